Background: an optimization exercise with open tools, aiming at small area. Do not read the settings as production practice.
RTL that was checked went through simulation tests only; none was proved equivalent to the original.
Order is by start time. A run may have started before the one above it ended, and the first run may already hold edits.
Not every run is shown, and edits may drop behaviour that the tests do not exercise.
No functional check of the RTL was part of runs 3 to 6 and 13 to 15.
Power figures rest on the tool's default switching activity, not on a simulated workload.

==> design/flow/design.v <==
module mc10101(input bit a1, b1, c1, d1, abcd2,
	       output bit nqa, qa,
	       output bit nqb, qb,
	       output bit nqc, qc,
	       output bit nqd, qd);
always_comb begin
   {qa, qb, qc, qd} = {a1, b1, c1, d1} | {4{abcd2}};
   nqa = !qa;
   nqb = !qb;
   nqc = !qc;
   nqd = !qd;
end
endmodule  
module mc10109(input bit a1, a2, a3, a4, b1, b2, b3, b4, b5,
	       output bit qa, nqa,
	       output bit qb, nqb);
  always_comb begin
    qa = a1 | a2 | a3 | a4;
    nqa = !qa;
    qb = b1 | b2 | b3 | b4 | b5;
    nqb = !qb;
  end
endmodule  
module mc10113(input bit a1,a2, b1,b2, c1,c2, d1,d2, ne,
	       output bit qa, qb, qc, qd);
  always_comb begin
    {qa,qb,qc,qd} = ne ? '0 : {a1 ^ a2, b1 ^ b2, c1 ^ c2, d1 ^ d2};
  end
endmodule  
module mc10136(input bit  d8, d4, d2, d1, nCryIn,
	       input bit  sel2, sel1, clk,
	       output bit q8, q4, q2, q1, nCryOut);
  bit [1:0] mode;
  bit [3:0] value;
  bit [3:0] ci;
  bit co;
  always_comb begin
    mode = {sel2, sel1};
    ci = 4'(!nCryIn);
  end
  always_ff @(posedge clk) begin
    unique case (mode)
      2'd0: value <= {d8,d4,d2,d1};
      2'd2: value <= value + ci;
      2'd1: value <= value - ci;
      2'd3: value <= value;
    endcase
  end
  always_comb begin
    unique case (mode)
      2'd0: co = 1;
      2'd2:  co = ci[0] & (value == 4'b1111);
      2'd1:  co = ci[0] & (value == 4'b0000);
      2'd3: co = 0;
    endcase
    nCryOut = !co;
    {q8,q4,q2,q1} = value;
  end
endmodule  
module mc10141(input bit shft0in,
               input bit d0, d1, d2, d3,
               input bit shft3in,
               input bit op2, op1,
               input bit clk,
               output bit q0, q1, q2, q3);
  bit [0:3] value;
  always_comb {q0,q1,q2,q3} = value;
  always_ff @(posedge clk) begin
    unique case ({op2, op1})
      2'd0:     
        value <= {d0,d1,d2,d3};
      2'd2:   
      value <= {value[1:3], shft3in};
      2'd1:   
      value <= {shft0in, value[0:2]};
      2'd3:     
        ;
    endcase
  end
endmodule
module mc10158(input bit d00,d01, d10,d11, d20,d21, d30,d31,
	       sel,
	       output bit b0, b1, b2, b3);
  always_comb {b0,b1,b2,b3} = sel ? {d01,d11,d21,d31} : {d00,d10,d20,d30};
endmodule
module mc10164(input bit d0,d1,d2,d3,d4,d5,d6,d7,
	       sel4, sel2, sel1,
	       nen,
	       output bit b);
  always_comb
    unique case ({nen, sel4, sel2, sel1})
      4'b0000: b = d0;
      4'b0001: b = d1;
      4'b0010: b = d2;
      4'b0011: b = d3;
      4'b0100: b = d4;
      4'b0101: b = d5;
      4'b0110: b = d6;
      4'b0111: b = d7;
      default: b = '0;
    endcase
endmodule
module mc10174(input bit d00,d01,d02,d03, d10,d11,d12,d13,
	       sel2,sel1, nen,
	       output bit b0,b1);
  always_comb begin
    if (!nen) begin
      unique case ({sel2, sel1})
	2'b00: b0 = d00;
	2'b01: b0 = d01;
	2'b10: b0 = d02;
	2'b11: b0 = d03;
      endcase
      unique case ({sel2, sel1})
	2'b00: b1 = d10;
	2'b01: b1 = d11;
	2'b10: b1 = d12;
	2'b11: b1 = d13;
      endcase
    end else
      {b0,b1} = 0;
  end
endmodule
module mc10179(input bit g8,g4,g2,g1, p8,p4,p2,p1, cin,
               output bit gout, pout, c8out, c2out);
  always_comb begin
    c8out = ~|{~g1,
  	       ~|{p1, g2},
  	       ~|{p1, p2, g4},
  	       ~|{p1, p2, p4, g8},
  	       ~|{p1, p2, p4, p8, cin}};
    c2out = ~|{~g4,
  	       ~|{p4, g8},
  	       ~|{p4, p8, cin}};
    gout = ~|{~g1,
  	      ~|{p1, g2},
  	      ~|{p1, p2, g4},
  	      ~|{p1, p2, p4, g8}};
    pout = p1 | p2 | p4 | p8;
  end
endmodule  
module mc10181(input bit s8,s4,s2,s1, boole, cin,
               input bit a8,a4,a2,a1, b8,b4,b2,b1,
               output bit f8,f4,f2,f1, cg, cp, cout);
  bit [3:0] G, P;
  bit notGG;
  bit [3:0] A;
  bit [3:0] B;
  always_comb begin
    A = {a8,a4,a2,a1};
    B = {b8,b4,b2,b1};
    G = ~(~({4{s8}} | B | A) | ~({4{s4}} | A | ~B));
    P = ~(~(~B | {4{s2}}) | ~({4{s1}} | B) | ~A);
    f8 = ~(G[3] ^ P[3] ^ (~(boole | G[2]) |
			  ~(boole | P[2] | G[1]) |
			  ~(boole | P[2] | P[1] | G[0]) |
			  ~(boole | P[2] | P[1] | P[0] | cin)));
    f4 = ~(G[2] ^ P[2] ^ (~(boole | G[1]) |
			  ~(boole | P[1] | G[0]) |
			  ~(boole | P[1] | P[0] | cin)));
    f2 = ~(G[1] ^ P[1] ^ (~(boole | G[0]) |
			  ~(boole | P[0] | cin)));
    f1 = ~(G[0] ^ P[0] ^ (~(boole | cin)));
    notGG = ~G[3]  |
            ~(P[3] | G[2]) |
            ~(P[3] | P[2]  | G[1]) |
            ~(P[3] | P[2]  | P[1]  | G[0]);
    cg = ~notGG;
    cp = P[3] | P[2] | P[1] | P[0];
    cout = ~(notGG | ~(P[3] | P[2] | P[1] | P[0] | cin));  
  end
endmodule  
module kl10_vma (
  input clk,
  input ad_13_h,
  input ad_14_h,
  input ad_15_h,
  input ad_16_a_h,
  input ad_17_a_h,
  input ad_18_a_h,
  input ad_19_h,
  input ad_20_h,
  input ad_21_h,
  input ad_22_a_h,
  input ad_23_a_h,
  input ad_24_a_h,
  input ad_25_h,
  input ad_26_h,
  input ad_27_h,
  input ad_28_a_h,
  input ad_29_a_h,
  input ad_30_a_h,
  input ad_31_h,
  input ad_32_h,
  input ad_33_h,
  input ad_34_a_h,
  input ad_35_a_h,
  input con_cond_sel_vma_h,
  input con_cond_vma_gets_num_h,
  input con_datao_apr_l,
  input con_load_prev_context_l,
  input cram_num_00_a_h,
  input cram_num_01_a_h,
  input cram_num_02_a_h,
  input cram_num_03_a_h,
  input cram_num_04_a_h,
  input csh3_gate_vma_27_33_h,
  input ctl1_load_pc_l,
  input diag_04_b_h,
  input diag_05_b_h,
  input diag_06_b_h,
  input diag_read_func_15x_l,
  input mcl1_load_vma_held_l,
  input mcl2_vma_read_or_write_l,
  input mcl4_vma_gets_ad_h,
  input mcl4_vma_inc_h,
  input mcl4_vmax_sel_1_h,
  input mcl4_vmax_sel_2_h,
  input mcl5_vmax_en_l,
  input mcl6_vma_fetch_h,
  input n_con_cond_vma_gets_num_l,
  input n_con_vma_sel_1_h,
  input n_con_vma_sel_2_h,
  input n_mcl2_vma_extended_h,
  input n_mcl5_adr_err_l,
  input n_mcl6_page_uebr_ref_a_l,
  input n_vma1_ac_ref_a_h,
  input n_vma1_local_ac_address_h,
  input n_vma1_misc_eq_0_h,
  input n_vma1_vma_section_0_1_l,
  input n_vma1_vma_section_0_h,
  input n_vma2_vma_12_l,
  input n_vma2_vma_13_l,
  input n_vma2_vma_14_l,
  input n_vma2_vma_15_l,
  input n_vma2_vma_16_l,
  input n_vma2_vma_17_l,
  input n_vma2_vma_18_l,
  input n_vma2_vma_19_l,
  input n_vma2_vma_20_l,
  input n_vma2_vma_21_l,
  input n_vma2_vma_22_l,
  input n_vma2_vma_23_l,
  input n_vma2_vma_24_l,
  input n_vma2_vma_25_l,
  input n_vma2_vma_26_l,
  input n_vma2_vma_27_l,
  input n_vma2_vma_28_l,
  input n_vma2_vma_29_l,
  input n_vma2_vma_30_l,
  input n_vma2_vma_31_l,
  input n_vma3_match_13_35_h,
  input n_vma3_pc_section_0_h,
  input n_vma4_pcs_section_0_h,
  input n_vma4_prev_sec_13_l,
  input n_vma4_prev_sec_14_l,
  input n_vma4_prev_sec_15_l,
  input scd3_trap_mix_32_h,
  input scd3_trap_mix_33_h,
  input scd3_trap_mix_34_h,
  input scd3_trap_mix_35_h,
  output ebus_d11,
  output ebus_d13,
  output ebus_d15,
  output ebus_d17,
  output ebus_d19,
  output ebus_d21,
  output ebus_d23,
  output ebus_d25,
  output ebus_d27,
  output ebus_d29,
  output ebus_d31,
  output ebus_d33,
  output ebus_d35,
  output vma1_ac_ref_a_h,
  output vma1_ac_ref_a_l,
  output vma1_ac_ref_h,
  output vma1_local_ac_address_l,
  output vma1_vma_32_b_h,
  output vma1_vma_33_b_h,
  output vma1_vma_34_b_h,
  output vma1_vma_35_b_h,
  output vma1_vma_section_0_l,
  output vma2_vma_12_h,
  output vma2_vma_13_a_h,
  output vma2_vma_14_a_h,
  output vma2_vma_15_a_h,
  output vma2_vma_16_a_h,
  output vma2_vma_17_a_h,
  output vma2_vma_17_h,
  output vma2_vma_18_h,
  output vma2_vma_19_h,
  output vma2_vma_20_h,
  output vma2_vma_21_a_h,
  output vma2_vma_21_h,
  output vma2_vma_22_a_h,
  output vma2_vma_22_h,
  output vma2_vma_23_a_h,
  output vma2_vma_23_h,
  output vma2_vma_24_a_h,
  output vma2_vma_24_h,
  output vma2_vma_25_a_h,
  output vma2_vma_25_h,
  output vma2_vma_26_a_h,
  output vma2_vma_26_h,
  output vma2_vma_27_h,
  output vma2_vma_28_h,
  output vma2_vma_29_h,
  output vma2_vma_30_h,
  output vma2_vma_31_h,
  output vma2_vma_32_h,
  output vma2_vma_33_h,
  output vma2_vma_34_h,
  output vma2_vma_35_h,
  output vma3_match_13_35_l,
  output vma3_pc_section_0_l,
  output vma4_pcs_section_0_l,
  output vma4_vma_13_in_h,
  output vma4_vma_14_in_h,
  output vma4_vma_15_in_h,
  output vma4_vma_16_in_h,
  output vma4_vma_17_in_h,
  output vma_18_a_h,
  output vma_19_a_h,
  output vma_20_a_h,
  output vma_27_g_h,
  output vma_28_g_h,
  output vma_29_g_h,
  output vma_30_g_h,
  output vma_31_g_h,
  output vma_32_g_h,
  output vma_33_g_h,
  output vma_ac_ref_l,
  output vma_held_or_pc_13_h,
  output vma_held_or_pc_14_h,
  output vma_held_or_pc_15_h,
  output vma_held_or_pc_16_h,
  output vma_held_or_pc_17_h,
  output vma_held_or_pc_18_h,
  output vma_held_or_pc_19_h,
  output vma_held_or_pc_20_h,
  output vma_held_or_pc_21_h,
  output vma_held_or_pc_22_h,
  output vma_held_or_pc_23_h,
  output vma_held_or_pc_24_h,
  output vma_held_or_pc_25_h,
  output vma_held_or_pc_26_h,
  output vma_held_or_pc_27_h,
  output vma_held_or_pc_28_h,
  output vma_held_or_pc_29_h,
  output vma_held_or_pc_30_h,
  output vma_held_or_pc_31_h,
  output vma_held_or_pc_32_h,
  output vma_held_or_pc_33_h,
  output vma_held_or_pc_34_h,
  output vma_held_or_pc_35_h
);
  wire vma1_20_27_eq_0_l;
  wire vma1_ad_18_h;
  wire vma1_ad_19_h;
  wire vma1_ad_20_23_cg_h;
  wire vma1_ad_20_23_cp_h;
  wire vma1_ad_20_h;
  wire vma1_ad_21_h;
  wire vma1_ad_22_h;
  wire vma1_ad_23_h;
  wire vma1_ad_24_27_cg_h;
  wire vma1_ad_24_27_cp_h;
  wire vma1_ad_24_h;
  wire vma1_ad_25_h;
  wire vma1_ad_26_h;
  wire vma1_ad_27_h;
  wire vma1_ad_28_31_cg_h;
  wire vma1_ad_28_31_cp_h;
  wire vma1_ad_28_h;
  wire vma1_ad_29_h;
  wire vma1_ad_30_h;
  wire vma1_ad_31_h;
  wire vma1_ad_32_h;
  wire vma1_ad_33_h;
  wire vma1_ad_34_h;
  wire vma1_ad_35_h;
  wire vma1_ad_cry_20_h;
  wire vma1_ad_cry_24_h;
  wire vma1_ad_cry_28_h;
  wire vma1_ad_cry_32_h;
  wire vma1_hi;
  wire vma1_local_l;
  wire vma1_misc_eq_0_l;
  wire vma1_spec_vma_gets_num_h;
  wire vma1_vma_section_0_1_h;
  wire vma2_cry_16_l;
  wire vma2_cry_20_l;
  wire vma2_cry_24_l;
  wire vma2_cry_28_l;
  wire vma2_cry_32_l;
  wire vma2_e10_14;
  wire vma2_e10_15;
  wire vma2_e20_1;
  wire vma2_e20_14;
  wire vma2_e20_15;
  wire vma2_e20_2;
  wire vma2_e43_1;
  wire vma2_e43_14;
  wire vma2_e43_15;
  wire vma2_e43_2;
  wire vma2_e53_1;
  wire vma2_e53_14;
  wire vma2_e53_15;
  wire vma2_e53_2;
  wire vma2_e80_1;
  wire vma2_e80_14;
  wire vma2_e80_15;
  wire vma2_e80_2;
  wire vma2_vma_13_h;
  wire vma2_vma_14_h;
  wire vma2_vma_15_h;
  wire vma2_vma_16_h;
  wire vma2_vma_27_a_h;
  wire vma2_vma_28_a_h;
  wire vma2_vma_29_a_h;
  wire vma2_vma_30_a_h;
  wire vma2_vma_31_a_h;
  wire vma2_vma_32_a_h;
  wire vma2_vma_33_a_h;
  wire vma2_vma_34_a_h;
  wire vma2_vma_35_a_h;
  wire vma3_adr_brk_13_h;
  wire vma3_adr_brk_14_h;
  wire vma3_adr_brk_15_h;
  wire vma3_adr_brk_16_h;
  wire vma3_adr_brk_17_h;
  wire vma3_adr_brk_18_h;
  wire vma3_adr_brk_19_h;
  wire vma3_adr_brk_20_h;
  wire vma3_adr_brk_21_h;
  wire vma3_adr_brk_22_h;
  wire vma3_adr_brk_23_h;
  wire vma3_adr_brk_24_h;
  wire vma3_adr_brk_25_h;
  wire vma3_adr_brk_26_h;
  wire vma3_adr_brk_27_h;
  wire vma3_adr_brk_28_h;
  wire vma3_adr_brk_29_h;
  wire vma3_adr_brk_30_h;
  wire vma3_adr_brk_31_h;
  wire vma3_adr_brk_32_h;
  wire vma3_adr_brk_33_h;
  wire vma3_adr_brk_34_h;
  wire vma3_adr_brk_35_h;
  wire vma3_match_13_19_l;
  wire vma3_match_16_19_l;
  wire vma3_match_20_23_l;
  wire vma3_match_24_27_l;
  wire vma3_match_28_31_l;
  wire vma3_match_32_35_l;
  wire vma3_pc_13_h;
  wire vma3_pc_14_h;
  wire vma3_pc_15_h;
  wire vma3_pc_16_h;
  wire vma3_pc_17_h;
  wire vma3_pc_18_h;
  wire vma3_pc_19_h;
  wire vma3_pc_20_h;
  wire vma3_pc_21_h;
  wire vma3_pc_22_h;
  wire vma3_pc_23_h;
  wire vma3_pc_24_h;
  wire vma3_pc_25_h;
  wire vma3_pc_26_h;
  wire vma3_pc_27_h;
  wire vma3_pc_28_h;
  wire vma3_pc_29_h;
  wire vma3_pc_30_h;
  wire vma3_pc_31_h;
  wire vma3_pc_32_h;
  wire vma3_pc_33_h;
  wire vma3_pc_34_h;
  wire vma3_pc_35_h;
  wire vma4_e24_3;
  wire vma4_held_13_h;
  wire vma4_held_14_h;
  wire vma4_held_15_h;
  wire vma4_held_16_h;
  wire vma4_held_17_h;
  wire vma4_held_18_h;
  wire vma4_held_19_h;
  wire vma4_held_20_h;
  wire vma4_held_21_h;
  wire vma4_held_22_h;
  wire vma4_held_23_h;
  wire vma4_held_24_h;
  wire vma4_held_25_h;
  wire vma4_held_26_h;
  wire vma4_held_27_h;
  wire vma4_held_28_h;
  wire vma4_held_29_h;
  wire vma4_held_30_h;
  wire vma4_held_31_h;
  wire vma4_held_32_h;
  wire vma4_held_33_h;
  wire vma4_held_34_h;
  wire vma4_held_35_h;
  wire vma4_prev_sec_13_h;
  wire vma4_prev_sec_14_h;
  wire vma4_prev_sec_15_h;
  wire vma4_prev_sec_16_17_h;
  wire vma4_prev_sec_16_h;
  wire vma4_prev_sec_17_h;
  wire vma4_vma_12_in_h;
  wire vma4_vmax_en_l;
  wire vma5_datao_apr_l;
  wire vma5_diag_04_h;
  wire vma5_diag_04_l;
  wire vma5_diag_05_h;
  wire vma5_diag_05_l;
  wire vma5_diag_06_h;
  wire vma5_diag_06_l;
  wire vma5_load_pc_l;
  wire vma5_load_vma_held_l;
  wire vma5_read_vma_a_l;
  wire vma5_read_vma_l;
  wire vma1_misc_eq_0_l__wor0;
  wire vma1_misc_eq_0_l__wor1;
  assign vma1_misc_eq_0_l = vma1_misc_eq_0_l__wor0 | vma1_misc_eq_0_l__wor1;   
  wire vma1_20_27_eq_0_l__wor0;
  wire vma1_20_27_eq_0_l__wor1;
  assign vma1_20_27_eq_0_l = vma1_20_27_eq_0_l__wor0 | vma1_20_27_eq_0_l__wor1;   
  wire vma4_vmax_en_l__wor0;
  wire vma4_vmax_en_l__wor1;
  assign vma4_vmax_en_l = vma4_vmax_en_l__wor0 | vma4_vmax_en_l__wor1;   
  wire vma3_match_13_19_l__wor0;
  wire vma3_match_13_19_l__wor1;
  wire vma3_match_13_19_l__wor2;
  wire vma3_match_13_19_l__wor3;
  assign vma3_match_13_19_l = vma3_match_13_19_l__wor0 | vma3_match_13_19_l__wor1 | vma3_match_13_19_l__wor2 | vma3_match_13_19_l__wor3;   
  wire vma3_match_16_19_l__wor0;
  wire vma3_match_16_19_l__wor1;
  wire vma3_match_16_19_l__wor2;
  wire vma3_match_16_19_l__wor3;
  assign vma3_match_16_19_l = vma3_match_16_19_l__wor0 | vma3_match_16_19_l__wor1 | vma3_match_16_19_l__wor2 | vma3_match_16_19_l__wor3;   
  wire vma3_match_20_23_l__wor0;
  wire vma3_match_20_23_l__wor1;
  wire vma3_match_20_23_l__wor2;
  wire vma3_match_20_23_l__wor3;
  assign vma3_match_20_23_l = vma3_match_20_23_l__wor0 | vma3_match_20_23_l__wor1 | vma3_match_20_23_l__wor2 | vma3_match_20_23_l__wor3;   
  wire vma3_match_24_27_l__wor0;
  wire vma3_match_24_27_l__wor1;
  wire vma3_match_24_27_l__wor2;
  wire vma3_match_24_27_l__wor3;
  assign vma3_match_24_27_l = vma3_match_24_27_l__wor0 | vma3_match_24_27_l__wor1 | vma3_match_24_27_l__wor2 | vma3_match_24_27_l__wor3;   
  wire vma3_match_28_31_l__wor0;
  wire vma3_match_28_31_l__wor1;
  wire vma3_match_28_31_l__wor2;
  wire vma3_match_28_31_l__wor3;
  assign vma3_match_28_31_l = vma3_match_28_31_l__wor0 | vma3_match_28_31_l__wor1 | vma3_match_28_31_l__wor2 | vma3_match_28_31_l__wor3;   
  wire vma3_match_32_35_l__wor0;
  wire vma3_match_32_35_l__wor1;
  wire vma3_match_32_35_l__wor2;
  wire vma3_match_32_35_l__wor3;
  assign vma3_match_32_35_l = vma3_match_32_35_l__wor0 | vma3_match_32_35_l__wor1 | vma3_match_32_35_l__wor2 | vma3_match_32_35_l__wor3;   
  mc10181 e1 (.a8(1'b0), .b8(1'b0), .a4(1'b0), .b4(1'b0), .a2(vma3_pc_18_h), .b2(1'b0), .a1(vma3_pc_19_h), .b1(1'b0), .cin(vma1_ad_cry_20_h), .s8(vma1_spec_vma_gets_num_h), .s4(1'b0), .s2(vma1_spec_vma_gets_num_h), .s1(1'b0), .boole(vma1_spec_vma_gets_num_h), .cout(), .f8(), .f4(), .f2(vma1_ad_18_h), .f1(vma1_ad_19_h), .cg(), .cp());
  mc10181 e48 (.a8(vma3_pc_20_h), .b8(1'b0), .a4(vma3_pc_21_h), .b4(1'b0), .a2(vma3_pc_22_h), .b2(1'b0), .a1(vma3_pc_23_h), .b1(1'b0), .cin(vma1_ad_cry_24_h), .s8(con_cond_vma_gets_num_h), .s4(1'b0), .s2(con_cond_vma_gets_num_h), .s1(1'b0), .boole(vma1_spec_vma_gets_num_h), .cout(), .f8(vma1_ad_20_h), .f4(vma1_ad_21_h), .f2(vma1_ad_22_h), .f1(vma1_ad_23_h), .cg(vma1_ad_20_23_cg_h), .cp(vma1_ad_20_23_cp_h));
  mc10181 e59 (.a8(vma3_pc_24_h), .b8(1'b0), .a4(vma3_pc_25_h), .b4(1'b0), .a2(vma3_pc_26_h), .b2(1'b0), .a1(vma3_pc_27_h), .b1(cram_num_00_a_h), .cin(vma1_ad_cry_28_h), .s8(con_cond_vma_gets_num_h), .s4(1'b0), .s2(con_cond_vma_gets_num_h), .s1(1'b0), .boole(vma1_spec_vma_gets_num_h), .cout(), .f8(vma1_ad_24_h), .f4(vma1_ad_25_h), .f2(vma1_ad_26_h), .f1(vma1_ad_27_h), .cg(vma1_ad_24_27_cg_h), .cp(vma1_ad_24_27_cp_h));
  mc10181 e85 (.a8(vma3_pc_28_h), .b8(cram_num_01_a_h), .a4(vma3_pc_29_h), .b4(cram_num_02_a_h), .a2(vma3_pc_30_h), .b2(cram_num_03_a_h), .a1(vma3_pc_31_h), .b1(cram_num_04_a_h), .cin(vma1_ad_cry_32_h), .s8(con_cond_vma_gets_num_h), .s4(1'b0), .s2(con_cond_vma_gets_num_h), .s1(1'b0), .boole(vma1_spec_vma_gets_num_h), .cout(vma1_ad_cry_28_h), .f8(vma1_ad_28_h), .f4(vma1_ad_29_h), .f2(vma1_ad_30_h), .f1(vma1_ad_31_h), .cg(vma1_ad_28_31_cg_h), .cp(vma1_ad_28_31_cp_h));
  mc10181 e84 (.a8(scd3_trap_mix_32_h), .b8(vma3_pc_32_h), .a4(scd3_trap_mix_33_h), .b4(vma3_pc_33_h), .a2(scd3_trap_mix_34_h), .b2(vma3_pc_34_h), .a1(scd3_trap_mix_35_h), .b1(vma3_pc_35_h), .cin(mcl4_vma_inc_h), .s8(con_cond_vma_gets_num_h), .s4(vma1_hi), .s2(vma1_hi), .s1(con_cond_vma_gets_num_h), .boole(vma1_spec_vma_gets_num_h), .cout(vma1_ad_cry_32_h), .f8(vma1_ad_32_h), .f4(vma1_ad_33_h), .f2(vma1_ad_34_h), .f1(vma1_ad_35_h), .cg(), .cp());
  mc10179 e79 (.g8(vma1_ad_20_23_cg_h), .p8(vma1_ad_20_23_cp_h), .g4(vma1_ad_20_23_cg_h), .p4(1'b0), .g2(vma1_ad_24_27_cg_h), .p2(vma1_ad_24_27_cp_h), .g1(vma1_ad_28_31_cg_h), .p1(vma1_ad_28_31_cp_h), .cin(vma1_ad_cry_32_h), .gout(), .pout(), .c8out(vma1_ad_cry_20_h), .c2out(vma1_ad_cry_24_h));
  mc10109 e69 (.b1(n_vma2_vma_18_l), .b2(n_vma2_vma_19_l), .b3(1'b0), .b4(n_vma2_vma_12_l), .b5(n_mcl5_adr_err_l), .nqb(), .qb(vma1_misc_eq_0_l__wor0), .a1(n_vma2_vma_28_l), .a2(n_vma2_vma_29_l), .a3(n_vma2_vma_30_l), .a4(n_vma2_vma_31_l), .nqa(), .qa(vma1_misc_eq_0_l__wor1));
  mc10109 e26 (.a1(n_vma2_vma_20_l), .a2(n_vma2_vma_21_l), .a3(n_vma2_vma_22_l), .a4(n_vma2_vma_23_l), .nqa(), .qa(vma1_20_27_eq_0_l__wor0), .b1(n_vma2_vma_24_l), .b2(n_vma2_vma_25_l), .b3(n_vma2_vma_26_l), .b4(n_vma2_vma_27_l), .b5(1'b0), .nqb(), .qb(vma1_20_27_eq_0_l__wor1));
  mc10109 e27 (.b1(vma1_20_27_eq_0_l), .b2(vma1_misc_eq_0_l), .b3(n_mcl6_page_uebr_ref_a_l), .b4(mcl2_vma_read_or_write_l), .b5(vma1_local_l), .nqb(vma1_ac_ref_h), .qb(vma_ac_ref_l), .a1(vma4_e24_3), .a2(n_vma4_prev_sec_13_l), .a3(n_vma4_prev_sec_14_l), .a4(n_vma4_prev_sec_15_l), .nqa(), .qa(vma4_pcs_section_0_l));
  mc10109 e15 (.b5(vma1_misc_eq_0_l), .b4(n_mcl6_page_uebr_ref_a_l), .b3(mcl2_vma_read_or_write_l), .b2(vma1_local_l), .b1(vma1_20_27_eq_0_l), .nqb(vma1_ac_ref_a_h), .qb(vma1_ac_ref_a_l), .a1(n_mcl2_vma_extended_h), .a2(mcl6_vma_fetch_h), .a3(vma1_vma_section_0_1_h), .a4(1'b0), .nqa(vma1_local_l), .qa());
  mc10101 e83 (.a1(con_cond_vma_gets_num_h), .abcd2(1'b0), .nqa(), .qa(vma1_spec_vma_gets_num_h), .b1(1'b0), .nqb(vma1_hi), .qb(), .c1(mcl5_vmax_en_l), .nqc(), .qc(vma4_vmax_en_l__wor0), .d1(n_con_cond_vma_gets_num_l), .nqd(), .qd(vma4_vmax_en_l__wor1));
  mc10109 e37 (.a1(n_vma1_vma_section_0_1_l), .a2(vma1_local_l), .a3(vma1_misc_eq_0_l), .a4(vma1_20_27_eq_0_l), .nqa(), .qa(vma1_local_ac_address_l), .b1(vma3_match_28_31_l), .b2(vma3_match_13_19_l), .b3(vma3_match_20_23_l), .b4(vma3_match_24_27_l), .b5(vma3_match_32_35_l), .nqb(), .qb(vma3_match_13_35_l));
  mc10109 e7 (.a1(n_vma2_vma_13_l), .a2(n_vma2_vma_14_l), .a3(n_vma2_vma_15_l), .a4(n_vma2_vma_16_l), .nqa(vma1_vma_section_0_1_h), .qa(), .b5(n_vma2_vma_13_l), .b4(n_vma2_vma_14_l), .b3(n_vma2_vma_15_l), .b2(n_vma2_vma_16_l), .b1(n_vma2_vma_17_l), .nqb(), .qb(vma1_vma_section_0_l));
  mc10158 e68 (.d00(1'b0), .d01(vma2_vma_27_h), .d10(1'b0), .d11(vma2_vma_28_h), .d20(1'b0), .d21(vma2_vma_29_h), .d30(1'b0), .d31(1'b0), .sel(csh3_gate_vma_27_33_h), .b0(vma_27_g_h), .b1(vma_28_g_h), .b2(vma_29_g_h), .b3());
  mc10158 e73 (.d00(1'b0), .d01(vma2_vma_30_h), .d10(1'b0), .d11(vma2_vma_31_h), .d20(1'b0), .d21(vma2_vma_32_h), .d30(1'b0), .d31(vma2_vma_33_h), .sel(csh3_gate_vma_27_33_h), .b0(vma_30_g_h), .b1(vma_31_g_h), .b2(vma_32_g_h), .b3(vma_33_g_h));
  mc10101 e78 (.a1(vma2_vma_32_h), .abcd2(1'b0), .nqa(), .qa(vma1_vma_32_b_h), .b1(vma2_vma_33_h), .nqb(), .qb(vma1_vma_33_b_h), .c1(vma2_vma_34_h), .nqc(), .qc(vma1_vma_34_b_h), .d1(vma2_vma_35_h), .nqd(), .qd(vma1_vma_35_b_h));
  mc10101 e2 (.a1(vma2_vma_13_h), .abcd2(1'b0), .nqa(), .qa(vma2_vma_13_a_h), .b1(vma2_vma_18_h), .nqb(), .qb(vma_18_a_h), .c1(vma2_vma_19_h), .nqc(), .qc(vma_19_a_h), .d1(vma2_vma_20_h), .nqd(), .qd(vma_20_a_h));
  mc10101 e3 (.a1(vma2_vma_14_h), .abcd2(1'b0), .nqa(), .qa(vma2_vma_14_a_h), .c1(vma2_vma_15_h), .nqc(), .qc(vma2_vma_15_a_h), .d1(vma2_vma_16_h), .nqd(), .qd(vma2_vma_16_a_h), .b1(vma2_vma_17_h), .nqb(), .qb(vma2_vma_17_a_h));
  mc10101 e31 (.b1(vma2_vma_21_h), .abcd2(1'b0), .nqb(), .qb(vma2_vma_21_a_h), .a1(vma2_vma_22_h), .nqa(), .qa(vma2_vma_22_a_h), .c1(vma2_vma_23_h), .nqc(), .qc(vma2_vma_23_a_h), .d1(vma2_vma_24_h), .nqd(), .qd(vma2_vma_24_a_h));
  mc10101 e41 (.b1(vma2_vma_25_h), .abcd2(1'b0), .nqb(), .qb(vma2_vma_25_a_h), .a1(vma2_vma_26_h), .nqa(), .qa(vma2_vma_26_a_h), .c1(vma2_vma_27_h), .nqc(), .qc(vma2_vma_27_a_h), .d1(vma2_vma_28_h), .nqd(), .qd(vma2_vma_28_a_h));
  mc10101 e74 (.b1(vma2_vma_29_h), .abcd2(1'b0), .nqb(), .qb(vma2_vma_29_a_h), .c1(vma2_vma_30_h), .nqc(), .qc(vma2_vma_30_a_h), .d1(vma2_vma_31_h), .nqd(), .qd(vma2_vma_31_a_h), .a1(1'b0), .nqa(), .qa());
  mc10101 e63 (.a1(vma2_vma_32_h), .abcd2(1'b0), .nqa(), .qa(vma2_vma_32_a_h), .b1(vma2_vma_33_h), .nqb(), .qb(vma2_vma_33_a_h), .c1(vma2_vma_34_h), .nqc(), .qc(vma2_vma_34_a_h), .d1(vma2_vma_35_h), .nqd(), .qd(vma2_vma_35_a_h));
  mc10136 e11 (.d8(vma4_vma_12_in_h), .d4(vma4_vma_13_in_h), .d2(vma4_vma_14_in_h), .d1(vma4_vma_15_in_h), .nCryIn(vma2_cry_16_l), .sel2(n_con_vma_sel_2_h), .sel1(n_con_vma_sel_1_h), .clk(clk), .nCryOut(), .q8(vma2_vma_12_h), .q4(vma2_vma_13_h), .q2(vma2_vma_14_h), .q1(vma2_vma_15_h));
  mc10136 e6 (.d8(vma4_vma_16_in_h), .d4(vma4_vma_17_in_h), .d2(vma2_e10_15), .d1(vma2_e10_14), .nCryIn(vma2_cry_20_l), .sel2(n_con_vma_sel_2_h), .sel1(n_con_vma_sel_1_h), .clk(clk), .nCryOut(vma2_cry_16_l), .q8(vma2_vma_16_h), .q4(vma2_vma_17_h), .q2(vma2_vma_18_h), .q1(vma2_vma_19_h));
  mc10136 e21 (.d8(vma2_e20_1), .d4(vma2_e20_2), .d2(vma2_e20_15), .d1(vma2_e20_14), .nCryIn(vma2_cry_24_l), .sel2(n_con_vma_sel_2_h), .sel1(n_con_vma_sel_1_h), .clk(clk), .nCryOut(vma2_cry_20_l), .q8(vma2_vma_20_h), .q4(vma2_vma_21_h), .q2(vma2_vma_22_h), .q1(vma2_vma_23_h));
  mc10136 e25 (.d8(vma2_e43_1), .d4(vma2_e43_2), .d2(vma2_e43_15), .d1(vma2_e43_14), .nCryIn(vma2_cry_28_l), .sel2(n_con_vma_sel_2_h), .sel1(n_con_vma_sel_1_h), .clk(clk), .nCryOut(vma2_cry_24_l), .q8(vma2_vma_24_h), .q4(vma2_vma_25_h), .q2(vma2_vma_26_h), .q1(vma2_vma_27_h));
  mc10136 e64 (.d8(vma2_e80_1), .d4(vma2_e80_2), .d2(vma2_e80_15), .d1(vma2_e80_14), .nCryIn(vma2_cry_32_l), .sel2(n_con_vma_sel_2_h), .sel1(n_con_vma_sel_1_h), .clk(clk), .nCryOut(vma2_cry_28_l), .q8(vma2_vma_28_h), .q4(vma2_vma_29_h), .q2(vma2_vma_30_h), .q1(vma2_vma_31_h));
  mc10136 e58 (.d8(vma2_e53_1), .d4(vma2_e53_2), .d2(vma2_e53_15), .d1(vma2_e53_14), .nCryIn(1'b0), .sel2(n_con_vma_sel_2_h), .sel1(n_con_vma_sel_1_h), .clk(clk), .nCryOut(vma2_cry_32_l), .q8(vma2_vma_32_h), .q4(vma2_vma_33_h), .q2(vma2_vma_34_h), .q1(vma2_vma_35_h));
  mc10158 e10 (.d00(1'b0), .d01(1'b0), .d10(1'b0), .d11(1'b0), .d20(vma1_ad_18_h), .d21(ad_18_a_h), .d30(vma1_ad_19_h), .d31(ad_19_h), .sel(mcl4_vma_gets_ad_h), .b0(), .b1(), .b2(vma2_e10_15), .b3(vma2_e10_14));
  mc10158 e20 (.d00(vma1_ad_20_h), .d01(ad_20_h), .d10(vma1_ad_21_h), .d11(ad_21_h), .d20(vma1_ad_22_h), .d21(ad_22_a_h), .d30(vma1_ad_23_h), .d31(ad_23_a_h), .sel(mcl4_vma_gets_ad_h), .b0(vma2_e20_1), .b1(vma2_e20_2), .b2(vma2_e20_15), .b3(vma2_e20_14));
  mc10158 e43 (.d00(vma1_ad_24_h), .d01(ad_24_a_h), .d10(vma1_ad_25_h), .d11(ad_25_h), .d20(vma1_ad_26_h), .d21(ad_26_h), .d30(vma1_ad_27_h), .d31(ad_27_h), .sel(mcl4_vma_gets_ad_h), .b0(vma2_e43_1), .b1(vma2_e43_2), .b2(vma2_e43_15), .b3(vma2_e43_14));
  mc10158 e80 (.d00(vma1_ad_28_h), .d01(ad_28_a_h), .d10(vma1_ad_29_h), .d11(ad_29_a_h), .d20(vma1_ad_30_h), .d21(ad_30_a_h), .d30(vma1_ad_31_h), .d31(ad_31_h), .sel(mcl4_vma_gets_ad_h), .b0(vma2_e80_1), .b1(vma2_e80_2), .b2(vma2_e80_15), .b3(vma2_e80_14));
  mc10158 e53 (.d00(vma1_ad_32_h), .d01(ad_32_h), .d10(vma1_ad_33_h), .d11(ad_33_h), .d20(vma1_ad_34_h), .d21(ad_34_a_h), .d30(vma1_ad_35_h), .d31(ad_35_a_h), .sel(mcl4_vma_gets_ad_h), .b0(vma2_e53_1), .b1(vma2_e53_2), .b2(vma2_e53_15), .b3(vma2_e53_14));
  mc10113 e42 (.b2(vma3_match_16_19_l), .b1(1'b0), .ne(1'b0), .qb(vma3_match_13_19_l__wor0), .a1(vma3_adr_brk_13_h), .a2(vma2_vma_13_a_h), .qa(vma3_match_13_19_l__wor1), .d2(vma3_adr_brk_14_h), .d1(vma2_vma_14_a_h), .qd(vma3_match_13_19_l__wor2), .c2(vma3_adr_brk_15_h), .c1(vma2_vma_15_a_h), .qc(vma3_match_13_19_l__wor3));
  mc10113 e23 (.b2(vma3_adr_brk_16_h), .b1(vma2_vma_16_a_h), .ne(1'b0), .qb(vma3_match_16_19_l__wor0), .a1(vma3_adr_brk_17_h), .a2(vma2_vma_17_a_h), .qa(vma3_match_16_19_l__wor1), .d2(vma3_adr_brk_18_h), .d1(vma_18_a_h), .qd(vma3_match_16_19_l__wor2), .c2(vma3_adr_brk_19_h), .c1(vma_19_a_h), .qc(vma3_match_16_19_l__wor3));
  mc10113 e39 (.b2(vma3_adr_brk_20_h), .b1(vma_20_a_h), .ne(1'b0), .qb(vma3_match_20_23_l__wor0), .a1(vma3_adr_brk_21_h), .a2(vma2_vma_21_a_h), .qa(vma3_match_20_23_l__wor1), .d2(vma3_adr_brk_22_h), .d1(vma2_vma_22_a_h), .qd(vma3_match_20_23_l__wor2), .c2(vma3_adr_brk_23_h), .c1(vma2_vma_23_a_h), .qc(vma3_match_20_23_l__wor3));
  mc10113 e55 (.b2(vma3_adr_brk_24_h), .b1(vma2_vma_24_a_h), .ne(1'b0), .qb(vma3_match_24_27_l__wor0), .a1(vma3_adr_brk_25_h), .a2(vma2_vma_25_a_h), .qa(vma3_match_24_27_l__wor1), .d2(vma3_adr_brk_26_h), .d1(vma2_vma_26_a_h), .qd(vma3_match_24_27_l__wor2), .c2(vma3_adr_brk_27_h), .c1(vma2_vma_27_a_h), .qc(vma3_match_24_27_l__wor3));
  mc10113 e77 (.b2(vma3_adr_brk_28_h), .b1(vma2_vma_28_a_h), .ne(1'b0), .qb(vma3_match_28_31_l__wor0), .a1(vma3_adr_brk_29_h), .a2(vma2_vma_29_a_h), .qa(vma3_match_28_31_l__wor1), .d2(vma3_adr_brk_30_h), .d1(vma2_vma_30_a_h), .qd(vma3_match_28_31_l__wor2), .c2(vma3_adr_brk_31_h), .c1(vma2_vma_31_a_h), .qc(vma3_match_28_31_l__wor3));
  mc10113 e65 (.b2(vma3_adr_brk_32_h), .b1(vma2_vma_32_a_h), .ne(1'b0), .qb(vma3_match_32_35_l__wor0), .a1(vma3_adr_brk_33_h), .a2(vma2_vma_33_a_h), .qa(vma3_match_32_35_l__wor1), .d2(vma3_adr_brk_34_h), .d1(vma2_vma_34_a_h), .qd(vma3_match_32_35_l__wor2), .c2(vma3_adr_brk_35_h), .c1(vma2_vma_35_a_h), .qc(vma3_match_32_35_l__wor3));
  mc10141 e47 (.shft0in(1'b0), .d0(1'b0), .d1(ad_13_h), .d2(ad_14_h), .d3(ad_15_h), .shft3in(1'b0), .op2(con_datao_apr_l), .op1(con_datao_apr_l), .clk(clk), .q0(), .q1(vma3_adr_brk_13_h), .q2(vma3_adr_brk_14_h), .q3(vma3_adr_brk_15_h));
  mc10141 e16 (.shft0in(1'b0), .d0(ad_16_a_h), .d1(ad_17_a_h), .d2(ad_18_a_h), .d3(ad_19_h), .shft3in(1'b0), .op2(vma5_datao_apr_l), .op1(vma5_datao_apr_l), .clk(clk), .q0(vma3_adr_brk_16_h), .q1(vma3_adr_brk_17_h), .q2(vma3_adr_brk_18_h), .q3(vma3_adr_brk_19_h));
  mc10141 e29 (.shft0in(1'b0), .d0(ad_20_h), .d1(ad_21_h), .d2(ad_22_a_h), .d3(ad_23_a_h), .shft3in(1'b0), .op2(vma5_datao_apr_l), .op1(vma5_datao_apr_l), .clk(clk), .q0(vma3_adr_brk_20_h), .q1(vma3_adr_brk_21_h), .q2(vma3_adr_brk_22_h), .q3(vma3_adr_brk_23_h));
  mc10141 e44 (.shft0in(1'b0), .d0(ad_24_a_h), .d1(ad_25_h), .d2(ad_26_h), .d3(ad_27_h), .shft3in(1'b0), .op2(vma5_datao_apr_l), .op1(vma5_datao_apr_l), .clk(clk), .q0(vma3_adr_brk_24_h), .q1(vma3_adr_brk_25_h), .q2(vma3_adr_brk_26_h), .q3(vma3_adr_brk_27_h));
  mc10141 e82 (.shft0in(1'b0), .d0(ad_28_a_h), .d1(ad_29_a_h), .d2(ad_30_a_h), .d3(ad_31_h), .shft3in(1'b0), .op2(vma5_datao_apr_l), .op1(vma5_datao_apr_l), .clk(clk), .q0(vma3_adr_brk_28_h), .q1(vma3_adr_brk_29_h), .q2(vma3_adr_brk_30_h), .q3(vma3_adr_brk_31_h));
  mc10141 e54 (.shft0in(1'b0), .d0(ad_32_h), .d1(ad_33_h), .d2(ad_34_a_h), .d3(ad_35_a_h), .shft3in(1'b0), .op2(vma5_datao_apr_l), .op1(vma5_datao_apr_l), .clk(clk), .q0(vma3_adr_brk_32_h), .q1(vma3_adr_brk_33_h), .q2(vma3_adr_brk_34_h), .q3(vma3_adr_brk_35_h));
  mc10141 e8 (.shft0in(1'b0), .d0(vma1_vma_section_0_l), .d1(vma2_vma_13_a_h), .d2(vma2_vma_14_a_h), .d3(vma2_vma_15_a_h), .shft3in(1'b0), .op2(ctl1_load_pc_l), .op1(ctl1_load_pc_l), .clk(clk), .q0(vma3_pc_section_0_l), .q1(vma3_pc_13_h), .q2(vma3_pc_14_h), .q3(vma3_pc_15_h));
  mc10141 e14 (.shft0in(1'b0), .d0(vma2_vma_16_a_h), .d1(vma2_vma_17_a_h), .d2(vma_18_a_h), .d3(vma_19_a_h), .shft3in(1'b0), .op2(vma5_load_pc_l), .op1(vma5_load_pc_l), .clk(clk), .q0(vma3_pc_16_h), .q1(vma3_pc_17_h), .q2(vma3_pc_18_h), .q3(vma3_pc_19_h));
  mc10141 e36 (.shft0in(1'b0), .d0(vma_20_a_h), .d1(vma2_vma_21_a_h), .d2(vma2_vma_22_a_h), .d3(vma2_vma_23_a_h), .shft3in(1'b0), .op2(vma5_load_pc_l), .op1(vma5_load_pc_l), .clk(clk), .q0(vma3_pc_20_h), .q1(vma3_pc_21_h), .q2(vma3_pc_22_h), .q3(vma3_pc_23_h));
  mc10141 e49 (.shft0in(1'b0), .d0(vma2_vma_24_a_h), .d1(vma2_vma_25_a_h), .d2(vma2_vma_26_a_h), .d3(vma2_vma_27_a_h), .shft3in(1'b0), .op2(vma5_load_pc_l), .op1(vma5_load_pc_l), .clk(clk), .q0(vma3_pc_24_h), .q1(vma3_pc_25_h), .q2(vma3_pc_26_h), .q3(vma3_pc_27_h));
  mc10141 e72 (.shft0in(1'b0), .d0(vma2_vma_28_a_h), .d1(vma2_vma_29_a_h), .d2(vma2_vma_30_a_h), .d3(vma2_vma_31_a_h), .shft3in(1'b0), .op2(vma5_load_pc_l), .op1(vma5_load_pc_l), .clk(clk), .q0(vma3_pc_28_h), .q1(vma3_pc_29_h), .q2(vma3_pc_30_h), .q3(vma3_pc_31_h));
  mc10141 e70 (.shft0in(1'b0), .d0(vma2_vma_32_a_h), .d1(vma2_vma_33_a_h), .d2(vma2_vma_34_a_h), .d3(vma2_vma_35_a_h), .shft3in(1'b0), .op2(vma5_load_pc_l), .op1(vma5_load_pc_l), .clk(clk), .q0(vma3_pc_32_h), .q1(vma3_pc_33_h), .q2(vma3_pc_34_h), .q3(vma3_pc_35_h));
  mc10158 e13 (.d00(1'b0), .d01(1'b0), .d10(vma3_pc_13_h), .d11(vma4_held_13_h), .d20(vma3_pc_14_h), .d21(vma4_held_14_h), .d30(vma3_pc_15_h), .d31(vma4_held_15_h), .sel(con_cond_sel_vma_h), .b0(), .b1(vma_held_or_pc_13_h), .b2(vma_held_or_pc_14_h), .b3(vma_held_or_pc_15_h));
  mc10158 e4 (.d00(vma3_pc_16_h), .d01(vma4_held_16_h), .d10(vma3_pc_17_h), .d11(vma4_held_17_h), .d20(vma3_pc_18_h), .d21(vma4_held_18_h), .d30(vma3_pc_19_h), .d31(vma4_held_19_h), .sel(con_cond_sel_vma_h), .b0(vma_held_or_pc_16_h), .b1(vma_held_or_pc_17_h), .b2(vma_held_or_pc_18_h), .b3(vma_held_or_pc_19_h));
  mc10158 e40 (.d00(vma3_pc_20_h), .d01(vma4_held_20_h), .d10(vma3_pc_21_h), .d11(vma4_held_21_h), .d20(vma3_pc_22_h), .d21(vma4_held_22_h), .d30(vma3_pc_23_h), .d31(vma4_held_23_h), .sel(con_cond_sel_vma_h), .b0(vma_held_or_pc_20_h), .b1(vma_held_or_pc_21_h), .b2(vma_held_or_pc_22_h), .b3(vma_held_or_pc_23_h));
  mc10158 e57 (.d00(vma3_pc_24_h), .d01(vma4_held_24_h), .d10(vma3_pc_25_h), .d11(vma4_held_25_h), .d20(vma3_pc_26_h), .d21(vma4_held_26_h), .d30(vma3_pc_27_h), .d31(vma4_held_27_h), .sel(con_cond_sel_vma_h), .b0(vma_held_or_pc_24_h), .b1(vma_held_or_pc_25_h), .b2(vma_held_or_pc_26_h), .b3(vma_held_or_pc_27_h));
  mc10158 e66 (.d00(vma3_pc_28_h), .d01(vma4_held_28_h), .d10(vma3_pc_29_h), .d11(vma4_held_29_h), .d20(vma3_pc_30_h), .d21(vma4_held_30_h), .d30(vma3_pc_31_h), .d31(vma4_held_31_h), .sel(con_cond_sel_vma_h), .b0(vma_held_or_pc_28_h), .b1(vma_held_or_pc_29_h), .b2(vma_held_or_pc_30_h), .b3(vma_held_or_pc_31_h));
  mc10158 e81 (.d00(vma3_pc_32_h), .d01(vma4_held_32_h), .d10(vma3_pc_33_h), .d11(vma4_held_33_h), .d20(vma3_pc_34_h), .d21(vma4_held_34_h), .d30(vma3_pc_35_h), .d31(vma4_held_35_h), .sel(con_cond_sel_vma_h), .b0(vma_held_or_pc_32_h), .b1(vma_held_or_pc_33_h), .b2(vma_held_or_pc_34_h), .b3(vma_held_or_pc_35_h));
  mc10141 e18 (.shft0in(1'b0), .d0(1'b0), .d1(vma2_vma_13_a_h), .d2(vma2_vma_14_a_h), .d3(vma2_vma_15_a_h), .shft3in(1'b0), .op2(mcl1_load_vma_held_l), .op1(mcl1_load_vma_held_l), .clk(clk), .q0(), .q1(vma4_held_13_h), .q2(vma4_held_14_h), .q3(vma4_held_15_h));
  mc10141 e5 (.shft0in(1'b0), .d0(vma2_vma_16_a_h), .d1(vma2_vma_17_a_h), .d2(vma_18_a_h), .d3(vma_19_a_h), .shft3in(1'b0), .op2(vma5_load_vma_held_l), .op1(vma5_load_vma_held_l), .clk(clk), .q0(vma4_held_16_h), .q1(vma4_held_17_h), .q2(vma4_held_18_h), .q3(vma4_held_19_h));
  mc10141 e30 (.shft0in(1'b0), .d0(vma_20_a_h), .d1(vma2_vma_21_a_h), .d2(vma2_vma_22_a_h), .d3(vma2_vma_23_a_h), .shft3in(1'b0), .op2(vma5_load_vma_held_l), .op1(vma5_load_vma_held_l), .clk(clk), .q0(vma4_held_20_h), .q1(vma4_held_21_h), .q2(vma4_held_22_h), .q3(vma4_held_23_h));
  mc10141 e56 (.shft0in(1'b0), .d0(vma2_vma_24_a_h), .d1(vma2_vma_25_a_h), .d2(vma2_vma_26_a_h), .d3(vma2_vma_27_a_h), .shft3in(1'b0), .op2(vma5_load_vma_held_l), .op1(vma5_load_vma_held_l), .clk(clk), .q0(vma4_held_24_h), .q1(vma4_held_25_h), .q2(vma4_held_26_h), .q3(vma4_held_27_h));
  mc10141 e67 (.shft0in(1'b0), .d0(vma2_vma_28_a_h), .d1(vma2_vma_29_a_h), .d2(vma2_vma_30_a_h), .d3(vma2_vma_31_a_h), .shft3in(1'b0), .op2(vma5_load_vma_held_l), .op1(vma5_load_vma_held_l), .clk(clk), .q0(vma4_held_28_h), .q1(vma4_held_29_h), .q2(vma4_held_30_h), .q3(vma4_held_31_h));
  mc10141 e75 (.shft0in(1'b0), .d0(vma2_vma_32_a_h), .d1(vma2_vma_33_a_h), .d2(vma2_vma_34_a_h), .d3(vma2_vma_35_a_h), .shft3in(1'b0), .op2(vma5_load_vma_held_l), .op1(vma5_load_vma_held_l), .clk(clk), .q0(vma4_held_32_h), .q1(vma4_held_33_h), .q2(vma4_held_34_h), .q3(vma4_held_35_h));
  mc10174 e12 (.d00(vma2_vma_12_h), .d01(1'b0), .d02(1'b0), .d03(1'b0), .b0(vma4_vma_12_in_h), .d10(vma2_vma_13_a_h), .d11(vma3_pc_13_h), .d12(vma4_prev_sec_13_h), .d13(ad_13_h), .b1(vma4_vma_13_in_h), .sel2(mcl4_vmax_sel_2_h), .sel1(mcl4_vmax_sel_1_h), .nen(vma4_vmax_en_l));
  mc10174 e17 (.d00(vma2_vma_14_a_h), .d01(vma3_pc_14_h), .d02(vma4_prev_sec_14_h), .d03(ad_14_h), .b0(vma4_vma_14_in_h), .d10(vma2_vma_15_a_h), .d11(vma3_pc_15_h), .d12(vma4_prev_sec_15_h), .d13(ad_15_h), .b1(vma4_vma_15_in_h), .sel2(mcl4_vmax_sel_2_h), .sel1(mcl4_vmax_sel_1_h), .nen(vma4_vmax_en_l));
  mc10174 e19 (.d00(vma2_vma_16_a_h), .d01(vma3_pc_16_h), .d02(vma4_prev_sec_16_h), .d03(ad_16_a_h), .b0(vma4_vma_16_in_h), .d10(vma2_vma_17_a_h), .d11(vma3_pc_17_h), .d12(vma4_prev_sec_17_h), .d13(ad_17_a_h), .b1(vma4_vma_17_in_h), .sel2(mcl4_vmax_sel_2_h), .sel1(mcl4_vmax_sel_1_h), .nen(vma4_vmax_en_l));
  mc10141 e32 (.shft0in(1'b0), .d0(1'b0), .d1(ad_13_h), .d2(ad_14_h), .d3(ad_15_h), .shft3in(1'b0), .op2(con_load_prev_context_l), .op1(con_load_prev_context_l), .clk(clk), .q0(), .q1(vma4_prev_sec_13_h), .q2(vma4_prev_sec_14_h), .q3(vma4_prev_sec_15_h));
  mc10141 e24 (.shft0in(1'b0), .d0(ad_16_a_h), .d1(ad_17_a_h), .d3(ad_17_a_h), .d2(ad_16_a_h), .shft3in(1'b0), .op2(con_load_prev_context_l), .op1(con_load_prev_context_l), .clk(clk), .q0(vma4_prev_sec_16_h), .q1(vma4_prev_sec_17_h), .q2(vma4_prev_sec_16_17_h), .q3(vma4_e24_3));
  mc10164 e33 (.d0(vma3_pc_15_h), .d1(vma3_pc_14_h), .d2(vma3_pc_13_h), .d3(n_vma1_misc_eq_0_h), .d4(vma4_held_15_h), .d5(vma4_held_14_h), .d6(vma4_held_13_h), .d7(n_vma1_ac_ref_a_h), .sel4(vma5_diag_04_h), .sel2(vma5_diag_05_h), .sel1(vma5_diag_06_h), .nen(vma5_read_vma_a_l), .b(ebus_d13));
  mc10164 e38 (.d0(vma3_adr_brk_15_h), .d1(vma3_adr_brk_14_h), .d2(vma3_adr_brk_13_h), .d3(n_vma1_local_ac_address_h), .d4(vma2_vma_15_a_h), .d5(vma2_vma_14_a_h), .d6(vma2_vma_13_a_h), .d7(n_vma3_match_13_35_h), .sel4(vma5_diag_04_h), .sel2(vma5_diag_05_h), .sel1(vma5_diag_06_h), .nen(vma5_read_vma_a_l), .b(ebus_d15));
  mc10164 e9 (.d0(vma3_pc_19_h), .d1(vma3_pc_18_h), .d2(vma3_pc_17_h), .d3(vma3_pc_16_h), .d4(vma4_held_19_h), .d5(vma4_held_18_h), .d6(vma4_held_17_h), .d7(vma4_held_16_h), .sel4(vma5_diag_04_h), .sel2(vma5_diag_05_h), .sel1(vma5_diag_06_h), .nen(vma5_read_vma_a_l), .b(ebus_d17));
  mc10164 e28 (.d0(vma3_adr_brk_19_h), .d1(vma3_adr_brk_18_h), .d2(vma3_adr_brk_17_h), .d3(vma3_adr_brk_16_h), .d4(vma_19_a_h), .d5(vma_18_a_h), .d6(vma2_vma_17_a_h), .d7(vma2_vma_16_a_h), .sel4(vma5_diag_04_h), .sel2(vma5_diag_05_h), .sel1(vma5_diag_06_h), .nen(vma5_read_vma_a_l), .b(ebus_d19));
  mc10164 e35 (.d0(vma3_pc_23_h), .d1(vma3_pc_22_h), .d2(vma3_pc_21_h), .d3(vma3_pc_20_h), .d4(vma4_held_23_h), .d5(vma4_held_22_h), .d6(vma4_held_21_h), .d7(vma4_held_20_h), .sel4(vma5_diag_04_h), .sel2(vma5_diag_05_h), .sel1(vma5_diag_06_h), .nen(vma5_read_vma_a_l), .b(ebus_d21));
  mc10164 e34 (.d0(vma3_adr_brk_23_h), .d1(vma3_adr_brk_22_h), .d2(vma3_adr_brk_21_h), .d3(vma3_adr_brk_20_h), .d4(vma2_vma_23_a_h), .d5(vma2_vma_22_a_h), .d6(vma2_vma_21_a_h), .d7(vma_20_a_h), .sel4(vma5_diag_04_h), .sel2(vma5_diag_05_h), .sel1(vma5_diag_06_h), .nen(vma5_read_vma_a_l), .b(ebus_d23));
  mc10101 e51 (.a1(diag_04_b_h), .abcd2(1'b0), .nqa(vma5_diag_04_l), .qa(vma5_diag_04_h), .c1(diag_read_func_15x_l), .nqc(), .qc(vma5_read_vma_l), .b1(ctl1_load_pc_l), .nqb(), .qb(vma5_load_pc_l), .d1(mcl1_load_vma_held_l), .nqd(), .qd(vma5_load_vma_held_l));
  mc10101 e46 (.b1(diag_05_b_h), .abcd2(1'b0), .nqb(vma5_diag_05_l), .qb(vma5_diag_05_h), .a1(diag_06_b_h), .nqa(vma5_diag_06_l), .qa(vma5_diag_06_h), .c1(con_datao_apr_l), .nqc(), .qc(vma5_datao_apr_l), .d1(vma5_read_vma_l), .nqd(), .qd(vma5_read_vma_a_l));
  mc10164 e22 (.d7(n_vma1_vma_section_0_h), .d6(n_vma3_pc_section_0_h), .d5(n_vma4_pcs_section_0_h), .d4(vma4_prev_sec_17_h), .d3(vma4_prev_sec_16_h), .d2(vma4_prev_sec_15_h), .d1(vma4_prev_sec_14_h), .d0(vma4_prev_sec_13_h), .sel4(vma5_diag_04_l), .sel2(vma5_diag_05_l), .sel1(vma5_diag_06_l), .nen(vma5_read_vma_a_l), .b(ebus_d11));
  mc10164 e52 (.d7(vma3_pc_27_h), .d6(vma3_pc_26_h), .d5(vma3_pc_25_h), .d4(vma3_pc_24_h), .d3(vma4_held_27_h), .d2(vma4_held_26_h), .d1(vma4_held_25_h), .d0(vma4_held_24_h), .sel4(vma5_diag_04_l), .sel2(vma5_diag_05_l), .sel1(vma5_diag_06_l), .nen(vma5_read_vma_l), .b(ebus_d25));
  mc10164 e50 (.d7(vma3_adr_brk_27_h), .d6(vma3_adr_brk_26_h), .d5(vma3_adr_brk_25_h), .d4(vma3_adr_brk_24_h), .d3(vma2_vma_27_a_h), .d2(vma2_vma_26_a_h), .d1(vma2_vma_25_a_h), .d0(vma2_vma_24_a_h), .sel4(vma5_diag_04_l), .sel2(vma5_diag_05_l), .sel1(vma5_diag_06_l), .nen(vma5_read_vma_l), .b(ebus_d27));
  mc10164 e61 (.d7(vma3_pc_31_h), .d6(vma3_pc_30_h), .d5(vma3_pc_29_h), .d4(vma3_pc_27_h), .d3(vma4_held_31_h), .d2(vma4_held_30_h), .d1(vma4_held_29_h), .d0(vma4_held_28_h), .sel4(vma5_diag_04_l), .sel2(vma5_diag_05_l), .sel1(vma5_diag_06_l), .nen(vma5_read_vma_l), .b(ebus_d29));
  mc10164 e71 (.d7(vma3_adr_brk_31_h), .d6(vma3_adr_brk_30_h), .d5(vma3_adr_brk_29_h), .d4(vma3_adr_brk_27_h), .d3(vma2_vma_31_a_h), .d2(vma2_vma_30_a_h), .d1(vma2_vma_29_a_h), .d0(vma2_vma_28_a_h), .sel4(vma5_diag_04_l), .sel2(vma5_diag_05_l), .sel1(vma5_diag_06_l), .nen(vma5_read_vma_l), .b(ebus_d31));
  mc10164 e76 (.d7(vma3_pc_35_h), .d6(vma3_pc_34_h), .d5(vma3_pc_33_h), .d4(vma3_pc_32_h), .d3(vma4_held_35_h), .d2(vma4_held_34_h), .d1(vma4_held_33_h), .d0(vma4_held_32_h), .sel4(vma5_diag_04_l), .sel2(vma5_diag_05_l), .sel1(vma5_diag_06_l), .nen(vma5_read_vma_l), .b(ebus_d33));
  mc10164 e60 (.d7(vma3_adr_brk_35_h), .d6(vma3_adr_brk_34_h), .d5(vma3_adr_brk_33_h), .d4(vma3_adr_brk_32_h), .d3(vma2_vma_35_a_h), .d2(vma2_vma_34_a_h), .d1(vma2_vma_33_a_h), .d0(vma2_vma_32_a_h), .sel4(vma5_diag_04_l), .sel2(vma5_diag_05_l), .sel1(vma5_diag_06_l), .nen(vma5_read_vma_l), .b(ebus_d35));
endmodule
==> design/flow/run.sh <==
#!/bin/bash
# synth_recipe.tcl (not shown) runs the flow's synth.tcl, then flattens the netlist and writes it again
# the make line also repeats each setting of config.mk as NAME=value (left out here)
make -C /OpenROAD-flow-scripts/flow DESIGN_CONFIG=/design/flow/config.mk WORK_HOME=/design/flow/orfs CLKGATE_MAP_FILE= SYNTH_SCRIPT=/design/flow/synth_recipe.tcl finish
==> design/flow/config.mk <==
export PLATFORM = sky130hd
export DESIGN_NAME = kl10_vma
export DESIGN_NICKNAME = kl10_vma
export VERILOG_FILES = /design/flow/design.v
export SDC_FILE = /design/flow/constraint.sdc
export NUM_CORES = 4
export LEC_CHECK = 0
export CAP_MARGIN = 20
export CORE_MARGIN = 2
export CORE_UTILIZATION = 40
export SLEW_MARGIN = 20
==> design/flow/constraint.sdc <==
create_clock -name core_clock -period 4.5 [get_ports {clk}]
set_input_delay 0.9000 -clock core_clock [delete_from_list [all_inputs] [get_ports {clk}]]
set_output_delay 0.9000 -clock core_clock [all_outputs]
set_load 0.01 [all_outputs]
==> results of run 1 <==
==> layout by cell type, fill, tap and decap left out, types with 7 or more instances in the layout <==
cell type and instances:
nor2_1 30, a222oi_1 8, buf_4 29, edfxtp_1 99, nand2_1 39, nand4_1 8
a22oi_1 22, a22o_1 10, inv_1 40, mux2_2 27, ha_1 30, a21oi_1 22
xor2_1 23, nand3_1 18, clkdlybuf4s50_1 182, nor2b_1 8, and2_1 12, xnor2_1 30
or2_2 7, nor4_1 13, o21ai_0 8, clkbuf_16 9
==> power breakdown <==
group	switching, µW	internal (µW)
Clock	341	485
Sequential	287	1240
Combinational	598	729
==> layer usage <==
| metal | vias up | track usage [%] | routed length (µm) |
|---|---|---|---|
| met4 | 0 | 8.662 | 390 |
| met1 | 2855 | 34.88 | 9903 |
| met2 | 270 | 39.78 | 10360 |
| met3 | 30 | 3.525 | 1440 |
| met5 | - | 0 | 0 |
| li1 | 2603 | - | - |
==> area by class of cell <==
class / count / area share [%]
multi-input cells: 420 / 36.47
flip-flops and latches: 99 / 32.73
repair buffers: 212 / 22.62
well taps: 220 / 3.031
clock buffers: 9 / 2.480
inverters: 40 / 1.653
clock inverters: 7 / 1.019
==> worst max path at each step <==
stage / to / slack, ns / cells after the start
finish: ebus_d35 / 0.33 / 7
global placement: e6.value[3]$_DFFE_PN_ / 0.19 / 15
global route: ebus_d27 / 0.22 / 7
CTS: ebus_d35 / 0.34 / 7
floorplan: e6.value[3]$_DFFE_PN_ / 0.78 / 14
detailed placement: e6.value[3]$_DFFE_PN_ / 0.15 / 15
==> per-stage QoR <==
| stage | instances | hold slack, ns | instance area, µm² | power [µW] | utilization [%] |
|---|---|---|---|---|---|
| 6_report | 1007 | 0.6575 | 9082 | 3681 | 55.36 |
| 5_1_grt | 1007 | 0.6662 | 9082 | 3852 | 55.36 |
| 4_1_cts | 1006 | 0.6500 | 9067 | 3683 | 55.27 |
| 3_5_place_dp | 990 | 0.6301 | 8750 | 2855 | 53.33 |
| 3_3_place_gp | 990 | 0.6282 | 8750 | 2828 | 53.33 |
| 2_1_floorplan | 599 | 0.6164 | 6651 | 2170 | - |
==> worst max-delay path: cells and delay by family <==
family | cells | cell delay, ns
simple gates | 2 | 0.50
buf+inv | 3 | 1.31
compound gates | 2 | 0.56
==> cell families after synthesis <==
| logic type | count (synthesis) | synth area share, % |
|---|---|---|
| multiplexers | 40 | 8.107 |
| buffers and inverters | 80 | 5.512 |
| adder cells (fa/ha/maj) | 36 | 7.449 |
| AO/OA/AOI/OAI | 118 | 13.09 |
| flip-flops | 99 | 44.70 |
| AND/OR/NAND/NOR | 173 | 14.17 |
| XOR/XNOR | 53 | 6.979 |
==> run notes, run 1 <==
count of buffers added by post-CTS timing repair for setup=0; post-route minimum period=4.172 ns; number of global-route vias before repair=5808; unrepaired setup endpoints after global routing=no; Distinct cells, synth=70; number of inserted filler cells in the final layout=1384; maximum operating frequency=239.7 MHz; run status=timing/DRC/antenna clean; Detailed Place HPWL=17000 µm; register area share after synthesis=44.70%; total inserted antenna cells=0; DIE AREA=0.01768 mm²; start point of the critical path=diag_05_b_h; clk slew on worst S/H paths=0.07 ns; top area cells in the synthesized netlist=edfxtp_1, ha_1, mux2_2, xnor2_1, xor2_1; async set or reset register ratio after synthesis=0%; gpl congestion=0.9247; required time at the endpoint of the critical path=3.60 ns; Post-Route Skew=0.01055 ns; worst min-delay path endpoint=e67.value[1]$_DFFE_PN_; count of final setup violators=0; most instantiated cells after synthesis=edfxtp_1, inv_1, nand2_1; path type of the worst min-delay path=reg2reg; final wirelength=22100 µm; die extent in x=133.0 µm; Crit Reg-Reg Endpoint=e6.value[3]$_DFFE_PN_; dpl ws=0.1482 ns; worst-case register-to-register setup slack=1.09 ns; worst-path fanout max=8; leading cell type by number of instances after synthesis=edfxtp_1; final routed wire length divided by cell count=21.95 µm; area of the core region=0.01641 mm²; class of the most critical setup path=in2out; area added between synthesis and finish=36.55%; Synth Area per Inst=11.10 µm²; post-synthesis cell type with the largest combined area=edfxtp_1; Max-cap violations=0; total clock sinks=99; area taken by multi-input logic gates=0.003312 mm²; Pwr per Cell Area=405.3 mW/mm²; share of post-route cells with drive strength above 1=12.45%; Gate Count Post-Synth=599; number of antenna-violating nets in the routed design=0; global route total overflow=0; TritonCTS Buffers=9; antenna violations before repair=0; vertical die dimension=133.0 µm; critical path data arrival time=3.27 ns; count of unresolved DRC violations after routing=0; Via Count=5758; startpoint of the worst hold path=e64.value[2]$_DFFE_PN_; post-layout net count=906; synthesized area=0.006651 mm²; worst hold path depth=1; prevailing post-synth register cell=edfxtp_1; number of instances resized during post-cts repair=0; vias per std cell=5.718; H-tree level count=3; pin slew with the least headroom to its limit=0.9470 ns; yosys synthesis warning count=10; worst-case clock buffer depth=2; final max-slew violation count=0; count of hold buffers inserted by post-cts repair=0; most numerous cell on the critical path=clkdlybuf4s50_1; final-report hold violation count=0; CP cell instances=clkdlybuf4s50_1 > buf_4 > and2_0 > a22o_1 > a222oi_1 > nand3_1 > clkdlybuf4s50_1; I/O Buffers=182; initial cell density of the core=40.54%; Static Leak=0.003417 µW; cell chosen for the clock root=clkbuf_16; cell depth of the worst flop-to-flop path=12; Iter 0 DRT Violations=531; TritonCTS clock tree=yes; max-slew headroom at the worst pin=36.80%; Worst VDD drop=0.1932 mV; Sequential cell area=0.002973 mm²; number of flops mapped to enable cells by yosys=99; TritonRoute pass-1 iters=7; clock latency at the later pin of the worst-skew pair=0.36 ns; R2R Path Start=e25.value[1]$_DFFE_PN_; final worst-path setup slack=0.3279 ns; cell type of the slowest stage on the worst timing path=clkdlybuf4s50_1; I/O pin total=183; pin count of the biggest net entering global routing=26; final cycle utilization of the critical path=92.71%; critical path startpoint category=input pin; biggest cell delay along the critical path=0.56 ns; number of placement rows=47; synthesis-stage register bit count=99; Total Neg Setup Slack=0 ns; area share of the leading cell type in the synthesized netlist=44.70%; wire length of the first global-routing pass=33510 µm; Crit. End Element=primary output; total track usage=24.93%
==> run 2: changes to the inputs <==
==> design/flow/design.v (replaced) <==
module kl10_vma (
  input clk,
  input ad_13_h,
  input ad_14_h,
  input ad_15_h,
  input ad_16_a_h,
  input ad_17_a_h,
  input ad_18_a_h,
  input ad_19_h,
  input ad_20_h,
  input ad_21_h,
  input ad_22_a_h,
  input ad_23_a_h,
  input ad_24_a_h,
  input ad_25_h,
  input ad_26_h,
  input ad_27_h,
  input ad_28_a_h,
  input ad_29_a_h,
  input ad_30_a_h,
  input ad_31_h,
  input ad_32_h,
  input ad_33_h,
  input ad_34_a_h,
  input ad_35_a_h,
  input con_cond_sel_vma_h,
  input con_cond_vma_gets_num_h,
  input con_datao_apr_l,
  input con_load_prev_context_l,
  input cram_num_00_a_h,
  input cram_num_01_a_h,
  input cram_num_02_a_h,
  input cram_num_03_a_h,
  input cram_num_04_a_h,
  input csh3_gate_vma_27_33_h,
  input ctl1_load_pc_l,
  input diag_04_b_h,
  input diag_05_b_h,
  input diag_06_b_h,
  input diag_read_func_15x_l,
  input mcl1_load_vma_held_l,
  input mcl2_vma_read_or_write_l,
  input mcl4_vma_gets_ad_h,
  input mcl4_vma_inc_h,
  input mcl4_vmax_sel_1_h,
  input mcl4_vmax_sel_2_h,
  input mcl5_vmax_en_l,
  input mcl6_vma_fetch_h,
  input n_con_cond_vma_gets_num_l,
  input n_con_vma_sel_1_h,
  input n_con_vma_sel_2_h,
  input n_mcl2_vma_extended_h,
  input n_mcl5_adr_err_l,
  input n_mcl6_page_uebr_ref_a_l,
  input n_vma1_ac_ref_a_h,
  input n_vma1_local_ac_address_h,
  input n_vma1_misc_eq_0_h,
  input n_vma1_vma_section_0_1_l,
  input n_vma1_vma_section_0_h,
  input n_vma2_vma_12_l,
  input n_vma2_vma_13_l,
  input n_vma2_vma_14_l,
  input n_vma2_vma_15_l,
  input n_vma2_vma_16_l,
  input n_vma2_vma_17_l,
  input n_vma2_vma_18_l,
  input n_vma2_vma_19_l,
  input n_vma2_vma_20_l,
  input n_vma2_vma_21_l,
  input n_vma2_vma_22_l,
  input n_vma2_vma_23_l,
  input n_vma2_vma_24_l,
  input n_vma2_vma_25_l,
  input n_vma2_vma_26_l,
  input n_vma2_vma_27_l,
  input n_vma2_vma_28_l,
  input n_vma2_vma_29_l,
  input n_vma2_vma_30_l,
  input n_vma2_vma_31_l,
  input n_vma3_match_13_35_h,
  input n_vma3_pc_section_0_h,
  input n_vma4_pcs_section_0_h,
  input n_vma4_prev_sec_13_l,
  input n_vma4_prev_sec_14_l,
  input n_vma4_prev_sec_15_l,
  input scd3_trap_mix_32_h,
  input scd3_trap_mix_33_h,
  input scd3_trap_mix_34_h,
  input scd3_trap_mix_35_h,
  output ebus_d11,
  output ebus_d13,
  output ebus_d15,
  output ebus_d17,
  output ebus_d19,
  output ebus_d21,
  output ebus_d23,
  output ebus_d25,
  output ebus_d27,
  output ebus_d29,
  output ebus_d31,
  output ebus_d33,
  output ebus_d35,
  output vma1_ac_ref_a_h,
  output vma1_ac_ref_a_l,
  output vma1_ac_ref_h,
  output vma1_local_ac_address_l,
  output vma1_vma_32_b_h,
  output vma1_vma_33_b_h,
  output vma1_vma_34_b_h,
  output vma1_vma_35_b_h,
  output vma1_vma_section_0_l,
  output vma2_vma_12_h,
  output vma2_vma_13_a_h,
  output vma2_vma_14_a_h,
  output vma2_vma_15_a_h,
  output vma2_vma_16_a_h,
  output vma2_vma_17_a_h,
  output vma2_vma_17_h,
  output vma2_vma_18_h,
  output vma2_vma_19_h,
  output vma2_vma_20_h,
  output vma2_vma_21_a_h,
  output vma2_vma_21_h,
  output vma2_vma_22_a_h,
  output vma2_vma_22_h,
  output vma2_vma_23_a_h,
  output vma2_vma_23_h,
  output vma2_vma_24_a_h,
  output vma2_vma_24_h,
  output vma2_vma_25_a_h,
  output vma2_vma_25_h,
  output vma2_vma_26_a_h,
  output vma2_vma_26_h,
  output vma2_vma_27_h,
  output vma2_vma_28_h,
  output vma2_vma_29_h,
  output vma2_vma_30_h,
  output vma2_vma_31_h,
  output vma2_vma_32_h,
  output vma2_vma_33_h,
  output vma2_vma_34_h,
  output vma2_vma_35_h,
  output vma3_match_13_35_l,
  output vma3_pc_section_0_l,
  output vma4_pcs_section_0_l,
  output vma4_vma_13_in_h,
  output vma4_vma_14_in_h,
  output vma4_vma_15_in_h,
  output vma4_vma_16_in_h,
  output vma4_vma_17_in_h,
  output vma_18_a_h,
  output vma_19_a_h,
  output vma_20_a_h,
  output vma_27_g_h,
  output vma_28_g_h,
  output vma_29_g_h,
  output vma_30_g_h,
  output vma_31_g_h,
  output vma_32_g_h,
  output vma_33_g_h,
  output vma_ac_ref_l,
  output vma_held_or_pc_13_h,
  output vma_held_or_pc_14_h,
  output vma_held_or_pc_15_h,
  output vma_held_or_pc_16_h,
  output vma_held_or_pc_17_h,
  output vma_held_or_pc_18_h,
  output vma_held_or_pc_19_h,
  output vma_held_or_pc_20_h,
  output vma_held_or_pc_21_h,
  output vma_held_or_pc_22_h,
  output vma_held_or_pc_23_h,
  output vma_held_or_pc_24_h,
  output vma_held_or_pc_25_h,
  output vma_held_or_pc_26_h,
  output vma_held_or_pc_27_h,
  output vma_held_or_pc_28_h,
  output vma_held_or_pc_29_h,
  output vma_held_or_pc_30_h,
  output vma_held_or_pc_31_h,
  output vma_held_or_pc_32_h,
  output vma_held_or_pc_33_h,
  output vma_held_or_pc_34_h,
  output vma_held_or_pc_35_h
);
  reg  [12:35] vma;
  reg  [13:35] brk;
  reg  [13:35] pc;
  reg          pc_sec0_l;
  reg  [13:35] held;
  reg  [13:17] psec;
  wire [13:35] ad = {ad_13_h, ad_14_h, ad_15_h, ad_16_a_h, ad_17_a_h, ad_18_a_h, ad_19_h,
                     ad_20_h, ad_21_h, ad_22_a_h, ad_23_a_h, ad_24_a_h, ad_25_h, ad_26_h,
                     ad_27_h, ad_28_a_h, ad_29_a_h, ad_30_a_h, ad_31_h, ad_32_h, ad_33_h,
                     ad_34_a_h, ad_35_a_h};
  wire [12:31] nv = {n_vma2_vma_12_l, n_vma2_vma_13_l, n_vma2_vma_14_l, n_vma2_vma_15_l,
                     n_vma2_vma_16_l, n_vma2_vma_17_l, n_vma2_vma_18_l, n_vma2_vma_19_l,
                     n_vma2_vma_20_l, n_vma2_vma_21_l, n_vma2_vma_22_l, n_vma2_vma_23_l,
                     n_vma2_vma_24_l, n_vma2_vma_25_l, n_vma2_vma_26_l, n_vma2_vma_27_l,
                     n_vma2_vma_28_l, n_vma2_vma_29_l, n_vma2_vma_30_l, n_vma2_vma_31_l};
  wire [32:35] trap = {scd3_trap_mix_32_h, scd3_trap_mix_33_h, scd3_trap_mix_34_h, scd3_trap_mix_35_h};
  wire [0:4]   num = {cram_num_00_a_h, cram_num_01_a_h, cram_num_02_a_h, cram_num_03_a_h, cram_num_04_a_h};
  wire         gn = con_cond_vma_gets_num_h;
  wire [4:0]   s32 = {1'b0, trap} + {1'b0, pc[32:35]} + {4'b0, mcl4_vma_inc_h};
  wire         cry32 = s32[4];
  wire         t20 = &pc[20:23];
  wire         t24 = &pc[24:27];
  wire         t28 = &pc[28:31];
  wire         cry28 = t28 & cry32;
  wire         cry24 = t20 & cry32;         
  wire         cry20 = t28 & t24 & t20 & cry32;
  wire [3:0]   s28 = pc[28:31] + {3'b0, cry32};
  wire [3:0]   s24 = pc[24:27] + {3'b0, cry28};
  wire [3:0]   s20 = pc[20:23] & {4{~cry24}};
  wire [1:0]   s18 = pc[18:19] + {1'b0, cry20};
  wire [18:35] vad = gn ? {9'b0, num, trap} : {s18, s20, s24, s28, s32[3:0]};
  wire         vmax_en = ~(mcl5_vmax_en_l | n_con_cond_vma_gets_num_l);
  reg  [12:17] vin_x;
  always @* begin
    case ({mcl4_vmax_sel_2_h, mcl4_vmax_sel_1_h})
      2'b00: vin_x = vma[12:17];
      2'b01: vin_x = {1'b0, pc[13:17]};
      2'b10: vin_x = {1'b0, psec};
      default: vin_x = {1'b0, ad[13:17]};
    endcase
  end
  wire [12:17] vin_hi = vin_x & {6{vmax_en}};
  wire [12:35] vin = {vin_hi, mcl4_vma_gets_ad_h ? ad[18:35] : vad};
  always @(posedge clk) begin
    case ({n_con_vma_sel_2_h, n_con_vma_sel_1_h})
      2'd0: vma <= vin;
      2'd1: vma <= vma - 24'd1;
      2'd2: vma <= vma + 24'd1;
      default: ;
    endcase
    if (!con_datao_apr_l) brk <= ad;
    if (!ctl1_load_pc_l) begin
      pc <= vma[13:35];
      pc_sec0_l <= vma1_vma_section_0_l;
    end
    if (!mcl1_load_vma_held_l) held <= vma[13:35];
    if (!con_load_prev_context_l) psec <= ad[13:17];
  end
  assign vma1_vma_section_0_l = |nv[13:17];
  wire   sec01_h = ~|nv[13:16];
  wire   local_l = ~(n_mcl2_vma_extended_h | mcl6_vma_fetch_h | sec01_h);
  wire   misc_l = nv[18] | nv[19] | nv[12] | n_mcl5_adr_err_l | (|nv[28:31]);
  wire   e2027_l = |nv[20:27];
  wire   acref_l = e2027_l | misc_l | n_mcl6_page_uebr_ref_a_l | mcl2_vma_read_or_write_l | local_l;
  assign vma_ac_ref_l = acref_l;
  assign vma1_ac_ref_h = ~acref_l;
  assign vma1_ac_ref_a_l = acref_l;
  assign vma1_ac_ref_a_h = ~acref_l;
  assign vma4_pcs_section_0_l = psec[17] | n_vma4_prev_sec_13_l | n_vma4_prev_sec_14_l | n_vma4_prev_sec_15_l;
  assign vma1_local_ac_address_l = n_vma1_vma_section_0_1_l | local_l | misc_l | e2027_l;
  assign vma3_match_13_35_l = |(brk ^ vma[13:35]);
  assign vma3_pc_section_0_l = pc_sec0_l;
  assign vma2_vma_12_h = vma[12];
  assign {vma2_vma_13_a_h, vma2_vma_14_a_h, vma2_vma_15_a_h, vma2_vma_16_a_h, vma2_vma_17_a_h} = vma[13:17];
  assign {vma2_vma_17_h, vma2_vma_18_h, vma2_vma_19_h, vma2_vma_20_h, vma2_vma_21_h, vma2_vma_22_h,
          vma2_vma_23_h, vma2_vma_24_h, vma2_vma_25_h, vma2_vma_26_h, vma2_vma_27_h, vma2_vma_28_h,
          vma2_vma_29_h, vma2_vma_30_h, vma2_vma_31_h, vma2_vma_32_h, vma2_vma_33_h, vma2_vma_34_h,
          vma2_vma_35_h} = vma[17:35];
  assign {vma_18_a_h, vma_19_a_h, vma_20_a_h} = vma[18:20];
  assign {vma2_vma_21_a_h, vma2_vma_22_a_h, vma2_vma_23_a_h, vma2_vma_24_a_h, vma2_vma_25_a_h,
          vma2_vma_26_a_h} = vma[21:26];
  assign {vma1_vma_32_b_h, vma1_vma_33_b_h, vma1_vma_34_b_h, vma1_vma_35_b_h} = vma[32:35];
  assign {vma_27_g_h, vma_28_g_h, vma_29_g_h, vma_30_g_h, vma_31_g_h, vma_32_g_h, vma_33_g_h} =
         vma[27:33] & {7{csh3_gate_vma_27_33_h}};
  assign {vma4_vma_13_in_h, vma4_vma_14_in_h, vma4_vma_15_in_h, vma4_vma_16_in_h, vma4_vma_17_in_h} = vin[13:17];
  wire [13:35] hop = con_cond_sel_vma_h ? held : pc;
  assign {vma_held_or_pc_13_h, vma_held_or_pc_14_h, vma_held_or_pc_15_h, vma_held_or_pc_16_h,
          vma_held_or_pc_17_h, vma_held_or_pc_18_h, vma_held_or_pc_19_h, vma_held_or_pc_20_h,
          vma_held_or_pc_21_h, vma_held_or_pc_22_h, vma_held_or_pc_23_h, vma_held_or_pc_24_h,
          vma_held_or_pc_25_h, vma_held_or_pc_26_h, vma_held_or_pc_27_h, vma_held_or_pc_28_h,
          vma_held_or_pc_29_h, vma_held_or_pc_30_h, vma_held_or_pc_31_h, vma_held_or_pc_32_h,
          vma_held_or_pc_33_h, vma_held_or_pc_34_h, vma_held_or_pc_35_h} = hop;
  wire [2:0] s = {diag_04_b_h, diag_05_b_h, diag_06_b_h};
  wire       en = ~diag_read_func_15x_l;
  function automatic m8(input [7:0] d, input [2:0] i);
    m8 = d[i];
  endfunction
  assign ebus_d13 = en & m8({n_vma1_ac_ref_a_h, held[13], held[14], held[15], n_vma1_misc_eq_0_h, pc[13], pc[14], pc[15]}, s);
  assign ebus_d15 = en & m8({n_vma3_match_13_35_h, vma[13], vma[14], vma[15], n_vma1_local_ac_address_h, brk[13], brk[14], brk[15]}, s);
  assign ebus_d17 = en & m8({held[16], held[17], held[18], held[19], pc[16], pc[17], pc[18], pc[19]}, s);
  assign ebus_d19 = en & m8({vma[16], vma[17], vma[18], vma[19], brk[16], brk[17], brk[18], brk[19]}, s);
  assign ebus_d21 = en & m8({held[20], held[21], held[22], held[23], pc[20], pc[21], pc[22], pc[23]}, s);
  assign ebus_d23 = en & m8({vma[20], vma[21], vma[22], vma[23], brk[20], brk[21], brk[22], brk[23]}, s);
  wire [2:0] si = ~s;
  assign ebus_d11 = en & m8({n_vma1_vma_section_0_h, n_vma3_pc_section_0_h, n_vma4_pcs_section_0_h, psec[17], psec[16], psec[15], psec[14], psec[13]}, si);
  assign ebus_d25 = en & m8({pc[27], pc[26], pc[25], pc[24], held[27], held[26], held[25], held[24]}, si);
  assign ebus_d27 = en & m8({brk[27], brk[26], brk[25], brk[24], vma[27], vma[26], vma[25], vma[24]}, si);
  assign ebus_d29 = en & m8({pc[31], pc[30], pc[29], pc[27], held[31], held[30], held[29], held[28]}, si);
  assign ebus_d31 = en & m8({brk[31], brk[30], brk[29], brk[27], vma[31], vma[30], vma[29], vma[28]}, si);
  assign ebus_d33 = en & m8({pc[35], pc[34], pc[33], pc[32], held[35], held[34], held[33], held[32]}, si);
  assign ebus_d35 = en & m8({brk[35], brk[34], brk[33], brk[32], vma[35], vma[34], vma[33], vma[32]}, si);
endmodule
==> run 2 against run 1 <==
Net effect: critical path depth down 1; clock skew shrank 0.0026 ns; global-route usage decreased by 1.7 points; non-clock buffer count down 22; clock power up 2%; via count down 5.1%; power increased by 29%; hold slack improved by 0.069 ns; cell count down 2.3%; sequential cell count stayed put; register-to-register slack improved by 0.23 ns.
==> run notes, run 2 <==
run status=timing/DRC/antenna clean; final-report hold violation count=0; count of unresolved DRC violations after routing=0; CP cell instances=clkdlybuf4s50_1 > buf_12 > mux4_2 > mux2i_1 > nor2_1 > clkdlybuf4s50_1; path type of the worst min-delay path=reg2reg; synthesized area=0.006914 mm²; critical path data arrival time=2.90 ns; H-tree level count=3; clk slew on worst S/H paths=0.07 ns; final routed wire length divided by cell count=21.36 µm; Crit Reg-Reg Endpoint=vma[29]$_DFFE_PP_; clock latency at the later pin of the worst-skew pair=0.34 ns; relative contribution of the clock network to total power=17.8%; yosys synthesis warning count=1; die extent in x=135.5 µm; vertical die dimension=135.5 µm; register bank with the most flops=vma; number of flops mapped to enable cells by yosys=99; final worst-path setup slack=0.6955 ns; most numerous cell on the critical path=clkdlybuf4s50_1; met2 usage=37.25%; post-layout net count=877; I/O Buffers=182; gpl congestion=0.9051; number of inserted filler cells in the final layout=1469; worst min-delay path endpoint=pc[25]$_DFFE_PN_; cell type of the slowest stage on the worst timing path=mux4_2; summed area of non-filler cells in the final layout=0.009180 mm²; number of flip-flops under the largest register name=24; Max-cap violations=0; dpl ws=0.4208 ns; total track usage=23.21%; antenna violations before repair=0; Synth Area per Inst=11.58 µm²; top library cells by usage in the layout, fill and taps aside=clkdlybuf4s50_1, edfxtp_1, nor2_1, nand2_1; R2R Path Start=pc[35]$_DFFE_PN_; register area share after synthesis=43.00%; design internal power=2959 µW; Distinct cells, synth=61; worst-case clock buffer depth=2; post-synthesis cell type with the largest combined area=edfxtp_1; number of global-route vias before repair=5429; global route total overflow=0; pin slew with the least headroom to its limit=1.005 ns; area added between synthesis and finish=32.77%; met3 layer usage reported by global route=2.544%; TritonCTS Buffers=9; number of non-filler instances in the completed layout=984; Worst VDD drop=0.3503 mV; final max-slew violation count=0; Gate Count Post-Synth=597; total clock sinks=99; worst hold path depth=0; required time at the endpoint of the critical path=3.60 ns; count of hold buffers inserted by post-cts repair=0; Static Leak=0.003375 µW; class of the most critical setup path=in2out; startpoint of the worst hold path=vma[25]$_DFFE_PP_; critical path startpoint category=input pin; final wirelength=21020 µm; number of antenna-violating nets in the routed design=0; Top Usage Layer GRT=met2; biggest cell delay along the critical path=0.53 ns; area taken by multi-input logic gates=0.003625 mm²; TritonCTS clock tree=yes; Via Count=5464; worst-case register-to-register setup slack=1.32 ns; max-slew headroom at the worst pin=32.93%; Detailed Place HPWL=16420 µm; Post-Place Cell Area=0.008856 mm²; Crit. End Element=primary output; routing usage on met1=33.90%; Pwr per Cell Area=519.2 mW/mm²; prevailing post-synth register cell=edfxtp_1; count of buffers added by post-CTS timing repair for setup=0; vias per std cell=5.553; maximum operating frequency=262.8 MHz; final core utilization=53.63%; final cycle utilization of the critical path=84.55%; number of instances resized during post-cts repair=0; total inserted antenna cells=0; share of power burned in combinational logic=46.2%; portion of total power attributed to sequential cells=36.0%; switching power total=1807 µW; I/O pin total=183; Post-Route Skew=0.007933 ns; top area cells in the synthesized netlist=edfxtp_1, mux4_2, ha_1, mux2_2, xnor2_1; number of placement rows=48; area of the core region=0.01712 mm²; most instantiated cells after synthesis=edfxtp_1, nor2_1, nand2_1; synthesis-stage register bit count=99; cell chosen for the clock root=clkbuf_16; wire length of the first global-routing pass=32010 µm; pin count of the biggest net entering global routing=31; unrepaired setup endpoints after global routing=no; commonest non-fill, non-tap cell in the layout=clkdlybuf4s50_1; initial cell density of the core=40.39%; DIE AREA=0.01835 mm²; share of post-route cells with drive strength above 1=12.12%; switching portion of total power=37.91%; Sequential cell area=0.002973 mm²; TritonRoute pass-1 iters=5; Total Neg Setup Slack=0 ns; cell depth of the worst flop-to-flop path=15; count of final setup violators=0; leading cell type by number of instances after synthesis=edfxtp_1; post-route minimum period=3.805 ns; worst-path fanout max=26; Cells after DPL=968; async set or reset register ratio after synthesis=0%; Iter 0 DRT Violations=418; area share of the leading cell type in the synthesized netlist=43.00%
-- run 2: changes by cell type in the layout (fill, tap and decap cells not counted), moves of 17 or more --
cell,delta
a22oi_1,-22
buf_4,-23
mux2i_1,+17
o21ai_0,+20
inv_1,-21
mux4_2,+25
-- run 2: worst max path at each step --
stage | from | end | slack, ns | depth (start not counted)
CTS | diag_05_b_h | ebus_d33 | 0.69 | 6
detailed placement | n_con_vma_sel_1_h | vma[14]$_DFFE_PP_ | 0.42 | 11
global route | n_con_vma_sel_1_h | vma[14]$_DFFE_PP_ | 0.49 | 11
global placement | n_con_vma_sel_1_h | vma[14]$_DFFE_PP_ | 0.47 | 11
floorplan | n_con_vma_sel_1_h | vma[12]$_DFFE_PP_ | 1.25 | 10
finish | diag_05_b_h | ebus_d33 | 0.70 | 6
-- run 2: final cells by class --
| class | count | share of cell area [%] |
|---|---|---|
| clock buffer | 9 | 2.453 |
| clock inverter | 7 | 1.077 |
| inverter | 20 | 0.8178 |
| multi-input combinational | 434 | 39.48 |
| sequential | 99 | 32.38 |
| tap | 225 | 3.067 |
| timing repair buffer | 190 | 20.72 |
-- run 2: metrics by stage --
| step | hold WS, ns | total power (µW) |
|---|---|---|
| 2_1_floorplan | 0.6146 | 2986 |
| 3_3_place_gp | 0.7107 | 3897 |
| 3_5_place_dp | 0.7031 | 3924 |
| 4_1_cts | 0.7247 | 4776 |
| 5_1_grt | 0.7447 | 5050 |
| 6_report | 0.7266 | 4766 |
-- run 2: cells by family after synthesis --
logic type | Yosys count | synth area share [%]
muxes | 75 | 16.88
buffers and inverters | 64 | 4.578
AOI/OAI and AO/OA | 116 | 11.60
and+or+nand+nor | 164 | 11.71
DFF | 99 | 43.00
xor gates and xnor gates | 44 | 5.574
adders and majority gates | 35 | 6.659
-- run 2: metal layers --
layer	vias to the layer above	wire (µm)
met3	17	864
met4	0	234
met1	2706	9787
met5	-	0
met2	153	10130
li1	2588	-
-- run 2: critical path, delay by kind of cell --
family / cells / cell delay (ns)
AND/OR/NAND/NOR: 1 / 0.06
multiplexers: 2 / 0.69
buffers and inverters: 3 / 1.23
-- run 2: power groups by stage --
stage / Combinational (µW) / Sequential, µW / Clock [µW]
detailed placement: 2190 / 1730 / 0
global route: 2400 / 1750 / 896
finish: 2200 / 1720 / 846
CTS: 2210 / 1710 / 861
global placement: 2180 / 1720 / 0
floorplan: 1420 / 1570 / 0
==> run 3: changes to the inputs <==
--- a/design/flow/design.v
+++ b/design/flow/design.v
@@ -226,13 +226,18 @@
   end
   wire [12:17] vin_hi = vin_x & {6{vmax_en}};
   wire [12:35] vin = {vin_hi, mcl4_vma_gets_ad_h ? ad[18:35] : vad};
+  wire         vload = ~n_con_vma_sel_2_h & ~n_con_vma_sel_1_h;
+  wire         vdec  = ~n_con_vma_sel_2_h;
+  wire [12:35] vw = vma ^ {24{vdec}};
+  wire [12:35] vt;
+  assign vt[35] = n_con_vma_sel_2_h ^ n_con_vma_sel_1_h;
+  genvar gi;
+  generate for (gi = 12; gi < 35; gi = gi + 1) begin : g_cnt
+    assign vt[gi] = vt[gi+1] & vw[gi+1];
+  end endgenerate
+  wire [12:35] vnext = vload ? vin : (vma ^ vt);
   always @(posedge clk) begin
-    case ({n_con_vma_sel_2_h, n_con_vma_sel_1_h})
-      2'd0: vma <= vin;
-      2'd1: vma <= vma - 24'd1;
-      2'd2: vma <= vma + 24'd1;
-      default: ;
-    endcase
+    vma <= vnext;
     if (!con_datao_apr_l) brk <= ad;
     if (!ctl1_load_pc_l) begin
       pc <= vma[13:35];
@@ -277,21 +282,23 @@
           vma_held_or_pc_33_h, vma_held_or_pc_34_h, vma_held_or_pc_35_h} = hop;
   wire [2:0] s = {diag_04_b_h, diag_05_b_h, diag_06_b_h};
   wire       en = ~diag_read_func_15x_l;
-  function automatic m8(input [7:0] d, input [2:0] i);
-    m8 = d[i];
-  endfunction
-  assign ebus_d13 = en & m8({n_vma1_ac_ref_a_h, held[13], held[14], held[15], n_vma1_misc_eq_0_h, pc[13], pc[14], pc[15]}, s);
-  assign ebus_d15 = en & m8({n_vma3_match_13_35_h, vma[13], vma[14], vma[15], n_vma1_local_ac_address_h, brk[13], brk[14], brk[15]}, s);
-  assign ebus_d17 = en & m8({held[16], held[17], held[18], held[19], pc[16], pc[17], pc[18], pc[19]}, s);
-  assign ebus_d19 = en & m8({vma[16], vma[17], vma[18], vma[19], brk[16], brk[17], brk[18], brk[19]}, s);
-  assign ebus_d21 = en & m8({held[20], held[21], held[22], held[23], pc[20], pc[21], pc[22], pc[23]}, s);
-  assign ebus_d23 = en & m8({vma[20], vma[21], vma[22], vma[23], brk[20], brk[21], brk[22], brk[23]}, s);
-  wire [2:0] si = ~s;
-  assign ebus_d11 = en & m8({n_vma1_vma_section_0_h, n_vma3_pc_section_0_h, n_vma4_pcs_section_0_h, psec[17], psec[16], psec[15], psec[14], psec[13]}, si);
-  assign ebus_d25 = en & m8({pc[27], pc[26], pc[25], pc[24], held[27], held[26], held[25], held[24]}, si);
-  assign ebus_d27 = en & m8({brk[27], brk[26], brk[25], brk[24], vma[27], vma[26], vma[25], vma[24]}, si);
-  assign ebus_d29 = en & m8({pc[31], pc[30], pc[29], pc[27], held[31], held[30], held[29], held[28]}, si);
-  assign ebus_d31 = en & m8({brk[31], brk[30], brk[29], brk[27], vma[31], vma[30], vma[29], vma[28]}, si);
-  assign ebus_d33 = en & m8({pc[35], pc[34], pc[33], pc[32], held[35], held[34], held[33], held[32]}, si);
-  assign ebus_d35 = en & m8({brk[35], brk[34], brk[33], brk[32], vma[35], vma[34], vma[33], vma[32]}, si);
+  wire [7:0] dsel;
+  genvar gk;
+  generate for (gk = 0; gk < 8; gk = gk + 1) begin : g_dec
+    assign dsel[gk] = en & (s == gk);
+  end endgenerate
+  assign ebus_d13 = |({n_vma1_ac_ref_a_h, held[13], held[14], held[15], n_vma1_misc_eq_0_h, pc[13], pc[14], pc[15]} & dsel);
+  assign ebus_d15 = |({n_vma3_match_13_35_h, vma[13], vma[14], vma[15], n_vma1_local_ac_address_h, brk[13], brk[14], brk[15]} & dsel);
+  assign ebus_d17 = |({held[16], held[17], held[18], held[19], pc[16], pc[17], pc[18], pc[19]} & dsel);
+  assign ebus_d19 = |({vma[16], vma[17], vma[18], vma[19], brk[16], brk[17], brk[18], brk[19]} & dsel);
+  assign ebus_d21 = |({held[20], held[21], held[22], held[23], pc[20], pc[21], pc[22], pc[23]} & dsel);
+  assign ebus_d23 = |({vma[20], vma[21], vma[22], vma[23], brk[20], brk[21], brk[22], brk[23]} & dsel);
+  wire [7:0] dseli = {dsel[0], dsel[1], dsel[2], dsel[3], dsel[4], dsel[5], dsel[6], dsel[7]};
+  assign ebus_d11 = |({n_vma1_vma_section_0_h, n_vma3_pc_section_0_h, n_vma4_pcs_section_0_h, psec[17], psec[16], psec[15], psec[14], psec[13]} & dseli);
+  assign ebus_d25 = |({pc[27], pc[26], pc[25], pc[24], held[27], held[26], held[25], held[24]} & dseli);
+  assign ebus_d27 = |({brk[27], brk[26], brk[25], brk[24], vma[27], vma[26], vma[25], vma[24]} & dseli);
+  assign ebus_d29 = |({pc[31], pc[30], pc[29], pc[27], held[31], held[30], held[29], held[28]} & dseli);
+  assign ebus_d31 = |({brk[31], brk[30], brk[29], brk[27], vma[31], vma[30], vma[29], vma[28]} & dseli);
+  assign ebus_d33 = |({pc[35], pc[34], pc[33], pc[32], held[35], held[34], held[33], held[32]} & dseli);
+  assign ebus_d35 = |({brk[35], brk[34], brk[33], brk[32], vma[35], vma[34], vma[33], vma[32]} & dseli);
 endmodule
==> design/flow/flow/run.sh (new file) <==
#!/bin/bash
# Standard layout, with the ports buffered by the smallest buffer cell.
set -euo pipefail
bash standard.sh 'BUFFER_PORTS_ARGS=-buffer_cell sky130_fd_sc_hd__buf_1' finish > make_flow.log 2>&1
==> design/flow/standard.sh (new file) <==
#!/bin/bash
# synth_recipe.tcl (not shown) runs the flow's synth.tcl, then flattens the netlist and writes it again
# the make line also repeats each setting of config.mk as NAME=value (left out here)
make -C /OpenROAD-flow-scripts/flow DESIGN_CONFIG=/design/flow/config.mk WORK_HOME=/design/flow/orfs CLKGATE_MAP_FILE= SYNTH_SCRIPT=/design/flow/synth_recipe.tcl "${@:-finish}"
removed: design/flow/run.sh
==> run 3 against run 2 <==
Net effect: clock power is 2.5% higher; clock-buffer cell count is 1 higher; first-iteration DRC count is 11% lower; clock skew is 0.0012 ns higher; core utilization is 5.8 points lower; synthesized cell count is 2.2% lower; via count is 2.2% lower; hold slack worse by 0.11 ns; non-clock buffer count is 5 higher; cell count is 5.9% lower; global-route usage is 0.23 points higher; worst setup slack better by 0.26 ns; critical path type unchanged.
==> run notes, run 3 <==
number of antenna-violating nets in the routed design=0; max-slew headroom at the worst pin=34.83%; synthesized-area fraction occupied by xor and xnor cells=7.805%; path type of the worst min-delay path=reg2reg; TritonCTS Buffers=9; Gate Count Post-Synth=584; unrepaired setup endpoints after global routing=no; initial cell density of the core=40.75%; synthesized area=0.006172 mm²; share of post-route cells with drive strength above 1=11.11%; Pwr per Cell Area=417.8 mW/mm²; top area cells in the synthesized netlist=edfxtp_1, dfxtp_1, mux2_2, xnor2_1, mux2i_1; DIE AREA=0.01644 mm²; Worst VDD drop=0.2533 mV; worst hold path depth=0; post-route minimum period=3.549 ns; most instantiated cells after synthesis=edfxtp_1, nand2_1, mux2_2; count of hold buffers inserted by post-cts repair=0; worst-case clock buffer depth=2; startpoint of the worst hold path=vma[19]$_DFF_P_; async set or reset register ratio after synthesis=0%; required time at the endpoint of the critical path=3.60 ns; Synth Area per Inst=10.57 µm²; leading cell type by number of instances after synthesis=edfxtp_1; Via Count=5345; post-synthesis cell type with the largest combined area=edfxtp_1; post-layout net count=832; register area share after synthesis=44.27%; total clock sinks=99; H-tree level count=3; worst-case register-to-register setup slack=1.58 ns; Distinct cells, synth=61; fraction of the mapped netlist area in simple logic gates=14.53%; summed area of non-filler cells in the final layout=0.007242 mm²; global route total overflow=0; count of unresolved DRC violations after routing=0; count of final setup violators=0; number of flip-flops under the largest register name=24; area of the core region=0.01515 mm²; TritonCTS clock tree=yes; yosys synthesis warning count=1; Total Neg Setup Slack=0 ns; cell depth of the worst flop-to-flop path=14; critical path startpoint category=input pin; number of instances resized during post-cts repair=0; final wirelength=19290 µm; Max-cap violations=0; worst min-delay path endpoint=pc[19]$_DFFE_PN_; Detailed Place HPWL=14110 µm; clock latency at the later pin of the worst-skew pair=0.36 ns; worst-path fanout max=20; register bank with the most flops=vma; die extent in x=128.2 µm; number of placement rows=45; gpl congestion=0.8651; commonest non-fill, non-tap cell in the layout=buf_1; Crit. End Element=primary output; total track usage=23.44%; Post-Synth Adder-Cell Area=2.473%; mux share of post-synthesis cell area=12.99%; antenna violations before repair=0; top library cells by usage in the layout, fill and taps aside=buf_1, edfxtp_1, nand2_1, mux2_2; area share of the leading cell type in the synthesized netlist=36.49%; post-synthesis compound-gate area fraction=12.12%; pin slew with the least headroom to its limit=0.9715 ns; wire length of the first global-routing pass=29070 µm; final routed wire length divided by cell count=20.83 µm; number of global-route vias before repair=5103; pin count of the biggest net entering global routing=34; Post-Route Skew=0.009115 ns; combinational family with the most area after synthesis=simple AND/OR/NAND/NOR gates; prevailing post-synth register cell=edfxtp_1; Iter 0 DRT Violations=372; vertical die dimension=128.2 µm; run status=timing/DRC/antenna clean; Post-Place Cell Area=0.006880 mm²; final max-slew violation count=0; synthesis-stage register bit count=99; I/O pin total=183; critical path data arrival time=2.65 ns; class of the most critical setup path=in2out; TritonRoute pass-1 iters=5; vias per std cell=5.772; Static Leak=0.002508 µW; Crit Reg-Reg Endpoint=vma[29]$_DFF_P_; total inserted antenna cells=0; I/O Buffers=182; maximum operating frequency=281.8 MHz; count of buffers added by post-CTS timing repair for setup=0; area added between synthesis and finish=17.33%; final core utilization=47.82%; final-report hold violation count=0; number of flops mapped to enable cells by yosys=75; clk slew on worst S/H paths=0.07 ns; cell chosen for the clock root=clkbuf_16; R2R Path Start=pc[35]$_DFFE_PN_; final cycle utilization of the critical path=78.87%
run 3: cell count changes after synthesis, sizes merged, moves of 10 or more:
cell / change
nor2: -10
mux2: +12
mux4: -23
ha: -23
edfxtp: -24
dfxtp: +24
clkbuf: +12
run 3: worst max path at each step:
stage / startpoint / endpoint / slack (ns) / depth (start not counted)
after floorplan: n_con_vma_sel_2_h / vma[13]$_DFF_P_ / 0.83 / 10
after global placement: diag_05_b_h / ebus_d33 / 1.01 / 7
after detailed placement: diag_05_b_h / ebus_d33 / 0.99 / 7
after CTS: diag_05_b_h / ebus_d33 / 0.98 / 7
after global routing: diag_05_b_h / ebus_d33 / 0.87 / 7
final: diag_05_b_h / ebus_d33 / 0.95 / 7
run 3: logic make-up (layout without fill, tap and decap cells):
kind of cell | after synthesis | after routing
simple gates | 169 | 169
xor+xnor | 55 | 55
buf+inv | 72 | 226
fa+ha+maj | 11 | 11
compound gates | 113 | 113
mux | 65 | 65
flops | 99 | 99
run 3: critical path: stages:
cell and delay, ns:
clkbuf_2 0.39, buf_4 0.33, mux2_2 0.37, a22o_1 0.18, nand2_1 0.06, o311ai_0 0.22, buf_1 0.20
run 3: per-stage QoR:
stage / hold slack (ns) / power (µW) / worst slack [ns] / instances
3_5_place_dp: 0.6104 / 2170 / 0.9935 / 909
4_1_cts: 0.6233 / 3041 / 0.9798 / 925
5_1_grt: 0.6377 / 3176 / 0.8665 / 926
6_report: 0.6169 / 3025 / 0.9509 / 926
2_1_floorplan: 0.5113 / 1890 / 0.8305 / 584
3_3_place_gp: 0.6059 / 2156 / 1.006 / 909
run 3: cell type report:
type | instances | area, µm²
repair buffers | 195 | 802.0
fillers | 1462 | 7904
well taps | 188 | 235.2
clock buffers | 10 | 250.2
multi-input cells | 413 | 3082
flip-flops and latches | 99 | 2733
clock inverters | 6 | 83.83
inverters | 15 | 56.30
run 3: metal layers:
layer  up-vias  track usage, %  wire length, µm
met4         0           7.369              413
li1       2472               -                -
met2       279           37.02             9067
met5         -               0                0
met1      2567           31.89             8375
met3        27           5.593             1433
run 3: report_power, final:
part | leakage (µW) | internal [µW] | switching [µW]
combinational | 0.00141 | 350 | 413
sequential | 0.000938 | 1150 | 248
clock | 0.000159 | 519 | 348
total | 0.00251 | 2020 | 1010
==> run 4: changes to the inputs <==
--- a/design/flow/config.mk
+++ b/design/flow/config.mk
@@ -7,5 +7,6 @@
 export LEC_CHECK = 0
 export CAP_MARGIN = 20
 export CORE_MARGIN = 2
-export CORE_UTILIZATION = 40
+export CORE_UTILIZATION = 60
+export CTS_BUF_LIST = sky130_fd_sc_hd__clkbuf_8
 export SLEW_MARGIN = 20
==> run 4 against run 3 <==
Net effect: first-iteration DRC count rose by 7.3%; worst setup slack worse by 0.32 ns; core utilization grew 21 points; hold slack gained 0.014 ns; clock power down 38%; sequential power about the same; wire length decreased by 11%; global-route usage grew 7.5 points; register-to-register slack lost 0.05 ns; power shrank 12%; cell count decreased by 5.7%; largest cell class unchanged; highest routed layer unchanged.
==> run notes, run 4 <==
routed wl met2=8170 µm; routed metal-1 wirelength=7195 µm; total track usage=30.91%; Distinct cells, synth=61; unrepaired setup endpoints after global routing=no; post-layout net count=831; vias per std cell=6.078; number of flip-flops under the largest register name=24; max-slew headroom at the worst pin=28.04%; area taken by multi-input logic gates=0.003082 mm²; number of instances resized during post-cts repair=0; I/O pin total=183; biggest cell delay along the critical path=0.57 ns; clk slew on worst S/H paths=0.09 ns; initial cell density of the core=60.88%; leading cell type by number of instances after synthesis=edfxtp_1; final core utilization=68.99%; prevailing post-synth register cell=edfxtp_1; global route total overflow=0; mux share of post-synthesis cell area=12.99%; clock latency at the later pin of the worst-skew pair=0.37 ns; Via Count=5306; Post-Route Skew=0.01401 ns; total inserted antenna cells=0; final-report hold violation count=0; Sequential cell area=0.002733 mm²; top library cells by usage in the layout, fill and taps aside=buf_1, edfxtp_1, nand2_1, mux2_2; number of inserted filler cells in the final layout=791; Detailed Place HPWL=12650 µm; count of hold buffers inserted by post-cts repair=0; TritonCTS Buffers=9; WP buf/inv=3; synthesized area=0.006172 mm²; met3 wire length=1471 µm; critical path data arrival time=2.97 ns; Worst VDD drop=0.2035 mV; Gate Count Post-Synth=584; share of post-route cells with drive strength above 1=11.13%; dpl ws=0.7097 ns; post-route minimum period=3.868 ns; total clock sinks=99; I/O Buffers=182; register bank with the most flops=vma; antenna violations before repair=0; worst-path fanout max=13; cell chosen for the clock root=clkbuf_8; post-synthesis cell type with the largest combined area=edfxtp_1; wire length of the first global-routing pass=26630 µm; yosys synthesis warning count=1; pin slew with the least headroom to its limit=1.073 ns; Total Neg Setup Slack=0 ns; TritonRoute pass-1 iters=5; fraction of the mapped netlist area in simple logic gates=14.53%; vertical die dimension=105.4 µm; area of the core region=0.01014 mm²; final worst-path setup slack=0.6321 ns; number of antenna-violating nets in the routed design=0; Crit. End Element=primary output; Max-cap violations=0; post-synthesis compound-gate area fraction=12.12%; Iter 0 DRT Violations=399; kind of cell with the highest combined delay on the critical path=buffers and inverters; Post-Synth Adder-Cell Area=2.473%; final cycle utilization of the critical path=85.95%; async set or reset register ratio after synthesis=0%; cell type of the slowest stage on the worst timing path=buf_1; class of the most critical setup path=in2out; number of flops mapped to enable cells by yosys=75; most numerous cell on the critical path=buf_1; die extent in x=105.4 µm; final max-slew violation count=0; TritonCTS clock tree=yes; DIE AREA=0.01111 mm²; most instantiated cells after synthesis=edfxtp_1, nand2_1, mux2_2; post-route total power=2671 µW; commonest non-fill, non-tap cell in the layout=buf_1; synthesis-stage register bit count=99; worst hold slack=0.6309 ns; required time at the endpoint of the critical path=3.60 ns; gpl congestion=0.9434; Static Leak=0.002433 µW; count of unresolved DRC violations after routing=0; count of buffers added by post-CTS timing repair for setup=0; CP cell instances=buf_1 > buf_4 > nor2b_1 > and3b_1 > a22oi_1 > o21ai_0 > buf_1; path type of the worst min-delay path=reg2reg; area added between synthesis and finish=13.32%; pin count of the biggest net entering global routing=30; top routing layer used=met4; number of placement rows=37; synthesized-area fraction occupied by xor and xnor cells=7.805%; maximum operating frequency=258.5 MHz; combinational family with the most area after synthesis=simple AND/OR/NAND/NOR gates; run status=timing/DRC/antenna clean; final routed wire length divided by cell count=19.67 µm; area share of the leading cell type in the synthesized netlist=36.49%; top area cells in the synthesized netlist=edfxtp_1, dfxtp_1, mux2_2, xnor2_1, mux2i_1; worst-case clock buffer depth=2; Pwr per Cell Area=381.8 mW/mm²; Synth Area per Inst=10.57 µm²; number of global-route vias before repair=5069; count of final setup violators=0; critical path startpoint category=input pin; final wirelength=17170 µm; H-tree level count=3; register area share after synthesis=44.27%
[run 4: power by group]
| part | switching (µW) | internal, µW | leakage, µW |
|---|---|---|---|
| Sequential | 233 | 1150 | 0.000938 |
| Clock | 330 | 210 | 0.0000963 |
| Combinational | 404 | 347 | 0.00140 |
| Total | 967 | 1700 | 0.00243 |
[run 4: layer usage]
layer,vias to the layer above,track usage [%]
li1,2453,-
met1,2527,42.28
met2,301,51.38
met3,25,4.329
met4,0,9.238
met5,-,0
[run 4: path summary, 6_finish.rpt]
check | startpoint | to | slack, ns | cells past startpoint
worst min-delay path | pc[23]$_DFFE_PN_ | vma[23]$_DFF_P_ | 0.63 | 2
worst min register to register | pc[23]$_DFFE_PN_ | vma[23]$_DFF_P_ | 0.63 | 2
worst max-delay path | diag_06_b_h | ebus_d21 | 0.63 | 7
worst max register to register | pc[35]$_DFFE_PN_ | vma[29]$_DFF_P_ | 1.53 | 14
[run 4: cells by family after synthesis]
| group | count (synthesis) |
|---|---|
| compound gates | 113 |
| buf+inv | 72 |
| flops | 99 |
| fa+ha+maj | 11 |
| simple gates | 169 |
| xor+xnor | 55 |
| mux | 65 |
[run 4: tightest hold or removal path: stages, from the launching register on]
cell      delay (ns)
edfxtp_1        0.39
a221oi_1        0.09
a21oi_1         0.11
[run 4: layout make-up]
| type | count | share of cell area [%] |
|---|---|---|
| multi-input cells | 413 | 44.06 |
| repair buffers | 194 | 11.06 |
| clock inverters | 7 | 0.8050 |
| inverters | 15 | 0.8050 |
| clock buffers | 9 | 1.771 |
| flip-flops and latches | 99 | 39.07 |
| well taps | 136 | 2.433 |
[run 4: per-stage QoR]
step           instance area (µm²)  cells
2_1_floorplan                 6172    584
3_3_place_gp                  6814    857
5_1_grt                       6994    873
3_5_place_dp                  6814    857
6_report                      6994    873
4_1_cts                       6994    873
==> run 5: changes to the inputs <==
==> design/flow/flow/run.sh (replaced) <==
#!/bin/bash
# The standard layout, with three changes:
#  - synthesis maps the logic with an area-oriented ABC script (flow/area.abc); the
#    registers, their names and cell types are those of the standard synthesis;
#  - the ports are buffered by the smallest buffer cell;
#  - clock tree synthesis inserts no dummy loads.
set -euo pipefail
HERE=$(pwd)
export MY_ABC_SCRIPT=$HERE/flow/area.abc
bash standard.sh SYNTH_SCRIPT=$HERE/flow/synth.tcl \
  'BUFFER_PORTS_ARGS=-buffer_cell sky130_fd_sc_hd__buf_1' \
  'CTS_ARGS=-sink_clustering_enable -repair_clock_nets -dont_use_dummy_load -buf_list sky130_fd_sc_hd__clkbuf_8' \
  finish > make_flow.log 2>&1
==> design/flow/flow/area.abc (new file) <==
&get -n
&st
&syn3
&dch -f
&nf -R 1000 -a
&put
topo
==> design/flow/flow/synth.tcl (new file) <==
# The standard flow's synthesis script, with ABC's mapping script replaced by the one named in MY_ABC_SCRIPT.
proc synth {args} {
  global abc_args
  if { [info exists abc_args] && [info exists ::env(MY_ABC_SCRIPT)] } {
    set i [lsearch -exact $abc_args -script]
    if { $i >= 0 } { lset abc_args [expr {$i + 1}] $::env(MY_ABC_SCRIPT) }
  }
  yosys synth -nofsm -noshare {*}$args
}
source $::env(SCRIPTS_DIR)/synth.tcl
# left out here: clear keep_hierarchy, flatten, clean up, hide names made inside functions, write 1_2_yosys.v
--- a/design/flow/config.mk
+++ b/design/flow/config.mk
@@ -8,5 +8,4 @@
 export CAP_MARGIN = 20
 export CORE_MARGIN = 2
 export CORE_UTILIZATION = 60
-export CTS_BUF_LIST = sky130_fd_sc_hd__clkbuf_8
 export SLEW_MARGIN = 20
==> run 5 against run 4 <==
Net effect: worst setup slack worse by 0.16 ns; core utilization is 5.4 points higher; power down 8.3%; highest routed layer unchanged; critical endpoint is now vma[12]$_DFF_P_.
==> run notes, run 5 <==
run status=timing/DRC/antenna clean; Post-Place Cell Area=0.006380 mm²; most numerous cell on the critical path=nor2_1; Distinct cells, synth=36; worst-path fanout max=3; critical path data arrival time=4.25 ns; count of buffers added by post-CTS timing repair for setup=0; startpoint of the worst hold path=vma[12]$_DFF_P_; final max-slew violation count=0; clk slew on worst S/H paths=0.08 ns; unrepaired setup endpoints after global routing=no; vias per std cell=6.229; most instantiated cells after synthesis=edfxtp_1, xnor2_1, nor2_1; Max-cap violations=0; I/O pin total=183; worst hold slack=0.5600 ns; final cycle utilization of the critical path=89.47%; top area cells in the synthesized netlist=edfxtp_1, dfxtp_1, xnor2_1, xor2_1, mux2_1; Pwr per Cell Area=375.5 mW/mm²; TritonRoute pass-1 iters=7; Via Count=4946; total track usage=32.68%; TritonCTS clock tree=yes; Crit Reg-Reg Endpoint=vma[12]$_DFF_P_; total inserted antenna cells=0; maximum operating frequency=248.4 MHz; Iter 0 DRT Violations=468; WP buf/inv=2; count of final setup violators=0; Gate Count Post-Synth=477; number of flops mapped to enable cells by yosys=75; post-synthesis cell type with the largest combined area=edfxtp_1; count of unresolved DRC violations after routing=0; Static Leak=0.002268 µW; async set or reset register ratio after synthesis=0%; R2R Path Start=vma[35]$_DFF_P_; vertical die dimension=99.11 µm; post-route minimum period=4.026 ns; DIE AREA=0.009823 mm²; area added between synthesis and finish=20.15%; kind of cell with the highest combined delay on the critical path=simple AND/OR/NAND/NOR gates; class of the most critical setup path=in2reg; area share of the leading cell type in the synthesized netlist=41.49%; die extent in x=99.11 µm; H-tree level count=3; global route total overflow=0; number of antenna-violating nets in the routed design=0; required time at the endpoint of the critical path=4.73 ns; Total Neg Setup Slack=0 ns; critical path startpoint category=input pin; CP endpoint=vma[12]$_DFF_P_; summed area of non-filler cells in the final layout=0.006521 mm²; synthesis-stage register bit count=99; number of global-route vias before repair=4593; path type of the worst min-delay path=reg2reg; antenna violations before repair=0; count of hold buffers inserted by post-cts repair=0; leading cell type by number of instances after synthesis=edfxtp_1; pin count of the biggest net entering global routing=29; register area share after synthesis=50.35%; final routed wire length divided by cell count=20.50 µm; max-slew headroom at the worst pin=34.00%; cell chosen for the clock root=clkbuf_8; synthesized area=0.005428 mm²; final-report hold violation count=0; number of flip-flops under the largest register name=24; worst-case register-to-register setup slack=0.76 ns; cell type of the slowest stage on the worst timing path=or3_1; wire length of the first global-routing pass=24630 µm; biggest cell delay along the critical path=0.42 ns; clock latency at the later pin of the worst-skew pair=0.37 ns; Crit path depth=22; yosys synthesis warning count=1; start point of the critical path=n_con_vma_sel_2_h; register bank with the most flops=vma; prevailing post-synth register cell=edfxtp_1; TritonCTS Buffers=9; I/O Buffers=182; top library cells by usage in the layout, fill and taps aside=buf_1, edfxtp_1, xnor2_1, nor2_1, buf_4; Worst VDD drop=0.2206 mV; total clock sinks=99; final wirelength=16280 µm; Crit. End Element=flip-flop; final core utilization=74.41%; number of placement rows=34; area of the core region=0.008763 mm²; commonest non-fill, non-tap cell in the layout=buf_1; Detailed Place HPWL=11790 µm; Post-Route Skew=0.03119 ns; worst-case clock buffer depth=2; CP cell instances=buf_1 > clkinv_1 > ha_1 > o21ai_0 > nor2_1 > nand2_1 > or3_1 > nor2_1 > nand3_1 > nor2_2 > and3_1 > nand4_1 > nand2b_1 > nor2_1 > nand2_1 > nor2_1 > nand2_1 > nor2_1 > nand2_1 > nor2_1 > xnor2_1 > o21ai_0; share of post-route cells with drive strength above 1=7.289%; cell depth of the worst flop-to-flop path=20; post-layout net count=787; Synth Area per Inst=11.38 µm²; gpl congestion=0.9105; pin slew with the least headroom to its limit=0.9840 ns; initial cell density of the core=61.94%
==> run 5: changes by cell type after synthesis, sizes merged, moves of 8 or more <==
cell	before	now
clkbuf	30	0
a222oi	0	19
mux2i	22	4
inv	14	0
mux2	35	22
clkinv	1	13
buf	27	16
nor2b	11	1
or4	9	1
xnor2	33	41
==> run 5: logic make-up (layout without fill, tap and decap cells) <==
group | count (synthesis) | in the layout | synth area share [%]
fa+ha+maj | 11 | 11 | 2.812
xor+xnor | 70 | 70 | 11.30
flops | 99 | 99 | 50.35
compound gates | 103 | 103 | 13.05
buf+inv | 29 | 238 | 3.112
simple gates | 134 | 134 | 12.01
mux | 31 | 31 | 7.377
==> run 5: worst min-delay path, cell delays in order, from the launching register on <==
cell and delay, ns:
dfxtp_1 0.35, nand4_1 0.09, o21ai_0 0.08
==> run 5: metal layers <==
metal / up-vias / wire length (µm) / global-route usage [%]
met1: 2377 / 6350 / 45.87
met5: - / 0 / 0
li1: 2225 / - / -
met3: 25 / 1782 / 4.849
met4: 0 / 269 / 10.96
met2: 319 / 7875 / 52.75
==> run 5: report_power, final <==
group / internal [µW] / switching (µW)
Combinational: 286 / 363
Clock: 180 / 273
Sequential: 1140 / 205
==> run 5: area by class of cell <==
| class | count | area [µm²] |
|---|---|---|
| multi-input cells | 349 | 2535 |
| inverters | 13 | 48.80 |
| flip-flops and latches | 99 | 2733 |
| clock buffers | 9 | 123.9 |
| repair buffers | 216 | 945.9 |
| fillers | 669 | 2242 |
| well taps | 108 | 135.1 |
==> run 5: what timing repair did <==
item	4_1_cts	5_1_grt
setup endpoints to repair	0	1
gates resized for setup	0	1
hold endpoints to repair	0	0
==> run 5: how the worst min path moves through the flow <==
stage / end / slack (ns) / depth (start not counted)
after floorplan: vma[12]$_DFF_P_ / 0.54 / 2
after global placement: vma[12]$_DFF_P_ / 0.54 / 2
after detailed placement: vma[12]$_DFF_P_ / 0.54 / 2
after CTS: vma[12]$_DFF_P_ / 0.55 / 2
after global routing: vma[12]$_DFF_P_ / 0.57 / 2
final: vma[12]$_DFF_P_ / 0.56 / 2
==> run 5: metrics by stage <==
stage | worst slack [ns] | instances | power, µW
floorplan | 0.1702 | 477 | 1732
global placement | 0.3050 | 784 | 1981
detailed placement | 0.1487 | 784 | 2001
CTS | 0.4814 | 793 | 2442
global route | 0.06198 | 794 | 2558
finish | 0.4739 | 794 | 2449
==> run 6: changes to the inputs <==
--- a/design/flow/config.mk
+++ b/design/flow/config.mk
@@ -8,4 +8,5 @@
 export CAP_MARGIN = 20
 export CORE_MARGIN = 2
 export CORE_UTILIZATION = 60
+export GPL_TIMING_DRIVEN = 0
 export SLEW_MARGIN = 20
==> run 6 against run 5 <==
Net effect: still clean on timing, DRC and antenna; hold slack got worse by 0.010 ns; sequential share of layout area decreased by 0.41 points; worst setup slack worse by 0.20 ns; clock power about the same; sequential cell count did not move; final area is 0.98% higher; clock-buffer cell count stayed put; area after synthesis stayed put; cell count decreased by 0.88%; clock skew shrank 0.0041 ns; synthesized cell count unchanged; largest cell class unchanged; largest power group unchanged.
==> run notes, run 6 <==
run status=timing/DRC/antenna clean; final-report hold violation count=0; total track usage=31.88%; Pwr per Cell Area=377.4 mW/mm²; Cells after DPL=774; cell depth of the worst flop-to-flop path=20; initial cell density of the core=61.94%; wire length of the first global-routing pass=24140 µm; R2R Path Start=vma[35]$_DFF_P_; TritonCTS Buffers=9; pin count of the biggest net entering global routing=44; final routed wire length divided by cell count=19.97 µm; Static Leak=0.002268 µW; I/O Buffers=182; final wirelength=15720 µm; final max-slew violation count=0; Detailed Place HPWL=11150 µm; path type of the worst min-delay path=reg2reg; register area share after synthesis=50.35%; total inserted antenna cells=0; pin slew with the least headroom to its limit=0.9555 ns; worst min-delay path endpoint=vma[12]$_DFF_P_; most instantiated cells after synthesis=edfxtp_1, xnor2_1, nor2_1; critical path data arrival time=4.49 ns; class of the most critical setup path=in2reg; yosys synthesis warning count=1; routing usage on met1=42.87%; Post-Place Cell Area=0.006357 mm²; summed area of non-filler cells in the final layout=0.006585 mm²; startpoint of the worst hold path=vma[12]$_DFF_P_; number of flip-flops under the largest register name=24; portion of total power attributed to sequential cells=53.9%; synthesis-stage register bit count=99; Worst VDD drop=0.2164 mV; Total Neg Setup Slack=0 ns; met2 usage=52.86%; prevailing post-synth register cell=edfxtp_1; relative contribution of the clock network to total power=18.4%; register bank with the most flops=vma; Crit Reg-Reg Endpoint=vma[12]$_DFF_P_; worst-case register-to-register setup slack=0.77 ns; Post-Route Skew=0.02711 ns; Iter 0 DRT Violations=417; number of global-route vias before repair=4711; TritonCTS clock tree=yes; area added between synthesis and finish=21.32%; Synth Area per Inst=11.38 µm²; total clock sinks=99; number of flops mapped to enable cells by yosys=75; critical path startpoint category=input pin; share of post-route cells with drive strength above 1=9.573%; post-layout net count=780; Crit. End Element=flip-flop; number of antenna-violating nets in the routed design=0; Distinct cells, synth=36; clock latency at the later pin of the worst-skew pair=0.37 ns; count of final setup violators=0; DIE AREA=0.009823 mm²; die extent in x=99.11 µm; worst hold path depth=2; switching power total=846.8 µW; vertical die dimension=99.11 µm; worst-case clock buffer depth=2; cell chosen for the clock root=clkbuf_8; count of hold buffers inserted by post-cts repair=0; Gate Count Post-Synth=477; top library cells by usage in the layout, fill and taps aside=buf_1, edfxtp_1, xnor2_1; worst hold slack=0.5497 ns; count of unresolved DRC violations after routing=0; max-slew headroom at the worst pin=35.91%; gpl congestion=0.8455; TritonRoute pass-1 iters=9; Via Count=4785; Top Usage Layer GRT=met2; post-route minimum period=4.222 ns; global route total overflow=0; leading cell type by number of instances after synthesis=edfxtp_1; number of placement rows=34; required time at the endpoint of the critical path=4.77 ns; vias per std cell=6.080; Max-cap violations=0; number of non-filler instances in the completed layout=787; clk slew on worst S/H paths=0.10 ns; switching portion of total power=34.07%; async set or reset register ratio after synthesis=0%; top area cells in the synthesized netlist=edfxtp_1, dfxtp_1, xnor2_1, xor2_1, mux2_1; area of the core region=0.008763 mm²; worst-path fanout max=25; final cycle utilization of the critical path=93.82%; synthesized area=0.005428 mm²; I/O pin total=183; H-tree level count=3; design internal power=1639 µW; commonest non-fill, non-tap cell in the layout=buf_1; maximum operating frequency=236.9 MHz; post-synthesis cell type with the largest combined area=edfxtp_1; area share of the leading cell type in the synthesized netlist=41.49%; met3 layer usage reported by global route=5.903%; share of power burned in combinational logic=27.8%; antenna violations before repair=0
run 6: repair_timing:
item	in CTS	in global routing
resized for setup	11	9
cloned	0	0
setup endpoints to repair	7	4
pin swaps	2	3
buffers inserted	1	3
run 6: cells by family after synthesis:
group | share of synthesized area, %
simple gates | 12.01
compound gates | 13.05
flops | 50.35
xor+xnor | 11.30
mux | 7.377
buf+inv | 3.112
fa+ha+maj | 2.812
run 6: layer usage:
| layer | wire, µm | share of wire (%) | vias to the layer above |
|---|---|---|---|
| met5 | 0 | 0 | - |
| met4 | 276 | 1.8 | 0 |
| met1 | 6177 | 39 | 2278 |
| met2 | 7729 | 49 | 262 |
| li1 | - | - | 2218 |
| met3 | 1534 | 9.8 | 27 |
run 6: how the worst max path moves through the flow:
stage	end	cells after the start	startpoint
5_1_grt	vma[12]$_DFF_P_	22	n_con_vma_sel_2_h
3_3_place_gp	vma[12]$_DFF_P_	22	n_con_vma_sel_2_h
6_report	vma[12]$_DFF_P_	22	n_con_vma_sel_2_h
2_1_floorplan	vma[12]$_DFF_P_	21	n_con_vma_sel_2_h
3_5_place_dp	vma[12]$_DFF_P_	22	n_con_vma_sel_2_h
4_1_cts	vma[12]$_DFF_P_	22	n_con_vma_sel_2_h
run 6: power groups by stage:
stage                     registers, µW  clock network (µW)  logic, µW
after detailed placement           1350                   0        668
after floorplan                    1310                   0        417
after global placement             1340                   0        645
after global routing               1360                 496        752
after CTS                          1330                 452        679
final                              1340                 456        690
run 6: critical path, cell delays in order:
cell and delay, ns:
buf_16 0.18, clkinv_1 0.13, ha_2 0.36, o21ai_1 0.10
nor2_1 0.16, nand2_1 0.12, or3_4 0.43, nor2_4 0.16
nand3_2 0.11, nor2_2 0.20, and3_4 0.24, nand4_1 0.14
nand2b_4 0.20, nor2_4 0.14, nand2_2 0.08, nor2_2 0.11
nand2_1 0.10, nor2_2 0.15, nand2_1 0.11, nor2_2 0.14
xnor2_1 0.12, o21ai_0 0.08
run 6: area by class of cell:
class                      instances  area [µm²]
tap                              108       135.1
timing repair buffer             193       812.0
inverter                          13       48.80
fill                             657        2178
clock buffer                       9       123.9
buffer                            16       120.1
multi-input combinational        349        2613
sequential                        99        2733
run 6: stage by stage:
stage,utilization (%),worst slack (ns),power [µW]
floorplan,-,0.1702,1732
global placement,71.27,-2.053,1989
detailed placement,72.54,-1.309,2023
CTS,74.41,0.01571,2465
global route,75.14,-0.01795,2611
finish,75.14,0.2782,2485
==> run 7: changes to the inputs <==
--- a/design/flow/design.v
+++ b/design/flow/design.v
@@ -227,14 +227,17 @@
   wire [12:17] vin_hi = vin_x & {6{vmax_en}};
   wire [12:35] vin = {vin_hi, mcl4_vma_gets_ad_h ? ad[18:35] : vad};
   wire         vload = ~n_con_vma_sel_2_h & ~n_con_vma_sel_1_h;
-  wire         vdec  = ~n_con_vma_sel_2_h;
-  wire [12:35] vw = vma ^ {24{vdec}};
-  wire [12:35] vt;
-  assign vt[35] = n_con_vma_sel_2_h ^ n_con_vma_sel_1_h;
+  wire         vup   = n_con_vma_sel_2_h & ~n_con_vma_sel_1_h;
+  wire         vdn   = ~n_con_vma_sel_2_h & n_con_vma_sel_1_h;
+  wire [12:35] vones, vzeros;
+  assign vones[35] = 1'b1;
+  assign vzeros[35] = 1'b1;
   genvar gi;
   generate for (gi = 12; gi < 35; gi = gi + 1) begin : g_cnt
-    assign vt[gi] = vt[gi+1] & vw[gi+1];
+    assign vones[gi] = vones[gi+1] & vma[gi+1];
+    assign vzeros[gi] = vzeros[gi+1] & ~vma[gi+1];
   end endgenerate
+  wire [12:35] vt = (vones & {24{vup}}) | (vzeros & {24{vdn}});
   wire [12:35] vnext = vload ? vin : (vma ^ vt);
   always @(posedge clk) begin
     vma <= vnext;
--- a/design/flow/config.mk
+++ b/design/flow/config.mk
@@ -8,5 +8,4 @@
 export CAP_MARGIN = 20
 export CORE_MARGIN = 2
 export CORE_UTILIZATION = 60
-export GPL_TIMING_DRIVEN = 0
 export SLEW_MARGIN = 20
==> run 7 against run 6 <==
Net effect: still clean; clock-buffer cell count is the same; sequential cell count unchanged; core utilization shrank 2.0 points; worst setup slack better by 0.42 ns; global-route usage fell by 0.059 points; critical path type unchanged; largest cell class unchanged; largest power group unchanged.
==> run notes, run 7 <==
Worst VDD drop=0.3029 mV; cell type of the slowest stage on the worst timing path=ha_1; Max-cap violations=0; global route total overflow=0; path type of the worst min-delay path=reg2reg; Post-Route Skew=0.03742 ns; total clock sinks=99; cell chosen for the clock root=clkbuf_8; critical path startpoint category=input pin; maximum operating frequency=263.2 MHz; I/O Buffers=182; count of unresolved DRC violations after routing=0; die extent in x=99.50 µm; pin slew with the least headroom to its limit=0.9434 ns; pin count of the biggest net entering global routing=28; critical path data arrival time=4.05 ns; run status=timing/DRC/antenna clean; area added between synthesis and finish=17.20%; Crit Reg-Reg Endpoint=vma[13]$_DFF_P_; async set or reset register ratio after synthesis=0%; count of hold buffers inserted by post-cts repair=0; area taken by multi-input logic gates=0.002572 mm²; CP cell instances=buf_1 > clkinv_1 > ha_1 > nand3_1 > nor2_1 > and3_1 > and3_1 > and3_1 > and3_1 > and3_1 > and3_1 > and2_0 > and3_1 > and3_1 > and3_1 > nor2_1 > xor2_1 > o21ai_0; Detailed Place HPWL=11440 µm; TritonRoute pass-1 iters=9; post-route minimum period=3.799 ns; number of flops mapped to enable cells by yosys=75; TritonCTS clock tree=yes; commonest non-fill, non-tap cell in the layout=buf_1; clk slew on worst S/H paths=0.10 ns; total inserted antenna cells=0; total track usage=31.82%; TritonCTS Buffers=9; kind of cell with the highest combined delay on the critical path=simple AND/OR/NAND/NOR gates; Static Leak=0.002198 µW; number of flip-flops under the largest register name=24; required time at the endpoint of the critical path=4.75 ns; final-report hold violation count=0; worst-case clock buffer depth=2; H-tree level count=3; wire length of the first global-routing pass=24360 µm; number of inserted filler cells in the final layout=680; antenna violations before repair=0; vias per std cell=6.220; worst-path fanout max=4; final cycle utilization of the critical path=84.42%; worst-case register-to-register setup slack=0.99 ns; WP buf/inv=2; Gate Count Post-Synth=487; final core utilization=73.17%; startpoint of the worst hold path=vma[12]$_DFF_P_; post-layout net count=780; Distinct cells, synth=39; count of final setup violators=0; gpl congestion=0.9118; worst min-delay path endpoint=vma[12]$_DFF_P_; register area share after synthesis=49.94%; worst hold path depth=2; area of the core region=0.008763 mm²; I/O pin total=183; number of instances resized during post-cts repair=0; top area cells in the synthesized netlist=edfxtp_1, dfxtp_1, mux2_1, xnor2_1, xor2_1; number of placement rows=34; DIE AREA=0.009899 mm²; leading cell type by number of instances after synthesis=edfxtp_1; vertical die dimension=99.50 µm; final max-slew violation count=0; yosys synthesis warning count=1; Via Count=4883; Crit. End Element=flip-flop; max-slew headroom at the worst pin=36.72%; area share of the leading cell type in the synthesized netlist=41.16%; synthesis-stage register bit count=99; number of global-route vias before repair=4683; number of antenna-violating nets in the routed design=0; summed area of non-filler cells in the final layout=0.006412 mm²; final wirelength=15490 µm; final routed wire length divided by cell count=19.74 µm; Post-Place Cell Area=0.006289 mm²; R2R Path Start=vma[34]$_DFF_P_; Pwr per Cell Area=372.0 mW/mm²; most instantiated cells after synthesis=edfxtp_1, nand2_1, nor2_1; register bank with the most flops=vma; top library cells by usage in the layout, fill and taps aside=buf_1, edfxtp_1, nand2_1, nor2_1, xnor2_1; biggest cell delay along the critical path=0.23 ns; synthesized area=0.005471 mm²; unrepaired setup endpoints after global routing=no; class of the most critical setup path=in2reg; most numerous cell on the critical path=and3_1; cell depth of the worst flop-to-flop path=15; post-synthesis cell type with the largest combined area=edfxtp_1; Iter 0 DRT Violations=487; count of buffers added by post-CTS timing repair for setup=0; prevailing post-synth register cell=edfxtp_1; clock latency at the later pin of the worst-skew pair=0.36 ns; Sequential cell area=0.002733 mm²; initial cell density of the core=62.44%; Synth Area per Inst=11.24 µm²; share of post-route cells with drive strength above 1=4.431%; Total Neg Setup Slack=0 ns
-- run 7: changes by cell type in the layout (fill, tap and decap cells not counted), sizes merged, moves of 5 or more --
cell,previous run,this run
a21oi,29,17
nand2,30,37
buf,208,197
a22oi,12,19
o22ai,0,6
nor2b,1,6
nor2,34,28
and3,4,10
xnor2,41,26
a211oi,0,5
-- run 7: worst max path at each step --
stage | startpoint | endpoint | slack [ns] | cells after the start
2_1_floorplan | n_con_vma_sel_1_h | vma[12]$_DFF_P_ | 0.78 | 17
3_3_place_gp | n_con_vma_sel_1_h | vma[12]$_DFF_P_ | 0.54 | 18
3_5_place_dp | n_con_vma_sel_1_h | vma[13]$_DFF_P_ | 0.40 | 18
4_1_cts | n_con_vma_sel_1_h | vma[13]$_DFF_P_ | 0.74 | 18
5_1_grt | n_con_vma_sel_1_h | vma[12]$_DFF_P_ | 0.43 | 18
6_report | n_con_vma_sel_1_h | vma[13]$_DFF_P_ | 0.70 | 18
-- run 7: where the power goes --
part / internal (µW) / total, µW / switching (µW) / leakage (µW)
combinational: 263 / 593 / 329 / 0.00119
clock: 180 / 443 / 263 / 0.0000647
sequential: 1140 / 1350 / 209 / 0.000944
-- run 7: kinds of logic (layout without fill, tap and decap cells) --
| group | count (synthesis) | in the layout | share of synthesized area (%) |
|---|---|---|---|
| compound gates | 107 | 107 | 13.70 |
| xor+xnor | 51 | 51 | 8.164 |
| fa+ha+maj | 13 | 13 | 3.247 |
| buf+inv | 30 | 220 | 3.156 |
| flops | 99 | 99 | 49.94 |
| mux | 31 | 31 | 7.363 |
| simple gates | 156 | 156 | 14.43 |
-- run 7: worst min-delay path: cells and delay by family, from the launching register on --
family	cells	cell delay (ns)
flops	1	0.36
simple gates	1	0.10
compound gates	1	0.07
-- run 7: layout make-up --
class / count / share of cell area [%]
Sequential cell: 99 / 42.61
Inverter: 14 / 0.8195
Clock buffer: 9 / 1.932
Tap cell: 108 / 2.107
Multi-Input combinational cell: 358 / 40.12
Timing Repair Buffer: 197 / 12.41
-- run 7: through the flow --
stage	worst slack, ns	instances	power (µW)	hold WS, ns
2_1_floorplan	0.7752	487	1710	0.5385
6_report	0.7010	785	2385	0.5656
5_1_grt	0.4349	785	2503	0.6035
3_5_place_dp	0.4047	776	1958	0.5432
4_1_cts	0.7446	785	2387	0.5572
3_3_place_gp	0.5449	776	1939	0.5357
-- run 7: metal layers --
layer	part of all wire (%)	global-route usage (%)
met3	11	4.568
met4	1.9	8.641
met5	0	0
met1	40	44.96
met2	47	52.13
==> run 8: changes to the inputs <==
--- a/design/flow/flow/run.sh
+++ b/design/flow/flow/run.sh
@@ -9,5 +9,5 @@
 export MY_ABC_SCRIPT=$HERE/flow/area.abc
 bash standard.sh SYNTH_SCRIPT=$HERE/flow/synth.tcl \
   'BUFFER_PORTS_ARGS=-buffer_cell sky130_fd_sc_hd__buf_1' \
-  'CTS_ARGS=-sink_clustering_enable -repair_clock_nets -dont_use_dummy_load -buf_list sky130_fd_sc_hd__clkbuf_8' \
+  'CTS_ARGS=-sink_clustering_enable -repair_clock_nets -dont_use_dummy_load -buf_list sky130_fd_sc_hd__clkbuf_8 -sink_clustering_size 30 -sink_clustering_max_diameter 150' \
   finish > make_flow.log 2>&1
==> run 8 against run 7 <==
Net effect: still clean on timing, DRC and antenna; hold slack is the same; clock skew unchanged; synthesized cell count unchanged; critical path type unchanged.
==> run notes, run 8 <==
run status=timing/DRC/antenna clean; critical path startpoint category=input pin; Total Neg Setup Slack=0 ns; area added between synthesis and finish=17.20%; critical path data arrival time=4.05 ns; initial cell density of the core=62.44%; H-tree level count=3; pin slew with the least headroom to its limit=0.9434 ns; I/O pin total=183; Static Leak=0.002198 µW; share of post-route cells with drive strength above 1=4.431%; Distinct cells, synth=39; max-slew headroom at the worst pin=36.72%; synthesis-stage register bit count=99; Post-Place Cell Area=0.006289 mm²; final max-slew violation count=0; die extent in x=99.50 µm; worst-case clock buffer depth=2; number of placement rows=34; post-layout net count=780; number of flip-flops under the largest register name=24; global route total overflow=0; class of the most critical setup path=in2reg; total track usage=31.82%; Cells after DPL=776; Max-cap violations=0; TritonCTS clock tree=yes; Via Count=4883; most instantiated cells after synthesis=edfxtp_1, nand2_1, nor2_1; wire length of the first global-routing pass=24360 µm; top area cells in the synthesized netlist=edfxtp_1, dfxtp_1, mux2_1, xnor2_1, xor2_1; worst-path fanout max=4; DIE AREA=0.009899 mm²; final-report hold violation count=0; Synth Area per Inst=11.24 µm²; vertical die dimension=99.50 µm; Post-Route Skew=0.03742 ns; number of instances resized during post-cts repair=0; number of global-route vias before repair=4683; pin count of the biggest net entering global routing=28; final routed wire length divided by cell count=19.74 µm; unrepaired setup endpoints after global routing=no; cell chosen for the clock root=clkbuf_8; number of antenna-violating nets in the routed design=0; area of the core region=0.008763 mm²; vias per std cell=6.220; total inserted antenna cells=0; clk slew on worst S/H paths=0.10 ns; I/O Buffers=182; top library cells by usage in the layout, fill and taps aside=buf_1, edfxtp_1, nand2_1, nor2_1, xnor2_1; count of buffers added by post-CTS timing repair for setup=0; antenna violations before repair=0; post-route minimum period=3.799 ns; register area share after synthesis=49.94%; prevailing post-synth register cell=edfxtp_1; commonest non-fill, non-tap cell in the layout=buf_1; total clock sinks=99; gpl congestion=0.9118; count of final setup violators=0; final cycle utilization of the critical path=84.42%; register bank with the most flops=vma; TritonCTS Buffers=9; number of flops mapped to enable cells by yosys=75; maximum operating frequency=263.2 MHz; TritonRoute pass-1 iters=9; path type of the worst min-delay path=reg2reg; leading cell type by number of instances after synthesis=edfxtp_1; async set or reset register ratio after synthesis=0%; area share of the leading cell type in the synthesized netlist=41.16%; clock latency at the later pin of the worst-skew pair=0.36 ns; final wirelength=15490 µm; Crit. End Element=flip-flop; post-synthesis cell type with the largest combined area=edfxtp_1; Gate Count Post-Synth=487; count of hold buffers inserted by post-cts repair=0; Worst VDD drop=0.3029 mV; final core utilization=73.17%; Pwr per Cell Area=372.0 mW/mm²; number of non-filler instances in the completed layout=785; Iter 0 DRT Violations=487; count of unresolved DRC violations after routing=0; required time at the endpoint of the critical path=4.75 ns; synthesized area=0.005471 mm²; yosys synthesis warning count=1; summed area of non-filler cells in the final layout=0.006412 mm²; Detailed Place HPWL=11440 µm
==> run 8: cell counts after synthesis <==
No cell type changed its count.
==> run 8: report_power, final <==
group | switching, µW | internal (µW) | leakage, µW
clock network | 263 | 180 | 0.0000647
logic | 329 | 263 | 0.00119
registers | 209 | 1140 | 0.000944
==> run 8: final timing paths <==
kind,start,endpoint,slack (ns),cells after the start
setup / recovery,n_con_vma_sel_1_h,vma[13]$_DFF_P_,0.70,18
hold / removal,vma[12]$_DFF_P_,vma[12]$_DFF_P_,0.57,2
setup reg to reg,vma[34]$_DFF_P_,vma[13]$_DFF_P_,0.99,15
hold reg to reg,vma[12]$_DFF_P_,vma[12]$_DFF_P_,0.57,2
==> run 8: cell families (layout without fill, tap and decap cells) <==
| group | after synthesis | count (layout) | share of synthesized area (%) |
|---|---|---|---|
| simple gates | 156 | 156 | 14.43 |
| xor+xnor | 51 | 51 | 8.164 |
| compound gates | 107 | 107 | 13.70 |
| flops | 99 | 99 | 49.94 |
| fa+ha+maj | 13 | 13 | 3.247 |
| mux | 31 | 31 | 7.363 |
| buf+inv | 30 | 220 | 3.156 |
==> run 8: cell type report <==
cell class	instances	area (µm²)
Fill cell	680	2351
Inverter	14	52.55
Sequential cell	99	2733
Clock buffer	9	123.9
Tap cell	108	135.1
Timing Repair Buffer	197	795.8
Multi-Input combinational cell	358	2572
==> run 8: metal layers <==
layer	global-route usage [%]	wire length, µm	vias to the layer above
li1	-	-	2246
met5	0	0	-
met2	52.13	7296	315
met3	4.568	1652	27
met1	44.96	6246	2295
met4	8.641	298	0
==> run 8: critical path, cell delays in order <==
cell and delay (ns):
buf_1 0.11, clkinv_1 0.11, ha_1 0.23, nand3_1 0.10
nor2_1 0.07, and3_1 0.21, and3_1 0.21, and3_1 0.21
and3_1 0.21, and3_1 0.21, and3_1 0.22, and2_0 0.21
and3_1 0.22, and3_1 0.21, and3_1 0.21, nor2_1 0.15
xor2_1 0.17, o21ai_0 0.09
==> run 8: stage by stage <==
| stage | hold slack (ns) | total power [µW] | setup WS (ns) |
|---|---|---|---|
| global route | 0.6035 | 2503 | 0.4349 |
| CTS | 0.5572 | 2387 | 0.7446 |
| detailed placement | 0.5432 | 1958 | 0.4047 |
| finish | 0.5656 | 2385 | 0.7010 |
| global placement | 0.5357 | 1939 | 0.5449 |
| floorplan | 0.5385 | 1710 | 0.7752 |
==> run 9: changes to the inputs <==
--- a/design/flow/flow/run.sh
+++ b/design/flow/flow/run.sh
@@ -9,5 +9,5 @@
 export MY_ABC_SCRIPT=$HERE/flow/area.abc
 bash standard.sh SYNTH_SCRIPT=$HERE/flow/synth.tcl \
   'BUFFER_PORTS_ARGS=-buffer_cell sky130_fd_sc_hd__buf_1' \
-  'CTS_ARGS=-sink_clustering_enable -repair_clock_nets -dont_use_dummy_load -buf_list sky130_fd_sc_hd__clkbuf_8 -sink_clustering_size 30 -sink_clustering_max_diameter 150' \
+  'CTS_ARGS=-sink_clustering_enable -repair_clock_nets -dont_use_dummy_load -buf_list sky130_fd_sc_hd__clkbuf_8' \
   finish > make_flow.log 2>&1
--- a/design/flow/config.mk
+++ b/design/flow/config.mk
@@ -7,5 +7,5 @@
 export LEC_CHECK = 0
 export CAP_MARGIN = 20
 export CORE_MARGIN = 2
-export CORE_UTILIZATION = 60
+export CORE_UTILIZATION = 75
 export SLEW_MARGIN = 20
==> run 9 against run 8 <==
Net effect: hold slack got worse by 0.0024 ns; worst setup slack worse by 0.069 ns; first-iteration DRC count rose by 44%; area after synthesis is the same; clock-buffer cell count unchanged; sequential share of layout area rose by 0.23 points; global-route usage rose by 8.8 points; non-clock buffer count fell by 3; via count up 6.2%; sequential cell count did not move; fmax decreased by 1.8%; register-to-register slack lost 0.04 ns.
==> run notes, run 9 <==
run status=timing/DRC/antenna clean; number of flops mapped to enable cells by yosys=75; worst-case register-to-register setup slack=0.95 ns; Cells after DPL=764; Worst VDD drop=0.2856 mV; Static Leak=0.002183 µW; prevailing post-synth register cell=edfxtp_1; register bank with the most flops=vma; Via Count=5184; Crit. End Element=flip-flop; die extent in x=89.41 µm; top library cells by usage in the layout, fill and taps aside=buf_1, edfxtp_1, nand2_1, nor2_1, xnor2_1; area of the core region=0.007176 mm²; start point of the critical path=n_con_vma_sel_1_h; final max-slew violation count=0; antenna violations before repair=0; Synth Area per Inst=11.24 µm²; register area share after synthesis=49.94%; H-tree level count=3; number of antenna-violating nets in the routed design=0; critical path startpoint category=input pin; R2R Path Start=vma[34]$_DFF_P_; commonest non-fill, non-tap cell in the layout=buf_1; pin slew with the least headroom to its limit=1.073 ns; number of flip-flops under the largest register name=24; async set or reset register ratio after synthesis=0%; Total Neg Setup Slack=0 ns; routed wl met2=7680 µm; unrepaired setup endpoints after global routing=no; total inserted antenna cells=0; met3 wire length=2368 µm; final cycle utilization of the critical path=85.95%; most instantiated cells after synthesis=edfxtp_1, nand2_1, nor2_1; post-synthesis cell type with the largest combined area=edfxtp_1; area added between synthesis and finish=16.58%; number of global-route vias before repair=4834; worst-case clock buffer depth=2; Detailed Place HPWL=11630 µm; path type of the worst min-delay path=reg2reg; final-report hold violation count=0; Post-Route Skew=0.04101 ns; total track usage=40.63%; share of post-route cells with drive strength above 1=4.006%; maximum operating frequency=258.6 MHz; routed metal-1 wirelength=5468 µm; wire length of the first global-routing pass=23990 µm; leading cell type by number of instances after synthesis=edfxtp_1; synthesized area=0.005471 mm²; Max-cap violations=0; cell depth of the worst flop-to-flop path=15; Distinct cells, synth=39; total clock sinks=99; vias per std cell=6.706; I/O Buffers=182; post-layout net count=777; initial cell density of the core=76.25%; CP endpoint=vma[12]$_DFF_P_; top area cells in the synthesized netlist=edfxtp_1, dfxtp_1, mux2_1, xnor2_1, xor2_1; I/O pin total=183; area share of the leading cell type in the synthesized netlist=41.16%; count of buffers added by post-CTS timing repair for setup=0; gpl congestion=0.9222; global route total overflow=0; clock latency at the later pin of the worst-skew pair=0.38 ns; synthesis-stage register bit count=99; final worst-path setup slack=0.6324 ns; clk slew on worst S/H paths=0.07 ns; count of hold buffers inserted by post-cts repair=0; max-slew headroom at the worst pin=28.48%; top routing layer used=met4; final wirelength=16380 µm; post-route minimum period=3.868 ns; number of instances resized during post-cts repair=0; number of non-filler instances in the completed layout=773; TritonRoute pass-1 iters=10; yosys synthesis warning count=1; required time at the endpoint of the critical path=4.73 ns; final routed wire length divided by cell count=21.19 µm; dpl ws=0.2929 ns; TritonCTS clock tree=yes; count of unresolved DRC violations after routing=0; Iter 0 DRT Violations=701; count of final setup violators=0; pin count of the biggest net entering global routing=31; Pwr per Cell Area=377.6 mW/mm²; cell chosen for the clock root=clkbuf_8; critical path data arrival time=4.10 ns; DIE AREA=0.007994 mm²; Gate Count Post-Synth=487; TritonCTS Buffers=9; worst-path fanout max=4; vertical die dimension=89.41 µm; Crit Reg-Reg Endpoint=vma[12]$_DFF_P_; number of inserted filler cells in the final layout=351; number of placement rows=31; class of the most critical setup path=in2reg
run 9: layout make-up:
cell class / instances / area [µm²] / share of cell area [%]
flip-flops and latches: 99 / 2733 / 42.84
inverters: 14 / 52.55 / 0.8239
well taps: 99 / 123.9 / 1.942
multi-input cells: 358 / 2572 / 40.33
clock buffers: 9 / 123.9 / 1.942
repair buffers: 194 / 773.2 / 12.12
run 9: how the worst min path moves through the flow:
stage	startpoint	to	slack [ns]	cells past startpoint
floorplan	vma[12]$_DFF_P_	vma[12]$_DFF_P_	0.54	2
global placement	vma[12]$_DFF_P_	vma[12]$_DFF_P_	0.54	2
detailed placement	vma[12]$_DFF_P_	vma[12]$_DFF_P_	0.55	2
CTS	vma[12]$_DFF_P_	vma[12]$_DFF_P_	0.56	2
global route	vma[12]$_DFF_P_	vma[12]$_DFF_P_	0.60	2
finish	vma[12]$_DFF_P_	vma[12]$_DFF_P_	0.56	2
run 9: logic make-up after synthesis:
family | count (synthesis) | share of synthesized area [%]
fa+ha+maj | 13 | 3.247
xor+xnor | 51 | 8.164
buf+inv | 30 | 3.156
flops | 99 | 49.94
mux | 31 | 7.363
simple gates | 156 | 14.43
compound gates | 107 | 13.70
run 9: stage by stage:
stage                     utilization (%)  hold slack [ns]  power [µW]  cell area [µm²]
final                               88.89           0.5632        2408             6379
after global placement              87.17           0.5369        1920             6255
after detailed placement            87.17           0.5530        1955             6255
after floorplan                         -           0.5385        1710             5472
after global routing                88.89           0.5988        2506             6379
after CTS                           88.89           0.5631        2383             6379
run 9: where the power goes:
part	internal (µW)	total (µW)	switching, µW
Clock	180	448	268
Sequential	1140	1350	213
Combinational	263	605	343
run 9: critical path, stage by stage:
cell and delay [ns]:
buf_1 0.12, clkinv_1 0.10, ha_1 0.22, nand3_1 0.11, nor2_1 0.08, and3_1 0.21, and3_1 0.22, and3_1 0.21
and3_1 0.21, and3_1 0.21, and3_1 0.20, and2_0 0.20, and3_1 0.22, and3_1 0.22, and3_1 0.21, mux2i_1 0.19
xor2_1 0.18, o21ai_0 0.08
run 9: layer usage:
layer | track usage, % | vias to the layer above
met5 | 0 | -
met3 | 8.680 | 100
met1 | 51.58 | 2325
met4 | 22.25 | 0
met2 | 65.32 | 515
li1 | - | 2244
==> run 10: changes to the inputs <==
==> design/flow/config.mk (replaced) <==
export PLATFORM = sky130hd
export DESIGN_NAME = kl10_vma
export DESIGN_NICKNAME = kl10_vma
export VERILOG_FILES = /design/flow/design.v
export SDC_FILE = /design/flow/constraint.sdc
export NUM_CORES = 4
export LEC_CHECK = 0
export CAP_MARGIN = 5
export CORE_MARGIN = 2
export CORE_UTILIZATION = 60
export SLEW_MARGIN = 5
==> run 10 against run 9 <==
Net effect: first-iteration DRC count is 31% lower; final area is 0.53% higher; clock power is 1% lower; die area is 24% higher; global-route usage is 8.8 points lower; fmax is 1.8% higher; critical endpoint is now vma[13]$_DFF_P_.
==> run notes, run 10 <==
Post-Synth Adder-Cell Area=3.247%; clk slew on worst S/H paths=0.10 ns; number of non-filler instances in the completed layout=785; required time at the endpoint of the critical path=4.75 ns; CP cell instances=buf_1 > clkinv_1 > ha_1 > nand3_1 > nor2_1 > and3_1 > and3_1 > and3_1 > and3_1 > and3_1 > and3_1 > and2_0 > and3_1 > and3_1 > and3_1 > nor2_1 > xor2_1 > o21ai_0; TritonRoute pass-1 iters=9; switching power total=800.7 µW; switching portion of total power=33.57%; H-tree level count=3; dpl ws=0.4047 ns; post-synthesis cell type with the largest combined area=edfxtp_1; final core utilization=73.17%; post-route minimum period=3.799 ns; count of unresolved DRC violations after routing=0; critical path startpoint category=input pin; async set or reset register ratio after synthesis=0%; number of inserted filler cells in the final layout=680; final max-slew violation count=0; cell type of the slowest stage on the worst timing path=ha_1; class of the most critical setup path=in2reg; Distinct cells, synth=39; number of global-route vias before repair=4683; fraction of the mapped netlist area in simple logic gates=14.43%; initial cell density of the core=62.44%; Max-cap violations=0; portion of total power attributed to sequential cells=56.6%; clock latency at the later pin of the worst-skew pair=0.36 ns; critical path data arrival time=4.05 ns; die extent in x=99.50 µm; final worst-path setup slack=0.7010 ns; share of power burned in combinational logic=24.8%; Total Neg Setup Slack=0 ns; number of antenna-violating nets in the routed design=0; summed area of non-filler cells in the final layout=0.006412 mm²; post-synthesis compound-gate area fraction=13.70%; Cells after DPL=776; synthesized-area fraction occupied by xor and xnor cells=8.164%; area of the core region=0.008763 mm²; count of buffers added by post-CTS timing repair for setup=0; area added between synthesis and finish=17.20%; routing usage on met1=44.96%; most instantiated cells after synthesis=edfxtp_1, nand2_1, nor2_1; top library cells by usage in the layout, fill and taps aside=buf_1, edfxtp_1, nand2_1, nor2_1, xnor2_1; number of flip-flops under the largest register name=24; Post-Place Cell Area=0.006289 mm²; design internal power=1585 µW; total inserted antenna cells=0; vertical die dimension=99.50 µm; commonest non-fill, non-tap cell in the layout=buf_1; number of flops mapped to enable cells by yosys=75; met3 layer usage reported by global route=4.568%; wire length of the first global-routing pass=24360 µm; pin count of the biggest net entering global routing=28; antenna violations before repair=0; yosys synthesis warning count=1; final-report hold violation count=0; Post-Route Skew=0.03742 ns; relative contribution of the clock network to total power=18.6%; met2 usage=52.13%; max-slew headroom at the worst pin=36.72%; I/O Buffers=182; Pwr per Cell Area=372.0 mW/mm²; WP buf/inv=2; kind of cell with the highest combined delay on the critical path=simple AND/OR/NAND/NOR gates; final routed wire length divided by cell count=19.74 µm; vias per std cell=6.220; DIE AREA=0.009899 mm²; path type of the worst min-delay path=reg2reg; final cycle utilization of the critical path=84.42%; Crit. End Element=flip-flop; unrepaired setup endpoints after global routing=no; Gate Count Post-Synth=487; area taken by multi-input logic gates=0.002572 mm²; synthesis-stage register bit count=99; number of placement rows=34; final wirelength=15490 µm; top area cells in the synthesized netlist=edfxtp_1, dfxtp_1, mux2_1, xnor2_1, xor2_1; prevailing post-synth register cell=edfxtp_1; pin slew with the least headroom to its limit=0.9434 ns; TritonCTS clock tree=yes; worst-path fanout max=4; area share of the leading cell type in the synthesized netlist=41.16%; global route total overflow=0; Static Leak=0.002198 µW; count of hold buffers inserted by post-cts repair=0; total clock sinks=99; synthesized area=0.005471 mm²; Iter 0 DRT Violations=487; mux share of post-synthesis cell area=7.363%; register bank with the most flops=vma; Detailed Place HPWL=11440 µm; biggest cell delay along the critical path=0.23 ns; worst-case clock buffer depth=2; register area share after synthesis=49.94%; Synth Area per Inst=11.24 µm²; I/O pin total=183; leading cell type by number of instances after synthesis=edfxtp_1; gpl congestion=0.9118; Via Count=4883; total track usage=31.82%; number of instances resized during post-cts repair=0; Worst VDD drop=0.3029 mV; share of post-route cells with drive strength above 1=4.431%; most numerous cell on the critical path=and3_1; combinational family with the most area after synthesis=simple AND/OR/NAND/NOR gates; count of final setup violators=0; Top Usage Layer GRT=met2; TritonCTS Buffers=9; Sequential cell area=0.002733 mm²; cell chosen for the clock root=clkbuf_8; post-layout net count=780; run status=timing/DRC/antenna clean; maximum operating frequency=263.2 MHz
## run 10: cell counts after synthesis
No cell type changed its count.
## run 10: kinds of logic after synthesis
| family | count (synthesis) |
|---|---|
| mux | 31 |
| flops | 99 |
| xor+xnor | 51 |
| simple gates | 156 |
| buf+inv | 30 |
| compound gates | 107 |
| fa+ha+maj | 13 |
## run 10: layout make-up
class / instances / area share, %
multi-input combinational: 358 / 40.12
timing repair buffer: 197 / 12.41
tap: 108 / 2.107
inverter: 14 / 0.8195
sequential: 99 / 42.61
clock buffer: 9 / 1.932
## run 10: metrics by stage
| stage | total power, µW | hold slack (ns) |
|---|---|---|
| floorplan | 1710 | 0.5385 |
| global placement | 1939 | 0.5357 |
| CTS | 2387 | 0.5572 |
| finish | 2385 | 0.5656 |
| detailed placement | 1958 | 0.5432 |
| global route | 2503 | 0.6035 |
## run 10: worst paths after layout
check	cells past startpoint	end	from	slack [ns]
setup / recovery	18	vma[13]$_DFF_P_	n_con_vma_sel_1_h	0.70
hold / removal	2	vma[12]$_DFF_P_	vma[12]$_DFF_P_	0.57
hold reg to reg	2	vma[12]$_DFF_P_	vma[12]$_DFF_P_	0.57
setup reg to reg	15	vma[13]$_DFF_P_	vma[34]$_DFF_P_	0.99
## run 10: metal layers
layer,vias to the layer above,part of all wire [%]
met5,-,0
met4,0,1.9
met3,27,11
met2,315,47
met1,2295,40
li1,2246,-
## run 10: worst min-delay path: stages, from the launching register on
cell and delay [ns]:
dfxtp_1 0.36, nand4_1 0.10, o21ai_0 0.07
## run 10: power by group through the flow
stage                     combinational, µW  clock (µW)  sequential [µW]
after global placement                  580           0             1360
after floorplan                         389           0             1320
after global routing                    650         476             1380
final                                   593         443             1350
after detailed placement                590           0             1370
after CTS                               595         444             1350
==> run 11: changes to the inputs <==
--- a/design/flow/config.mk
+++ b/design/flow/config.mk
@@ -5,7 +5,8 @@
 export SDC_FILE = /design/flow/constraint.sdc
 export NUM_CORES = 4
 export LEC_CHECK = 0
-export CAP_MARGIN = 5
+export CAP_MARGIN = 20
 export CORE_MARGIN = 2
 export CORE_UTILIZATION = 60
-export SLEW_MARGIN = 5
+export GPL_TIMING_DRIVEN = 0
+export SLEW_MARGIN = 20
==> run 11 against run 10 <==
Net effect: synthesized cell count unchanged; sequential cell count is the same; critical path depth unchanged; global-route usage is 1.5 points lower; fmax is 2.5% lower; sequential power about the same; cell count grew 0.89%; clock skew rose by 0.00083 ns; critical endpoint is now vma[12]$_DFF_P_; largest power group unchanged.
==> run notes, run 11 <==
Synth Area per Inst=11.24 µm²; register bank with the most flops=vma; vertical die dimension=99.50 µm; global route total overflow=0; share of post-route cells with drive strength above 1=6.725%; synthesized-area fraction occupied by xor and xnor cells=8.164%; synthesized area=0.005471 mm²; commonest non-fill, non-tap cell in the layout=buf_1; number of placement rows=34; R2R Path Start=vma[35]$_DFF_P_; Crit. End Element=flip-flop; number of flops mapped to enable cells by yosys=75; Distinct cells, synth=39; async set or reset register ratio after synthesis=0%; final wirelength=15100 µm; total clock sinks=99; TritonRoute pass-1 iters=5; post-route minimum period=3.898 ns; initial cell density of the core=62.44%; count of buffers added by post-CTS timing repair for setup=0; Total Neg Setup Slack=0 ns; required time at the endpoint of the critical path=4.80 ns; worst-path fanout max=4; startpoint of the worst hold path=vma[12]$_DFF_P_; Max-cap violations=0; WP buf/inv=2; pin count of the biggest net entering global routing=49; wire length of the first global-routing pass=23330 µm; area share of the leading cell type in the synthesized netlist=41.16%; total inserted antenna cells=0; top area cells in the synthesized netlist=edfxtp_1, dfxtp_1, mux2_1, xnor2_1, xor2_1; count of hold buffers inserted by post-cts repair=0; worst min-delay path endpoint=vma[12]$_DFF_P_; unrepaired setup endpoints after global routing=no; post-synthesis compound-gate area fraction=13.70%; I/O Buffers=182; path type of the worst min-delay path=reg2reg; Detailed Place HPWL=11110 µm; clock latency at the later pin of the worst-skew pair=0.37 ns; area of the core region=0.008763 mm²; Gate Count Post-Synth=487; Post-Route Skew=0.03826 ns; number of instances resized during post-cts repair=0; most instantiated cells after synthesis=edfxtp_1, nand2_1, nor2_1; post-layout net count=787; top library cells by usage in the layout, fill and taps aside=buf_1, edfxtp_1, nand2_1, xnor2_1; count of unresolved DRC violations after routing=0; prevailing post-synth register cell=edfxtp_1; pin slew with the least headroom to its limit=1.035 ns; worst-case register-to-register setup slack=0.86 ns; gpl congestion=0.8542; leading cell type by number of instances after synthesis=edfxtp_1; class of the most critical setup path=in2reg; final-report hold violation count=0; Static Leak=0.002238 µW; critical path startpoint category=input pin; I/O pin total=183; worst hold path depth=2; Post-Synth Adder-Cell Area=3.247%; antenna violations before repair=0; Worst VDD drop=0.2015 mV; post-synthesis cell type with the largest combined area=edfxtp_1; TritonCTS Buffers=9; Crit Reg-Reg Endpoint=vma[12]$_DFF_P_; CP cell instances=buf_1 > clkinv_1 > ha_1 > nand2b_1 > nor3_1 > nor3b_1 > nor2b_1 > nand2_1 > nor3_1 > nand2b_1 > nor2_1 > nand2_1 > nor4_1 > nand2_1 > nor3_1 > mux2i_1 > xor2_1 > o21ai_0; DIE AREA=0.009899 mm²; final max-slew violation count=0; mux share of post-synthesis cell area=7.363%; Pwr per Cell Area=372.6 mW/mm²; run status=timing/DRC/antenna clean; critical path data arrival time=4.19 ns; summed area of non-filler cells in the final layout=0.006502 mm²; cell depth of the worst flop-to-flop path=15; final cycle utilization of the critical path=86.62%; number of inserted filler cells in the final layout=662; clk slew on worst S/H paths=0.11 ns; die extent in x=99.50 µm; Iter 0 DRT Violations=402; TritonCTS clock tree=yes; cell type of the slowest stage on the worst timing path=nor4_1; vias per std cell=6.129; final routed wire length divided by cell count=19.06 µm; register area share after synthesis=49.94%; yosys synthesis warning count=1; number of antenna-violating nets in the routed design=0; combinational family with the most area after synthesis=simple AND/OR/NAND/NOR gates; total track usage=30.33%; area added between synthesis and finish=18.84%; fraction of the mapped netlist area in simple logic gates=14.43%; maximum operating frequency=256.6 MHz; biggest cell delay along the critical path=0.52 ns; worst-case clock buffer depth=2; Post-Place Cell Area=0.006379 mm²; kind of cell with the highest combined delay on the critical path=simple AND/OR/NAND/NOR gates; number of flip-flops under the largest register name=24; Via Count=4854; number of global-route vias before repair=4716; count of final setup violators=0; synthesis-stage register bit count=99; cell chosen for the clock root=clkbuf_8; H-tree level count=3; max-slew headroom at the worst pin=30.99%
-- run 11: cell counts after synthesis --
Identical to the previous run, type by type.
-- run 11: worst min-delay path, stage by stage (launching register included) --
cell     delay (ns)
dfxtp_1        0.36
nand4_1        0.09
o21ai_0        0.08
-- run 11: worst max-delay path by stage --
stage                 startpoint               to  depth (start not counted)
6_report       n_con_vma_sel_2_h  vma[12]$_DFF_P_                         18
5_1_grt        n_con_vma_sel_2_h  vma[12]$_DFF_P_                         18
4_1_cts        n_con_vma_sel_2_h  vma[12]$_DFF_P_                         18
3_5_place_dp   n_con_vma_sel_1_h  vma[12]$_DFF_P_                         18
3_3_place_gp         diag_06_b_h         ebus_d15                          5
2_1_floorplan  n_con_vma_sel_1_h  vma[12]$_DFF_P_                         17
-- run 11: stage by stage --
stage	util [%]	instances	power, µW	hold WS [ns]	setup slack [ns]
4_1_cts	74.20	792	2419	0.5730	0.7044
6_report	74.20	792	2423	0.5675	0.6022
2_1_floorplan	-	487	1710	0.5385	0.7752
5_1_grt	74.20	792	2547	0.5914	0.2325
3_3_place_gp	71.77	777	1965	0.5111	-0.4142
3_5_place_dp	72.79	783	1989	0.5580	0.3264
-- run 11: kinds of logic (layout without fill, tap and decap cells) --
kind of cell / count (synthesis) / count (layout)
XOR/XNOR: 51 / 51
AO/OA/AOI/OAI: 107 / 107
adder cells (fa/ha/maj): 13 / 13
multiplexers: 31 / 31
flip-flops: 99 / 99
AND/OR/NAND/NOR: 156 / 156
buffers and inverters: 30 / 227
-- run 11: report_power, final --
group	internal [µW]	total (µW)	switching [µW]
clock network	180	448	268
logic	294	627	333
registers	1140	1350	207
total	1620	2420	807
-- run 11: final cells by class --
type,count,area (µm²),share of cell area (%)
Sequential cell,99,2733,42.02
Multi-Input combinational cell,358,2603,40.02
Timing Repair Buffer,188,735.7,11.31
Tap cell,108,135.1,2.078
Clock buffer,9,123.9,1.905
Buffer,16,120.1,1.847
Inverter,14,52.55,0.8082
-- run 11: per-layer routing --
layer | routed length [µm] | track usage [%]
met1 | 5961 | 41.12
met4 | 183 | 8.325
met2 | 7311 | 50.78
met5 | 0 | 0
met3 | 1638 | 5.411
==> run 12: changes to the inputs <==
--- a/design/flow/flow/run.sh
+++ b/design/flow/flow/run.sh
@@ -10,4 +10,5 @@
 bash standard.sh SYNTH_SCRIPT=$HERE/flow/synth.tcl \
   'BUFFER_PORTS_ARGS=-buffer_cell sky130_fd_sc_hd__buf_1' \
   'CTS_ARGS=-sink_clustering_enable -repair_clock_nets -dont_use_dummy_load -buf_list sky130_fd_sc_hd__clkbuf_8' \
+  GPL_KEEP_OVERFLOW=0 \
   finish > make_flow.log 2>&1
--- a/design/flow/config.mk
+++ b/design/flow/config.mk
@@ -8,5 +8,4 @@
 export CAP_MARGIN = 20
 export CORE_MARGIN = 2
 export CORE_UTILIZATION = 60
-export GPL_TIMING_DRIVEN = 0
 export SLEW_MARGIN = 20
==> run 12 against run 11 <==
Net effect: still clean; clock-buffer cell count unchanged; cell count decreased by 2.0%; final area down 1.9%; critical path depth stayed put; sequential power is essentially flat; wire length rose by 3.4%; first-iteration DRC count is 11% higher; core utilization down 1.4 points; area after synthesis stayed put; hold slack improved by 0.023 ns; global-route usage rose by 1.2 points; clock power fell by 0.9%; largest cell class unchanged.
==> run notes, run 12 <==
number of inserted filler cells in the final layout=670; synthesis-stage register bit count=99; Max-cap violations=0; register bank with the most flops=vma; total track usage=31.51%; pin count of the biggest net entering global routing=49; Post-Route Skew=0.03589 ns; TritonCTS Buffers=9; H-tree level count=3; gpl congestion=0.9225; Static Leak=0.002158 µW; biggest cell delay along the critical path=0.22 ns; register area share after synthesis=49.94%; wire length of the first global-routing pass=24210 µm; number of non-filler instances in the completed layout=776; final max-slew violation count=0; Gate Count Post-Synth=487; die extent in x=99.50 µm; clk slew on worst S/H paths=0.10 ns; DIE AREA=0.009899 mm²; top library cells by usage in the layout, fill and taps aside=buf_1, edfxtp_1, nand2_1, xnor2_1; Pwr per Cell Area=374.1 mW/mm²; maximum operating frequency=263.0 MHz; path type of the worst min-delay path=reg2reg; Synth Area per Inst=11.24 µm²; Crit. End Element=flip-flop; area added between synthesis and finish=16.62%; most instantiated cells after synthesis=edfxtp_1, nand2_1, nor2_1; area of the core region=0.008763 mm²; critical path data arrival time=4.02 ns; area share of the leading cell type in the synthesized netlist=41.16%; I/O pin total=183; final routed wire length divided by cell count=20.11 µm; post-layout net count=771; async set or reset register ratio after synthesis=0%; pin slew with the least headroom to its limit=1.070 ns; vias per std cell=6.300; critical path startpoint category=input pin; commonest non-fill, non-tap cell in the layout=buf_1; summed area of non-filler cells in the final layout=0.006381 mm²; worst-case clock buffer depth=2; unrepaired setup endpoints after global routing=no; TritonCTS clock tree=yes; count of unresolved DRC violations after routing=0; clock latency at the later pin of the worst-skew pair=0.36 ns; prevailing post-synth register cell=edfxtp_1; worst-path fanout max=4; top area cells in the synthesized netlist=edfxtp_1, dfxtp_1, mux2_1, xnor2_1, xor2_1; I/O Buffers=182; final-report hold violation count=0; Detailed Place HPWL=11290 µm; number of instances resized during post-cts repair=0; cell type of the slowest stage on the worst timing path=ha_1; final core utilization=72.82%; number of flops mapped to enable cells by yosys=75; number of global-route vias before repair=4755; cell chosen for the clock root=clkbuf_8; final cycle utilization of the critical path=84.50%; synthesized area=0.005471 mm²; max-slew headroom at the worst pin=28.64%; number of flip-flops under the largest register name=24; post-route minimum period=3.802 ns; count of hold buffers inserted by post-cts repair=0; share of post-route cells with drive strength above 1=4.491%; required time at the endpoint of the critical path=4.72 ns; vertical die dimension=99.50 µm; yosys synthesis warning count=1; Via Count=4889; number of antenna-violating nets in the routed design=0; Cells after DPL=767; final wirelength=15600 µm; CP cell instances=buf_1 > clkinv_1 > ha_1 > nand3_1 > nor2_1 > and3_1 > and3_1 > and3_1 > and3_1 > and3_1 > and3_1 > and2_0 > and3_1 > and3_1 > and3_1 > mux2i_1 > xor2_1 > o21ai_0; most numerous cell on the critical path=and3_1; cell depth of the worst flop-to-flop path=15; antenna violations before repair=0; R2R Path Start=vma[34]$_DFF_P_; total inserted antenna cells=0; CP endpoint=vma[12]$_DFF_P_; global route total overflow=0; initial cell density of the core=62.44%; Post-Place Cell Area=0.006257 mm²; count of buffers added by post-CTS timing repair for setup=0; run status=timing/DRC/antenna clean; post-route total power=2387 µW; Distinct cells, synth=39; leading cell type by number of instances after synthesis=edfxtp_1; Crit Reg-Reg Endpoint=vma[12]$_DFF_P_; post-synthesis cell type with the largest combined area=edfxtp_1; worst-case register-to-register setup slack=1.04 ns; Iter 0 DRT Violations=446; start point of the critical path=n_con_vma_sel_1_h; TritonRoute pass-1 iters=6; number of placement rows=34; class of the most critical setup path=in2reg; total clock sinks=99; Worst VDD drop=0.2697 mV; count of final setup violators=0
## run 12: cell counts after synthesis
Identical to the previous run, type by type.
## run 12: worst min path at each step
stage	from	endpoint	slack, ns	cells past startpoint
after floorplan	vma[12]$_DFF_P_	vma[12]$_DFF_P_	0.54	2
after global placement	vma[12]$_DFF_P_	vma[12]$_DFF_P_	0.54	2
after detailed placement	vma[12]$_DFF_P_	vma[12]$_DFF_P_	0.57	2
after CTS	vma[12]$_DFF_P_	vma[12]$_DFF_P_	0.58	2
after global routing	vma[12]$_DFF_P_	vma[12]$_DFF_P_	0.63	2
final	vma[12]$_DFF_P_	vma[12]$_DFF_P_	0.59	2
## run 12: logic make-up after synthesis
logic type | share of synthesized area [%]
AND/OR/NAND/NOR | 14.43
AO/OA/AOI/OAI | 13.70
flip-flops | 49.94
XOR/XNOR | 8.164
multiplexers | 7.363
buffers and inverters | 3.156
adder cells (fa/ha/maj) | 3.247
## run 12: metrics by stage
| stage | hold WS [ns] | setup WS (ns) | TNS (ns) |
|---|---|---|---|
| 3_5_place_dp | 0.5687 | 0.3588 | 0 |
| 6_report | 0.5902 | 0.6976 | 0 |
| 4_1_cts | 0.5827 | 0.7203 | 0 |
| 3_3_place_gp | 0.5439 | -0.5464 | -5.198 |
| 5_1_grt | 0.6266 | 0.3080 | 0 |
| 2_1_floorplan | 0.5385 | 0.7752 | 0 |
## run 12: area by class of cell
cell class                 count  area, µm²  area share [%]
clock buffer                   9      123.9           1.941
inverter                      14      52.55          0.8235
multi-input combinational    358       2603           40.78
sequential                    99       2733           42.82
tap                          108      135.1           2.118
timing repair buffer         188      734.5           11.51
## run 12: layer usage
| metal | vias up | GRT usage [%] | share of wire [%] |
|---|---|---|---|
| met5 | - | 0 | 0 |
| met4 | 0 | 11.38 | 2.1 |
| met3 | 34 | 3.584 | 8.7 |
| met2 | 287 | 52.08 | 48 |
| met1 | 2334 | 43.46 | 41 |
| li1 | 2234 | - | - |
## run 12: critical path, delay by kind of cell
family | cells | cell delay (ns)
adder cells (fa/ha/maj) | 1 | 0.22
XOR/XNOR | 1 | 0.17
multiplexers | 1 | 0.17
AO/OA/AOI/OAI | 1 | 0.09
AND/OR/NAND/NOR | 12 | 2.29
buffers and inverters | 2 | 0.21
## run 12: power breakdown
group / internal [µW] / leakage, µW / switching, µW
clock network: 180 / 0.0000647 / 264
registers: 1140 / 0.000944 / 209
logic: 261 / 0.00115 / 332
==> run 13: changes to the inputs <==
--- a/design/flow/design.v
+++ b/design/flow/design.v
@@ -276,7 +276,12 @@
   assign {vma_27_g_h, vma_28_g_h, vma_29_g_h, vma_30_g_h, vma_31_g_h, vma_32_g_h, vma_33_g_h} =
          vma[27:33] & {7{csh3_gate_vma_27_33_h}};
   assign {vma4_vma_13_in_h, vma4_vma_14_in_h, vma4_vma_15_in_h, vma4_vma_16_in_h, vma4_vma_17_in_h} = vin[13:17];
-  wire [13:35] hop = con_cond_sel_vma_h ? held : pc;
+  wire [13:35] hop;
+  wire         hop_sel_h = con_cond_sel_vma_h;
+  wire         hop_sel_l = ~con_cond_sel_vma_h;
+  generate for (gi = 13; gi <= 35; gi = gi + 1) begin : g_hop
+    kl10_vma_ao22 u_hop (.a(held[gi]), .sa(hop_sel_h), .b(pc[gi]), .sb(hop_sel_l), .y(hop[gi]));
+  end endgenerate
   assign {vma_held_or_pc_13_h, vma_held_or_pc_14_h, vma_held_or_pc_15_h, vma_held_or_pc_16_h,
           vma_held_or_pc_17_h, vma_held_or_pc_18_h, vma_held_or_pc_19_h, vma_held_or_pc_20_h,
           vma_held_or_pc_21_h, vma_held_or_pc_22_h, vma_held_or_pc_23_h, vma_held_or_pc_24_h,
@@ -305,3 +310,6 @@
   assign ebus_d33 = |({pc[35], pc[34], pc[33], pc[32], held[35], held[34], held[33], held[32]} & dseli);
   assign ebus_d35 = |({brk[35], brk[34], brk[33], brk[32], vma[35], vma[34], vma[33], vma[32]} & dseli);
 endmodule
+module kl10_vma_ao22 (input a, sa, b, sb, output y);
+  assign y = (a & sa) | (b & sb);
+endmodule
--- a/design/flow/config.mk
+++ b/design/flow/config.mk
@@ -9,3 +9,4 @@
 export CORE_MARGIN = 2
 export CORE_UTILIZATION = 60
 export SLEW_MARGIN = 20
+export SYNTH_HIERARCHICAL = 1
==> run 13 against run 12 <==
Net effect: worst setup slack worse by 0.48 ns; area after synthesis decreased by 0.87%; global-route usage rose by 1.3 points; fmax down 11%; sequential share of layout area fell by 0.42 points; clock power up 2%; first-iteration DRC count up 3.8%; still clean on timing, DRC and antenna.
==> run notes, run 13 <==
area added between synthesis and finish=18.80%; total clock sinks=99; yosys synthesis warning count=7; top area cells in the synthesized netlist=edfxtp_1, dfxtp_1, xnor2_1, a22o_1, a222oi_1; clock latency at the later pin of the worst-skew pair=0.36 ns; commonest non-fill, non-tap cell in the layout=buf_1; Worst VDD drop=0.2915 mV; post-synthesis cell type with the largest combined area=edfxtp_1; post-layout net count=773; vias per std cell=6.275; Iter 0 DRT Violations=463; synthesized-area fraction occupied by xor and xnor cells=8.235%; TritonCTS clock tree=yes; Max-cap violations=0; final wirelength=15850 µm; total track usage=32.77%; class of the most critical setup path=in2reg; most instantiated cells after synthesis=edfxtp_1, nand2_1, xnor2_1; I/O pin total=183; path type of the worst min-delay path=reg2reg; maximum operating frequency=233.5 MHz; Gate Count Post-Synth=487; critical path data arrival time=4.58 ns; Via Count=4882; CP cell instances=buf_1 > clkinv_1 > ha_2 > nand2b_4 > nor4_4 > nor2b_4 > nor2b_4 > nand2b_1 > or3_4 > or3_4 > or3_4 > or3_4 > nor3_4 > nand2b_1 > or3_4 > nor3_2 > o21ai_0 > xor2_1 > o22ai_1; TritonRoute pass-1 iters=5; initial cell density of the core=61.89%; post-route minimum period=4.283 ns; vertical die dimension=99.08 µm; most numerous cell on the critical path=or3_4; run status=timing/DRC/antenna clean; total inserted antenna cells=0; number of antenna-violating nets in the routed design=0; required time at the endpoint of the critical path=4.79 ns; share of post-route cells with drive strength above 1=6.567%; fraction of the mapped netlist area in simple logic gates=14.07%; final cycle utilization of the critical path=95.17%; I/O Buffers=182; gpl congestion=0.8631; Post-Synth Adder-Cell Area=3.276%; final max-slew violation count=0; global route total overflow=0; post-synthesis compound-gate area fraction=17.88%; Crit. End Element=flip-flop; worst-case clock buffer depth=2; number of global-route vias before repair=4814; unrepaired setup endpoints after global routing=no; Distinct cells, synth=38; critical path startpoint category=input pin; antenna violations before repair=0; biggest cell delay along the critical path=0.36 ns; register area share after synthesis=50.38%; Pwr per Cell Area=379.9 mW/mm²; pin count of the biggest net entering global routing=45; final routed wire length divided by cell count=20.37 µm; synthesized area=0.005424 mm²; die extent in x=99.08 µm; wire length of the first global-routing pass=24710 µm; number of flops mapped to enable cells by yosys=75; count of hold buffers inserted by post-cts repair=0; max-slew headroom at the worst pin=30.84%; Total Neg Setup Slack=0 ns; combinational family with the most area after synthesis=compound AO/OA/AOI/OAI gates; final-report hold violation count=0; cell type of the slowest stage on the worst timing path=or3_4; synthesis-stage register bit count=99; clk slew on worst S/H paths=0.10 ns; prevailing post-synth register cell=edfxtp_1; count of unresolved DRC violations after routing=0; area share of the leading cell type in the synthesized netlist=41.52%; count of final setup violators=0; Synth Area per Inst=11.14 µm²; DIE AREA=0.009817 mm²; mux share of post-synthesis cell area=2.837%; Static Leak=0.002166 µW; H-tree level count=3; worst hold slack=0.5806 ns; top library cells by usage in the layout, fill and taps aside=buf_1, edfxtp_1, nand2_1, xnor2_1; Detailed Place HPWL=11290 µm; pin slew with the least headroom to its limit=1.037 ns; number of flip-flops under the largest register name=24; async set or reset register ratio after synthesis=0%; register bank with the most flops=vma; number of inserted filler cells in the final layout=681; number of placement rows=34; Post-Route Skew=0.02369 ns; TritonCTS Buffers=9; worst-path fanout max=4; area of the core region=0.008763 mm²; leading cell type by number of instances after synthesis=edfxtp_1; cell chosen for the clock root=clkbuf_8
## run 13: changes by cell type in the layout (fill, tap and decap cells not counted), moves of 4 or more
cell / delta
nand2_1: -5
a22o_1: +19
mux2_1: -23
nor2b_1: +4
or3_4: +5
xnor2_1: +5
and2_0: -6
nor3_1: -5
nor2_1: -5
xor2_1: -5
## run 13: logic make-up (layout without fill, tap and decap cells)
logic type	Yosys count	count (layout)
AND/OR/NAND/NOR	148	148
buffers and inverters	32	215
adder cells (fa/ha/maj)	13	13
XOR/XNOR	51	51
multiplexers	9	9
AO/OA/AOI/OAI	135	135
flip-flops	99	99
## run 13: layout make-up
cell class	instances	area [µm²]	share of cell area, %
Multi-Input combinational cell	356	2629	40.80
Clock buffer	9	123.9	1.922
Tap cell	108	135.1	2.097
Timing Repair Buffer	190	763.2	11.84
Inverter	16	60.06	0.9320
Sequential cell	99	2733	42.41
## run 13: timing repair
| item | in CTS | in global routing |
|---|---|---|
| setup buffers | 0 | 1 |
| gates resized for setup | 3 | 13 |
| endpoints found under the setup margin | 3 | 4 |
| pin swaps | 1 | 3 |
## run 13: critical path: cells and delay by family
kind / cells / cell delay, ns
xor gates and xnor gates: 1 / 0.19
buffers and inverters: 2 / 0.16
AOI/OAI and AO/OA: 2 / 0.28
adders and majority gates: 1 / 0.19
and+or+nand+nor: 13 / 2.86
## run 13: metal layers
layer | up-vias | GRT usage (%) | part of all wire, %
met4 | 0 | 11.17 | 2.1
li1 | 2270 | - | -
met1 | 2275 | 45.68 | 40
met3 | 35 | 5.390 | 10
met2 | 302 | 52.65 | 48
met5 | - | 0 | 0
## run 13: stage by stage
step / worst slack, ns / util, % / instance area, µm² / total power, µW / std cells
6_report: 0.2173 / 73.53 / 6444 / 2448 / 778
2_1_floorplan: 0.1067 / - / 5424 / 1736 / 487
5_1_grt: 0.004551 / 73.53 / 6444 / 2574 / 778
4_1_cts: 0.0006217 / 72.69 / 6370 / 2431 / 777
3_5_place_dp: -0.5033 / 71.09 / 6230 / 1986 / 768
3_3_place_gp: -0.5865 / 69.86 / 6122 / 1956 / 761
## run 13: power breakdown
| part | internal (µW) | leakage (µW) | total (µW) | switching, µW |
|---|---|---|---|---|
| combinational | 276 | 0.00116 | 614 | 339 |
| sequential | 1150 | 0.000943 | 1380 | 234 |
| clock | 180 | 0.0000647 | 454 | 274 |
| total | 1600 | 0.00217 | 2450 | 846 |
## run 13: final timing paths
check | slack, ns | start | end | cells past startpoint
setup / recovery | 0.22 | n_con_vma_sel_2_h | vma[12]$_DFF_P_ | 19
hold / removal | 0.58 | vma[12]$_DFF_P_ | vma[12]$_DFF_P_ | 2
setup reg to reg | 0.55 | vma[35]$_DFF_P_ | vma[12]$_DFF_P_ | 16
hold reg to reg | 0.58 | vma[12]$_DFF_P_ | vma[12]$_DFF_P_ | 2
## run 13: modules after synthesis (local to each module, per instance)
module / flip-flops and latches / times used / cells inside / area [µm²]
kl10_vma_ao22: 0 / 23 / 1 / 8.758
kl10_vma: 99 / 1 / 464 / 5223
==> run 14: changes to the inputs <==
==> design/flow/flow/area.abc (replaced) <==
&get -n
&st
&dc2
&dch -f
&nf -R 1000 -a
&put
topo
==> run 14 against run 13 <==
Net effect: hold slack got worse by 0.075 ns; sequential share of layout area grew 0.42 points; via count is 5.5% higher; core utilization unchanged; register-to-register slack got worse by 0.17 ns; synthesized cell count rose by 2.7%; worst setup slack got worse by 0.13 ns; still clean on timing, DRC and antenna; cell count rose by 2.2%; sequential power down 4%.
==> run notes, run 14 <==
H-tree level count=3; Gate Count Post-Synth=500; Worst VDD drop=0.2566 mV; final-report hold violation count=0; synthesized area=0.005359 mm²; relative contribution of the clock network to total power=19.3%; max-slew headroom at the worst pin=25.64%; clock latency at the later pin of the worst-skew pair=0.37 ns; gpl congestion=0.8719; count of unresolved DRC violations after routing=0; unrepaired setup endpoints after global routing=yes; async set or reset register ratio after synthesis=0%; total clock sinks=99; worst-path fanout max=4; number of flip-flops under the largest register name=24; area added between synthesis and finish=19.08%; prevailing post-synth register cell=edfxtp_1; number of global-route vias before repair=4771; critical path startpoint category=input pin; Pwr per Cell Area=364.3 mW/mm²; count of hold buffers inserted by post-cts repair=0; CP cell instances=buf_1 > clkinv_1 > ha_1 > nand2b_1 > or3_4 > or3_4 > or3_4 > or4_4 > nor3_4 > nand2b_1 > nor3_2 > nand2b_1 > or3_4 > or3_4 > nor2b_1 > xnor2_1 > mux2_1; dpl ws=-0.4007 ns; total track usage=32.27%; initial cell density of the core=61.75%; Synth Area per Inst=10.72 µm²; antenna violations before repair=0; Cells after DPL=780; clk slew on worst S/H paths=0.07 ns; switching power total=780.5 µW; total inserted antenna cells=0; class of the most critical setup path=in2reg; cell chosen for the clock root=clkbuf_8; critical path data arrival time=4.66 ns; yosys synthesis warning count=7; Detailed Place HPWL=11490 µm; cell depth of the worst flop-to-flop path=14; number of inserted filler cells in the final layout=653; commonest non-fill, non-tap cell in the layout=buf_1; TritonCTS Buffers=9; number of antenna-violating nets in the routed design=0; worst hold path depth=1; register area share after synthesis=50.99%; post-layout net count=790; design internal power=1544 µW; area share of the leading cell type in the synthesized netlist=42.03%; I/O pin total=183; synthesis-stage register bit count=99; TritonCTS clock tree=yes; TritonRoute pass-1 iters=6; share of power burned in combinational logic=23.5%; pin slew with the least headroom to its limit=1.115 ns; Crit. End Element=flip-flop; final routed wire length divided by cell count=20.39 µm; Distinct cells, synth=41; I/O Buffers=182; die extent in x=98.51 µm; vertical die dimension=98.51 µm; Iter 0 DRT Violations=454; final cycle utilization of the critical path=98.06%; Via Count=5151; top area cells in the synthesized netlist=edfxtp_1, dfxtp_1, a22o_1, o21ai_0, a222oi_1; maximum operating frequency=226.6 MHz; pin count of the biggest net entering global routing=32; vias per std cell=6.479; number of non-filler instances in the completed layout=795; most numerous cell on the critical path=or3_4; number of placement rows=34; post-synthesis cell type with the largest combined area=edfxtp_1; count of final setup violators=0; worst-case clock buffer depth=2; final wirelength=16210 µm; most instantiated cells after synthesis=edfxtp_1, o21ai_0, a21oi_1, nand2_1, a22o_1; Max-cap violations=0; portion of total power attributed to sequential cells=57.2%; register bank with the most flops=vma; run status=timing/DRC/antenna clean; required time at the endpoint of the critical path=4.74 ns; post-route minimum period=4.413 ns; wire length of the first global-routing pass=24320 µm; share of post-route cells with drive strength above 1=5.968%; number of flops mapped to enable cells by yosys=75; biggest cell delay along the critical path=0.47 ns; Post-Route Skew=0.03260 ns; Static Leak=0.002181 µW; top library cells by usage in the layout, fill and taps aside=buf_1, edfxtp_1, o21ai_0, nand2_1, a21oi_1; cell type of the slowest stage on the worst timing path=or4_4; path type of the worst min-delay path=reg2reg; global route total overflow=0; DIE AREA=0.009703 mm²; final max-slew violation count=0; leading cell type by number of instances after synthesis=edfxtp_1; switching portion of total power=33.57%; area of the core region=0.008678 mm²; final worst-path setup slack=0.08712 ns
-- run 14: modules after synthesis (local to each module, per instance) --
module	cells inside	flip-flops and latches	cell area, µm²	copies in the design
kl10_vma_ao22	1	0	8.758	23
kl10_vma	477	99	5157	1
-- run 14: worst paths after layout --
| kind | startpoint | to | slack, ns |
|---|---|---|---|
| setup / recovery | n_con_vma_sel_2_h | vma[15]$_DFF_P_ | 0.09 |
| hold / removal | vma[12]$_DFF_P_ | vma[12]$_DFF_P_ | 0.51 |
| setup reg to reg | vma[35]$_DFF_P_ | vma[15]$_DFF_P_ | 0.38 |
| hold reg to reg | vma[12]$_DFF_P_ | vma[12]$_DFF_P_ | 0.51 |
-- run 14: cell families (layout without fill, tap and decap cells) --
| kind of cell | Yosys count | count (layout) | share of synthesized area, % |
|---|---|---|---|
| AO/OA/AOI/OAI | 171 | 171 | 22.09 |
| XOR/XNOR | 36 | 36 | 5.884 |
| adder cells (fa/ha/maj) | 13 | 13 | 3.315 |
| buffers and inverters | 32 | 219 | 3.362 |
| flip-flops | 99 | 99 | 50.99 |
| multiplexers | 2 | 2 | 0.3969 |
| AND/OR/NAND/NOR | 147 | 147 | 13.96 |
-- run 14: power groups by stage --
stage / Clock [µW] / Sequential [µW] / Combinational [µW]
floorplan: 0 / 1300 / 348
global placement: 0 / 1330 / 523
detailed placement: 0 / 1340 / 537
CTS: 450 / 1320 / 543
global route: 479 / 1350 / 595
finish: 448 / 1330 / 547
-- run 14: what timing repair did --
item                                    4_1_cts  5_1_grt
buffers inserted                              1        5
pin swaps                                     1        1
endpoints found under the setup margin        3        4
resized for setup                             2        7
cloned                                        0        0
-- run 14: cell type report --
cell class	instances	area, µm²	area share [%]
well taps	108	135.1	2.118
flip-flops and latches	99	2733	42.82
inverters	16	60.06	0.9412
multi-input cells	369	2542	39.84
repair buffers	194	787.0	12.33
clock buffers	9	123.9	1.941
-- run 14: metrics by stage --
stage | hold WS [ns] | area (µm²) | setup TNS [ns] | utilization [%] | power (µW)
floorplan | 0.4756 | 5378 | 0 | - | 1648
global placement | 0.4745 | 6076 | -5.093 | 70.01 | 1854
detailed placement | 0.4840 | 6168 | -1.635 | 71.08 | 1877
CTS | 0.5034 | 6310 | -0.01292 | 72.71 | 2313
global route | 0.5305 | 6381 | -0.1000 | 73.53 | 2424
finish | 0.5053 | 6381 | 0 | 73.53 | 2325
-- run 14: routing by layer --
| metal | routed length, µm | vias to the layer above | GRT usage, % | part of all wire [%] |
|---|---|---|---|---|
| met2 | 7979 | 318 | 53.79 | 49 |
| met1 | 6266 | 2453 | 43.17 | 39 |
| met5 | 0 | - | 0 | 0 |
| met3 | 1716 | 30 | 7.092 | 11 |
| li1 | - | 2350 | - | - |
| met4 | 251 | 0 | 8.641 | 1.5 |
-- run 14: worst max-delay path, delay by kind of cell --
family	cells	cell delay (ns)
fa+ha+maj	1	0.14
buf+inv	2	0.17
xor+xnor	1	0.12
mux	1	0.30
simple gates	12	3.02
==> run 15: changes to the inputs <==
--- a/design/flow/design.v
+++ b/design/flow/design.v
@@ -230,13 +230,7 @@
   wire         vup   = n_con_vma_sel_2_h & ~n_con_vma_sel_1_h;
   wire         vdn   = ~n_con_vma_sel_2_h & n_con_vma_sel_1_h;
   wire [12:35] vones, vzeros;
-  assign vones[35] = 1'b1;
-  assign vzeros[35] = 1'b1;
-  genvar gi;
-  generate for (gi = 12; gi < 35; gi = gi + 1) begin : g_cnt
-    assign vones[gi] = vones[gi+1] & vma[gi+1];
-    assign vzeros[gi] = vzeros[gi+1] & ~vma[gi+1];
-  end endgenerate
+  kl10_vma_prefix u_prefix (.v(vma), .ones(vones), .zeros(vzeros));
   wire [12:35] vt = (vones & {24{vup}}) | (vzeros & {24{vdn}});
   wire [12:35] vnext = vload ? vin : (vma ^ vt);
   always @(posedge clk) begin
@@ -279,8 +273,9 @@
   wire [13:35] hop;
   wire         hop_sel_h = con_cond_sel_vma_h;
   wire         hop_sel_l = ~con_cond_sel_vma_h;
-  generate for (gi = 13; gi <= 35; gi = gi + 1) begin : g_hop
-    kl10_vma_ao22 u_hop (.a(held[gi]), .sa(hop_sel_h), .b(pc[gi]), .sb(hop_sel_l), .y(hop[gi]));
+  genvar gh;
+  generate for (gh = 13; gh <= 35; gh = gh + 1) begin : g_hop
+    kl10_vma_ao22 u_hop (.a(held[gh]), .sa(hop_sel_h), .b(pc[gh]), .sb(hop_sel_l), .y(hop[gh]));
   end endgenerate
   assign {vma_held_or_pc_13_h, vma_held_or_pc_14_h, vma_held_or_pc_15_h, vma_held_or_pc_16_h,
           vma_held_or_pc_17_h, vma_held_or_pc_18_h, vma_held_or_pc_19_h, vma_held_or_pc_20_h,
@@ -310,6 +305,15 @@
   assign ebus_d33 = |({pc[35], pc[34], pc[33], pc[32], held[35], held[34], held[33], held[32]} & dseli);
   assign ebus_d35 = |({brk[35], brk[34], brk[33], brk[32], vma[35], vma[34], vma[33], vma[32]} & dseli);
 endmodule
+module kl10_vma_prefix (input [12:35] v, output [12:35] ones, output [12:35] zeros);
+  assign ones[35] = 1'b1;
+  assign zeros[35] = 1'b1;
+  genvar i;
+  generate for (i = 12; i < 35; i = i + 1) begin : g_chain
+    assign ones[i] = ones[i+1] & v[i+1];
+    assign zeros[i] = zeros[i+1] & ~v[i+1];
+  end endgenerate
+endmodule
 module kl10_vma_ao22 (input a, sa, b, sb, output y);
   assign y = (a & sa) | (b & sb);
 endmodule
==> run 15 against run 14 <==
Net effect: largest power group unchanged; sequential power barely moved; sequential share of layout area fell by 0.49 points; clock skew shrank 0.015 ns; register-to-register slack better by 0.52 ns; worst setup slack better by 0.81 ns; global-route usage rose by 1.7 points; non-clock buffer count fell by 2; combinational power rose by 8.8%.
==> run notes, run 15 <==
run status=timing/DRC/antenna clean; TritonRoute pass-1 iters=6; final cycle utilization of the critical path=80.07%; summed area of non-filler cells in the final layout=0.006455 mm²; Distinct cells, synth=37; Post-Route Skew=0.01786 ns; synthesized area=0.005508 mm²; pin slew with the least headroom to its limit=1.054 ns; leading cell type by number of instances after synthesis=edfxtp_1; I/O Buffers=182; Static Leak=0.002183 µW; TritonCTS clock tree=yes; number of flip-flops under the largest register name=24; Crit Reg-Reg Endpoint=vma[13]$_DFF_P_; TritonCTS Buffers=9; relative contribution of the clock network to total power=18.6%; design internal power=1570 µW; final wirelength=16960 µm; R2R Path Start=vma[34]$_DFF_P_; final routed wire length divided by cell count=21.18 µm; top library cells by usage in the layout, fill and taps aside=buf_1, edfxtp_1, o21ai_0, a22oi_1, a22o_1; number of antenna-violating nets in the routed design=0; global route total overflow=0; Cells after DPL=792; clock latency at the later pin of the worst-skew pair=0.36 ns; Total Neg Setup Slack=0 ns; final-report hold violation count=0; total clock sinks=99; async set or reset register ratio after synthesis=0%; share of power burned in combinational logic=24.8%; total inserted antenna cells=0; number of placement rows=34; vias per std cell=6.602; switching power total=825.7 µW; Max-cap violations=0; class of the most critical setup path=reg2reg; Synth Area per Inst=10.80 µm²; number of flops mapped to enable cells by yosys=75; DIE AREA=0.009962 mm²; area added between synthesis and finish=17.20%; clk slew on worst S/H paths=0.09 ns; count of unresolved DRC violations after routing=0; yosys synthesis warning count=7; Via Count=5288; Pwr per Cell Area=371.2 mW/mm²; cell depth of the worst flop-to-flop path=16; prevailing post-synth register cell=edfxtp_1; commonest non-fill, non-tap cell in the layout=buf_1; final core utilization=73.30%; most instantiated cells after synthesis=edfxtp_1, o21ai_0, a22oi_1; count of hold buffers inserted by post-cts repair=0; share of post-route cells with drive strength above 1=4.329%; final max-slew violation count=0; die extent in x=99.81 µm; worst-path fanout max=11; Crit. End Element=flip-flop; initial cell density of the core=62.55%; worst min-delay path endpoint=vma[12]$_DFF_P_; critical path data arrival time=3.84 ns; register bank with the most flops=vma; area of the core region=0.008806 mm²; top area cells in the synthesized netlist=edfxtp_1, dfxtp_1, a22oi_1, a22o_1, o21ai_0; post-route total power=2396 µW; H-tree level count=3; startpoint of the worst hold path=vma[12]$_DFF_P_; post-synthesis cell type with the largest combined area=edfxtp_1; antenna violations before repair=0; total track usage=34.02%; synthesis-stage register bit count=99; Detailed Place HPWL=12220 µm; register area share after synthesis=49.61%; pin count of the biggest net entering global routing=25; Gate Count Post-Synth=510; area share of the leading cell type in the synthesized netlist=40.89%; maximum operating frequency=277.5 MHz; max-slew headroom at the worst pin=29.73%; number of non-filler instances in the completed layout=801; path type of the worst min-delay path=reg2reg; required time at the endpoint of the critical path=4.73 ns; worst-case clock buffer depth=2; post-layout net count=793; switching portion of total power=34.46%; wire length of the first global-routing pass=26030 µm; I/O pin total=183; vertical die dimension=99.81 µm; count of final setup violators=0; Worst VDD drop=0.2288 mV; gpl congestion=0.8391; portion of total power attributed to sequential cells=56.5%; post-route minimum period=3.603 ns; Post-Place Cell Area=0.006331 mm²; cell chosen for the clock root=clkbuf_8; worst hold path depth=1; critical path startpoint category=flip-flop; worst-case register-to-register setup slack=0.90 ns; number of global-route vias before repair=4964; number of instances resized during post-cts repair=0; Iter 0 DRT Violations=584; count of buffers added by post-CTS timing repair for setup=0; unrepaired setup endpoints after global routing=no
-- run 15: layout make-up --
type	instances	area, µm²
inverters	19	71.32
repair buffers	192	785.8
multi-input cells	374	2606
clock buffers	9	123.9
flip-flops and latches	99	2733
fillers	673	2351
well taps	108	135.1
-- run 15: cell families (layout without fill, tap and decap cells) --
| logic type | after synthesis | count (layout) | share of synthesized area (%) |
|---|---|---|---|
| other | 1 | 2 | 0.06809 |
| adders and majority gates | 10 | 10 | 2.544 |
| and+or+nand+nor | 138 | 138 | 13.45 |
| muxes | 3 | 3 | 0.6133 |
| xor gates and xnor gates | 43 | 43 | 6.838 |
| DFF | 99 | 99 | 49.61 |
| AOI/OAI and AO/OA | 178 | 178 | 22.99 |
| buffers and inverters | 38 | 220 | 3.885 |
-- run 15: metrics by stage --
| stage | setup WS [ns] | hold slack [ns] |
|---|---|---|
| CTS | 0.9741 | 0.5113 |
| detailed placement | 0.9149 | 0.4979 |
| global placement | -0.5157 | 0.4771 |
| global route | 0.5538 | 0.5685 |
| finish | 0.8967 | 0.5099 |
| floorplan | 1.172 | 0.4958 |
-- run 15: Yosys stat by module (local to each module, per instance) --
module	copies in the design	cells	area (µm²)
kl10_vma_prefix	1	55	301.5
kl10_vma_ao22	23	1	8.758
kl10_vma	1	432	5005
-- run 15: worst max-delay path by stage --
stage                       startpoint              end  cells past startpoint  slack [ns]
finish                 vma[34]$_DFF_P_  vma[13]$_DFF_P_                     16        0.90
global route           vma[33]$_DFF_P_  vma[13]$_DFF_P_                     16        0.55
CTS                    vma[34]$_DFF_P_  vma[13]$_DFF_P_                     16        0.97
detailed placement  scd3_trap_mix_35_h  vma[30]$_DFF_P_                     13        0.91
global placement           diag_06_b_h         ebus_d33                      5       -0.52
floorplan                  diag_06_b_h         ebus_d33                      3        1.17
-- run 15: layer usage --
layer	track usage [%]	part of all wire [%]
met2	55.09	46
met4	10.01	2.5
met5	0	0
met3	6.267	11
met1	47.37	40
-- run 15: critical path: stages (launching register included) --
cell,delay (ns)
dfxtp_1,0.42
nor3_1,0.29
nand2b_1,0.16
nor4_1,0.29
nand2b_1,0.16
nor3_1,0.23
nand2b_1,0.14
nor3_1,0.23
nand2b_1,0.14
nor3_1,0.21
nand2b_1,0.13
nor3_1,0.22
nand2b_1,0.16
nor3_1,0.16
a22oi_1,0.13
xnor2_1,0.13
mux2_1,0.31
-- run 15: power by group through the flow --
| stage | sequential [µW] | combinational (µW) | clock [µW] |
|---|---|---|---|
| after global placement | 1360 | 569 | 0 |
| after floorplan | 1320 | 381 | 0 |
| after CTS | 1350 | 589 | 451 |
| final | 1350 | 595 | 447 |
| after global routing | 1380 | 648 | 490 |
| after detailed placement | 1370 | 584 | 0 |

-- afterwards: timing with drivers on the ports --
In the flow no input, the clock included, has a driving cell. The finished layouts below were timed again as built, in two steps. Step 1 (the two cells are an assumption about what drives the block):
set clk [get_ports {clk}]
set_driving_cell -lib_cell sky130_fd_sc_hd__clkbuf_16 $clk
set_driving_cell -lib_cell sky130_fd_sc_hd__buf_2 [delete_from_list [all_inputs] $clk]
Step 2 times the ports against the registers' clock, not the clock port: input delays grow and output delays shrink by t, the midpoint of the rising clock arrivals with the driver on. Three values: no drivers, after step 1, after step 2; two values: the first two.
run | shift t [ns] | setup WS [ns] | worst setup path at the end | latest minus earliest clock arrival (ns) | pins driven straight from the clock port
run 1 | 0.395 | 0.328 / 0.301 / 0.146 | input to register | 0.011 / 0.012 | 1
run 2 | 0.381 | 0.695 / 0.662 / 0.364 | input to register | 0.008 / 0.008 | 1
run 3 | 0.395 | 0.951 / 0.923 / 0.923 | input to output | 0.010 / 0.010 | 1
run 4 | 0.394 | 0.632 / 0.607 / 0.607 | input to output | 0.015 / 0.015 | 1
run 5 | 0.388 | 0.474 / 0.413 / 0.025 | input to register | 0.032 / 0.032 | 1
run 6 | 0.396 | 0.278 / 0.231 / -0.166 | input to register | 0.027 / 0.027 | 1
run 7 | 0.378 | 0.701 / 0.712 / 0.334 | input to register | 0.038 / 0.038 | 1
run 8 | 0.378 | 0.701 / 0.712 / 0.334 | input to register | 0.038 / 0.038 | 1
run 9 | 0.388 | 0.632 / 0.639 / 0.251 | input to register | 0.042 / 0.042 | 1
run 10 | 0.378 | 0.701 / 0.712 / 0.334 | input to register | 0.038 / 0.038 | 1
run 11 | 0.379 | 0.602 / 0.613 / 0.234 | input to register | 0.038 / 0.038 | 1
run 12 | 0.381 | 0.698 / 0.705 / 0.324 | input to register | 0.037 / 0.038 | 1
run 13 | 0.385 | 0.217 / 0.227 / -0.158 | input to register | 0.024 / 0.024 | 1
run 14 | 0.383 | 0.087 / 0.084 / -0.299 | input to register | 0.035 / 0.034 | 1
run 15 | 0.376 | 0.897 / 0.897 / 0.844 | input to register | 0.017 / 0.017 | 1
With both steps, setup timing fails in run 6, run 13 and run 14, where it was met with ideal ports. The setup slack of run 5, which loses most, moves by -0.061 ns with the drivers and by -0.449 ns with both steps.
